Context: an optimization exercise on an open-source flow, tuned for small area. The choices shown serve that exercise and are no tape-out recipe. RTL that was checked went through simulation tests only; none was proved equivalent to the original. Runs are listed by start time; runs that overlapped did not see each other's results, and the first one shown may already differ from the original design. The series may have gaps, and a smaller design here may also do less where the tests do not look. No functional check of the RTL was part of runs 3 to 8. Power is estimated from default activity; no workload was simulated.

==> flow/design.v <==
`timescale 1ns/10ps
module ISE(
 input               clk
,input               reset
,input       [4:0]   image_in_index
,input       [23:0]  pixel_in
,output reg          busy
,output reg          out_valid
,output reg  [1:0]   color_index
,output reg  [4:0]   image_out_index
);
reg     [21:0]  sum;
reg     [13:0]  cnt;
reg     [15:0]  avg_arr         [0:31];
reg     [ 4:0]  index_arr       [0:31];
reg     [ 1:0]  color_arr       [0:31];
reg     [ 4:0]  i;
reg             sort_end,sort_period;
wire    [7:0]   r_data          =       pixel_in[23:16];
wire    [7:0]   g_data          =       pixel_in[15: 8];
wire    [7:0]   b_data          =       pixel_in[ 7: 0];
wire            r_en            =       ( r_data >= g_data ) && ( r_data >= b_data );
wire            g_en            =       ( g_data >  r_data ) && ( g_data >= b_data );
wire            b_en            =       ( b_data >  r_data ) && ( b_data >  g_data );
reg     [13:0]  pixel_cnt;
wire    [13:0]  pixel_cnt_pre   =    busy | ( &pixel_cnt[13:0] )       ?           14'd0           :
                                                                           pixel_cnt + 14'd1       ;
reg     [13:0]  r_cnt, g_cnt, b_cnt;
wire    [13:0]  r_cnt_pre       =       busy    ?       14'd0           :
                                        r_en    ?   r_cnt + 14'd1       :
                                                    r_cnt;
wire    [13:0]  g_cnt_pre       =       busy    ?       14'd0           :
                                        g_en    ?   g_cnt + 14'd1       :
                                                    g_cnt;
wire    [13:0]  b_cnt_pre       =       busy    ?       14'd0           :
                                        b_en    ?   b_cnt + 14'd1       :
                                                    b_cnt;
reg     [21:0]  r_sum, g_sum, b_sum;
wire    [21:0]  r_sum_pre       =       busy    ?       22'd0           :
                                        r_en    ?   r_sum + r_data      :
                                                    r_sum;
wire    [21:0]  g_sum_pre       =       busy    ?       22'd0           :
                                        g_en    ?   g_sum + g_data      :
                                                    g_sum;
wire    [21:0]  b_sum_pre       =       busy    ?       22'd0           :
                                        b_en    ?   b_sum + b_data      :
                                                    b_sum;
reg     [ 1:0]  image;
wire    [ 1:0]  image_pre       =     
                                    ( &pixel_cnt[13:0] )                         ?
                                     ( ( r_cnt > g_cnt ) && ( r_cnt > b_cnt )    ?   2'h0        :
                                       ( g_cnt > r_cnt ) && ( g_cnt > b_cnt )    ?   2'h1        :
                                                                                     2'h2    )   :  image;
reg             busy_keep;
wire            busy_keep_pre   =       (&image_in_index)  && (~|pixel_cnt_pre[13:0]) ? 1'b1 : busy_keep  ;
wire            busy_pre        =  
                                    ( busy_keep )?  1'b1   :                                                
                                   ( &pixel_cnt[13:0] ) ? 1'b1:1'b0 ;
reg             image_in_index_keep;
wire            image_in_index_keep_pre   =       (&image_in_index) ? 1'b1 : image_in_index_keep  ;
wire     [5:0]  image_in_index_1          =       busy_keep_pre     ? 6'd32 :  image_in_index ;
wire            sort_end_pre    =   ( i== ( ~ ( ~image_in_index_1 + 6'd1 ) ) ) & sort_period  ;
reg             final_sort_end;
wire            final_sort_end_pre =   sort_end_pre & busy_keep ? 1'b1 : final_sort_end;
wire            sort_period_pre =   ( final_sort_end| sort_end_pre) ? 1'b0:
                                    ( busy )      ? 1'b1 :
                                       sort_period;
reg      [4:0]  out_cnt;    
wire     [4:0]  out_cnt_pre             =       out_valid ? out_cnt +1 : out_cnt;
reg             out_done;
wire            out_done_pre            =  ( out_valid & (&out_cnt) ) | out_done ;
wire            out_valid_pre           =  (&out_cnt) | out_done  ? 1'b0 :   final_sort_end  & busy_keep ;
wire     [1:0]  color_index_pre         =       out_valid_pre ? color_arr[out_cnt_pre] : color_index;
wire     [4:0]  image_out_index_pre     =       out_valid_pre ? index_arr[out_cnt_pre] : image_out_index;
wire          [4:0]  i_pre           =   ( sort_end_pre        ) ?   5'd0   :
                                           sort_period           ?   i+5'd1 :
                                                                          i ;
wire     [15:0]  avg_arr_tmp0        =  avg_arr[0]  ;
wire     [ 4:0]  index_arr_tmp0      =  index_arr[0];
wire     [ 1:0]  color_arr_tmp0      =  color_arr[0];
wire     [15:0]  avg_arr_tmp1        =  avg_arr[1]  ;
wire     [ 4:0]  index_arr_tmp1      =  index_arr[1];
wire     [ 1:0]  color_arr_tmp1      =  color_arr[1];
wire     [15:0]  avg_arr_tmp2        =  avg_arr[2]  ;
wire     [ 4:0]  index_arr_tmp2      =  index_arr[2];
wire     [ 1:0]  color_arr_tmp2      =  color_arr[2];
wire     [15:0]  avg_arr_tmp3        =  avg_arr[3]  ;
wire     [ 4:0]  index_arr_tmp3      =  index_arr[3];
wire     [ 1:0]  color_arr_tmp3      =  color_arr[3];
wire     [15:0]  avg_arr_tmp4        =  avg_arr[4]  ;
wire     [ 4:0]  index_arr_tmp4      =  index_arr[4];
wire     [ 1:0]  color_arr_tmp4      =  color_arr[4];
wire     [15:0]  avg_arr_tmp5        =  avg_arr[5]  ;
wire     [ 4:0]  index_arr_tmp5      =  index_arr[5];
wire     [ 1:0]  color_arr_tmp5      =  color_arr[5];
wire     [15:0]  avg_arr_tmp6        =  avg_arr[6]  ;
wire     [ 4:0]  index_arr_tmp6      =  index_arr[6];
wire     [ 1:0]  color_arr_tmp6      =  color_arr[6];
wire     [15:0]  avg_arr_tmp7        =  avg_arr[7]  ;
wire     [ 4:0]  index_arr_tmp7      =  index_arr[7];
wire     [ 1:0]  color_arr_tmp7      =  color_arr[7];
wire     [15:0]  avg_arr_tmp8        =  avg_arr[8]  ;
wire     [ 4:0]  index_arr_tmp8      =  index_arr[8];
wire     [ 1:0]  color_arr_tmp8      =  color_arr[8];
wire     [15:0]  avg_arr_tmp9        =  avg_arr[9]  ;
wire     [ 4:0]  index_arr_tmp9      =  index_arr[9];
wire     [ 1:0]  color_arr_tmp9      =  color_arr[9];
wire     [15:0]  avg_arr_tmp10        =  avg_arr[10]  ;
wire     [ 4:0]  index_arr_tmp10      =  index_arr[10];
wire     [ 1:0]  color_arr_tmp10      =  color_arr[10];
wire     [15:0]  avg_arr_tmp11        =  avg_arr[11]  ;
wire     [ 4:0]  index_arr_tmp11      =  index_arr[11];
wire     [ 1:0]  color_arr_tmp11      =  color_arr[11];
wire     [15:0]  avg_arr_tmp12        =  avg_arr[12]  ;
wire     [ 4:0]  index_arr_tmp12      =  index_arr[12];
wire     [ 1:0]  color_arr_tmp12      =  color_arr[12];
wire     [15:0]  avg_arr_tmp13        =  avg_arr[13]  ;
wire     [ 4:0]  index_arr_tmp13      =  index_arr[13];
wire     [ 1:0]  color_arr_tmp13      =  color_arr[13];
wire     [15:0]  avg_arr_tmp14        =  avg_arr[14]  ;
wire     [ 4:0]  index_arr_tmp14      =  index_arr[14];
wire     [ 1:0]  color_arr_tmp14      =  color_arr[14];
wire     [15:0]  avg_arr_tmp15        =  avg_arr[15]  ;
wire     [ 4:0]  index_arr_tmp15      =  index_arr[15];
wire     [ 1:0]  color_arr_tmp15      =  color_arr[15];
wire     [15:0]  avg_arr_tmp16        =  avg_arr[16]  ;
wire     [ 4:0]  index_arr_tmp16      =  index_arr[16];
wire     [ 1:0]  color_arr_tmp16      =  color_arr[16];
wire     [15:0]  avg_arr_tmp17        =  avg_arr[17]  ;
wire     [ 4:0]  index_arr_tmp17      =  index_arr[17];
wire     [ 1:0]  color_arr_tmp17      =  color_arr[17];
wire     [15:0]  avg_arr_tmp18        =  avg_arr[18]  ;
wire     [ 4:0]  index_arr_tmp18      =  index_arr[18];
wire     [ 1:0]  color_arr_tmp18      =  color_arr[18];
wire     [15:0]  avg_arr_tmp19        =  avg_arr[19]  ;
wire     [ 4:0]  index_arr_tmp19      =  index_arr[19];
wire     [ 1:0]  color_arr_tmp19      =  color_arr[19];
wire     [15:0]  avg_arr_tmp20        =  avg_arr[20]  ;
wire     [ 4:0]  index_arr_tmp20      =  index_arr[20];
wire     [ 1:0]  color_arr_tmp20      =  color_arr[20];
wire     [15:0]  avg_arr_tmp21        =  avg_arr[21]  ;
wire     [ 4:0]  index_arr_tmp21      =  index_arr[21];
wire     [ 1:0]  color_arr_tmp21      =  color_arr[21];
wire     [15:0]  avg_arr_tmp22        =  avg_arr[22]  ;
wire     [ 4:0]  index_arr_tmp22      =  index_arr[22];
wire     [ 1:0]  color_arr_tmp22      =  color_arr[22];
wire     [15:0]  avg_arr_tmp23        =  avg_arr[23]  ;
wire     [ 4:0]  index_arr_tmp23      =  index_arr[23];
wire     [ 1:0]  color_arr_tmp23      =  color_arr[23];
wire     [15:0]  avg_arr_tmp24        =  avg_arr[24]  ;
wire     [ 4:0]  index_arr_tmp24      =  index_arr[24];
wire     [ 1:0]  color_arr_tmp24      =  color_arr[24];
wire     [15:0]  avg_arr_tmp25        =  avg_arr[25]  ;
wire     [ 4:0]  index_arr_tmp25      =  index_arr[25];
wire     [ 1:0]  color_arr_tmp25      =  color_arr[25];
wire     [15:0]  avg_arr_tmp26        =  avg_arr[26]  ;
wire     [ 4:0]  index_arr_tmp26      =  index_arr[26];
wire     [ 1:0]  color_arr_tmp26      =  color_arr[26];
wire     [15:0]  avg_arr_tmp27        =  avg_arr[27]  ;
wire     [ 4:0]  index_arr_tmp27      =  index_arr[27];
wire     [ 1:0]  color_arr_tmp27      =  color_arr[27];
wire     [15:0]  avg_arr_tmp28        =  avg_arr[28]  ;
wire     [ 4:0]  index_arr_tmp28      =  index_arr[28];
wire     [ 1:0]  color_arr_tmp28      =  color_arr[28];
wire     [15:0]  avg_arr_tmp29        =  avg_arr[29]  ;
wire     [ 4:0]  index_arr_tmp29      =  index_arr[29];
wire     [ 1:0]  color_arr_tmp29      =  color_arr[29];
wire     [15:0]  avg_arr_tmp30        =  avg_arr[30]  ;
wire     [ 4:0]  index_arr_tmp30      =  index_arr[30];
wire     [ 1:0]  color_arr_tmp30      =  color_arr[30];
wire     [15:0]  avg_arr_tmp31        =  avg_arr[31]  ;
wire     [ 4:0]  index_arr_tmp31      =  index_arr[31];
wire     [ 1:0]  color_arr_tmp31      =  color_arr[31];
always @(*)
begin
    case(image_pre)
        2'h0 : cnt = r_cnt;
        2'h1 : cnt = g_cnt;
        2'h2 : cnt = b_cnt;
       default : cnt = 14'd0 ;
    endcase
end
always @(*)
begin
    case(image_pre)
        2'h0 : sum = r_sum;
        2'h1 : sum = g_sum;
        2'h2 : sum = b_sum;
       default : sum = 22'd0 ;
    endcase
end
reg     [15:0]  image_avg ;
wire    [15:0]  image_avg_pre       =       {sum,8'd0} / cnt ;
always @(posedge clk )
begin
    if( &pixel_cnt[13:0] & busy_keep_pre )
    begin
        color_arr[image_in_index_1-1]  <=      image_pre ;
        avg_arr[image_in_index_1-1]    <=      image_avg_pre ;
        index_arr[image_in_index_1-1]  <=      image_in_index_1-1;
    end
    else if( &pixel_cnt[13:0] )
    begin
        color_arr[image_in_index_1]  <=      image_pre ;
        avg_arr[image_in_index_1]    <=      image_avg_pre ;
        index_arr[image_in_index_1]  <=      image_in_index_1;
    end
    else if(sort_period)
    begin
        if( color_arr[i] < color_arr [image_in_index_1-5'd1] )
        begin
        end
        else if ( ( avg_arr[i] < avg_arr[image_in_index_1-5'd1] ) && ( color_arr[i] ==color_arr [image_in_index_1-5'd1] )  )
        begin
        end    
        else
        begin
            color_arr[i]  <=   color_arr[image_in_index_1-1];
            avg_arr[i]    <=   avg_arr[image_in_index_1-1]  ;
            index_arr[i]  <=   index_arr[image_in_index_1-1];
            color_arr[image_in_index_1-1] <=   color_arr[i];
            avg_arr[image_in_index_1-1]   <=   avg_arr[i]  ;
            index_arr[image_in_index_1-1] <=   index_arr[i];
        end      
    end
end
always @(posedge clk or posedge reset)
begin
   if (reset)
   begin
       r_cnt               <=  14'd0;
       g_cnt               <=  14'd0;
       b_cnt               <=  14'd0;
       r_sum               <=  22'd0;
       g_sum               <=  22'd0;
       b_sum               <=  22'd0;
       pixel_cnt           <=  14'd0;
       busy                <=   1'd0;
       busy_keep                <=   1'd0;
       image               <=   2'd3;
       image_avg           <=  16'd0;
       i                   <=   5'd0;
       sort_period         <=   1'd0;
       sort_end            <=   1'd0;
       final_sort_end            <=   1'b0;
       color_index             <=   2'd0;
       image_out_index         <=   5'd0;
       image_in_index_keep     <=   1'd0;
        out_valid              <=   1'd0;
        out_cnt              <=   1'd0;
        out_done             <=   1'd0;
   end
   else
   begin
       r_cnt               <=  r_cnt_pre;
       g_cnt               <=  g_cnt_pre;
       b_cnt               <=  b_cnt_pre;
       r_sum               <=  r_sum_pre;
       g_sum               <=  g_sum_pre;
       b_sum               <=  b_sum_pre;
       pixel_cnt           <=  pixel_cnt_pre;
       busy                <=  busy_pre;
       busy_keep                <=  busy_keep_pre;
       image               <=  image_pre;
       image_avg           <=  image_avg_pre;
       i                   <=  i_pre;
       sort_period         <=   sort_period_pre;
       sort_end            <=   sort_end_pre;
       final_sort_end            <=   final_sort_end_pre;
        out_valid              <=   out_valid_pre;
        out_cnt              <=   out_cnt_pre;
        out_done             <=   out_done_pre;
       color_index             <=   color_index_pre;
       image_out_index         <=   image_out_index_pre;
       image_in_index_keep     <=    image_in_index_keep_pre;
   end
end
endmodule
==> flow/run.sh <==
#!/bin/bash
# synth_recipe.tcl (not shown) runs the flow's synth.tcl, then flattens the netlist and writes it again
# the make line also repeats each setting of config.mk as NAME=value (left out here)
make -C /OpenROAD-flow-scripts/flow DESIGN_CONFIG=/design/flow/config.mk WORK_HOME=/design/flow/orfs CLKGATE_MAP_FILE= SYNTH_SCRIPT=/design/flow/synth_recipe.tcl finish
==> flow/config.mk <==
export PLATFORM = sky130hd
export DESIGN_NAME = ISE
export DESIGN_NICKNAME = ISE
export VERILOG_FILES = /design/flow/design.v
export SDC_FILE = /design/flow/constraint.sdc
export NUM_CORES = 4
export LEC_CHECK = 0
export CAP_MARGIN = 20
export CORE_MARGIN = 2
export CORE_UTILIZATION = 40
export PLACE_DENSITY = 0.6
export SLEW_MARGIN = 20
==> flow/constraint.sdc <==
create_clock -name core_clock -period 85.0 [get_ports {clk}]
set_input_delay 17.0000 -clock core_clock [delete_from_list [all_inputs] [get_ports {clk}]]
set_output_delay 17.0000 -clock core_clock [all_outputs]
set_load 0.01 [all_outputs]
==> qor.csv, run 1 <==
stage,metric,value,unit
run_status,status,no timing/DRC/antenna violations,
clocking,root_buffer,clkbuf_16,
routing,dr.pass1.iters,6,
setup_path,worst-path-max-fanout,34,
logic_synthesis,synth_seq_area_share,0.3450,
placement,dpl.hpwl,176900,um
logic_synthesis,yosysWarnings,1,
final_layout,fin_nets,7395,
logic_synthesis,synth_area,0.07474,mm2
routing,wl_per_cell,28.60,um
timing,relSlewSlack,0.1457,
floorplan,pin_count,40,
placement,portBuffers,39,
clocking,ctsHoldBuffers,0,
timing,finalCritPeriodShare,0.9376,
routing,dr_total_vias,61830,
grt,antenna_found_initial,1,
logic_synthesis,yosysUniqueCellTypes,131,
final_layout,drive_gt1_frac,0.2123,
timing,report.final.slew_viol_count,0,
logic_synthesis,synth_nets,7351,
final_layout,syn_to_final_growth,12.37,%
routing,routed_wl,271300,um
grt,grt_pass1_vias,59620,
clocking,clkTransAtPathRegs,0.06,ns
routing,vias_per_cell,6.518,
clocking,worstSkewPairLatency,0.77,ns
floorplan,die-area,0.1903,mm2
timing,setup_slack,5.307,ns
placement,place_area,0.07954,mm2
logic_synthesis,syn_avg_cell_area,10.87,um2
final_layout,design_area,0.08398,mm2
setup_path,crit_type,reg2reg,
routing,drt_iter0_markers,6948,
timing,setup_viol,0,
floorplan,core-area,0.1856,mm2
setup_path,critPathSlowestCell,or4_1,
placement,post-place-ws,-1.888,ns
logic_synthesis,async_flop_share,0.1665,
logic_synthesis,synth_edf_count,736,
floorplan,core.rowCount,158,
logic_synthesis,syn-instance-count,6876,
setup_path,cp-start-kind,register,
setup_path,required,85.45,ns
routing,ant_nets,0,
grt,grt_pass1_wl,396300,um
logic_synthesis,ys.flop_type,edfxtp_1,
logic_synthesis,ys_ff_latch,883,
timing,holdWs,0.4734,ns
floorplan,start_util,0.4026,
run,drv_cap,0,
floorplan,die_w,436.3,um
clocking,htree_levels,3,
clocking,cts_buffer_depth,3,
clocking,cts_buffers,102,
worst_hold_path,hold_path_class,reg2reg,
grt,track_usage,0.2764,
setup_path,cp_common_cell,o21a_1,
clocking,cts_tree,yes,
timing,skew,0.05051,ns
routing,drc_errors,0,
clocking,clock_sinks,883,
setup_path,critPathMaxStageDelay,0.53,ns
timing,finalHoldViolations,0,
placement,post-place-cells,9236,
final_layout,final_cells,9487,
setup_path,worstSetupEndpointType,register,
grt,grt_overflow,0,
placement,gp_congestion,0.9339,
timing,fin_crit,79.69,ns
timing,worstMarginPinSlew,1.276,ns
grt,grt_max_degree,97,
setup_path,worstPathArrival,80.14,ns
floorplan,die_h,436.3,um
timing,fmax,0.01255,GHz
[cell type report]
type | instances | area [um2]
diodes | 2 | 5.005
clock buffers | 120 | 2660
clock inverters | 69 | 679.4
fillers | 17020 | 101600
inverters | 156 | 596.8
multi-input cells | 5367 | 47830
flip-flops and latches | 883 | 25810
well taps | 2480 | 3103
repair buffers | 410 | 3302
[registers in the layout (all words and copies together), names as in the netlist, 22 cells and up]
register	cells
g_sum	22
index_arr	160
b_sum	22
avg_arr	512
color_arr	64
r_sum	22
[synthesized netlist by cell type, types with 17 or more instances]
cell type / count / share of area
nor3_1: 214 / 0.014
clkbuf_1: 365 / 0.018
a21o_1: 91 / 0.0091
a21oi_1: 342 / 0.023
xnor2_1: 161 / 0.019
o21bai_1: 33 / 0.0033
dfrtp_1: 145 / 0.049
mux4_2: 484 / 0.15
nand2b_1: 66 / 0.0055
a31oi_1: 32 / 0.0027
and3_1: 46 / 0.0039
or3_1: 47 / 0.0039
inv_1: 146 / 0.0073
o31ai_1: 63 / 0.0063
mux2i_1: 786 / 0.11
o21a_1: 216 / 0.022
o21ai_0: 279 / 0.019
xor2_1: 105 / 0.012
nor2_1: 546 / 0.027
or2_2: 46 / 0.0039
mux2_2: 86 / 0.013
nand3_1: 108 / 0.0072
a211oi_1: 28 / 0.0028
o21ai_1: 26 / 0.0017
nor2b_1: 57 / 0.0048
nor4_1: 42 / 0.0035
a21oi_2: 30 / 0.0035
a211o_1: 18 / 0.0021
ha_1: 440 / 0.074
buf_1: 63 / 0.0032
o211ai_1: 35 / 0.0035
edfxtp_1: 736 / 0.30
a22oi_1: 22 / 0.0022
o22ai_1: 80 / 0.0067
buf_2: 17 / 0.0011
nand2_1: 417 / 0.021
nand4_1: 59 / 0.0049
and2_1: 51 / 0.0043
[per-stage QoR]
stage	utilization	setup TNS, ns
2_1_floorplan	-	0
3_3_place_gp	0.4284	-4.647
3_5_place_dp	0.4285	-59.13
4_1_cts	0.4468	0
5_1_grt	0.4524	-14.87
6_report	0.4524	0
[layout by cell type (no fill, tap or decap), drive strengths merged, types with 53 or more instances in the layout]
cell type,count
clkinv,56
clkbuf,122
or2,56
nand4,60
nand2,417
mux4,484
xnor2,161
nor2,549
mux2,88
mux2i,787
nand2b,66
nand3,110
dfrtp,145
and2,53
nor3,217
o21ai,306
o22ai,80
o31ai,65
inv,158
o21a,216
buf,369
a21o,92
edfxtp,736
nor2b,57
ha,440
xor2,105
a21oi,372
[worst max-delay path, delay by kind of cell (launching register included)]
family | cells | cell delay [ns]
compound gates | 256 | 45.68
simple gates | 107 | 17.69
fa+ha+maj | 30 | 9.17
buf+inv | 20 | 3.17
mux | 11 | 3.07
flops | 1 | 0.50
[routing by layer]
metal / vias to the layer above / GRT usage / part of all wire
li1: 26820 / - / -
met1: 30710 / 0.3572 / 0.39
met2: 3494 / 0.4384 / 0.46
met3: 813 / 0.05864 / 0.10
met4: 0 / 0.1385 / 0.057
met5: - / 0 / 0
[cells by family after synthesis]
group                    count (synthesis)  share of synthesized area
flip-flops                             883                     0.3450
AND/OR/NAND/NOR                       1800                     0.1171
buffers and inverters                  630                    0.03395
adder cells (fa/ha/maj)                444                    0.07473
multiplexers                          1359                     0.2646
AO/OA/AOI/OAI                         1494                     0.1335
XOR/XNOR                               266                    0.03117
[worst paths after layout]
path                            cells past startpoint                  from                  endpoint  slack (ns)
worst min register to register                      1    out_done$_DFF_PP0_        out_done$_DFF_PP0_        0.47
max in group asynchronous                           3                 reset     b_cnt[11]$_DFFE_PP0P_       66.67
worst max-delay path                              424  g_cnt[4]$_DFFE_PP0P_  avg_arr[30][0]$_DFFE_PP_        5.31
worst max register to register                    424  g_cnt[4]$_DFFE_PP0P_  avg_arr[30][0]$_DFFE_PP_        5.31
min in group asynchronous                           2                 reset      g_sum[0]$_DFFE_PP0P_       16.77
worst min-delay path                                1    out_done$_DFF_PP0_        out_done$_DFF_PP0_        0.47
[what timing repair did]
action / CTS / global route
buffers inserted: 0 / 54
pin swaps: 0 / 38
gates resized for setup: 17 / 149
gates cloned: 0 / 6
endpoints found under the setup margin: 32 / 96
Power of run 1 is not shown: the default activity estimate is doubtful for this run.
==> run 2, diff against run 1 <==
==> flow/design.v (replaced) <==
`timescale 1ns/10ps
module ISE(
 input               clk
,input               reset
,input       [4:0]   image_in_index
,input       [23:0]  pixel_in
,output              busy
,output reg          out_valid
,output reg  [1:0]   color_index
,output reg  [4:0]   image_out_index
);
reg     [13:0]  pc;          
reg             bcyc;        
reg             fin;         
assign busy = bcyc | fin;
wire            pc_last = &pc;
wire            hi_zero = ~|pc[13:5];
wire            pc_zero = hi_zero & ~|pc[4:0];
wire            wr      = hi_zero & (&pc[4:0]);
wire            step    = hi_zero & ~pc[4] & ~bcyc;
wire            freeze  = fin & pc[10] & pc[5];
always @(posedge clk or posedge reset)
begin
    if (reset) begin
        pc   <= 14'd0;
        bcyc <= 1'b0;
        fin  <= 1'b0;
    end else begin
        bcyc <= pc_last;
        fin  <= fin | (pc_last & (&image_in_index));
        if (pc_last | bcyc)
            pc <= 14'd0;
        else if (!freeze)
            pc <= pc + 14'd1;
    end
end
wire    [7:0]   r_data = pixel_in[23:16];
wire    [7:0]   g_data = pixel_in[15: 8];
wire    [7:0]   b_data = pixel_in[ 7: 0];
wire            r_en   = (r_data >= g_data) && (r_data >= b_data);
wire            g_en   = !r_en && (g_data >= b_data);
wire            b_en   = !r_en && !g_en;
wire            cnt_en = !busy && !pc_last;
reg     [13:0]  r_cnt, g_cnt, b_cnt;
reg     [21:0]  r_sum, g_sum, b_sum;
always @(posedge clk)
begin
    r_cnt <= (pc_zero ? 14'd0 : r_cnt) + {13'd0, cnt_en & r_en};
    g_cnt <= (pc_zero ? 14'd0 : g_cnt) + {13'd0, cnt_en & g_en};
    b_cnt <= (pc_zero ? 14'd0 : b_cnt) + {13'd0, cnt_en & b_en};
    r_sum <= (pc_zero ? 22'd0 : r_sum) + {14'd0, (cnt_en & r_en) ? r_data : 8'd0};
    g_sum <= (pc_zero ? 22'd0 : g_sum) + {14'd0, (cnt_en & g_en) ? g_data : 8'd0};
    b_sum <= (pc_zero ? 22'd0 : b_sum) + {14'd0, (cnt_en & b_en) ? b_data : 8'd0};
end
wire            dom_r = (r_cnt > g_cnt) && (r_cnt > b_cnt);
wire            dom_g = !dom_r && (g_cnt > r_cnt) && (g_cnt > b_cnt);
wire    [1:0]   dom   = dom_r ? 2'd0 : dom_g ? 2'd1 : 2'd2;
wire    [13:0]  n_sel = dom_r ? r_cnt : dom_g ? g_cnt : b_cnt;
wire    [21:0]  s_sel = dom_r ? r_sum : dom_g ? g_sum : b_sum;
reg     [1:0]   d_col;
reg     [13:0]  d_n;
reg     [13:0]  d_r;
reg     [15:0]  d_q;
wire    [15:0]  d_t  = {1'b0, d_r, d_q[15]} - {2'b00, d_n};
wire            d_ge = ~d_t[15];
always @(posedge clk)
begin
    if (bcyc) begin
        d_col <= dom;
        d_n   <= n_sel;
        d_r   <= s_sel[21:8];
        d_q   <= {s_sel[7:0], 8'd0};
    end else if (step) begin
        d_r   <= d_ge ? d_t[13:0] : {d_r[12:0], d_q[15]};
        d_q   <= {d_q[14:0], d_ge};
    end
end
reg     [575:0] ring;
wire    [17:0]  tail  = ring[575:558];
wire    [4:0]   tidx  = pc[4:0];
wire            sent  = (tidx == image_out_index) && (color_index != 2'd3);
wire    [17:0]  head  = wr   ? {d_col, d_q} :
                        sent ? {2'd3, tail[15:0]} :
                               tail;
always @(posedge clk)
    ring <= {ring[557:0], head};
reg     [17:0]  best;
reg     [4:0]   best_idx;
wire            take      = (tidx == 5'd0) || (head <= best);
wire    [17:0]  best_nxt  = take ? head : best;
wire    [4:0]   bidx_nxt  = take ? tidx : best_idx;
always @(posedge clk)
begin
    best     <= best_nxt;
    best_idx <= bidx_nxt;
end
wire            pass_end = fin & (&pc[4:0]) & ~hi_zero;
always @(posedge clk or posedge reset)
begin
    if (reset) begin
        out_valid       <= 1'b0;
        color_index     <= 2'd3;
        image_out_index <= 5'd0;
    end else begin
        out_valid       <= pass_end;
        if (pass_end) begin
            color_index     <= best_nxt[17:16];
            image_out_index <= bidx_nxt;
        end
    end
end
endmodule
==> qor.csv, run 2 <==
stage,metric,value,unit,change
clocking,cts_setup_buffers,0,,unchanged
placement,place_area,0.02537,mm2,-68%
clocking,cts_tree,yes,,
logic_synthesis,synth-compound-area-share,0.08280,,-0.05071
timing,setup_viol,0,,unchanged
routing,met1_length,22110,um,-79%
logic_synthesis,yosysWarnings,1,,unchanged
clocking,cts_buffers,75,,-26%
timing,worstMarginPinSlew,1.016,ns,-0.2602 ns
timing,relSlewSlack,0.3229,,+0.1772
timing,skew,0.02739,ns,-0.02312 ns
final_layout,syn_to_final_growth,15.78,%,
placement,dpl.hpwl,29960,um,-83%
floorplan,die_w,249.7,um,-43%
clocking,worstSkewPairLatency,0.62,ns,-0.15 ns
timing,fmax,0.04649,GHz,+270%
logic_synthesis,synth_top_cell_by_area,dfxtp_1,,
run,drv_cap,0,,unchanged
timing,finalCritPeriodShare,0.2530,,-0.6845
placement,gp_congestion,0.8676,,-7.1%
setup_path,worstPathArrival,22.02,ns,-58.12 ns
final_layout,drive_gt1_frac,0.09056,,-0.1217
logic_synthesis,synth_seq_area_share,0.6716,,+0.3266
timing,report.final.slew_viol_count,0,,unchanged
floorplan,start_util,0.4023,,about the same
final_layout,insertedDiodeCount,0,,-2
logic_synthesis,yosysTopAreaCellShare,0.5795,,+0.2838
clocking,htree_levels,3,,unchanged
clocking,clkTransAtPathRegs,0.06,ns,about the same
routing,vias_per_cell,4.868,,-25%
setup_path,worst-path-max-fanout,25,,-26%
power_and_ir_drop,p_per_area,30.41,mW/mm2,
logic_synthesis,synth-xor-area-share,0.03627,,+0.005097
clocking,root_buffer,clkbuf_16,,
routing,dr_total_vias,13910,,-77%
clocking,ctsResizeCount,0,,-17
setup_path,cp_common_cell,a21o_1,,
floorplan,die-area,0.06235,mm2,-67%
logic_synthesis,synthSimpleGateAreaFrac,0.09031,,-0.02674
grt,grt_pass1_vias,14140,,-76%
setup_path,cp-start-kind,input pin,,
final_layout,top_register,ring,,
placement,portBuffers,39,,unchanged
routing,dr.pass1.iters,5,,-1
timing,finalHoldViolations,0,,unchanged
final_layout,layout_common_cells,"dfxtp_1 (699), nor2_1 (135), ha_1 (131)",,
routing,wl_per_cell,15.63,um,-45%
routing,drc_errors,0,,unchanged
logic_synthesis,syn-instance-count,1940,,-72%
logic_synthesis,synthAdderAreaFrac,0.07119,,-0.003541
logic_synthesis,synth_nets,2106,,-71%
power_and_ir_drop,ir_drop,0.02064,mV,
grt,grt_overflow,0,,unchanged
final_layout,fin_util,0.4658,,+0.01342
routing,routed.top_layer,met4,,
grt,antenna_found_initial,3,,+2
logic_synthesis,synth_area,0.02415,mm2,-68%
grt,grt_max_degree,66,,-32%
logic_synthesis,netlist_top_cells_area,"dfxtp_1 (58%), ha_1 (6.8%), edfxtp_1 (6.7%)",,
clocking,ctsHoldBuffers,0,,unchanged
setup_path,critPathMaxStageDelay,0.59,ns,+0.06 ns
final_layout,design_area,0.02796,mm2,-67%
logic_synthesis,ys.flop_type,dfxtp_1,,
logic_synthesis,synthTopCellsByCount,"dfxtp_1 (699), nor2_1 (136), ha_1 (131)",,
logic_synthesis,yosysMostFrequentCell,dfxtp_1,,
routing,drt_iter0_markers,803,,-88%
final_layout,largest_reg_flops,576,,+13%
logic_synthesis,synth_edf_count,54,,-93%
logic_synthesis,ys_ff_latch,777,,-12%
setup_path,critPathSlowestCell,a2111oi_0,,
floorplan,core.rowCount,90,,-43%
logic_synthesis,yosysUniqueCellTypes,80,,-39%
logic_synthesis,synth_top_family_by_area,simple AND/OR/NAND/NOR gates,,
worst_hold_path,hold_path_class,reg2reg,,
setup_path,worstSetupEndpointType,register,,
final_layout,final_common_cell,dfxtp_1,,
timing,holdWs,0.3117,ns,-0.1618 ns
floorplan,core-area,0.06002,mm2,-68%
final_layout,fin_nets,2183,,-70%
timing,fin_crit,21.51,ns,-58.18 ns
grt,grt_pass1_wl,73720,um,-81%
timing,rsz0062_at_grt,no,,
floorplan,pin_count,40,,unchanged
routing,wl_met3,2007,um,-93%
setup_path,crit_type,in2reg,,
grt,track_usage,0.1474,,-0.1291
floorplan,die_h,249.7,um,-43%
clocking,cts_buffer_depth,3,,unchanged
setup_path,required,85.51,ns,+0.06 ns
routing,route.met2.wl,18960,um,-85%
logic_synthesis,synth.area.mux_share,0.02135,,-0.2433
setup_path,crit_chain,clkdlybuf4s50_1 > inv_1 > ha_1 > nand2b_1 > a21o_1 > a21o_1 > a21o_1 > a211o_1 > o211a_1 > a2111oi_0 > ha_1 > inv_1 > fa_1 > nor2b_1 > o21ai_0 > a21boi_0 > o21ai_0 > a21oi_1 > nand3_1 > xor2_1,,
run_status,status,no timing/DRC/antenna violations,,
clocking,clock_sinks,777,,-12%
power_and_ir_drop,p_leak,0.01151,uW,
logic_synthesis,async_flop_share,0.03089,,-0.1356
routing,routed_wl,44680,um,-84%
timing,final.setup.tns,0,ns,unchanged
logic_synthesis,syn_avg_cell_area,12.45,um2,+15%
routing,ant_nets,0,,unchanged
-- run 2: per-layer routing --
metal / GRT usage / vias to the layer above
met1: 0.2047 / 6665
met5: 0 / -
met4: 0.06609 / 0
met3: 0.02837 / 93
met2: 0.2231 / 286
li1: - / 6870
-- run 2: worst paths after layout --
path | slack (ns) | startpoint | end | cells after the start
min in group asynchronous | 16.65 | reset | image_out_index[1]$_DFFE_PP0P_ | 2
hold reg to reg | 0.31 | ring[504]$_DFF_P_ | ring[522]$_DFF_P_ | 0
setup reg to reg | 79.80 | pc[4]$_DFFE_PP0P_ | r_sum[20]$_DFF_P_ | 16
setup / recovery | 63.49 | pixel_in[16] | g_sum[14]$_DFF_P_ | 20
hold / removal | 0.31 | ring[504]$_DFF_P_ | ring[522]$_DFF_P_ | 0
max in group asynchronous | 67.90 | reset | color_index[0]$_DFFE_PP1P_ | 3
-- run 2: cell families after synthesis --
| kind of cell | count (synthesis) |
|---|---|
| xor+xnor | 100 |
| simple gates | 441 |
| flops | 777 |
| buf+inv | 160 |
| mux | 48 |
| fa+ha+maj | 135 |
| compound gates | 279 |
-- run 2: report_power, final --
| group | switching (uW) | internal [uW] |
|---|---|---|
| Clock | 140 | 194 |
| Sequential | 12.2 | 383 |
| Combinational | 76.5 | 43.6 |
-- run 2: layout make-up --
class | instances | area (um2)
fillers | 5269 | 32060
flip-flops and latches | 777 | 16220
multi-input cells | 1003 | 7303
clock buffers | 98 | 2120
well taps | 782 | 978.4
repair buffers | 49 | 485.5
clock inverters | 38 | 436.7
inverters | 111 | 416.7
-- run 2: critical path: cells and delay by family --
family / cells / cell delay [ns]
AOI/OAI and AO/OA: 10 / 2.92
xor gates and xnor gates: 1 / 0.18
adders and majority gates: 3 / 0.93
buffers and inverters: 3 / 0.58
and+or+nand+nor: 3 / 0.41
-- run 2: through the flow --
stage	cells	setup WS, ns	power [uW]
after floorplan	1940	64.23	485.5
after global placement	2721	63.00	518.2
after detailed placement	2721	62.87	522.4
after CTS	2857	63.53	859.7
after global routing	2858	62.95	893.0
final	2858	63.49	850.3
==> run 3, diff against run 2 <==
==> flow/design.v (replaced) <==
`timescale 1ns/10ps
module ISE(
 input               clk
,input               reset
,input       [4:0]   image_in_index
,input       [23:0]  pixel_in
,output              busy
,output              out_valid
,output      [1:0]   color_index
,output reg  [4:0]   image_out_index
);
reg     [13:0]  pc;          
reg             bcyc;        
reg             fin;         
assign busy = bcyc | fin;
wire            pc_last  = &pc;
wire            pc_zero5 = ~|pc[4:0];
wire            pc_zero  = ~|pc[13:5] & pc_zero5;
wire            lo_zone  = ~|pc[13:9];                  
wire            step     = lo_zone & (&pc[4:0]);        
wire            sorting  = fin & ~lo_zone;              
wire            after1   = fin & (pc[10] | (pc[9] & (|pc[8:5])));  
wire            freeze   = fin & pc[10] & pc[9] & pc[0];
always @(posedge clk or posedge reset)
begin
    if (reset) begin
        pc   <= 14'd0;
        bcyc <= 1'b0;
        fin  <= 1'b0;
    end else begin
        bcyc <= pc_last;
        fin  <= fin | (pc_last & (&image_in_index));
        if (pc_last | bcyc)
            pc <= 14'd0;
        else if (!freeze)
            pc <= pc + 14'd1;
    end
end
wire    [7:0]   r_data = pixel_in[23:16];
wire    [7:0]   g_data = pixel_in[15: 8];
wire    [7:0]   b_data = pixel_in[ 7: 0];
wire            r_en   = (r_data >= g_data) && (r_data >= b_data);
wire            g_en   = !r_en && (g_data >= b_data);
wire            b_en   = !r_en && !g_en;
wire            cnt_en = !busy && !pc_last;
reg     [13:0]  r_cnt, g_cnt;
reg     [21:0]  r_sum, g_sum, b_sum;
always @(posedge clk)
begin
    r_cnt <= (pc_zero ? 14'd0 : r_cnt) + {13'd0, cnt_en & r_en};
    g_cnt <= (pc_zero ? 14'd0 : g_cnt) + {13'd0, cnt_en & g_en};
    r_sum <= (pc_zero ? 22'd0 : r_sum) + {14'd0, (cnt_en & r_en) ? r_data : 8'd0};
    g_sum <= (pc_zero ? 22'd0 : g_sum) + {14'd0, (cnt_en & g_en) ? g_data : 8'd0};
    b_sum <= (pc_zero ? 22'd0 : b_sum) + {14'd0, (cnt_en & b_en) ? b_data : 8'd0};
end
wire    [13:0]  b_cnt = ~(r_cnt + g_cnt);
wire            dom_r = (r_cnt > g_cnt) && (r_cnt > b_cnt);
wire            dom_g = !dom_r && (g_cnt > r_cnt) && (g_cnt > b_cnt);
wire    [1:0]   dom   = dom_r ? 2'd0 : dom_g ? 2'd1 : 2'd2;
wire    [13:0]  n_sel = dom_r ? r_cnt : dom_g ? g_cnt : b_cnt;
wire    [21:0]  s_sel = dom_r ? r_sum : dom_g ? g_sum : b_sum;
reg     [575:0] ring;
wire    [17:0]  tail = ring[575:558];
wire    [4:0]   tidx = pc[4:0];          
reg     [27:0]  xr;
wire    [13:0]  d_r = xr[13:0];
wire    [13:0]  d_n = xr[27:14];
wire    [17:0]  best     = xr[17:0];
wire    [4:0]   best_idx = xr[22:18];
wire    [15:0]  d_t  = {1'b0, d_r, tail[15]} - {2'b00, d_n};
wire            d_ge = ~d_t[15];
wire            sent = after1 && (tidx == image_out_index);
wire    [17:0]  head = bcyc ? {dom, s_sel[7:0], 8'd0} :
                       step ? {tail[17:16], tail[14:0], d_ge} :
                       sent ? {2'd3, tail[15:0]} :
                              tail;
always @(posedge clk)
    ring <= {ring[557:0], head};
wire            take     = (tidx == 5'd0) || (head <= best);
wire    [4:0]   bidx_nxt = take ? tidx : best_idx;
always @(posedge clk)
begin
    if (bcyc)
        xr <= {n_sel, s_sel[21:8]};
    else if (step)
        xr[13:0] <= d_ge ? d_t[13:0] : {d_r[12:0], tail[15]};
    else if (sorting && take)
        xr[22:0] <= {tidx, head};
end
wire            pass_end = sorting & (&pc[4:0]);
assign out_valid   = after1 & pc_zero5;
assign color_index = best[17:16];
always @(posedge clk)
    if (pass_end)
        image_out_index <= bidx_nxt;
endmodule
--- a/flow/config.mk
+++ b/flow/config.mk
@@ -9,4 +9,5 @@
 export CORE_MARGIN = 2
-export CORE_UTILIZATION = 40
-export PLACE_DENSITY = 0.6
+export CORE_UTILIZATION = 70
+export CTS_BUF_LIST = sky130_fd_sc_hd__clkbuf_4
+export PLACE_DENSITY = 0.8
 export SLEW_MARGIN = 20
==> qor.csv, run 3 <==
stage,metric,value,unit,change
logic_synthesis,yosysUniqueCellTypes,66,,-18%
timing,rsz0062_at_grt,no,,
floorplan,core-area,0.03164,mm2,-47%
power_and_ir_drop,p_leak,0.01131,uW,-1.8%
run_status,status,no timing/DRC/antenna violations,,
clocking,cts_setup_buffers,0,,unchanged
floorplan,die-area,0.03361,mm2,-46%
final_layout,final_common_cell,dfxtp_1,,
timing,relSlewSlack,0.3424,,+0.01955
power_and_ir_drop,p_per_area,28.30,mW/mm2,-6.9%
routing,drc_errors,0,,unchanged
logic_synthesis,netlist_top_cells_area,"dfxtp_1 (60%), ha_1 (7.8%), edfxtp_1 (4.4%)",,
setup_path,r2r-start,r_cnt[4]$_DFF_P_,,
grt,grt_max_degree,59,,-11%
timing,worstMarginPinSlew,0.9864,ns,-0.02932 ns
clocking,root_buffer,clkbuf_4,,
setup_path,worstSetupEndpointType,register,,
clocking,clock_sinks,719,,-7.5%
setup_path,cp-start-kind,input pin,,
logic_synthesis,ys_ff_latch,719,,-7.5%
placement,portBuffers,39,,unchanged
clocking,ctsResizeCount,0,,unchanged
timing,skew,0.06735,ns,+0.03996 ns
floorplan,die_h,183.3,um,-27%
logic_synthesis,synth_top_cell_by_area,dfxtp_1,,
floorplan,core.rowCount,65,,-28%
setup_path,crit_type,in2reg,,
routing,routed_wl,45350,um,+1.5%
setup_path,r2r.worst_path.cells,25,,+9
logic_synthesis,yosysMostFrequentCell,dfxtp_1,,
routing,vias_per_cell,5.499,,+13%
timing,finalCritPeriodShare,0.2490,,-0.004016
logic_synthesis,ys.flop_type,dfxtp_1,,
grt,antenna_found_initial,2,,-1
clocking,cts_buffer_depth,3,,unchanged
timing,fmax,0.04724,GHz,+1.6%
final_layout,reg_top3,"ring: 576 flops, xr: 28 flops",,
power_and_ir_drop,ir_drop,0.02142,mV,+3.8%
routing,ant_nets,0,,unchanged
logic_synthesis,synth_area,0.02251,mm2,-6.8%
grt,grt_overflow,0,,unchanged
clocking,worstSkewPairLatency,0.86,ns,+0.24 ns
setup_path,required,85.71,ns,+0.20 ns
timing,holdWs,0.2701,ns,-0.04153 ns
timing,fin_crit,21.17,ns,-0.3414 ns
final_layout,largest_reg_flops,576,,unchanged
timing,report.final.slew_viol_count,0,,unchanged
logic_synthesis,synth_seq_area_share,0.6576,,-0.01405
worst_hold_path,hold_start,ring[534]$_DFF_P_,,
floorplan,start_util,0.7116,,+0.3093
logic_synthesis,yosysWarnings,1,,unchanged
final_layout,syn_to_final_growth,12.38,%,
logic_synthesis,synth_nets,2055,,-2.4%
routing,drt_iter0_markers,930,,+16%
grt,grt_pass1_vias,14800,,+4.7%
clocking,htree_levels,4,,+1
placement,post-place-cells,2286,,-16%
final_layout,final_cells,2564,,-10%
logic_synthesis,synthTopCellsByCount,"dfxtp_1 (670), ha_1 (141), nor2_1 (136)",,
final_layout,drive_gt1_frac,0.1278,,+0.03722
setup_path,worst-path-max-fanout,10,,-60%
grt,track_usage,0.2817,,+0.1343
timing,setup_viol,0,,unchanged
logic_synthesis,synth_edf_count,33,,-39%
final_layout,top_register,ring,,
routing,dr_total_vias,14100,,+1.3%
floorplan,pin_count,40,,unchanged
clocking,ctsHoldBuffers,0,,unchanged
grt,grt_pass1_wl,73910,um,+0.25%
floorplan,die_w,183.3,um,-27%
logic_synthesis,yosysTopAreaCellShare,0.5958,,+0.01627
placement,dpl.hpwl,29200,um,-2.6%
clocking,clkTransAtPathRegs,0.08,ns,+0.02 ns
logic_synthesis,async_flop_share,0.02225,,-0.008635
final_layout,layout_common_cells,"dfxtp_1 (670), clkbuf_4 (230), ha_1 (141)",,
routing,dr.pass1.iters,6,,+1
worst_hold_path,hold_path_class,reg2reg,,
logic_synthesis,syn_avg_cell_area,11.99,um2,-3.7%
power_and_ir_drop,fin_total_pwr,716.1,uW,-16%
worst_hold_path,whs_path_depth,0,,unchanged
final_layout,fin_nets,2227,,+2.0%
setup_path,worstPathArrival,21.87,ns,-0.15 ns
routing,wl_per_cell,17.69,um,+13%
clocking,cts_buffers,163,,+120%
timing,finalHoldViolations,0,,unchanged
setup_path,ff2ff_setup_slack,77.61,ns,-2.19 ns
logic_synthesis,syn-instance-count,1878,,-3.2%
placement,gp_congestion,0.9374,,+8.0%
run,drv_cap,0,,unchanged
worst_hold_path,min_to,ring[552]$_DFF_P_,,
timing,final.setup.tns,0,ns,unchanged
setup_path,rr_endpoint,xr[13]$_DFFE_PP_,,
clocking,cts_tree,yes,,
-- run 3: cell types whose count changed in the layout (fill, tap and decap cells not counted), moves of 13 or more --
cell | previous run | this run
clkbuf_4 | 1 | 230
clkbuf_16 | 77 | 0
xor2_1 | 24 | 57
dfxtp_1 | 699 | 670
mux2_2 | 28 | 1
xnor2_1 | 76 | 51
clkinv_1 | 4 | 26
edfxtp_1 | 54 | 33
o221ai_1 | 21 | 3
a221oi_1 | 5 | 18
-- run 3: where the power goes --
part	internal [uW]	leakage, uW	switching (uW)
clock network	132	0.00120	129
logic	39.3	0.00419	52.9
registers	351	0.00591	11.7
total	522	0.0113	194
-- run 3: layout make-up --
type,count,area (um2)
Multi-Input combinational cell,997,7048
Timing Repair Buffer,51,478.0
Sequential cell,719,14800
Tap cell,402,503.0
Clock buffer,230,1727
Inverter,118,442.9
Fill cell,1905,6335
Clock inverter,45,294.0
Antenna cell,2,5.005
-- run 3: critical path, stage by stage --
cell	delay, ns
clkdlybuf4s50_1	0.47
ha_1	0.31
nand2b_1	0.15
a21o_1	0.18
a21o_1	0.17
a21oi_1	0.13
o21ai_0	0.09
o2111ai_1	0.24
and3_1	0.41
and2_1	0.18
ha_1	0.16
inv_1	0.05
fa_1	0.40
nor2b_1	0.12
o21ai_0	0.14
a21boi_0	0.29
o21ai_0	0.20
a21oi_1	0.70
and3_1	0.28
xnor2_1	0.13
nor2_1	0.05
-- run 3: cell families after synthesis --
kind of cell	after synthesis	synth area share
xor gates and xnor gates	108	0.04201
adders and majority gates	146	0.08281
muxes	10	0.004502
and+or+nand+nor	447	0.09714
DFF	719	0.6576
AOI/OAI and AO/OA	286	0.08631
buffers and inverters	162	0.02968
-- run 3: metrics by stage --
stage / worst slack [ns] / utilization / area, um2
after floorplan: 64.14 / - / 22510
after global placement: 63.19 / 0.7356 / 23270
after detailed placement: 63.07 / 0.7356 / 23270
after CTS: 63.97 / 0.7994 / 25290
after global routing: 63.57 / 0.7998 / 25300
final: 63.83 / 0.7998 / 25300
-- run 3: worst max-delay path by stage --
stage | startpoint | to | cells after the start
after global placement | pixel_in[8] | b_sum[18]$_DFF_P_ | 22
after detailed placement | pixel_in[8] | b_sum[20]$_DFF_P_ | 22
after global routing | pixel_in[8] | b_sum[20]$_DFF_P_ | 22
after floorplan | pixel_in[8] | b_sum[18]$_DFF_P_ | 22
after CTS | pixel_in[8] | b_sum[20]$_DFF_P_ | 22
final | pixel_in[0] | g_sum[16]$_DFF_P_ | 21
-- run 3: routing by layer --
metal / vias up / GRT usage / share of wire
met5: - / 0 / 0
met4: 0 / 0.1398 / 0.038
met3: 137 / 0.08856 / 0.079
met2: 526 / 0.4494 / 0.46
met1: 6622 / 0.3479 / 0.42
li1: 6814 / - / -
==> run 4, diff against run 3 <==
--- a/flow/config.mk
+++ b/flow/config.mk
@@ -9,5 +9,4 @@
 export CORE_MARGIN = 2
-export CORE_UTILIZATION = 70
-export CTS_BUF_LIST = sky130_fd_sc_hd__clkbuf_4
-export PLACE_DENSITY = 0.8
+export CORE_UTILIZATION = 40
+export PLACE_DENSITY = 0.6
 export SLEW_MARGIN = 20
==> qor.csv, run 4 <==
stage,metric,value,unit,change
run_status,status,no timing/DRC/antenna violations,,
timing,relSlewSlack,0.2897,,-0.05275
floorplan,die-area,0.05820,mm2,+73%
timing,finalCritPeriodShare,0.2512,,+0.002189
final_layout,layout_common_cells,"dfxtp_1 (670), ha_1 (141), nor2_1 (136)",,
clocking,worstSkewPairLatency,0.61,ns,-0.25 ns
worst_hold_path,hold_path_class,reg2reg,,
logic_synthesis,synth_top_cell_by_area,dfxtp_1,,
clocking,clock_sinks,719,,unchanged
timing,report.final.slew_viol_count,0,,unchanged
grt,grt_overflow,0,,unchanged
power_and_ir_drop,ir_drop,0.01819,mV,-15%
setup_path,crit_chain,clkdlybuf4s50_1 > inv_1 > ha_1 > nand2b_1 > a21o_1 > a21o_1 > a211o_1 > a21oi_1 > o21ai_0 > and3b_1 > and2_1 > ha_1 > inv_1 > fa_1 > nor2b_1 > o21ai_0 > a21boi_0 > o21ai_0 > a211oi_1 > nand4_1 > xor2_1 > nor2_1,,
clocking,cts_buffer_depth,3,,unchanged
grt,grt_pass1_vias,13170,,-11%
routing,wl_per_cell,15.95,um,-9.8%
logic_synthesis,synthTopCellsByCount,"dfxtp_1 (670), ha_1 (141), nor2_1 (136)",,
final_layout,insertedDiodeCount,0,,-2
setup_path,ff2ff_setup_slack,76.48,ns,-1.13 ns
timing,finalHoldViolations,0,,unchanged
floorplan,pin_count,40,,unchanged
grt,track_usage,0.1563,,-0.1254
logic_synthesis,synth_edf_count,33,,unchanged
logic_synthesis,syn-instance-count,1878,,unchanged
final_layout,final_common_cell,dfxtp_1,,
setup_path,worst-path-max-fanout,9,,-1
clocking,ctsResizeCount,0,,unchanged
logic_synthesis,ys_ff_latch,719,,unchanged
timing,holdWs,0.3177,ns,+0.04754 ns
logic_synthesis,synth_seq_area_share,0.6576,,unchanged
routing,drt_iter0_markers,880,,-5.4%
clocking,clkTransAtPathRegs,0.06,ns,-0.02 ns
setup_path,cp-start-kind,input pin,,
logic_synthesis,syn_avg_cell_area,11.99,um2,unchanged
power_and_ir_drop,p_leak,0.01137,uW,+0.52%
routing,dr_total_vias,13180,,-6.5%
timing,skew,0.02756,ns,-0.03979 ns
clocking,htree_levels,3,,-1
grt,grt_pass1_wl,71030,um,-3.9%
logic_synthesis,yosysWarnings,1,,unchanged
final_layout,syn_to_final_growth,16.59,%,
setup_path,required,85.46,ns,-0.25 ns
logic_synthesis,async_flop_share,0.02225,,unchanged
routing,drc_errors,0,,unchanged
setup_path,critPathSlowestCell,a211oi_1,,
clocking,cts_tree,yes,,
floorplan,die_w,241.2,um,+32%
floorplan,core-area,0.05542,mm2,+75%
floorplan,die_h,241.2,um,+32%
clocking,cts_setup_buffers,0,,unchanged
setup_path,worstPathArrival,21.81,ns,-0.06 ns
floorplan,start_util,0.4063,,-0.3054
power_and_ir_drop,p_per_area,29.74,mW/mm2,+5.1%
clocking,root_buffer,clkbuf_16,,
run,drv_cap,0,,unchanged
placement,gp_congestion,0.8720,,-7.0%
final_layout,largest_reg_flops,576,,unchanged
placement,portBuffers,39,,unchanged
grt,grt_max_degree,79,,+34%
logic_synthesis,yosysUniqueCellTypes,66,,unchanged
routing,routed_wl,44100,um,-2.8%
setup_path,critPathMaxStageDelay,0.73,ns,+0.03 ns
final_layout,drive_gt1_frac,0.07536,,-0.05242
logic_synthesis,ys.flop_type,dfxtp_1,,
clocking,cts_buffers,71,,-56%
timing,final.setup.tns,0,ns,unchanged
final_layout,fin_nets,2135,,-4.1%
timing,fmax,0.04683,GHz,-0.87%
setup_path,crit_type,in2reg,,
logic_synthesis,synth_nets,2055,,unchanged
routing,vias_per_cell,4.767,,-13%
logic_synthesis,yosysTopAreaCellShare,0.5958,,unchanged
final_layout,fin_util,0.4737,,-0.3261
grt,antenna_found_initial,0,,-2
timing,fin_crit,21.35,ns,+0.1861 ns
setup_path,cp_common_cell,o21ai_0,,
floorplan,core.rowCount,86,,+32%
setup_path,worstSetupEndpointType,register,,
timing,setup_viol,0,,unchanged
placement,dpl.hpwl,30040,um,+2.9%
final_layout,top_register,ring,,
logic_synthesis,netlist_top_cells_area,"dfxtp_1 (60%), ha_1 (7.8%), edfxtp_1 (4.4%)",,
routing,ant_nets,0,,unchanged
logic_synthesis,synth_area,0.02251,mm2,unchanged
routing,dr.pass1.iters,5,,-1
final_layout,reg_top3,"ring: 576 flops, xr: 28 flops",,
clocking,ctsHoldBuffers,0,,unchanged
timing,worstMarginPinSlew,1.054,ns,+0.06798 ns
logic_synthesis,yosysMostFrequentCell,dfxtp_1,,
timing,rsz0062_at_grt,no,,
[run 4: where the power goes]
part / switching, uW / internal [uW]
Sequential: 11.3 / 351
Clock: 130 / 197
Combinational: 52.1 / 38.8
Total: 194 / 587
[run 4: final timing paths]
kind / to / cells after the start / from
max: b_sum[18]$_DFF_P_ / 22 / pixel_in[8]
max reg2reg: xr[5]$_DFFE_PP_ / 26 / r_cnt[4]$_DFF_P_
min in group asynchronous: pc[12]$_DFFE_PP0P_ / 2 / reset
min reg2reg: ring[494]$_DFF_P_ / 0 / ring[476]$_DFF_P_
min: ring[494]$_DFF_P_ / 0 / ring[476]$_DFF_P_
max in group asynchronous: pc[2]$_DFFE_PP0P_ / 2 / reset
[run 4: through the flow]
| stage | instances | worst slack (ns) | instance area (um2) | power (uW) |
|---|---|---|---|---|
| 6_report | 2765 | 63.65 | 26250 | 780.7 |
| 3_3_place_gp | 2633 | 63.06 | 23720 | 455.5 |
| 2_1_floorplan | 1878 | 64.14 | 22510 | 434.2 |
| 5_1_grt | 2765 | 63.13 | 26250 | 816.1 |
| 4_1_cts | 2765 | 63.63 | 26250 | 788.3 |
| 3_5_place_dp | 2633 | 62.97 | 23720 | 458.9 |
[run 4: cell type report]
class	instances	area, um2
clock buffers	98	2136
well taps	748	935.9
multi-input cells	997	7052
fillers	4944	29170
clock inverters	34	399.1
flip-flops and latches	719	14800
inverters	118	442.9
repair buffers	51	480.5
[run 4: kinds of logic after synthesis]
kind of cell    Yosys count  synth area share
flops                   719            0.6576
xor+xnor                108           0.04201
buf+inv                 162           0.02968
compound gates          286           0.08631
mux                      10          0.004502
fa+ha+maj               146           0.08281
simple gates            447           0.09714
[run 4: layer usage]
metal  vias up  global-route usage  wire [um]
met1      6248              0.2259      22570
li1       6540                   -          -
met3        97             0.03099       1866
met5         -                   0          0
met2       297              0.2280      18330
met4         0             0.06416       1334
[run 4: critical path, delay by kind of cell]
| kind | cells | cell delay, ns |
|---|---|---|
| compound gates | 9 | 2.14 |
| simple gates | 6 | 1.09 |
| fa+ha+maj | 3 | 0.82 |
| buf+inv | 3 | 0.61 |
| xor+xnor | 1 | 0.16 |
==> run 5, diff against run 4 <==
--- a/flow/config.mk
+++ b/flow/config.mk
@@ -9,4 +9,7 @@
 export CORE_MARGIN = 2
-export CORE_UTILIZATION = 40
-export PLACE_DENSITY = 0.6
+export CORE_UTILIZATION = 70
+export CTS_BUF_LIST = sky130_fd_sc_hd__clkbuf_16
+export CTS_CLUSTER_DIAMETER = 100
+export CTS_CLUSTER_SIZE = 30
+export PLACE_DENSITY = 0.8
 export SLEW_MARGIN = 20
==> qor.csv, run 5 <==
stage,metric,value,unit,change
final_layout,seqCellArea,0.01480,mm2,unchanged
final_layout,reg_top3,"ring: 576 flops, xr: 28 flops",,
grt,track_usage,0.2575,,+0.1012
power_and_ir_drop,p_leak,0.01051,uW,-7.6%
clocking,ctsHoldBuffers,0,,unchanged
floorplan,die_h,183.3,um,-24%
timing,skew,0.02291,ns,-0.004653 ns
power_and_ir_drop,fin_total_pwr,610.6,uW,-22%
timing,rsz0062_at_grt,no,,
final_layout,nFillCells,2040,,-59%
routing,vias_per_cell,5.647,,+18%
timing,report.final.slew_viol_count,0,,unchanged
logic_synthesis,synth_top_cell_by_area,dfxtp_1,,
timing,relSlewSlack,0.4069,,+0.1172
worst_hold_path,hold_path_class,reg2reg,,
grt,grt_max_degree,59,,-25%
routing,routed_wl,42550,um,-3.5%
setup_path,cp-start-kind,input pin,,
run_status,status,no timing/DRC/antenna violations,,
logic_synthesis,synth_seq_area_share,0.6576,,unchanged
logic_synthesis,synth_nets,2055,,unchanged
final_layout,syn_to_final_growth,6.863,%,
logic_synthesis,yosysMostFrequentCell,dfxtp_1,,
grt,grt_pass1_vias,13110,,-0.42%
clocking,cts_buffer_depth,3,,unchanged
floorplan,core-area,0.03164,mm2,-43%
routing,drc_errors,0,,unchanged
routing,drt_iter0_markers,920,,+4.5%
final_layout,drive_gt1_frac,0.03068,,-0.04468
logic_synthesis,ys_ff_latch,719,,unchanged
final_layout,final_cells,2326,,-16%
floorplan,die_w,183.3,um,-24%
placement,portBuffers,39,,unchanged
final_layout,layout_common_cells,"dfxtp_1 (670), ha_1 (141), nor2_1 (136)",,
floorplan,die-area,0.03361,mm2,-42%
final_layout,top_register,ring,,
setup_path,worstPathArrival,21.83,ns,+0.02 ns
timing,setup_viol,0,,unchanged
power_and_ir_drop,p_per_area,25.38,mW/mm2,-15%
final_layout,design_area,0.02406,mm2,-8.3%
setup_path,crit_type,in2reg,,
floorplan,pin_count,40,,unchanged
placement,dpl.hpwl,29200,um,-2.8%
grt,grt_pass1_wl,68300,um,-3.8%
logic_synthesis,synth.area.mux_share,0.004502,,unchanged
setup_path,worstSetupEndpointType,register,,
logic_synthesis,synthTopCellsByCount,"dfxtp_1 (670), ha_1 (141), nor2_1 (136)",,
clocking,cts_setup_buffers,0,,unchanged
final_layout,fin_nets,2092,,-2.0%
routing,wl_per_cell,18.29,um,+15%
logic_synthesis,synth-xor-area-share,0.04201,,unchanged
logic_synthesis,synth-compound-area-share,0.08631,,unchanged
timing,fmax,0.04684,GHz,about the same
clocking,htree_levels,1,,-2
logic_synthesis,synth_top_family_by_area,simple AND/OR/NAND/NOR gates,,
placement,gp_congestion,0.9374,,+7.5%
clocking,cts_tree,yes,,
logic_synthesis,synth_area,0.02251,mm2,unchanged
setup_path,required,85.48,ns,+0.02 ns
clocking,cts_buffers,28,,-61%
timing,worstMarginPinSlew,0.8897,ns,-0.1647 ns
clocking,clock_sinks,719,,unchanged
final_layout,final_common_cell,dfxtp_1,,
logic_synthesis,syn_avg_cell_area,11.99,um2,unchanged
logic_synthesis,syn-instance-count,1878,,unchanged
power_and_ir_drop,ir_drop,0.02493,mV,+37%
final_layout,largest_reg_flops,576,,unchanged
floorplan,start_util,0.7116,,+0.3054
timing,fin_crit,21.35,ns,-0.004600 ns
clocking,ctsResizeCount,0,,unchanged
timing,finalHoldViolations,0,,unchanged
grt,grt_overflow,0,,unchanged
logic_synthesis,synthSimpleGateAreaFrac,0.09714,,unchanged
grt,antenna_found_initial,0,,unchanged
clocking,clkTransAtPathRegs,0.12,ns,+0.06 ns
placement,place_area,0.02327,mm2,-1.9%
clocking,root_buffer,clkbuf_16,,
timing,finalCritPeriodShare,0.2512,,about the same
logic_synthesis,netlist_top_cells_area,"dfxtp_1 (60%), ha_1 (7.8%), edfxtp_1 (4.4%)",,
logic_synthesis,async_flop_share,0.02225,,unchanged
routing,ant_nets,0,,unchanged
run,drv_cap,0,,unchanged
floorplan,core.rowCount,65,,-24%
logic_synthesis,yosysUniqueCellTypes,66,,unchanged
clocking,worstSkewPairLatency,0.60,ns,about the same
logic_synthesis,yosysTopAreaCellShare,0.5958,,unchanged
timing,final.setup.tns,0,ns,unchanged
final_layout,multi_input_area,0.007048,mm2,about the same
logic_synthesis,ys.flop_type,dfxtp_1,,
routing,dr.pass1.iters,7,,+2
routing,dr_total_vias,13140,,-0.35%
logic_synthesis,yosysWarnings,1,,unchanged
logic_synthesis,synthAdderAreaFrac,0.08281,,unchanged
placement,post-place-cells,2286,,-13%
logic_synthesis,synth_edf_count,33,,unchanged
setup_path,worst-path-max-fanout,9,,unchanged
[run 5: cell types whose count changed in the layout (fill, tap and decap cells not counted), sizes merged]
cell      delta
clkbuf      -70
clkinv      -13
bufinv       -6
inv          -3
clkinvlp     -2
diode        +1
[run 5: where the power goes]
part           leakage [uW]  switching (uW)  internal, uW
clock              0.000402            95.9          61.1
sequential          0.00591            11.5           351
combinational       0.00419            52.1          39.3
total                0.0105             159           451
[run 5: worst paths after layout]
| kind | startpoint | depth (start not counted) | slack, ns | to |
|---|---|---|---|---|
| setup / recovery | pixel_in[8] | 22 | 63.65 | b_sum[18]$_DFF_P_ |
| max in group asynchronous | reset | 2 | 67.82 | pc[1]$_DFFE_PP0P_ |
| min in group asynchronous | reset | 2 | 16.77 | pc[10]$_DFFE_PP0P_ |
| hold / removal | ring[38]$_DFF_P_ | 0 | 0.33 | ring[56]$_DFF_P_ |
| hold reg to reg | ring[38]$_DFF_P_ | 0 | 0.33 | ring[56]$_DFF_P_ |
| setup reg to reg | r_cnt[2]$_DFF_P_ | 25 | 77.60 | xr[10]$_DFFE_PP_ |
[run 5: logic make-up (layout without fill, tap and decap cells)]
| group | after synthesis | count (layout) |
|---|---|---|
| DFF | 719 | 719 |
| buffers and inverters | 162 | 207 |
| adders and majority gates | 146 | 146 |
| AOI/OAI and AO/OA | 286 | 286 |
| and+or+nand+nor | 447 | 447 |
| muxes | 10 | 10 |
| other | 0 | 1 |
| xor gates and xnor gates | 108 | 108 |
[run 5: area by class of cell]
type | instances | area share
multi-input combinational | 997 | 0.2929
clock inverter | 10 | 0.003328
sequential | 719 | 0.6153
tap | 402 | 0.02091
clock buffer | 28 | 0.02912
timing repair buffer | 51 | 0.01987
inverter | 118 | 0.01841
antenna | 1 | 0.0001040
[run 5: through the flow]
| step | hold WS [ns] | worst slack, ns | util |
|---|---|---|---|
| floorplan | 0.3096 | 64.14 | - |
| global placement | 0.3104 | 63.19 | 0.7356 |
| detailed placement | 0.3121 | 63.07 | 0.7356 |
| CTS | 0.3272 | 63.70 | 0.7603 |
| global route | 0.3318 | 63.30 | 0.7604 |
| finish | 0.3295 | 63.65 | 0.7605 |
[run 5: per-layer routing]
layer / global-route usage / wire, um / up-vias / part of all wire
met4: 0.07680 / 1272 / 0 / 0.030
met3: 0.03991 / 2604 / 86 / 0.061
met5: 0 / 0 / - / 0
met2: 0.4271 / 19650 / 403 / 0.46
li1: - / - / 6402 / -
met1: 0.3521 / 19020 / 6245 / 0.45
[run 5: critical path, stage by stage]
cell and delay (ns):
clkdlybuf4s50_1 0.51, inv_1 0.05, ha_1 0.26, nand2b_1 0.14, a21o_1 0.18, a21o_1 0.17, a211o_1 0.29, a21oi_1 0.13
o21ai_0 0.11, and3b_1 0.35, and2_1 0.17, ha_1 0.16, inv_1 0.05, fa_1 0.40, nor2b_1 0.13, o21ai_0 0.12
a21boi_0 0.26, o21ai_0 0.18, a211oi_1 0.73, nand4_1 0.20, xor2_1 0.17, nor2_1 0.05
==> run 6, diff against run 5 <==
--- a/flow/config.mk
+++ b/flow/config.mk
@@ -10,5 +10,5 @@
 export CORE_UTILIZATION = 70
-export CTS_BUF_LIST = sky130_fd_sc_hd__clkbuf_16
-export CTS_CLUSTER_DIAMETER = 100
-export CTS_CLUSTER_SIZE = 30
+export CTS_BUF_LIST = sky130_fd_sc_hd__clkbuf_8
+export CTS_CLUSTER_DIAMETER = 60
+export CTS_CLUSTER_SIZE = 16
 export PLACE_DENSITY = 0.8
==> qor.csv, run 6 <==
stage,metric,value,unit,change
timing,fmax,0.04684,GHz,about the same
floorplan,die_h,183.3,um,unchanged
placement,dpl.hpwl,29200,um,unchanged
routing,drt_iter0_markers,766,,-17%
timing,worstMarginPinSlew,0.9272,ns,+0.03744 ns
worst_hold_path,hold_start,ring[11]$_DFF_P_,,
setup_path,crit_type,in2reg,,
floorplan,die_w,183.3,um,unchanged
run,drv_cap,0,,unchanged
final_layout,top_register,ring,,
final_layout,final_common_cell,dfxtp_1,,
final_layout,design_area,0.02419,mm2,+0.54%
floorplan,start_util,0.7116,,unchanged
logic_synthesis,ys_ff_latch,719,,unchanged
worst_hold_path,hold_path_class,reg2reg,,
power_and_ir_drop,power.sequential.fraction,0.585,,-0.008
routing,routed_wl,42150,um,-0.93%
routing,ant_nets,0,,unchanged
final_layout,seqCellArea,0.01480,mm2,unchanged
final_layout,reg_top3,"ring: 576 flops, xr: 28 flops",,
grt,grt_pass1_wl,68400,um,+0.15%
logic_synthesis,async_flop_share,0.02225,,unchanged
power_and_ir_drop,p_switching,164.8,uW,+3.4%
grt,antenna_found_initial,0,,unchanged
routing,vias_per_cell,5.599,,-0.86%
clocking,cts_setup_buffers,0,,unchanged
final_layout,fin_nets,2118,,+1.2%
clocking,ctsHoldBuffers,0,,unchanged
logic_synthesis,yosysTopAreaCellShare,0.5958,,unchanged
logic_synthesis,synth_nets,2055,,unchanged
power_and_ir_drop,clkPwrFrac,0.267,,+0.010
final_layout,layout_common_cells,"dfxtp_1 (670), ha_1 (141), nor2_1 (136)",,
logic_synthesis,syn_avg_cell_area,11.99,um2,unchanged
setup_path,r2r-start,r_cnt[2]$_DFF_P_,,
clocking,cts_buffer_depth,3,,unchanged
logic_synthesis,synth_top_cell_by_area,dfxtp_1,,
timing,final.setup.tns,0,ns,unchanged
grt,grt_pass1_vias,13330,,+1.7%
logic_synthesis,yosysMostFrequentCell,dfxtp_1,,
timing,setup_slack,63.65,ns,-0.001400 ns
clocking,cts_tree,yes,,
setup_path,rr_endpoint,xr[3]$_DFFE_PP_,,
routing,dr_total_vias,13210,,+0.55%
floorplan,die-area,0.03361,mm2,unchanged
worst_hold_path,whs_path_depth,0,,unchanged
power_and_ir_drop,p_leak,0.01059,uW,+0.84%
floorplan,core.rowCount,65,,unchanged
final_layout,insertedDiodeCount,0,,-1
clocking,cts_buffers,54,,+93%
logic_synthesis,syn-instance-count,1878,,unchanged
timing,skew,0.05057,ns,+0.02766 ns
clocking,clock_sinks,719,,unchanged
routing,wl_per_cell,17.87,um,-2.3%
logic_synthesis,netlist_top_cells_area,"dfxtp_1 (60%), ha_1 (7.8%), edfxtp_1 (4.4%)",,
logic_synthesis,synth_area,0.02251,mm2,unchanged
final_layout,multi_input_area,0.007048,mm2,unchanged
logic_synthesis,ys.flop_type,dfxtp_1,,
timing,finalHoldViolations,0,,unchanged
routing,drc_errors,0,,unchanged
worst_hold_path,min_to,ring[29]$_DFF_P_,,
timing,report.final.slew_viol_count,0,,unchanged
power_and_ir_drop,internal_power,453.8,uW,+0.58%
setup_path,required,85.47,ns,about the same
setup_path,worstPathArrival,21.82,ns,about the same
setup_path,worst-path-max-fanout,9,,unchanged
logic_synthesis,synthTopCellsByCount,"dfxtp_1 (670), ha_1 (141), nor2_1 (136)",,
power_and_ir_drop,p_per_area,25.57,mW/mm2,+0.77%
power_and_ir_drop,ir_drop,0.02118,mV,-15%
placement,gp_congestion,0.9374,,unchanged
clocking,ctsResizeCount,0,,unchanged
timing,relSlewSlack,0.3819,,-0.02496
clocking,worstSkewPairLatency,0.65,ns,+0.05 ns
clocking,root_buffer,clkbuf_8,,
grt,track_usage,0.2582,,+0.0007286
grt,grt_overflow,0,,unchanged
final_layout,drive_gt1_frac,0.04701,,+0.01633
timing,fin_crit,21.35,ns,+0.001400 ns
logic_synthesis,yosysWarnings,1,,unchanged
final_layout,syn_to_final_growth,7.436,%,
grt,grt_max_degree,59,,unchanged
setup_path,ff2ff_setup_slack,77.69,ns,+0.09 ns
final_layout,nFillCells,2023,,-0.83%
setup_path,cp-start-kind,input pin,,
logic_synthesis,synth_seq_area_share,0.6576,,unchanged
logic_synthesis,synth_edf_count,33,,unchanged
power_and_ir_drop,swShare,0.2664,,+0.005277
clocking,htree_levels,2,,+1
clocking,clkTransAtPathRegs,0.10,ns,-0.02 ns
timing,finalCritPeriodShare,0.2512,,about the same
floorplan,core-area,0.03164,mm2,unchanged
logic_synthesis,yosysUniqueCellTypes,66,,unchanged
placement,portBuffers,39,,unchanged
floorplan,pin_count,40,,unchanged
setup_path,r2r.worst_path.cells,25,,unchanged
timing,setup_viol,0,,unchanged
setup_path,worstSetupEndpointType,register,,
timing,rsz0062_at_grt,no,,
placement,post-place-ws,63.07,ns,unchanged
placement,place_area,0.02327,mm2,unchanged
final_layout,largest_reg_flops,576,,unchanged
routing,dr.pass1.iters,5,,-2
power_and_ir_drop,p_comb_frac,0.148,,-0.002
run_status,status,no timing/DRC/antenna violations,,
==> run 6: through the flow <==
stage            util  hold slack, ns  total power, uW  instances
6_report       0.7646          0.2946            618.6       2359
4_1_cts        0.7644          0.3076            621.8       2358
5_1_grt        0.7646          0.3105            649.4       2359
3_5_place_dp   0.7356          0.3121            459.1       2286
3_3_place_gp   0.7356          0.3104            454.4       2286
2_1_floorplan       -          0.3096            434.2       1878
==> run 6: layer usage <==
layer / global-route usage / part of all wire / wire, um
met1: 0.3541 / 0.45 / 19010
met5: 0 / 0 / 0
met3: 0.04925 / 0.066 / 2798
met2: 0.4115 / 0.45 / 18950
met4: 0.09536 / 0.033 / 1399
==> run 6: power by group through the flow <==
| stage | registers [uW] | clock network (uW) | logic [uW] |
|---|---|---|---|
| floorplan | 365 | 0 | 69.2 |
| global placement | 369 | 0 | 85.2 |
| detailed placement | 370 | 0 | 89.4 |
| CTS | 362 | 170 | 90.4 |
| global route | 364 | 182 | 103 |
| finish | 362 | 165 | 91.5 |
==> run 6: critical path: stages <==
cell and delay, ns:
clkdlybuf4s50_1 0.45, inv_1 0.06, ha_1 0.26, nand2b_1 0.11, a21o_1 0.12, a21o_1 0.10, a21oi_1 0.05, o21ai_0 0.16
o2111ai_1 0.25, nor3_2 0.49, nand2_1 0.16, fa_1 0.47, nor2b_1 0.13, o21ai_0 0.22, a21boi_0 0.38, o21ai_0 0.20
a21oi_1 0.72, nand3_1 0.23, xor2_1 0.18, nor2_1 0.06
==> run 6: how the worst max path moves through the flow <==
stage,startpoint,endpoint,slack [ns],cells past startpoint
after floorplan,pixel_in[8],b_sum[18]$_DFF_P_,64.14,22
after global placement,pixel_in[8],b_sum[18]$_DFF_P_,63.19,22
after detailed placement,pixel_in[8],b_sum[20]$_DFF_P_,63.07,22
final,pixel_in[16],r_sum[18]$_DFF_P_,63.65,20
after global routing,pixel_in[8],b_sum[20]$_DFF_P_,63.32,22
after CTS,pixel_in[8],b_sum[20]$_DFF_P_,63.75,22
==> run 6: kinds of logic (layout without fill, tap and decap cells) <==
family	Yosys count	in the layout	synth area share
buffers and inverters	162	241	0.02968
and+or+nand+nor	447	447	0.09714
AOI/OAI and AO/OA	286	286	0.08631
adders and majority gates	146	146	0.08281
xor gates and xnor gates	108	108	0.04201
DFF	719	719	0.6576
muxes	10	10	0.004502
==> run 6: final cells by class <==
class                   count  share of cell area
clock buffers              55             0.03130
inverters                 118             0.01831
flip-flops and latches    719              0.6120
clock inverters            17            0.006414
repair buffers             51             0.01976
multi-input cells         997              0.2914
well taps                 402             0.02079
==> run 7, diff against run 6 <==
==> flow/flow/run.sh (new file) <==
#!/bin/bash
# Standard ORFS layout (standard.sh, unchanged synthesis), with:
#  - port buffers of the smallest buffer cell,
#  - clock tree synthesis without dummy loads.
set -euo pipefail
export BUFFER_PORTS_ARGS="-buffer_cell sky130_fd_sc_hd__buf_1"
export CTS_ARGS="-sink_clustering_enable -repair_clock_nets -buf_list sky130_fd_sc_hd__clkbuf_8 -sink_clustering_size 16 -sink_clustering_max_diameter 60 -dont_use_dummy_load"
bash standard.sh > standard_flow.log 2>&1
==> flow/standard.sh (new file) <==
#!/bin/bash
# synth_recipe.tcl (not shown) runs the flow's synth.tcl, then flattens the netlist and writes it again
# the make line also repeats each setting of config.mk as NAME=value (left out here)
make -C /OpenROAD-flow-scripts/flow DESIGN_CONFIG=/design/flow/config.mk WORK_HOME=/design/flow/orfs CLKGATE_MAP_FILE= SYNTH_SCRIPT=/design/flow/synth_recipe.tcl "${@:-finish}"
removed: flow/run.sh
==> qor.csv, run 7 <==
stage,metric,value,unit,change
run_status,status,no timing/DRC/antenna violations,,
logic_synthesis,synth_seq_area_share,0.6576,,unchanged
placement,gp_congestion,0.9046,,-3.5%
routing,wl_per_cell,18.38,um,+2.9%
logic_synthesis,synth_top_cell_by_area,dfxtp_1,,
power_and_ir_drop,p_per_area,25.37,mW/mm2,-0.78%
clocking,worstSkewPairLatency,0.63,ns,-0.02 ns
final_layout,insertedDiodeCount,0,,unchanged
timing,skew,0.04691,ns,-0.003662 ns
setup_path,cp-start-kind,input pin,,
placement,post-place-cells,2284,,-0.087%
logic_synthesis,syn_avg_cell_area,11.99,um2,unchanged
final_layout,fin_util,0.7504,,-0.01412
final_layout,final_common_cell,dfxtp_1,,
grt,antenna_found_initial,0,,unchanged
logic_synthesis,syn-instance-count,1878,,unchanged
logic_synthesis,netlist_top_cells_area,"dfxtp_1 (60%), ha_1 (7.8%), edfxtp_1 (4.4%)",,
run,drv_cap,0,,unchanged
grt,grt_pass1_vias,13340,,+0.060%
routing,drc_errors,0,,unchanged
logic_synthesis,yosysTopAreaCellShare,0.5958,,unchanged
final_layout,top_register,ring,,
clocking,cts_buffers,53,,-1.9%
timing,relSlewSlack,0.3573,,-0.02461
setup_path,worstSetupEndpointType,register,,
setup_path,required,85.50,ns,+0.03 ns
floorplan,die-area,0.03361,mm2,unchanged
clocking,htree_levels,2,,unchanged
logic_synthesis,synth_edf_count,33,,unchanged
grt,grt_pass1_wl,69380,um,+1.4%
clocking,clkTransAtPathRegs,0.09,ns,about the same
routing,vias_per_cell,5.651,,+0.93%
setup_path,cp-endpoint,b_sum[18]$_DFF_P_,,
clocking,cts_setup_buffers,0,,unchanged
setup_path,crit_path_start,pixel_in[8],,
placement,dpl.hpwl,30830,um,+5.6%
logic_synthesis,synthTopCellsByCount,"dfxtp_1 (670), ha_1 (141), nor2_1 (136)",,
logic_synthesis,ys.flop_type,dfxtp_1,,
logic_synthesis,yosysMostFrequentCell,dfxtp_1,,
final_layout,largest_reg_flops,576,,unchanged
logic_synthesis,synth_nets,2055,,unchanged
timing,rsz0062_at_grt,no,,
setup_path,worst-path-max-fanout,9,,unchanged
routing,routed_wl,42960,um,+1.9%
final_layout,drive_gt1_frac,0.03979,,-0.007217
setup_path,r2r-start,r_cnt[2]$_DFF_P_,,
logic_synthesis,async_flop_share,0.02225,,unchanged
routing,dr_total_vias,13210,,-0.0076%
clocking,cts_buffer_depth,3,,unchanged
floorplan,core.rowCount,65,,unchanged
worst_hold_path,hold_start,ring[118]$_DFF_P_,,
timing,finalHoldViolations,0,,unchanged
logic_synthesis,yosysUniqueCellTypes,66,,unchanged
clocking,root_buffer,clkbuf_8,,
timing,finalCritPeriodShare,0.2464,,-0.004739
timing,worstMarginPinSlew,0.9605,ns,+0.03337 ns
logic_synthesis,yosysWarnings,1,,unchanged
grt,grt_overflow,0,,unchanged
placement,portBuffers,39,,unchanged
timing,final.setup.tns,0,ns,unchanged
floorplan,core-area,0.03164,mm2,unchanged
setup_path,r2r.worst_path.cells,24,,-4.0%
timing,report.final.slew_viol_count,0,,unchanged
power_and_ir_drop,fin_total_pwr,602.4,uW,-2.6%
logic_synthesis,synth_area,0.02251,mm2,unchanged
final_layout,design_area,0.02374,mm2,-1.8%
setup_path,crit_type,in2reg,,
routing,ant_nets,0,,unchanged
floorplan,die_w,183.3,um,unchanged
timing,fin_crit,20.95,ns,-0.4028 ns
timing,fmax,0.04774,GHz,+1.9%
floorplan,start_util,0.7116,,unchanged
grt,track_usage,0.2634,,+0.005226
setup_path,ff2ff_setup_slack,77.23,ns,-0.46 ns
power_and_ir_drop,ir_drop,0.02590,mV,+22%
final_layout,fin_nets,2114,,-0.19%
routing,drt_iter0_markers,1102,,+44%
worst_hold_path,hold_path_class,reg2reg,,
logic_synthesis,ys_ff_latch,719,,unchanged
final_layout,reg_top3,"ring: 576 flops, xr: 28 flops",,
clocking,ctsResizeCount,0,,unchanged
final_layout,final_cells,2337,,-0.93%
placement,place_area,0.02301,mm2,-1.1%
grt,grt_max_degree,64,,+8.5%
clocking,clock_sinks,719,,unchanged
setup_path,rr_endpoint,xr[12]$_DFFE_PP_,,
final_layout,syn_to_final_growth,5.452,%,
timing,setup_viol,0,,unchanged
clocking,ctsHoldBuffers,0,,unchanged
setup_path,worstPathArrival,21.44,ns,-0.38 ns
final_layout,layout_common_cells,"dfxtp_1 (670), ha_1 (141), nor2_1 (136)",,
clocking,cts_tree,yes,,
routing,dr.pass1.iters,7,,+2
floorplan,die_h,183.3,um,unchanged
power_and_ir_drop,p_leak,0.01037,uW,-2.2%
floorplan,pin_count,40,,unchanged
==> run 7: cell counts after synthesis <==
Identical to the previous run, type by type.
==> run 7: cell families (layout without fill, tap and decap cells) <==
group	Yosys count	after routing	share of synthesized area
and+or+nand+nor	447	447	0.09714
adders and majority gates	146	146	0.08281
buffers and inverters	162	219	0.02968
DFF	719	719	0.6576
muxes	10	10	0.004502
xor gates and xnor gates	108	108	0.04201
AOI/OAI and AO/OA	286	286	0.08631
==> run 7: per-layer routing <==
layer	GRT usage	wire (um)
met3	0.04468	2761
met1	0.3591	19220
met4	0.1030	1579
met5	0	0
met2	0.4236	19400
==> run 7: report_power, final <==
group          internal (uW)  total [uW]  switching [uW]  leakage [uW]
clock                   55.8         151            94.9      0.000381
sequential               351         362            11.3       0.00591
combinational           38.2        89.7            51.5       0.00407
total                    445         602             158        0.0104
==> run 7: how the worst min path moves through the flow <==
| stage | slack (ns) | cells past startpoint | endpoint |
|---|---|---|---|
| 4_1_cts | 0.27 | 0 | ring[136]$_DFF_P_ |
| 3_5_place_dp | 0.31 | 0 | ring[203]$_DFF_P_ |
| 5_1_grt | 0.27 | 0 | ring[136]$_DFF_P_ |
| 3_3_place_gp | 0.31 | 0 | ring[107]$_DFF_P_ |
| 2_1_floorplan | 0.31 | 0 | ring[100]$_DFF_P_ |
| 6_report | 0.27 | 0 | ring[136]$_DFF_P_ |
==> run 7: critical path: stages <==
cell and delay [ns]:
buf_1 0.13, inv_1 0.07, ha_1 0.26, nand2b_1 0.14
a21o_1 0.17, a21o_1 0.17, a211o_1 0.28, a21oi_1 0.11
o21ai_0 0.11, and3b_1 0.37, and2_1 0.17, ha_1 0.17
inv_1 0.06, fa_1 0.41, nor2b_1 0.12, o21ai_0 0.10
a21boi_0 0.25, o21ai_0 0.17, a211oi_1 0.74, nand4_1 0.21
xor2_1 0.17, nor2_1 0.05
==> run 7: per-stage QoR <==
stage                     hold WS, ns  setup WS, ns
after floorplan                0.3096         64.14
after global placement         0.3098         63.55
after detailed placement       0.3121         63.47
after CTS                      0.2731         64.13
after global routing           0.2707         63.60
final                          0.2708         64.05
==> run 7: area by class of cell <==
| type | instances | area, um2 |
|---|---|---|
| Fill cell | 2060 | 7895 |
| Timing Repair Buffer | 48 | 214.0 |
| Tap cell | 402 | 503.0 |
| Multi-Input combinational cell | 997 | 7048 |
| Inverter | 118 | 442.9 |
| Clock buffer | 53 | 729.5 |
| Sequential cell | 719 | 14800 |
==> run 8, diff against run 7 <==
==> flow/flow/run.sh (replaced) <==
#!/bin/bash
# The standard layout (standard.sh), with three changes:
#  - synthesis: the standard flow's script, but ABC maps with flow/area.abc (area oriented) and no
#    adder cells are forced in (ADDER_MAP_FILE empty); registers are unchanged,
#  - port buffers of the smallest buffer cell,
#  - clock tree synthesis without dummy loads.
# Each tool's output goes to ORFS's own logs; make's output to standard_flow.log.
set -euo pipefail
W=$PWD
{ head -n 1 synth_recipe.tcl; cat flow/abc_override.tcl; tail -n +2 synth_recipe.tcl; } > area_synth.tcl
export AREA_ABC_SCRIPT=$W/flow/area.abc
export BUFFER_PORTS_ARGS="-buffer_cell sky130_fd_sc_hd__buf_1"
export CTS_ARGS="-sink_clustering_enable -repair_clock_nets -buf_list sky130_fd_sc_hd__clkbuf_8 -sink_clustering_size 16 -sink_clustering_max_diameter 60 -dont_use_dummy_load"
bash standard.sh SYNTH_SCRIPT=$W/area_synth.tcl ADDER_MAP_FILE= finish > standard_flow.log 2>&1
==> flow/flow/abc_override.tcl (new file) <==
# Map with an area-oriented ABC script instead of the one ORFS's synthesis names;
# everything else in the synthesis is the standard one.
proc abc {args} {
  set i [lsearch -exact $args -script]
  if { $i >= 0 } {
    set args [lreplace $args [expr {$i+1}] [expr {$i+1}] $::env(AREA_ABC_SCRIPT)]
  }
  yosys abc {*}$args
}
==> flow/flow/area.abc (new file) <==
strash
ifraig
scorr
dc2
strash
dch -f
amap
topo
==> qor.csv, run 8 <==
stage,metric,value,unit,change
run_status,status,no timing/DRC/antenna violations,,
logic_synthesis,syn-instance-count,1863,,-0.80%
timing,skew,0.09954,ns,+0.05263 ns
clocking,cts_setup_buffers,0,,unchanged
clocking,cts_buffer_depth,3,,unchanged
timing,final.setup.tns,0,ns,unchanged
final_layout,syn_to_final_growth,6.896,%,
final_layout,seqCellArea,0.01480,mm2,unchanged
timing,fmax,0.04378,GHz,-8.3%
logic_synthesis,netlist_top_cells_area,"dfxtp_1 (65%), nor2_1 (5.5%), edfxtp_1 (4.8%)",,
placement,dpl.hpwl,30350,um,-1.6%
final_layout,final_common_cell,dfxtp_1,,
routing,drc_errors,0,,unchanged
logic_synthesis,ys_ff_latch,719,,unchanged
logic_synthesis,yosysTopAreaCellShare,0.6519,,+0.05616
setup_path,cp-start-kind,input pin,,
final_layout,multi_input_area,0.005134,mm2,-27%
clocking,cts_tree,yes,,
logic_synthesis,async_flop_share,0.02225,,unchanged
logic_synthesis,synth_area,0.02057,mm2,-8.6%
routing,routed_wl,44430,um,+3.4%
placement,portBuffers,39,,unchanged
logic_synthesis,synth_edf_count,33,,unchanged
setup_path,required,85.56,ns,+0.06 ns
placement,gp_congestion,0.9513,,+5.2%
final_layout,top_register,ring,,
clocking,cts_buffers,52,,-1.9%
final_layout,nFillCells,1785,,-13%
routing,drt_iter0_markers,1215,,+10%
floorplan,pin_count,40,,unchanged
timing,report.final.slew_viol_count,0,,unchanged
setup_path,cp_common_cell,nor2_1,,
grt,grt_overflow,0,,unchanged
routing,wl_per_cell,18.93,um,+3.0%
clocking,clkTransAtPathRegs,0.09,ns,about the same
final_layout,reg_top3,"ring: 576 flops, xr: 28 flops",,
logic_synthesis,synthTopCellsByCount,"dfxtp_1 (670), nor2_1 (304), clkinv_1 (168)",,
timing,finalHoldViolations,0,,unchanged
logic_synthesis,synth_nets,1894,,-7.8%
setup_path,r2r.worst_path.cells,46,,+92%
grt,grt_max_degree,58,,-9.4%
routing,vias_per_cell,5.798,,+2.6%
setup_path,worstPathArrival,23.40,ns,+1.96 ns
floorplan,die-area,0.03078,mm2,-8.4%
run,drv_cap,0,,unchanged
grt,grt_pass1_vias,13240,,-0.73%
final_layout,largest_reg_flops,576,,unchanged
logic_synthesis,ys.flop_type,dfxtp_1,,
worst_hold_path,hold_path_class,reg2reg,,
worst_hold_path,whs_path_depth,0,,unchanged
logic_synthesis,syn_avg_cell_area,11.04,um2,-7.9%
logic_synthesis,yosysMostFrequentCell,dfxtp_1,,
logic_synthesis,synth_top_cell_by_area,dfxtp_1,,
clocking,ctsResizeCount,0,,unchanged
grt,grt_pass1_wl,70310,um,+1.3%
timing,relSlewSlack,0.2701,,-0.08720
setup_path,worst-path-max-fanout,7,,-2
clocking,clock_sinks,719,,unchanged
floorplan,core-area,0.02886,mm2,-8.8%
timing,setup_viol,0,,unchanged
clocking,root_buffer,clkbuf_8,,
floorplan,start_util,0.7130,,+0.001325
setup_path,worstSetupEndpointType,register,,
routing,dr.pass1.iters,5,,-2
final_layout,insertedDiodeCount,0,,unchanged
floorplan,core.rowCount,62,,-4.6%
grt,track_usage,0.2917,,+0.02831
routing,ant_nets,0,,unchanged
timing,rsz0062_at_grt,no,,
setup_path,crit_type,in2reg,,
floorplan,die_h,175.4,um,-4.3%
grt,antenna_found_initial,0,,unchanged
setup_path,critPathSlowestCell,nor2_1,,
timing,fin_crit,22.84,ns,+1.896 ns
logic_synthesis,yosysWarnings,1,,unchanged
clocking,worstSkewPairLatency,0.63,ns,about the same
final_layout,drive_gt1_frac,0.03311,,-0.006681
floorplan,die_w,175.4,um,-4.3%
routing,dr_total_vias,13610,,+3.0%
setup_path,critPathMaxStageDelay,0.34,ns,-0.40 ns
logic_synthesis,synth_seq_area_share,0.7195,,+0.06198
timing,finalCritPeriodShare,0.2687,,+0.02230
logic_synthesis,yosysUniqueCellTypes,50,,-24%
timing,worstMarginPinSlew,1.095,ns,+0.1343 ns
final_layout,layout_common_cells,"dfxtp_1 (670), nor2_1 (304), clkinv_1 (168)",,
clocking,ctsHoldBuffers,0,,unchanged
final_layout,fin_nets,1996,,-5.6%
clocking,htree_levels,2,,unchanged
[run 8: final cells by class]
| cell class | count | area share |
|---|---|---|
| sequential | 719 | 0.6731 |
| multi-input combinational | 974 | 0.2334 |
| clock buffer | 52 | 0.03254 |
| inverter | 168 | 0.02867 |
| tap | 384 | 0.02185 |
| timing repair buffer | 50 | 0.01041 |
[run 8: path summary, 6_finish.rpt]
| kind | endpoint | slack (ns) | startpoint |
|---|---|---|---|
| max reg2reg | xr[6]$_DFFE_PP_ | 75.58 | r_cnt[1]$_DFF_P_ |
| max | g_sum[20]$_DFF_P_ | 62.16 | pixel_in[1] |
| min | ring[410]$_DFF_P_ | 0.29 | ring[392]$_DFF_P_ |
| min in group asynchronous | pc[8]$_DFFE_PP0P_ | 16.37 | reset |
| min reg2reg | ring[410]$_DFF_P_ | 0.29 | ring[392]$_DFF_P_ |
| max in group asynchronous | pc[11]$_DFFE_PP0P_ | 68.32 | reset |
[run 8: logic make-up after synthesis]
group | Yosys count | synth area share
flops | 719 | 0.7195
buf+inv | 170 | 0.03138
xor+xnor | 4 | 0.001703
compound gates | 454 | 0.1439
simple gates | 516 | 0.1034
[run 8: worst max-delay path: cells and delay by family]
| family | cells | cell delay (ns) |
|---|---|---|
| compound gates | 16 | 1.88 |
| buf+inv | 5 | 0.85 |
| simple gates | 22 | 3.66 |
[run 8: layer usage]
layer / vias to the layer above / track usage / share of wire
li1: 6533 / - / -
met1: 6333 / 0.3836 / 0.42
met2: 584 / 0.4798 / 0.47
met3: 158 / 0.04545 / 0.064
met4: 0 / 0.1353 / 0.048
met5: - / 0 / 0
[run 8: through the flow]
stage	instances	hold WS [ns]	worst slack (ns)	util	cell area [um2]
2_1_floorplan	1863	0.3096	62.87	-	20570
3_3_place_gp	2295	0.3099	62.08	0.7373	21280
3_5_place_dp	2295	0.3121	61.66	0.7373	21280
4_1_cts	2347	0.2816	62.28	0.7621	21990
5_1_grt	2347	0.2767	61.39	0.7621	21990
6_report	2347	0.2892	62.16	0.7621	21990
Power of run 8 is not shown: the default activity estimate is doubtful for this run.
==> run 9, diff against run 8 <==
--- a/flow/design.v
+++ b/flow/design.v
@@ -11,2 +11,15 @@
 );
+function carry18;
+    input [17:0] a;
+    input [17:0] b;
+    input        cin;
+    integer      i;
+    reg          c;
+    begin
+        c = cin;
+        for (i = 0; i < 18; i = i + 1)
+            c = (a[i] & b[i]) | (a[i] & c) | (b[i] & c);
+        carry18 = c;
+    end
+endfunction
 reg     [13:0]  pc;          
@@ -56,4 +69,8 @@
 wire    [13:0]  b_cnt = ~(r_cnt + g_cnt);
-wire            dom_r = (r_cnt > g_cnt) && (r_cnt > b_cnt);
-wire            dom_g = !dom_r && (g_cnt > r_cnt) && (g_cnt > b_cnt);
+wire            r_gt_g = carry18({4'hf, r_cnt}, {4'h0, ~g_cnt}, 1'b0);
+wire            g_gt_r = carry18({4'hf, g_cnt}, {4'h0, ~r_cnt}, 1'b0);
+wire            r_gt_b = r_cnt[13] | carry18({4'hf, r_cnt[12:0], 1'b0}, {4'h0, g_cnt}, 1'b0);
+wire            g_gt_b = g_cnt[13] | carry18({4'hf, g_cnt[12:0], 1'b0}, {4'h0, r_cnt}, 1'b0);
+wire            dom_r = r_gt_g && r_gt_b;
+wire            dom_g = g_gt_r && g_gt_b;
 wire    [1:0]   dom   = dom_r ? 2'd0 : dom_g ? 2'd1 : 2'd2;
@@ -78,3 +95,3 @@
     ring <= {ring[557:0], head};
-wire            take     = (tidx == 5'd0) || (head <= best);
+wire            take     = (tidx == 5'd0) || carry18(best, ~head, 1'b1);    
 wire    [4:0]   bidx_nxt = take ? tidx : best_idx;
==> flow/flow/area.abc (replaced) <==
strash
ifraig
scorr
dc2
strash
dch -f
amap -F 4
strash
dc2
dch -f
amap -F 4
topo
==> qor.csv, run 9 <==
stage,metric,value,unit,change
clocking,ctsHoldBuffers,0,,unchanged
run,drv_cap,0,,unchanged
final_layout,multi_input_area,0.004703,mm2,-8.4%
final_layout,reg_top3,"ring: 576 flops, xr: 28 flops",,
clocking,htree_levels,2,,unchanged
timing,final.setup.tns,0,ns,unchanged
routing,wl_per_cell,19.12,um,+0.98%
placement,gp_congestion,0.9390,,-1.3%
clocking,cts_buffers,52,,unchanged
worst_hold_path,hold_path_class,reg2reg,,
grt,track_usage,0.2843,,-0.007394
timing,finalHoldViolations,0,,unchanged
setup_path,worstPathArrival,24.19,ns,+0.79 ns
logic_synthesis,yosysWarnings,1,,unchanged
setup_path,r2r-start,xr[0]$_DFFE_PP_,,
setup_path,cp-start-kind,input pin,,
setup_path,worstSetupEndpointType,register,,
floorplan,die_w,173.2,um,-1.3%
final_layout,seqCellArea,0.01480,mm2,unchanged
logic_synthesis,yosysTopAreaCellShare,0.6696,,+0.01771
routing,drc_errors,0,,unchanged
final_layout,insertedDiodeCount,0,,unchanged
clocking,clkTransAtPathRegs,0.10,ns,about the same
clocking,clock_sinks,719,,unchanged
logic_synthesis,synth_nets,1774,,-6.3%
logic_synthesis,syn-instance-count,1743,,-6.4%
grt,grt_overflow,0,,unchanged
placement,dpl.hpwl,28360,um,-6.6%
grt,grt_pass1_vias,12620,,-4.7%
final_layout,largest_reg_flops,576,,unchanged
routing,drt_iter0_markers,1362,,+12%
routing,vias_per_cell,5.825,,+0.47%
clocking,worstSkewPairLatency,0.62,ns,about the same
logic_synthesis,synth_top_cell_by_area,dfxtp_1,,
timing,relSlewSlack,0.4716,,+0.2016
timing,setup_viol,0,,unchanged
logic_synthesis,synthTopCellsByCount,"dfxtp_1 (670), nor2_1 (228), clkinv_1 (139)",,
setup_path,crit_type,in2reg,,
floorplan,pin_count,40,,unchanged
timing,fin_crit,23.66,ns,+0.8174 ns
timing,rsz0062_at_grt,no,,
clocking,ctsResizeCount,0,,unchanged
floorplan,start_util,0.7151,,+0.002130
setup_path,critPathSlowestCell,nor2_1,,
timing,report.final.slew_viol_count,0,,unchanged
grt,antenna_found_initial,0,,unchanged
routing,dr.pass1.iters,6,,+1
logic_synthesis,synth_seq_area_share,0.7391,,+0.01955
logic_synthesis,ys.flop_type,dfxtp_1,,
clocking,cts_buffer_depth,3,,unchanged
timing,finalCritPeriodShare,0.2784,,+0.009616
floorplan,core.rowCount,61,,-1.6%
final_layout,top_register,ring,,
routing,routed_wl,42440,um,-4.5%
timing,worstMarginPinSlew,0.7726,ns,-0.3223 ns
clocking,cts_tree,yes,,
timing,skew,0.07842,ns,-0.02113 ns
final_layout,drive_gt1_frac,0.03529,,+0.002175
final_layout,fin_nets,1875,,-6.1%
final_layout,syn_to_final_growth,7.033,%,
run_status,status,no timing/DRC/antenna violations,,
logic_synthesis,async_flop_share,0.02225,,unchanged
final_layout,nFillCells,1675,,-6.2%
logic_synthesis,synth_area,0.02003,mm2,-2.6%
placement,portBuffers,39,,unchanged
clocking,cts_setup_buffers,0,,unchanged
logic_synthesis,yosysMostFrequentCell,dfxtp_1,,
routing,ant_nets,0,,unchanged
final_layout,layout_common_cells,"dfxtp_1 (670), nor2_1 (227), clkinv_1 (139)",,
setup_path,worst-path-max-fanout,10,,+3
floorplan,die_h,173.2,um,-1.3%
logic_synthesis,yosysUniqueCellTypes,43,,-14%
floorplan,core-area,0.02801,mm2,-2.9%
clocking,root_buffer,clkbuf_8,,
setup_path,cp_common_cell,nor2_1,,
setup_path,critPathMaxStageDelay,0.52,ns,+0.18 ns
final_layout,final_common_cell,dfxtp_1,,
grt,grt_pass1_wl,67050,um,-4.6%
logic_synthesis,synth_edf_count,33,,unchanged
routing,dr_total_vias,12930,,-5.0%
setup_path,required,85.53,ns,-0.03 ns
grt,grt_max_degree,59,,+1.7%
floorplan,die-area,0.02998,mm2,-2.6%
worst_hold_path,hold_start,ring[69]$_DFF_P_,,
logic_synthesis,netlist_top_cells_area,"dfxtp_1 (67%), edfxtp_1 (4.9%), nor2_1 (4.3%)",,
logic_synthesis,syn_avg_cell_area,11.49,um2,+4.1%
setup_path,crit_path_start,pixel_in[9],,
timing,fmax,0.04227,GHz,-3.5%
logic_synthesis,ys_ff_latch,719,,unchanged
-- run 9: kinds of logic after synthesis --
| group | share of synthesized area |
|---|---|
| AND/OR/NAND/NOR | 0.08964 |
| AO/OA/AOI/OAI | 0.1445 |
| buffers and inverters | 0.02680 |
| flip-flops | 0.7391 |
-- run 9: metrics by stage --
stage	hold slack (ns)	instance area [um2]	setup slack (ns)	instances	util
2_1_floorplan	0.3096	20030	62.90	1743	-
3_3_place_gp	0.3099	20720	62.13	2168	0.7398
3_5_place_dp	0.3121	20720	61.25	2168	0.7398
4_1_cts	0.2906	21440	61.53	2220	0.7654
5_1_grt	0.2888	21440	60.60	2220	0.7654
6_report	0.2849	21440	61.34	2220	0.7654
-- run 9: critical path: cells and delay by family --
| kind | cells | cell delay (ns) |
|---|---|---|
| AOI/OAI and AO/OA | 9 | 1.41 |
| buffers and inverters | 3 | 0.51 |
| and+or+nand+nor | 28 | 5.29 |
-- run 9: cell type report --
cell class | count | area share
tap | 378 | 0.02206
inverter | 139 | 0.02434
multi-input combinational | 883 | 0.2194
timing repair buffer | 49 | 0.01033
sequential | 719 | 0.6905
clock buffer | 52 | 0.03338
-- run 9: final timing paths --
check | endpoint | slack, ns | depth (start not counted)
max | g_sum[21]$_DFF_P_ | 61.34 | 40
min | ring[87]$_DFF_P_ | 0.28 | 0
max reg2reg | xr[1]$_DFFE_PP_ | 75.17 | 55
min reg2reg | ring[87]$_DFF_P_ | 0.28 | 0
max in group asynchronous | pc[1]$_DFFE_PP0P_ | 68.34 | 2
min in group asynchronous | pc[2]$_DFFE_PP0P_ | 16.37 | 2
-- run 9: per-layer routing --
metal	GRT usage	vias to the layer above	wire length [um]
met1	0.3678	6084	17320
li1	-	6165	-
met3	0.05453	120	3319
met2	0.4768	563	20230
met5	0	-	0
met4	0.1105	0	1564
Power of run 9 is not shown: the default activity estimate is doubtful for this run.
==> run 10, diff against run 9 <==
--- a/flow/design.v
+++ b/flow/design.v
@@ -31,7 +31,10 @@
 wire            pc_zero  = ~|pc[13:5] & pc_zero5;
-wire            lo_zone  = ~|pc[13:9];                  
-wire            step     = lo_zone & (&pc[4:0]);        
-wire            sorting  = fin & ~lo_zone;              
-wire            after1   = fin & (pc[10] | (pc[9] & (|pc[8:5])));  
-wire            freeze   = fin & pc[10] & pc[9] & pc[0];
+wire            ge544    = (|pc[13:10]) | (pc[9] & (|pc[8:5]));   
+wire            ge576    = (|pc[13:10]) | (pc[9] & (|pc[8:6]));   
+wire            visit    = ~ge544 & (&pc[4:0]);                   
+wire            serial   = ~ge544 & (|pc[13:5]) & ~pc[4] & ~(&pc[3:0]);  
+wire            bit14    = pc[3:0] == 4'd14;
+wire            sorting  = fin & ge544;                           
+wire            after1   = fin & ge576;
+wire            freeze   = fin & pc[10] & pc[9] & pc[5] & pc[0];
 always @(posedge clk or posedge reset)
@@ -81,14 +84,19 @@
 wire    [4:0]   tidx = pc[4:0];          
-reg     [27:0]  xr;
-wire    [13:0]  d_r = xr[13:0];
-wire    [13:0]  d_n = xr[27:14];
+reg     [28:0]  xr;
+wire    [14:0]  d_r = xr[14:0];
+wire    [13:0]  d_n = xr[28:15];
 wire    [17:0]  best     = xr[17:0];
 wire    [4:0]   best_idx = xr[22:18];
-wire    [15:0]  d_t  = {1'b0, d_r, tail[15]} - {2'b00, d_n};
-wire            d_ge = ~d_t[15];
+reg             d_q;         
+reg             d_s;         
+reg             d_c;         
+wire            s_m  = (~bit14 & d_n[0]) ^ d_q;
+wire            s_ci = (pc[3:0] == 4'd0) ? d_q : d_c;
+wire            s_o  = d_s ^ s_m ^ s_ci;
+wire            s_co = (d_s & s_m) | (d_s & s_ci) | (s_m & s_ci);
 wire            sent = after1 && (tidx == image_out_index);
-wire    [17:0]  head = bcyc ? {dom, s_sel[7:0], 8'd0} :
-                       step ? {tail[17:16], tail[14:0], d_ge} :
-                       sent ? {2'd3, tail[15:0]} :
-                              tail;
+wire    [17:0]  head = bcyc  ? {dom, s_sel[7:0], 8'd0} :
+                       visit ? {tail[17:16], tail[14:0], d_q} :
+                       sent  ? {2'd3, tail[15:0]} :
+                               tail;
 always @(posedge clk)
@@ -99,8 +107,19 @@
 begin
-    if (bcyc)
-        xr <= {n_sel, s_sel[21:8]};
-    else if (step)
-        xr[13:0] <= d_ge ? d_t[13:0] : {d_r[12:0], tail[15]};
-    else if (sorting && take)
+    if (bcyc) begin
+        xr  <= {n_sel, 1'b0, s_sel[21:8]};
+        d_q <= 1'b1;
+    end else if (serial) begin
+        xr[14:0] <= {s_o, d_r[14:1]};
+        if (!bit14)
+            xr[28:15] <= {d_n[0], d_n[13:1]};
+        else
+            d_q <= ~s_o;
+    end else if (sorting && take)
         xr[22:0] <= {tidx, head};
+    if (visit)
+        d_s <= tail[15];
+    else if (serial)
+        d_s <= d_r[0];
+    if (serial)
+        d_c <= s_co;
 end
==> qor.csv, run 10 <==
stage,metric,value,unit,change
timing,worstMarginPinSlew,0.8932,ns,+0.1207 ns
floorplan,die_w,172.5,um,-0.36%
clocking,cts_tree,yes,,
clocking,ctsResizeCount,0,,unchanged
worst_hold_path,min_to,ring[38]$_DFF_P_,,
routing,dr_total_vias,12140,,-6.1%
setup_path,cp-start-kind,input pin,,
final_layout,nFillCells,1701,,+1.6%
setup_path,worst-path-max-fanout,8,,-2
logic_synthesis,yosysUniqueCellTypes,45,,+4.7%
routing,wl_per_cell,16.99,um,-11%
setup_path,rr_endpoint,xr[13]$_DFFE_PP_,,
timing,skew,0.07491,ns,-0.003511 ns
logic_synthesis,ys.flop_type,dfxtp_1,,
logic_synthesis,synth_top_cell_by_area,dfxtp_1,,
logic_synthesis,ys_ff_latch,723,,+0.56%
logic_synthesis,yosysTopAreaCellShare,0.6767,,+0.007029
final_layout,fin_nets,1836,,-2.1%
timing,final.setup.tns,0,ns,unchanged
logic_synthesis,synth_area,0.01988,mm2,-0.74%
setup_path,worstPathArrival,23.46,ns,-0.73 ns
logic_synthesis,syn_avg_cell_area,11.67,um2,+1.6%
logic_synthesis,synth_top_family_by_area,compound AO/OA/AOI/OAI gates,,
clocking,htree_levels,2,,unchanged
setup_path,required,85.48,ns,-0.05 ns
floorplan,core-area,0.02786,mm2,-0.54%
logic_synthesis,synth-compound-area-share,0.1347,,-0.009742
routing,drc_errors,0,,unchanged
worst_hold_path,hold_path_class,reg2reg,,
logic_synthesis,synth.area.mux_share,0,,unchanged
final_layout,final_cells,2182,,-1.7%
timing,fmax,0.04353,GHz,+3.0%
floorplan,die-area,0.02977,mm2,-0.73%
setup_path,worstSetupEndpointType,register,,
clocking,cts_setup_buffers,0,,unchanged
logic_synthesis,synthSimpleGateAreaFrac,0.08804,,-0.001594
clocking,clock_sinks,723,,+0.56%
routing,drt_iter0_markers,1168,,-14%
placement,gp_congestion,0.9120,,-2.9%
clocking,ctsHoldBuffers,0,,unchanged
floorplan,start_util,0.7137,,-0.001426
grt,track_usage,0.2522,,-0.03209
final_layout,top_register,ring,,
setup_path,r2r-start,r_cnt[2]$_DFF_P_,,
routing,routed_wl,37070,um,-13%
setup_path,r2r.worst_path.cells,46,,-16%
run,drv_cap,0,,unchanged
grt,grt_overflow,0,,unchanged
final_layout,final_common_cell,dfxtp_1,,
floorplan,pin_count,40,,unchanged
floorplan,core.rowCount,61,,unchanged
routing,dr.pass1.iters,9,,+3
grt,grt_pass1_wl,60740,um,-9.4%
timing,relSlewSlack,0.4023,,-0.06933
logic_synthesis,yosysWarnings,1,,unchanged
clocking,clkTransAtPathRegs,0.09,ns,about the same
clocking,worstSkewPairLatency,0.60,ns,-0.02 ns
timing,report.final.slew_viol_count,0,,unchanged
grt,grt_pass1_vias,11890,,-5.8%
final_layout,drive_gt1_frac,0.03605,,+0.0007633
logic_synthesis,netlist_top_cells_area,"dfxtp_1 (68%), edfxtp_1 (5.3%), nor2_1 (4.1%)",,
timing,setup_viol,0,,unchanged
final_layout,layout_common_cells,"dfxtp_1 (672), nor2_1 (217), clkinv_1 (142)",,
timing,rsz0062_at_grt,no,,
clocking,root_buffer,clkbuf_8,,
placement,dpl.hpwl,24950,um,-12%
placement,portBuffers,39,,unchanged
routing,vias_per_cell,5.563,,-4.5%
setup_path,cp_common_cell,nor2_1,,
worst_hold_path,hold_start,ring[20]$_DFF_P_,,
worst_hold_path,whs_path_depth,0,,unchanged
grt,grt_max_degree,61,,+3.4%
logic_synthesis,async_flop_share,0.02213,,-0.0001231
logic_synthesis,synth-xor-area-share,0,,unchanged
setup_path,critPathSlowestCell,nor4_1,,
clocking,cts_buffers,52,,unchanged
logic_synthesis,syn-instance-count,1703,,-2.3%
setup_path,ff2ff_setup_slack,76.98,ns,+1.81 ns
timing,fin_crit,22.97,ns,-0.6859 ns
final_layout,largest_reg_flops,576,,unchanged
setup_path,critPathMaxStageDelay,0.60,ns,+0.08 ns
grt,antenna_found_initial,0,,unchanged
final_layout,syn_to_final_growth,7.099,%,about the same
logic_synthesis,synthAdderAreaFrac,0,,unchanged
final_layout,reg_top3,"ring: 576 flops, xr: 29 flops",,
floorplan,die_h,172.5,um,-0.36%
routing,ant_nets,0,,unchanged
clocking,cts_buffer_depth,3,,unchanged
run_status,status,no timing/DRC/antenna violations,,
logic_synthesis,synth_edf_count,35,,+6.1%
logic_synthesis,yosysMostFrequentCell,dfxtp_1,,
timing,finalCritPeriodShare,0.2703,,-0.008069
logic_synthesis,synthTopCellsByCount,"dfxtp_1 (672), nor2_1 (218), clkinv_1 (142)",,
timing,finalHoldViolations,0,,unchanged
logic_synthesis,synth_seq_area_share,0.7497,,+0.01057
logic_synthesis,synth_nets,1734,,-2.3%
setup_path,crit_type,in2reg,,
placement,post-place-cells,2129,,-1.8%
[run 10: changes by cell type after synthesis, sizes merged, moves of 10 or more]
cell | previous run | this run
o221ai | 25 | 54
a22oi | 41 | 16
a21oi | 116 | 96
nand2 | 123 | 140
a221oi | 14 | 1
o22ai | 57 | 45
a222oi | 3 | 14
nor2 | 228 | 218
o21ai | 83 | 93
[run 10: kinds of logic after synthesis]
family                 Yosys count
and+or+nand+nor                425
AOI/OAI and AO/OA              411
DFF                            723
buffers and inverters          144
[run 10: layout make-up]
cell class / count / area, um2 / share of cell area
flip-flops and latches: 723 / 14900 / 0.7000
multi-input cells: 836 / 4436 / 0.2083
clock buffers: 52 / 715.7 / 0.03361
inverters: 142 / 533.0 / 0.02503
well taps: 378 / 473.0 / 0.02221
repair buffers: 50 / 229.0 / 0.01075
diodes: 1 / 2.502 / 0.0001175
[run 10: worst max-delay path by stage]
| stage | end | from | cells past startpoint |
|---|---|---|---|
| after floorplan | g_sum[21]$_DFF_P_ | pixel_in[1] | 41 |
| after global placement | g_sum[21]$_DFF_P_ | pixel_in[9] | 40 |
| after detailed placement | g_sum[21]$_DFF_P_ | pixel_in[9] | 40 |
| after CTS | g_sum[21]$_DFF_P_ | pixel_in[9] | 40 |
| after global routing | g_sum[21]$_DFF_P_ | pixel_in[1] | 43 |
| final | g_sum[21]$_DFF_P_ | pixel_in[9] | 40 |
[run 10: worst max-delay path: cells and delay by family]
kind,cells,cell delay [ns]
AND/OR/NAND/NOR,25,4.38
buffers and inverters,4,0.65
AO/OA/AOI/OAI,11,1.44
[run 10: layer usage]
metal | part of all wire | routed length (um) | GRT usage | vias up
met5 | 0 | 0 | 0 | -
met4 | 0.024 | 899 | 0.07514 | 0
met3 | 0.061 | 2244 | 0.04222 | 76
met2 | 0.47 | 17250 | 0.4111 | 380
met1 | 0.45 | 16680 | 0.3513 | 5643
li1 | - | - | - | 6039
[run 10: metrics by stage]
step           cell area (um2)  utilization  setup WS [ns]  hold slack (ns)
6_report                 21290       0.7643          62.03           0.2947
5_1_grt                  21290       0.7642          61.06           0.3003
3_5_place_dp             20570       0.7386          61.51           0.3121
2_1_floorplan            19880            -          62.79           0.3096
4_1_cts                  21290       0.7642          62.13           0.2812
3_3_place_gp             20570       0.7386          61.74           0.3099
Power of run 10 is not shown: the default activity estimate is doubtful for this run.
==> run 11, diff against run 10 <==
--- a/flow/flow/run.sh
+++ b/flow/flow/run.sh
@@ -12,3 +12,3 @@
 export BUFFER_PORTS_ARGS="-buffer_cell sky130_fd_sc_hd__buf_1"
-export CTS_ARGS="-sink_clustering_enable -repair_clock_nets -buf_list sky130_fd_sc_hd__clkbuf_8 -sink_clustering_size 16 -sink_clustering_max_diameter 60 -dont_use_dummy_load"
+export CTS_ARGS="-sink_clustering_enable -repair_clock_nets -buf_list sky130_fd_sc_hd__clkbuf_16 -sink_clustering_size 24 -sink_clustering_max_diameter 50 -dont_use_dummy_load"
 bash standard.sh SYNTH_SCRIPT=$W/area_synth.tcl ADDER_MAP_FILE= finish > standard_flow.log 2>&1
==> qor.csv, run 11 <==
stage,metric,value,unit,change
logic_synthesis,ys_ff_latch,723,,unchanged
final_layout,nFillCells,1611,,-5.3%
routing,routed_wl,42200,um,+14%
placement,dpl.hpwl,24950,um,unchanged
worst_hold_path,whs_path_depth,0,,unchanged
clocking,worstSkewPairLatency,0.57,ns,-0.03 ns
final_layout,reg_top3,"ring: 576 flops, xr: 29 flops",,
setup_path,worstPathArrival,23.61,ns,+0.15 ns
setup_path,ff2ff_setup_slack,76.80,ns,-0.18 ns
placement,portBuffers,39,,unchanged
logic_synthesis,netlist_top_cells_area,"dfxtp_1 (68%), edfxtp_1 (5.3%), nor2_1 (4.1%)",,
logic_synthesis,yosysMostFrequentCell,dfxtp_1,,
timing,skew,0.08710,ns,+0.01219 ns
clocking,ctsHoldBuffers,0,,unchanged
setup_path,critPathMaxStageDelay,0.61,ns,about the same
timing,final.setup.tns,0,ns,unchanged
logic_synthesis,synth_nets,1734,,unchanged
logic_synthesis,syn-instance-count,1703,,unchanged
worst_hold_path,hold_path_class,reg2reg,,
final_layout,final_common_cell,dfxtp_1,,
setup_path,crit_type,in2reg,,
setup_path,cp_common_cell,nor2_1,,
routing,drt_iter0_markers,1393,,+19%
floorplan,die_w,172.5,um,unchanged
grt,grt_pass1_wl,66520,um,+9.5%
clocking,clkTransAtPathRegs,0.08,ns,about the same
clocking,cts_buffers,42,,-19%
floorplan,start_util,0.7137,,unchanged
setup_path,crit_cells,40,,unchanged
final_layout,largest_reg_flops,576,,unchanged
clocking,ctsResizeCount,0,,unchanged
clocking,cts_setup_buffers,0,,unchanged
timing,setup_viol,0,,unchanged
routing,drc_errors,0,,unchanged
timing,finalCritPeriodShare,0.2728,,+0.002494
routing,dr_total_vias,12670,,+4.3%
grt,grt_max_degree,61,,unchanged
floorplan,core-area,0.02786,mm2,unchanged
setup_path,r2r.worst_path.cells,46,,unchanged
final_layout,fin_nets,1826,,-0.54%
logic_synthesis,ys.flop_type,dfxtp_1,,
routing,vias_per_cell,5.831,,+4.8%
final_layout,layout_common_cells,"dfxtp_1 (672), nor2_1 (217), clkinv_1 (142)",,
logic_synthesis,async_flop_share,0.02213,,unchanged
logic_synthesis,synth_area,0.01988,mm2,unchanged
clocking,clock_sinks,723,,unchanged
routing,wl_per_cell,19.43,um,+14%
logic_synthesis,syn_avg_cell_area,11.67,um2,unchanged
timing,finalHoldViolations,0,,unchanged
final_layout,fin_util,0.7764,,+0.01204
routing,ant_nets,0,,unchanged
timing,relSlewSlack,0.4083,,+0.006006
logic_synthesis,synth_top_cell_by_area,dfxtp_1,,
setup_path,worst-path-max-fanout,8,,unchanged
final_layout,seqCellArea,0.01490,mm2,unchanged
worst_hold_path,min_to,ring[69]$_DFF_P_,,
floorplan,pin_count,40,,unchanged
setup_path,required,85.43,ns,-0.05 ns
setup_path,critPathSlowestCell,nor4_1,,
clocking,cts_buffer_depth,3,,unchanged
final_layout,multi_input_area,0.004436,mm2,unchanged
final_layout,drive_gt1_frac,0.03067,,-0.005376
timing,worstMarginPinSlew,0.8842,ns,-0.008975 ns
placement,gp_congestion,0.9120,,unchanged
logic_synthesis,synthTopCellsByCount,"dfxtp_1 (672), nor2_1 (218), clkinv_1 (142)",,
timing,report.final.slew_viol_count,0,,unchanged
timing,rsz0062_at_grt,no,,
setup_path,cpLargestDelayFamily,simple AND/OR/NAND/NOR gates,,
timing,fmax,0.04313,GHz,-0.91%
floorplan,die-area,0.02977,mm2,unchanged
run,drv_cap,0,,unchanged
grt,antenna_found_initial,2,,+2
final_layout,syn_to_final_growth,8.785,%,
floorplan,core.rowCount,61,,unchanged
timing,fin_crit,23.19,ns,+0.2120 ns
floorplan,die_h,172.5,um,unchanged
routing,dr.pass1.iters,8,,-1
logic_synthesis,yosysTopAreaCellShare,0.6767,,unchanged
setup_path,worstSetupEndpointType,register,,
worst_hold_path,hold_start,ring[51]$_DFF_P_,,
run_status,status,no timing/DRC/antenna violations,,
clocking,cts_tree,yes,,
logic_synthesis,synth_seq_area_share,0.7497,,unchanged
setup_path,critPathBufInv,4,,unchanged
clocking,root_buffer,clkbuf_16,,
grt,track_usage,0.2826,,+0.03037
setup_path,cp-start-kind,input pin,,
logic_synthesis,yosysUniqueCellTypes,45,,unchanged
clocking,htree_levels,2,,unchanged
final_layout,top_register,ring,,
grt,grt_overflow,0,,unchanged
logic_synthesis,yosysWarnings,1,,unchanged
setup_path,rr_endpoint,xr[13]$_DFFE_PP_,,
grt,grt_pass1_vias,12390,,+4.2%
logic_synthesis,synth_edf_count,35,,unchanged
setup_path,r2r-start,r_cnt[1]$_DFF_P_,,
## run 11: cell types whose count changed in the layout (fill, tap and decap cells not counted), sizes merged
cell,previous run,this run
clkbuf,52,42
## run 11: kinds of logic (layout without fill, tap and decap cells)
group / after synthesis / in the layout / synth area share
simple gates: 425 / 425 / 0.08804
other cells: 0 / 1 / 0
compound gates: 411 / 411 / 0.1347
buf+inv: 144 / 234 / 0.02756
flops: 723 / 723 / 0.7497
## run 11: per-stage QoR
step	hold WS [ns]	setup WS, ns	instance area (um2)	cells
after detailed placement	0.3121	61.51	20570	2129
after CTS	0.2801	61.91	21630	2171
after global placement	0.3099	61.74	20570	2129
after global routing	0.2820	60.90	21630	2171
final	0.2851	61.81	21630	2172
after floorplan	0.3096	62.79	19880	1703
## run 11: metal layers
metal | share of wire | up-vias | GRT usage | wire, um
met5 | 0.00017 | - | 0 | 7
met4 | 0.043 | 2 | 0.1303 | 1810
met3 | 0.082 | 147 | 0.06508 | 3446
met2 | 0.46 | 610 | 0.4521 | 19580
met1 | 0.41 | 5889 | 0.3696 | 17360
li1 | - | 6017 | - | -
## run 11: worst max-delay path by stage
stage                startpoint                 to  slack (ns)
finish              pixel_in[9]  g_sum[21]$_DFF_P_       61.81
global route        pixel_in[1]  g_sum[21]$_DFF_P_       60.90
CTS                 pixel_in[9]  g_sum[21]$_DFF_P_       61.91
detailed placement  pixel_in[9]  g_sum[21]$_DFF_P_       61.51
global placement    pixel_in[9]  g_sum[21]$_DFF_P_       61.74
floorplan           pixel_in[1]  g_sum[21]$_DFF_P_       62.79
## run 11: cell type report
cell class / count / area share
Antenna cell: 1 / 0.0001157
Clock buffer: 42 / 0.04859
Inverter: 142 / 0.02464
Multi-Input combinational cell: 836 / 0.2051
Sequential cell: 723 / 0.6891
Tap cell: 378 / 0.02187
Timing Repair Buffer: 50 / 0.01059
Power of run 11 is not shown: the default activity estimate is doubtful for this run.
==> run 12, diff against run 11 <==
--- a/flow/flow/run.sh
+++ b/flow/flow/run.sh
@@ -12,3 +12,3 @@
 export BUFFER_PORTS_ARGS="-buffer_cell sky130_fd_sc_hd__buf_1"
-export CTS_ARGS="-sink_clustering_enable -repair_clock_nets -buf_list sky130_fd_sc_hd__clkbuf_16 -sink_clustering_size 24 -sink_clustering_max_diameter 50 -dont_use_dummy_load"
+export CTS_ARGS="-sink_clustering_enable -repair_clock_nets -buf_list {sky130_fd_sc_hd__clkbuf_8 sky130_fd_sc_hd__clkbuf_16} -sink_clustering_size 20 -sink_clustering_max_diameter 50 -dont_use_dummy_load"
 bash standard.sh SYNTH_SCRIPT=$W/area_synth.tcl ADDER_MAP_FILE= finish > standard_flow.log 2>&1
==> qor.csv, run 12 <==
stage,metric,value,unit,change
setup_path,crit_type,in2reg,,
logic_synthesis,async_flop_share,0.02213,,unchanged
final_layout,syn_to_final_growth,9.289,%,
timing,fin_crit,23.38,ns,+0.1954 ns
floorplan,pin_count,40,,unchanged
logic_synthesis,ys.flop_type,dfxtp_1,,
setup_path,cp_common_cell,nor2_1,,
routing,routed_wl,42970,um,+1.8%
logic_synthesis,synth_edf_count,35,,unchanged
setup_path,required,85.44,ns,about the same
setup_path,critPathBufInv,4,,unchanged
setup_path,cp-start-kind,input pin,,
timing,setup_viol,0,,unchanged
timing,report.final.slew_viol_count,0,,unchanged
clocking,root_buffer,clkbuf_16,,
timing,fmax,0.04277,GHz,-0.84%
setup_path,critPathSlowestCell,nor4_1,,
floorplan,die_w,172.5,um,unchanged
logic_synthesis,synth-xor-area-share,0,,unchanged
clocking,htree_levels,2,,unchanged
routing,ant_nets,0,,unchanged
clocking,worstSkewPairLatency,0.57,ns,about the same
routing,drc_errors,0,,unchanged
clocking,cts_setup_buffers,0,,unchanged
final_layout,largest_reg_flops,576,,unchanged
logic_synthesis,synth_area,0.01988,mm2,unchanged
timing,worstMarginPinSlew,0.9150,ns,+0.03072 ns
grt,grt_max_degree,61,,unchanged
clocking,ctsResizeCount,0,,unchanged
logic_synthesis,synth_top_family_by_area,compound AO/OA/AOI/OAI gates,,
timing,skew,0.07546,ns,-0.01164 ns
timing,rsz0062_at_grt,no,,
logic_synthesis,synthTopCellsByCount,"dfxtp_1 (672), nor2_1 (218), clkinv_1 (142)",,
clocking,cts_buffer_depth,3,,unchanged
logic_synthesis,synth.area.mux_share,0,,unchanged
placement,gp_congestion,0.9120,,unchanged
setup_path,worstSetupEndpointType,register,,
logic_synthesis,ys_ff_latch,723,,unchanged
final_layout,drive_gt1_frac,0.03283,,+0.002158
clocking,clock_sinks,723,,unchanged
timing,finalCritPeriodShare,0.2751,,+0.002299
grt,grt_pass1_wl,68480,um,+2.9%
floorplan,die-area,0.02977,mm2,unchanged
logic_synthesis,yosysUniqueCellTypes,45,,unchanged
clocking,cts_tree,yes,,
logic_synthesis,synth_nets,1734,,unchanged
timing,final.setup.tns,0,ns,unchanged
logic_synthesis,syn_avg_cell_area,11.67,um2,unchanged
routing,drt_iter0_markers,1378,,-1.1%
logic_synthesis,yosysWarnings,1,,unchanged
clocking,cts_buffers,46,,+9.5%
logic_synthesis,yosysMostFrequentCell,dfxtp_1,,
logic_synthesis,netlist_top_cells_area,"dfxtp_1 (68%), edfxtp_1 (5.3%), nor2_1 (4.1%)",,
grt,grt_overflow,0,,unchanged
logic_synthesis,synthAdderAreaFrac,0,,unchanged
grt,grt_pass1_vias,12710,,+2.6%
logic_synthesis,synth_top_cell_by_area,dfxtp_1,,
logic_synthesis,synthSimpleGateAreaFrac,0.08804,,unchanged
logic_synthesis,synth_seq_area_share,0.7497,,unchanged
final_layout,reg_top3,"ring: 576 flops, xr: 29 flops",,
routing,dr_total_vias,12770,,+0.85%
setup_path,worst-path-max-fanout,8,,unchanged
floorplan,core.rowCount,61,,unchanged
run,drv_cap,0,,unchanged
timing,relSlewSlack,0.3878,,-0.02056
logic_synthesis,yosysTopAreaCellShare,0.6767,,unchanged
clocking,ctsHoldBuffers,0,,unchanged
final_layout,layout_common_cells,"dfxtp_1 (672), nor2_1 (217), clkinv_1 (142)",,
worst_hold_path,hold_path_class,reg2reg,,
setup_path,cpLargestDelayFamily,simple AND/OR/NAND/NOR gates,,
grt,antenna_found_initial,0,,-2
routing,wl_per_cell,19.75,um,+1.6%
routing,dr.pass1.iters,5,,-3
setup_path,worstPathArrival,23.82,ns,+0.21 ns
timing,finalHoldViolations,0,,unchanged
final_layout,final_common_cell,dfxtp_1,,
placement,portBuffers,39,,unchanged
final_layout,fin_nets,1830,,+0.22%
clocking,clkTransAtPathRegs,0.09,ns,about the same
floorplan,die_h,172.5,um,unchanged
floorplan,core-area,0.02786,mm2,unchanged
logic_synthesis,syn-instance-count,1703,,unchanged
run_status,status,no timing/DRC/antenna violations,,
grt,track_usage,0.2891,,+0.006522
floorplan,start_util,0.7137,,unchanged
final_layout,top_register,ring,,
logic_synthesis,synth-compound-area-share,0.1347,,unchanged
placement,dpl.hpwl,24950,um,unchanged
routing,vias_per_cell,5.870,,+0.67%
setup_path,critPathMaxStageDelay,0.67,ns,+0.06 ns
[run 12: cell counts after synthesis]
Identical to the previous run, type by type.
[run 12: layout make-up]
type	instances	area, um2
sequential	723	14900
tap	378	473.0
antenna	1	2.502
timing repair buffer	50	229.0
clock buffer	46	1151
inverter	142	533.0
multi-input combinational	836	4436
fill	1571	6130
[run 12: path summary, 6_finish.rpt]
check	startpoint	endpoint	slack, ns	depth (start not counted)
min in group asynchronous	reset	pc[12]$_DFFE_PP0P_	16.39	2
max reg2reg	r_cnt[2]$_DFF_P_	xr[13]$_DFFE_PP_	76.60	46
min reg2reg	ring[51]$_DFF_P_	ring[69]$_DFF_P_	0.27	0
max in group asynchronous	reset	pc[7]$_DFFE_PP0P_	68.24	2
max	pixel_in[9]	g_sum[21]$_DFF_P_	61.62	40
min	ring[51]$_DFF_P_	ring[69]$_DFF_P_	0.27	0
[run 12: metrics by stage]
step             util  setup slack (ns)  cell area [um2]  instances  hold slack [ns]
2_1_floorplan       -             62.79            19880       1703           0.3096
3_3_place_gp   0.7386             61.74            20570       2129           0.3099
3_5_place_dp   0.7386             61.51            20570       2129           0.3121
4_1_cts        0.7799             61.80            21730       2175           0.2675
5_1_grt        0.7799             60.70            21730       2175           0.2683
6_report       0.7800             61.62            21730       2176           0.2691
[run 12: kinds of logic (layout without fill, tap and decap cells)]
| kind of cell | count (synthesis) | count (layout) |
|---|---|---|
| buffers and inverters | 144 | 238 |
| AO/OA/AOI/OAI | 411 | 411 |
| AND/OR/NAND/NOR | 425 | 425 |
| other | 0 | 1 |
| flip-flops | 723 | 723 |
[run 12: layer usage]
layer | global-route usage | up-vias | part of all wire
li1 | - | 6009 | -
met1 | 0.3803 | 5942 | 0.41
met2 | 0.4764 | 650 | 0.47
met3 | 0.05013 | 172 | 0.074
met4 | 0.1250 | 0 | 0.046
met5 | 0 | - | 0
Power of run 12 is not shown: the default activity estimate is doubtful for this run.
==> run 13, diff against run 12 <==
--- a/flow/flow/run.sh
+++ b/flow/flow/run.sh
@@ -12,3 +12,3 @@
 export BUFFER_PORTS_ARGS="-buffer_cell sky130_fd_sc_hd__buf_1"
-export CTS_ARGS="-sink_clustering_enable -repair_clock_nets -buf_list {sky130_fd_sc_hd__clkbuf_8 sky130_fd_sc_hd__clkbuf_16} -sink_clustering_size 20 -sink_clustering_max_diameter 50 -dont_use_dummy_load"
+export CTS_ARGS="-sink_clustering_enable -repair_clock_nets -buf_list sky130_fd_sc_hd__clkbuf_4 -sink_clustering_size 10 -sink_clustering_max_diameter 40 -dont_use_dummy_load"
 bash standard.sh SYNTH_SCRIPT=$W/area_synth.tcl ADDER_MAP_FILE= finish > standard_flow.log 2>&1
==> qor.csv, run 13 <==
stage,metric,value,unit,change
run_status,status,no timing/DRC/antenna violations,,
timing,finalHoldViolations,0,,unchanged
logic_synthesis,syn_avg_cell_area,11.67,um2,unchanged
final_layout,fin_nets,1868,,+2.1%
grt,antenna_found_initial,1,,+1
routing,drc_errors,0,,unchanged
timing,finalCritPeriodShare,0.2683,,-0.006796
floorplan,die_w,172.5,um,unchanged
final_layout,layout_common_cells,"dfxtp_1 (672), nor2_1 (217), clkinv_1 (142)",,
logic_synthesis,yosysWarnings,1,,unchanged
timing,rsz0062_at_grt,no,,
timing,final.setup.tns,0,ns,unchanged
final_layout,drive_gt1_frac,0.05286,,+0.02003
floorplan,die-area,0.02977,mm2,unchanged
final_layout,syn_to_final_growth,6.696,%,
routing,dr_total_vias,12380,,-3.1%
clocking,clkTransAtPathRegs,0.10,ns,about the same
timing,worstMarginPinSlew,0.8891,ns,-0.02582 ns
setup_path,cpLargestDelayFamily,simple AND/OR/NAND/NOR gates,,
clocking,cts_buffer_depth,3,,unchanged
clocking,ctsResizeCount,0,,unchanged
final_layout,final_common_cell,dfxtp_1,,
logic_synthesis,yosysUniqueCellTypes,45,,unchanged
grt,grt_overflow,0,,unchanged
clocking,worstSkewPairLatency,0.73,ns,+0.16 ns
logic_synthesis,synth_edf_count,35,,unchanged
timing,fin_crit,22.80,ns,-0.5777 ns
logic_synthesis,synthTopCellsByCount,"dfxtp_1 (672), nor2_1 (218), clkinv_1 (142)",,
routing,drt_iter0_markers,1183,,-14%
timing,setup_viol,0,,unchanged
clocking,clock_sinks,723,,unchanged
routing,wl_per_cell,16.87,um,-15%
floorplan,die_h,172.5,um,unchanged
floorplan,core.rowCount,61,,unchanged
logic_synthesis,synth_top_cell_by_area,dfxtp_1,,
clocking,cts_buffers,84,,+83%
worst_hold_path,hold_path_class,reg2reg,,
floorplan,core-area,0.02786,mm2,unchanged
final_layout,nFillCells,1744,,+11%
logic_synthesis,synth_area,0.01988,mm2,unchanged
placement,portBuffers,39,,unchanged
routing,ant_nets,0,,unchanged
logic_synthesis,netlist_top_cells_area,"dfxtp_1 (68%), edfxtp_1 (5.3%), nor2_1 (4.1%)",,
floorplan,pin_count,40,,unchanged
grt,track_usage,0.2568,,-0.03229
clocking,cts_tree,yes,,
setup_path,worst-path-max-fanout,8,,unchanged
setup_path,cp_common_cell,nor2_1,,
setup_path,worstSetupEndpointType,register,,
placement,gp_congestion,0.9120,,unchanged
routing,routed_wl,37380,um,-13%
final_layout,fin_util,0.7615,,-0.01850
logic_synthesis,ys_ff_latch,723,,unchanged
logic_synthesis,ys.flop_type,dfxtp_1,,
setup_path,crit_type,in2reg,,
run,drv_cap,0,,unchanged
clocking,ctsHoldBuffers,0,,unchanged
grt,grt_max_degree,61,,unchanged
timing,fmax,0.04385,GHz,+2.5%
logic_synthesis,synth_nets,1734,,unchanged
setup_path,critPathMaxStageDelay,0.58,ns,-0.09 ns
setup_path,critPathSlowestCell,nor4_1,,
timing,skew,0.06984,ns,-0.005618 ns
clocking,cts_setup_buffers,0,,unchanged
timing,relSlewSlack,0.4050,,+0.01728
logic_synthesis,synth_seq_area_share,0.7497,,unchanged
clocking,htree_levels,3,,+1
floorplan,start_util,0.7137,,unchanged
routing,dr.pass1.iters,8,,+3
grt,grt_pass1_vias,12090,,-4.9%
clocking,root_buffer,clkbuf_4,,
routing,vias_per_cell,5.585,,-4.9%
grt,grt_pass1_wl,61350,um,-10%
final_layout,largest_reg_flops,576,,unchanged
setup_path,required,85.59,ns,+0.15 ns
final_layout,reg_top3,"ring: 576 flops, xr: 29 flops",,
setup_path,worstPathArrival,23.39,ns,-0.43 ns
logic_synthesis,yosysTopAreaCellShare,0.6767,,unchanged
timing,report.final.slew_viol_count,0,,unchanged
setup_path,cp-start-kind,input pin,,
logic_synthesis,async_flop_share,0.02213,,unchanged
placement,dpl.hpwl,24950,um,unchanged
logic_synthesis,syn-instance-count,1703,,unchanged
setup_path,critPathBufInv,4,,unchanged
final_layout,top_register,ring,,
logic_synthesis,yosysMostFrequentCell,dfxtp_1,,
run 13: cell count changes in the layout (fill, tap and decap cells not counted), sizes merged:
| cell | previous run | this run |
|---|---|---|
| diode | 1 | 3 |
| clkbuf | 46 | 84 |
run 13: cells by family after synthesis:
| family | Yosys count | synth area share |
|---|---|---|
| flip-flops | 723 | 0.7497 |
| AND/OR/NAND/NOR | 425 | 0.08804 |
| AO/OA/AOI/OAI | 411 | 0.1347 |
| buffers and inverters | 144 | 0.02756 |
run 13: area by class of cell:
type | count | area [um2] | area share
tap | 378 | 473.0 | 0.02230
clock buffer | 84 | 630.6 | 0.02973
multi-input combinational | 836 | 4436 | 0.2091
timing repair buffer | 50 | 229.0 | 0.01079
sequential | 723 | 14900 | 0.7026
inverter | 142 | 533.0 | 0.02513
antenna | 3 | 7.507 | 0.0003539
run 13: through the flow:
| stage | hold slack (ns) | area (um2) | cells | worst slack, ns |
|---|---|---|---|---|
| after floorplan | 0.3096 | 19880 | 1703 | 62.79 |
| after global placement | 0.3099 | 20570 | 2129 | 61.74 |
| after detailed placement | 0.3121 | 20570 | 2129 | 61.51 |
| after CTS | 0.2814 | 21210 | 2213 | 62.24 |
| after global routing | 0.2946 | 21210 | 2215 | 61.18 |
| final | 0.2884 | 21210 | 2216 | 62.20 |
run 13: path summary, 6_finish.rpt:
path,to,slack [ns],from,depth (start not counted)
worst max-delay path,g_sum[21]$_DFF_P_,62.20,pixel_in[9],40
max in group asynchronous,pc[7]$_DFFE_PP0P_,68.38,reset,2
worst min register to register,ring[486]$_DFF_P_,0.29,ring[468]$_DFF_P_,0
worst min-delay path,ring[486]$_DFF_P_,0.29,ring[468]$_DFF_P_,0
min in group asynchronous,pc[13]$_DFFE_PP0P_,16.27,reset,2
worst max register to register,xr[13]$_DFFE_PP_,76.99,r_cnt[2]$_DFF_P_,46
run 13: layer usage:
layer / share of wire / vias to the layer above / track usage
met5: 0 / - / 0
li1: - / 6130 / -
met4: 0.026 / 0 / 0.09330
met2: 0.47 / 385 / 0.4170
met1: 0.44 / 5761 / 0.3436
met3: 0.063 / 100 / 0.05541
run 13: worst register-to-register path, delay by kind of cell, from the launching register on:
family          cells  cell delay, ns
compound gates     19            2.78
flops               1            0.43
buf+inv             7            1.66
simple gates       20            2.69
Power of run 13 is not shown: the default activity estimate is doubtful for this run.
==> run 14, diff against run 13 <==
--- a/flow/flow/run.sh
+++ b/flow/flow/run.sh
@@ -12,3 +12,3 @@
 export BUFFER_PORTS_ARGS="-buffer_cell sky130_fd_sc_hd__buf_1"
-export CTS_ARGS="-sink_clustering_enable -repair_clock_nets -buf_list sky130_fd_sc_hd__clkbuf_4 -sink_clustering_size 10 -sink_clustering_max_diameter 40 -dont_use_dummy_load"
+export CTS_ARGS="-sink_clustering_enable -repair_clock_nets -buf_list sky130_fd_sc_hd__clkbuf_8 -sink_clustering_size 16 -sink_clustering_max_diameter 60 -dont_use_dummy_load"
 bash standard.sh SYNTH_SCRIPT=$W/area_synth.tcl ADDER_MAP_FILE= finish > standard_flow.log 2>&1
==> flow/flow/area.abc (replaced) <==
strash
ifraig
scorr
dc2
strash
dch -f
amap -F 4
strash
dc2
dch -f
amap -F 4
strash
dc2
dch -f
amap -F 4
topo
==> qor.csv, run 14 <==
stage,metric,value,unit,change
run_status,status,no timing/DRC/antenna violations,,
timing,setup_viol,0,,unchanged
timing,finalHoldViolations,0,,unchanged
final_layout,nFillCells,1809,,+3.7%
final_layout,final_common_cell,dfxtp_1,,
logic_synthesis,async_flop_share,0.02213,,unchanged
placement,dpl.hpwl,23530,um,-5.7%
logic_synthesis,synth_seq_area_share,0.7532,,+0.003555
setup_path,worst-path-max-fanout,8,,unchanged
grt,grt_pass1_wl,56480,um,-7.9%
routing,vias_per_cell,5.615,,+0.53%
grt,track_usage,0.2411,,-0.01575
routing,dr.pass1.iters,8,,unchanged
floorplan,pin_count,40,,unchanged
floorplan,die_w,172.1,um,-0.23%
timing,finalCritPeriodShare,0.2648,,-0.003521
logic_synthesis,yosysTopAreaCellShare,0.6799,,+0.003209
floorplan,die-area,0.02963,mm2,-0.46%
final_layout,layout_common_cells,"dfxtp_1 (672), nor2_1 (218), clkinv_1 (146)",,
setup_path,cp_common_cell,nor2_1,,
clocking,root_buffer,clkbuf_8,,
timing,relSlewSlack,0.3711,,-0.03395
routing,ant_nets,0,,unchanged
clocking,htree_levels,2,,-1
final_layout,reg_top3,"ring: 576 flops, xr: 29 flops",,
setup_path,ff2ff_setup_slack,77.04,ns,+0.05 ns
logic_synthesis,ys.flop_type,dfxtp_1,,
floorplan,start_util,0.7123,,-0.001417
final_layout,drive_gt1_frac,0.03600,,-0.01687
final_layout,fin_nets,1811,,-3.1%
floorplan,core-area,0.02778,mm2,-0.27%
run,drv_cap,0,,unchanged
logic_synthesis,synthTopCellsByCount,"dfxtp_1 (672), nor2_1 (219), clkinv_1 (146)",,
clocking,ctsResizeCount,0,,unchanged
logic_synthesis,synth_nets,1709,,-1.4%
logic_synthesis,syn_avg_cell_area,11.79,um2,+1.0%
setup_path,required,85.52,ns,-0.07 ns
logic_synthesis,yosysUniqueCellTypes,44,,-2.2%
routing,dr_total_vias,12110,,-2.2%
clocking,cts_tree,yes,,
setup_path,cpLargestDelayFamily,simple AND/OR/NAND/NOR gates,,
placement,portBuffers,39,,unchanged
final_layout,largest_reg_flops,576,,unchanged
clocking,ctsHoldBuffers,0,,unchanged
timing,fin_crit,22.50,ns,-0.2993 ns
clocking,cts_setup_buffers,0,,unchanged
timing,fmax,0.04444,GHz,+1.3%
logic_synthesis,synth_area,0.01979,mm2,-0.47%
setup_path,critPathBufInv,4,,unchanged
setup_path,cp-start-kind,input pin,,
setup_path,critPathSlowestCell,nor2_1,,
grt,grt_overflow,0,,unchanged
routing,routed_wl,34920,um,-6.6%
grt,antenna_found_initial,0,,-1
final_layout,insertedDiodeCount,0,,-3
grt,grt_use_met1,0.3291,,-0.01448
routing,wl_per_cell,16.20,um,-4.0%
timing,final.setup.tns,0,ns,unchanged
setup_path,critPathMaxStageDelay,0.38,ns,-0.20 ns
setup_path,crit_type,in2reg,,
grt,grt_pass1_vias,11800,,-2.4%
logic_synthesis,yosysWarnings,1,,unchanged
clocking,cts_buffer_depth,3,,unchanged
logic_synthesis,synth_top_cell_by_area,dfxtp_1,,
routing,drt_iter0_markers,1012,,-14%
final_layout,top_register,ring,,
grt,grt_max_degree,53,,-13%
logic_synthesis,synth_edf_count,35,,unchanged
timing,report.final.slew_viol_count,0,,unchanged
logic_synthesis,syn-instance-count,1678,,-1.5%
clocking,cts_buffers,51,,-39%
logic_synthesis,ys_ff_latch,723,,unchanged
clocking,worstSkewPairLatency,0.59,ns,-0.14 ns
floorplan,die_h,172.1,um,-0.23%
logic_synthesis,netlist_top_cells_area,"dfxtp_1 (68%), edfxtp_1 (5.3%), nor2_1 (4.2%)",,
timing,skew,0.03568,ns,-0.03417 ns
routing,drc_errors,0,,unchanged
final_layout,syn_to_final_growth,7.069,%,
placement,gp_congestion,0.9408,,+3.2%
grt,top_usage_layer,met2,,
clocking,clkTransAtPathRegs,0.09,ns,about the same
grt,use_met3,0.05219,,-0.003223
worst_hold_path,hold_path_class,reg2reg,,
timing,worstMarginPinSlew,0.9335,ns,+0.04434 ns
setup_path,worstSetupEndpointType,register,,
clocking,clock_sinks,723,,unchanged
floorplan,core.rowCount,61,,unchanged
logic_synthesis,yosysMostFrequentCell,dfxtp_1,,
setup_path,worstPathArrival,23.02,ns,-0.37 ns
timing,rsz0062_at_grt,no,,
grt,met2_usage,0.3794,,-0.03757
## run 14: cell types whose count changed in the layout (fill, tap and decap cells not counted), moves of 4 or more
cell,change
a22oi_1,-9
clkbuf_4,-84
o22ai_1,+9
clkbuf_8,+51
o221ai_1,+8
clkinv_1,+4
o21ai_0,-28
nand2_1,-13
nand3_1,+4
nor2b_1,-8
a21oi_1,+6
and3_1,+4
nor3_1,+5
## run 14: cell type report
| cell class | count | area [um2] | area share |
|---|---|---|---|
| Inverter | 146 | 548.0 | 0.02587 |
| Tap cell | 378 | 473.0 | 0.02232 |
| Timing Repair Buffer | 51 | 236.5 | 0.01116 |
| Multi-Input combinational cell | 807 | 4323 | 0.2040 |
| Sequential cell | 723 | 14900 | 0.7035 |
| Clock buffer | 51 | 701.9 | 0.03313 |
## run 14: worst reg2reg max path, delay by kind of cell (launching register included)
kind | cells | cell delay, ns
AOI/OAI and AO/OA | 30 | 4.50
and+or+nand+nor | 9 | 1.49
buffers and inverters | 8 | 1.18
DFF | 1 | 0.42
## run 14: logic make-up (layout without fill, tap and decap cells)
| family | Yosys count | in the layout | synth area share |
|---|---|---|---|
| buffers and inverters | 148 | 248 | 0.02845 |
| AO/OA/AOI/OAI | 394 | 394 | 0.1328 |
| flip-flops | 723 | 723 | 0.7532 |
| AND/OR/NAND/NOR | 413 | 413 | 0.08555 |
## run 14: path summary, 6_finish.rpt
check                                  start                  to  cells past startpoint
setup / recovery                 pixel_in[9]   g_sum[21]$_DFF_P_                     39
max in group asynchronous              reset  pc[10]$_DFFE_PP0P_                      2
min in group asynchronous              reset   pc[1]$_DFFE_PP0P_                      2
hold / removal             ring[194]$_DFF_P_   ring[212]$_DFF_P_                      0
hold reg to reg            ring[194]$_DFF_P_   ring[212]$_DFF_P_                      0
setup reg to reg            g_cnt[2]$_DFF_P_    xr[13]$_DFFE_PP_                     47
## run 14: per-layer routing
metal  vias to the layer above  wire length, um
met4                         0             1195
met2                       462            15540
met3                       101             2603
met5                         -                0
li1                       5959                -
met1                      5583            15580
## run 14: per-stage QoR
step	utilization	hold WS, ns	std cells	worst slack (ns)	area, um2
6_report	0.7626	0.3116	2156	62.50	21190
5_1_grt	0.7626	0.3180	2156	61.82	21190
4_1_cts	0.7626	0.3102	2156	62.63	21190
3_5_place_dp	0.7373	0.3121	2105	62.06	20480
3_3_place_gp	0.7373	0.3097	2105	62.35	20480
2_1_floorplan	-	0.3096	1678	62.97	19790
Power of run 14 is not shown: the default activity estimate is doubtful for this run.
==> run 15, diff against run 14 <==
--- a/flow/flow/run.sh
+++ b/flow/flow/run.sh
@@ -12,3 +12,3 @@
 export BUFFER_PORTS_ARGS="-buffer_cell sky130_fd_sc_hd__buf_1"
-export CTS_ARGS="-sink_clustering_enable -repair_clock_nets -buf_list sky130_fd_sc_hd__clkbuf_8 -sink_clustering_size 16 -sink_clustering_max_diameter 60 -dont_use_dummy_load"
+export CTS_ARGS="-sink_clustering_enable -repair_clock_nets -buf_list sky130_fd_sc_hd__clkbuf_4 -sink_clustering_size 9 -sink_clustering_max_diameter 40 -dont_use_dummy_load"
 bash standard.sh SYNTH_SCRIPT=$W/area_synth.tcl ADDER_MAP_FILE= finish > standard_flow.log 2>&1
==> qor.csv, run 15 <==
stage,metric,value,unit,change
setup_path,critPathSlowestCell,nor2_1,,
setup_path,worstSetupEndpointType,register,,
worst_hold_path,whs_path_depth,0,,unchanged
final_layout,nFillCells,1857,,+2.7%
routing,dr_total_vias,12250,,+1.2%
placement,gp_congestion,0.9408,,unchanged
logic_synthesis,synth_seq_area_share,0.7532,,unchanged
grt,grt_pass1_wl,56700,um,+0.39%
final_layout,top_register,ring,,
final_layout,layout_common_cells,"dfxtp_1 (672), nor2_1 (218), clkinv_1 (146)",,
timing,fin_crit,22.39,ns,-0.1139 ns
setup_path,r2r.worst_path.cells,47,,unchanged
timing,rsz0062_at_grt,no,,
grt,grt_overflow,0,,unchanged
clocking,ctsResizeCount,0,,unchanged
setup_path,required,85.54,ns,+0.02 ns
floorplan,die_h,172.1,um,unchanged
routing,drc_errors,0,,unchanged
timing,final.setup.tns,0,ns,unchanged
final_layout,syn_to_final_growth,7.063,%,about the same
clocking,worstSkewPairLatency,0.73,ns,+0.14 ns
logic_synthesis,async_flop_share,0.02213,,unchanged
grt,grt_pass1_vias,12080,,+2.4%
logic_synthesis,ys_ff_latch,723,,unchanged
logic_synthesis,synthTopCellsByCount,"dfxtp_1 (672), nor2_1 (219), clkinv_1 (146)",,
clocking,clock_sinks,723,,unchanged
floorplan,die-area,0.02963,mm2,unchanged
placement,dpl.hpwl,23530,um,unchanged
setup_path,r2r-start,g_cnt[2]$_DFF_P_,,
grt,antenna_found_initial,1,,+1
final_layout,fin_nets,1853,,+2.3%
logic_synthesis,synth_nets,1709,,unchanged
logic_synthesis,synth_top_cell_by_area,dfxtp_1,,
final_layout,drive_gt1_frac,0.05824,,+0.02225
final_layout,largest_reg_flops,576,,unchanged
run_status,status,no timing/DRC/antenna violations,,
final_layout,reg_top3,"ring: 576 flops, xr: 29 flops",,
clocking,cts_buffer_depth,3,,unchanged
clocking,cts_setup_buffers,0,,unchanged
logic_synthesis,netlist_top_cells_area,"dfxtp_1 (68%), edfxtp_1 (5.3%), nor2_1 (4.2%)",,
routing,drt_iter0_markers,992,,-2.0%
timing,finalCritPeriodShare,0.2634,,-0.001340
setup_path,cp-start-kind,input pin,,
logic_synthesis,yosysTopAreaCellShare,0.6799,,unchanged
logic_synthesis,yosysUniqueCellTypes,44,,unchanged
run,drv_cap,0,,unchanged
timing,relSlewSlack,0.3710,,about the same
placement,portBuffers,39,,unchanged
setup_path,ff2ff_setup_slack,77.00,ns,-0.04 ns
grt,grt_max_degree,53,,unchanged
setup_path,crit_type,in2reg,,
timing,worstMarginPinSlew,0.9435,ns,+0.009988 ns
clocking,cts_tree,yes,,
final_layout,final_common_cell,dfxtp_1,,
grt,track_usage,0.2431,,+0.001979
final_layout,seqCellArea,0.01490,mm2,unchanged
clocking,htree_levels,3,,+1
clocking,ctsHoldBuffers,0,,unchanged
timing,finalHoldViolations,0,,unchanged
worst_hold_path,hold_path_class,reg2reg,,
timing,setup_viol,0,,unchanged
final_layout,multi_input_area,0.004323,mm2,unchanged
timing,fmax,0.04466,GHz,+0.51%
floorplan,core.rowCount,61,,unchanged
clocking,root_buffer,clkbuf_4,,
floorplan,die_w,172.1,um,unchanged
worst_hold_path,hold_start,ring[245]$_DFF_P_,,
logic_synthesis,yosysMostFrequentCell,dfxtp_1,,
floorplan,pin_count,40,,unchanged
logic_synthesis,yosysWarnings,1,,unchanged
routing,ant_nets,0,,unchanged
floorplan,core-area,0.02778,mm2,unchanged
setup_path,rr_endpoint,xr[8]$_DFFE_PP_,,
logic_synthesis,synth_area,0.01979,mm2,unchanged
setup_path,cp_common_cell,nor2_1,,
setup_path,worstPathArrival,22.93,ns,-0.09 ns
floorplan,start_util,0.7123,,unchanged
routing,wl_per_cell,15.88,um,-2.0%
routing,dr.pass1.iters,6,,-2
timing,report.final.slew_viol_count,0,,unchanged
timing,skew,0.1186,ns,+0.08289 ns
setup_path,worst-path-max-fanout,8,,unchanged
logic_synthesis,ys.flop_type,dfxtp_1,,
logic_synthesis,synth_edf_count,35,,unchanged
clocking,clkTransAtPathRegs,0.09,ns,about the same
logic_synthesis,syn_avg_cell_area,11.79,um2,unchanged
routing,routed_wl,34920,um,about the same
clocking,cts_buffers,93,,+82%
logic_synthesis,syn-instance-count,1678,,unchanged
worst_hold_path,min_to,ring[263]$_DFF_P_,,
routing,vias_per_cell,5.571,,-0.77%
setup_path,critPathMaxStageDelay,0.38,ns,about the same
[run 15: logic make-up after synthesis]
| family | synth area share |
|---|---|
| buffers and inverters | 0.02845 |
| AO/OA/AOI/OAI | 0.1328 |
| flip-flops | 0.7532 |
| AND/OR/NAND/NOR | 0.08555 |
[run 15: metrics by stage]
stage	instances	utilization	worst slack (ns)	cell area [um2]	hold WS (ns)
2_1_floorplan	1678	-	62.97	19790	0.3096
3_3_place_gp	2105	0.7373	62.35	20480	0.3097
3_5_place_dp	2105	0.7373	62.06	20480	0.3121
4_1_cts	2198	0.7625	62.72	21180	0.2516
5_1_grt	2199	0.7626	61.90	21190	0.2550
6_report	2199	0.7626	62.61	21190	0.2628
[run 15: worst max-delay path by stage]
| stage | cells past startpoint | endpoint | startpoint |
|---|---|---|---|
| floorplan | 38 | b_sum[21]$_DFF_P_ | pixel_in[9] |
| global placement | 39 | b_sum[21]$_DFF_P_ | pixel_in[9] |
| detailed placement | 38 | g_sum[21]$_DFF_P_ | pixel_in[9] |
| CTS | 38 | g_sum[21]$_DFF_P_ | pixel_in[9] |
| global route | 39 | g_sum[21]$_DFF_P_ | pixel_in[9] |
| finish | 38 | g_sum[21]$_DFF_P_ | pixel_in[9] |
[run 15: area by class of cell]
class,instances,share of cell area
Clock buffer,93,0.03296
Tap cell,378,0.02232
Antenna cell,1,0.0001181
Sequential cell,723,0.7035
Multi-Input combinational cell,807,0.2041
Timing Repair Buffer,51,0.01116
Inverter,146,0.02587
[run 15: critical path, delay by kind of cell]
kind | cells | cell delay (ns)
compound gates | 13 | 1.88
buf+inv | 4 | 0.59
simple gates | 21 | 3.47
[run 15: layer usage]
| layer | part of all wire | GRT usage | vias up |
|---|---|---|---|
| met5 | 0 | 0 | - |
| met4 | 0.039 | 0.1257 | 0 |
| met3 | 0.065 | 0.05310 | 99 |
| met2 | 0.44 | 0.3752 | 426 |
| met1 | 0.45 | 0.3258 | 5667 |
| li1 | - | - | 6059 |
Power of run 15 is not shown: the default activity estimate is doubtful for this run.
==> run 16, diff against run 15 <==
--- a/flow/flow/run.sh
+++ b/flow/flow/run.sh
@@ -12,3 +12,3 @@
 export BUFFER_PORTS_ARGS="-buffer_cell sky130_fd_sc_hd__buf_1"
-export CTS_ARGS="-sink_clustering_enable -repair_clock_nets -buf_list sky130_fd_sc_hd__clkbuf_4 -sink_clustering_size 9 -sink_clustering_max_diameter 40 -dont_use_dummy_load"
+export CTS_ARGS="-sink_clustering_enable -repair_clock_nets -buf_list sky130_fd_sc_hd__clkbuf_8 -sink_clustering_size 16 -sink_clustering_max_diameter 60 -dont_use_dummy_load"
 bash standard.sh SYNTH_SCRIPT=$W/area_synth.tcl ADDER_MAP_FILE= finish > standard_flow.log 2>&1
--- a/flow/config.mk
+++ b/flow/config.mk
@@ -9,7 +9,4 @@
 export CORE_MARGIN = 2
-export CORE_UTILIZATION = 70
-export CTS_BUF_LIST = sky130_fd_sc_hd__clkbuf_8
-export CTS_CLUSTER_DIAMETER = 60
-export CTS_CLUSTER_SIZE = 16
-export PLACE_DENSITY = 0.8
+export CORE_UTILIZATION = 75
+export PLACE_DENSITY = 0.85
 export SLEW_MARGIN = 20
==> qor.csv, run 16 <==
stage,metric,value,unit,change
final_layout,drive_gt1_frac,0.03545,,-0.02279
run,drv_cap,0,,unchanged
final_layout,syn_to_final_growth,6.760,%,
setup_path,cp_common_cell,nor2_1,,
placement,dpl.hpwl,24820,um,+5.5%
grt,grt_max_degree,45,,-15%
grt,track_usage,0.2654,,+0.02236
floorplan,die_h,166.4,um,-3.3%
timing,worstMarginPinSlew,0.9826,ns,+0.03912 ns
routing,drt_iter0_markers,1194,,+20%
final_layout,layout_common_cells,"dfxtp_1 (672), nor2_1 (218), clkinv_1 (146)",,
grt,grt_pass1_wl,59280,um,+4.6%
logic_synthesis,synth_nets,1709,,unchanged
clocking,clock_sinks,723,,unchanged
logic_synthesis,synth_seq_area_share,0.7532,,unchanged
logic_synthesis,ys_ff_latch,723,,unchanged
setup_path,critPathMaxStageDelay,0.43,ns,+0.05 ns
logic_synthesis,synth_area,0.01979,mm2,unchanged
logic_synthesis,yosysTopAreaCellShare,0.6799,,unchanged
timing,relSlewSlack,0.3380,,-0.03301
placement,gp_congestion,0.9350,,-0.62%
placement,portBuffers,39,,unchanged
logic_synthesis,netlist_top_cells_area,"dfxtp_1 (68%), edfxtp_1 (5.3%), nor2_1 (4.2%)",,
grt,grt_pass1_vias,11940,,-1.1%
clocking,cts_buffer_depth,3,,unchanged
clocking,ctsHoldBuffers,0,,unchanged
logic_synthesis,yosysWarnings,1,,unchanged
timing,rsz0062_at_grt,no,,
logic_synthesis,async_flop_share,0.02213,,unchanged
setup_path,worstPathArrival,23.09,ns,+0.16 ns
placement,post-place-ws,61.92,ns,-0.1364 ns
timing,report.final.slew_viol_count,0,,unchanged
final_layout,nFillCells,1456,,-22%
routing,ant_nets,0,,unchanged
final_layout,final_common_cell,dfxtp_1,,
final_layout,reg_top3,"ring: 576 flops, xr: 29 flops",,
logic_synthesis,syn_avg_cell_area,11.79,um2,unchanged
setup_path,cp-start-kind,input pin,,
final_layout,design_area,0.02113,mm2,-0.28%
final_layout,fin_nets,1810,,-2.3%
timing,setup_slack,62.38,ns,-0.2338 ns
logic_synthesis,syn-instance-count,1678,,unchanged
logic_synthesis,yosysUniqueCellTypes,44,,unchanged
logic_synthesis,ys.flop_type,dfxtp_1,,
setup_path,worst-path-max-fanout,8,,unchanged
logic_synthesis,yosysMostFrequentCell,dfxtp_1,,
clocking,ctsResizeCount,0,,unchanged
final_layout,insertedDiodeCount,0,,-1
final_layout,seqCellArea,0.01490,mm2,unchanged
grt,antenna_found_initial,0,,-1
placement,place_area,0.02042,mm2,-0.30%
setup_path,required,85.47,ns,-0.07 ns
floorplan,core.rowCount,59,,-3.3%
clocking,cts_tree,yes,,
run_status,status,no timing/DRC/antenna violations,,
routing,drc_errors,0,,unchanged
clocking,cts_setup_buffers,0,,unchanged
timing,setup_viol,0,,unchanged
clocking,htree_levels,2,,-1
setup_path,worstSetupEndpointType,register,,
routing,dr_total_vias,12320,,+0.56%
floorplan,die_w,166.4,um,-3.3%
timing,fmax,0.04420,GHz,-1.0%
routing,dr.pass1.iters,7,,+1
final_layout,top_register,ring,,
timing,fin_crit,22.62,ns,+0.2338 ns
routing,wl_per_cell,17.57,um,+11%
timing,finalHoldViolations,0,,unchanged
final_layout,multi_input_area,0.004323,mm2,unchanged
floorplan,die-area,0.02770,mm2,-6.5%
clocking,cts_buffers,51,,-45%
logic_synthesis,synth_edf_count,35,,unchanged
logic_synthesis,synth_top_cell_by_area,dfxtp_1,,
setup_path,crit_type,in2reg,,
worst_hold_path,hold_path_class,reg2reg,,
floorplan,core-area,0.02598,mm2,-6.5%
routing,routed_wl,37110,um,+6.3%
routing,vias_per_cell,5.833,,+4.7%
clocking,clkTransAtPathRegs,0.10,ns,about the same
floorplan,pin_count,40,,unchanged
grt,grt_overflow,0,,unchanged
timing,skew,0.05408,ns,-0.06448 ns
timing,finalCritPeriodShare,0.2662,,+0.002751
floorplan,start_util,0.7615,,+0.04925
clocking,worstSkewPairLatency,0.60,ns,-0.13 ns
clocking,root_buffer,clkbuf_8,,
timing,final.setup.tns,0,ns,unchanged
logic_synthesis,synthTopCellsByCount,"dfxtp_1 (672), nor2_1 (219), clkinv_1 (146)",,
final_layout,largest_reg_flops,576,,unchanged
setup_path,critPathSlowestCell,nor2_1,,
-- run 16: cell count changes in the layout (fill, tap and decap cells not counted) --
cell,delta
clkbuf_8,+51
buf_4,-1
diode_2,-1
clkbuf_4,-93
-- run 16: layer usage --
layer / vias up / part of all wire / track usage
met5: - / 0 / 0
met4: 0 / 0.032 / 0.09145
met3: 112 / 0.081 / 0.05228
met2: 540 / 0.47 / 0.4382
met1: 5721 / 0.42 / 0.3563
li1: 5946 / - / -
-- run 16: stage by stage --
| stage | hold slack, ns | instances | util |
|---|---|---|---|
| 2_1_floorplan | 0.3096 | 1678 | - |
| 3_3_place_gp | 0.3097 | 2061 | 0.7860 |
| 3_5_place_dp | 0.3121 | 2061 | 0.7860 |
| 4_1_cts | 0.2923 | 2112 | 0.8130 |
| 5_1_grt | 0.2945 | 2112 | 0.8130 |
| 6_report | 0.2885 | 2112 | 0.8130 |
-- run 16: kinds of logic (layout without fill, tap and decap cells) --
logic type / count (synthesis) / count (layout) / synth area share
simple gates: 413 / 413 / 0.08555
compound gates: 394 / 394 / 0.1328
buf+inv: 148 / 247 / 0.02845
flops: 723 / 723 / 0.7532
-- run 16: area by class of cell --
cell class | count | share of cell area
clock buffer | 51 | 0.03323
timing repair buffer | 50 | 0.01084
tap | 335 | 0.01984
inverter | 146 | 0.02594
multi-input combinational | 807 | 0.2046
sequential | 723 | 0.7055
-- run 16: path summary, 6_finish.rpt --
check                            startpoint                end  slack (ns)  cells after the start
max                             pixel_in[9]  g_sum[21]$_DFF_P_       62.38                     38
min                        ring[87]$_DFF_P_  ring[105]$_DFF_P_        0.29                      0
max reg2reg                g_cnt[2]$_DFF_P_   xr[13]$_DFFE_PP_       76.41                     47
min reg2reg                ring[87]$_DFF_P_  ring[105]$_DFF_P_        0.29                      0
max in group asynchronous             reset  pc[7]$_DFFE_PP0P_       68.27                      2
min in group asynchronous             reset  pc[2]$_DFFE_PP0P_       16.44                      2
-- run 16: critical path: cells and delay by family --
family	cells	cell delay [ns]
buffers and inverters	4	0.65
AOI/OAI and AO/OA	13	1.90
and+or+nand+nor	21	3.53
Power of run 16 is not shown: the default activity estimate is doubtful for this run.
==> run 17, diff against run 16 <==
==> flow/run.sh (new file) <==
#!/bin/bash
# synth_recipe.tcl (not shown) runs the flow's synth.tcl, then flattens the netlist and writes it again
# the make line also repeats each setting of config.mk as NAME=value (left out here)
make -C /OpenROAD-flow-scripts/flow DESIGN_CONFIG=/design/flow/config.mk WORK_HOME=/design/flow/orfs CLKGATE_MAP_FILE= SYNTH_SCRIPT=/design/flow/synth_recipe.tcl finish
--- a/flow/config.mk
+++ b/flow/config.mk
@@ -9,4 +9,7 @@
 export CORE_MARGIN = 2
-export CORE_UTILIZATION = 75
-export PLACE_DENSITY = 0.85
+export CORE_UTILIZATION = 70
+export CTS_BUF_LIST = sky130_fd_sc_hd__clkbuf_8
+export CTS_CLUSTER_DIAMETER = 60
+export CTS_CLUSTER_SIZE = 16
+export PLACE_DENSITY = 0.8
 export SLEW_MARGIN = 20
removed: flow/flow/run.sh
removed: flow/flow/abc_override.tcl
removed: flow/flow/area.abc
removed: flow/standard.sh
==> qor.csv, run 17 <==
stage,metric,value,unit,change
run_status,status,no timing/DRC/antenna violations,,
timing,worstMarginPinSlew,0.9589,ns,-0.02371 ns
clocking,worstSkewPairLatency,0.66,ns,+0.06 ns
logic_synthesis,synth_nets,2048,,+20%
clocking,ctsHoldBuffers,0,,unchanged
grt,met2_usage,0.4267,,-0.01153
clocking,cts_buffers,53,,+3.9%
setup_path,worstSetupEndpointType,register,,
placement,dpl.hpwl,29360,um,+18%
placement,gp_congestion,0.8749,,-6.4%
timing,rsz0062_at_grt,no,,
grt,grt_pass1_wl,70570,um,+19%
routing,dr.pass1.iters,7,,unchanged
clocking,root_buffer,clkbuf_8,,
floorplan,die_w,183.0,um,+10%
logic_synthesis,yosysUniqueCellTypes,78,,+77%
routing,vias_per_cell,5.593,,-4.1%
setup_path,ff2ff_setup_slack,78.71,ns,+2.30 ns
logic_synthesis,ys.flop_type,dfxtp_1,,
power_and_ir_drop,p_per_area,25.55,mW/mm2,
routing,wl_per_cell,18.55,um,+5.6%
timing,final.setup.tns,0,ns,unchanged
final_layout,final_common_cell,dfxtp_1,,
logic_synthesis,yosysMostFrequentCell,dfxtp_1,,
setup_path,worst-path-max-fanout,10,,+2
final_layout,syn_to_final_growth,7.180,%,
logic_synthesis,synthTopCellsByCount,"dfxtp_1 (672), nor2_1 (138), inv_1 (109)",,
timing,fin_crit,21.80,ns,-0.8259 ns
final_layout,fin_util,0.7617,,-0.05124
grt,track_usage,0.2676,,+0.002167
logic_synthesis,synth_top_cell_by_area,dfxtp_1,,
final_layout,largest_reg_flops,576,,unchanged
logic_synthesis,ys_ff_latch,723,,unchanged
floorplan,pin_count,40,,unchanged
worst_hold_path,hold_start,ring[94]$_DFF_P_,,
final_layout,insertedDiodeCount,0,,unchanged
logic_synthesis,syn_avg_cell_area,11.71,um2,-0.69%
timing,finalHoldViolations,0,,unchanged
grt,grt_overflow,0,,unchanged
setup_path,crit_path_start,pixel_in[16],,
timing,setup_viol,0,,unchanged
setup_path,worstPathArrival,22.38,ns,-0.71 ns
grt,top_usage_layer,met2,,
floorplan,die_h,183.0,um,+10%
logic_synthesis,async_flop_share,0.02213,,unchanged
routing,routed_wl,43990,um,+19%
final_layout,top_register,ring,,
setup_path,critPathMaxStageDelay,0.47,ns,+0.04 ns
grt,grt_pass1_vias,13190,,+10%
timing,fmax,0.04587,GHz,+3.8%
floorplan,core-area,0.03156,mm2,+21%
grt,grt_max_degree,59,,+31%
setup_path,crit_type,in2reg,,
setup_path,cp-start-kind,input pin,,
clocking,cts_tree,yes,,
final_layout,nFillCells,2004,,+38%
final_layout,layout_common_cells,"dfxtp_1 (672), nor2_1 (138), inv_1 (118)",,
floorplan,core.rowCount,65,,+10%
final_layout,seqCellArea,0.01491,mm2,about the same
routing,drt_iter0_markers,969,,-19%
routing,ant_nets,0,,unchanged
setup_path,required,85.58,ns,+0.11 ns
final_layout,drive_gt1_frac,0.05025,,+0.01480
floorplan,start_util,0.7107,,-0.05080
timing,skew,0.05929,ns,+0.005212 ns
power_and_ir_drop,p_leak,0.01004,uW,
clocking,clkTransAtPathRegs,0.10,ns,about the same
logic_synthesis,synth_seq_area_share,0.6646,,-0.08863
grt,use_met3,0.03912,,-0.01316
final_layout,multi_input_area,0.006820,mm2,+58%
logic_synthesis,synth_area,0.02243,mm2,+13%
setup_path,cp_common_cell,a21oi_1,,
logic_synthesis,netlist_top_cells_area,"dfxtp_1 (60%), ha_1 (5.4%), edfxtp_1 (4.7%)",,
timing,relSlewSlack,0.3607,,+0.02273
worst_hold_path,hold_path_class,reg2reg,,
run,drv_cap,0,,unchanged
clocking,cts_setup_buffers,0,,unchanged
grt,antenna_found_initial,0,,unchanged
final_layout,fin_nets,2085,,+15%
logic_synthesis,yosysTopAreaCellShare,0.5999,,-0.07999
final_layout,reg_top3,"ring: 576 flops, xr: 29 flops",,
routing,dr_total_vias,13270,,+7.7%
clocking,clock_sinks,723,,unchanged
timing,report.final.slew_viol_count,0,,unchanged
power_and_ir_drop,ir_drop,0.01944,mV,
clocking,ctsResizeCount,0,,unchanged
logic_synthesis,synth_edf_count,35,,unchanged
setup_path,critPathSlowestCell,clkdlybuf4s50_1,,
logic_synthesis,syn-instance-count,1915,,+14%
clocking,htree_levels,2,,unchanged
grt,grt_use_met1,0.3765,,+0.02019
placement,portBuffers,39,,unchanged
setup_path,r2r-start,g_cnt[3]$_DFF_P_,,
logic_synthesis,yosysWarnings,1,,unchanged
routing,drc_errors,0,,unchanged
floorplan,die-area,0.03349,mm2,+21%
timing,finalCritPeriodShare,0.2565,,-0.009716
clocking,cts_buffer_depth,3,,unchanged
## run 17: layout make-up
cell class              count  area share
clock inverters            17    0.005518
inverters                 111     0.01733
multi-input cells        1011      0.2837
flip-flops and latches    723      0.6201
clock buffers              56     0.03206
repair buffers             52     0.02030
well taps                 402     0.02093
## run 17: logic make-up after synthesis
logic type,after synthesis,synth area share
fa+ha+maj,108,0.06131
mux,36,0.01651
flops,723,0.6646
simple gates,444,0.09485
xor+xnor,99,0.03866
buf+inv,181,0.03202
compound gates,324,0.09206
## run 17: routing by layer
layer | routed length (um) | vias to the layer above
met4 | 1506 | 0
met5 | 0 | -
met3 | 2436 | 91
met1 | 20050 | 6247
li1 | - | 6494
met2 | 20000 | 435
## run 17: power by group
group / internal, uW / total, uW / switching, uW
Sequential: 354 / 370 / 16.0
Clock: 64.2 / 168 / 104
Combinational: 35.3 / 77.1 / 41.8
## run 17: per-stage QoR
stage                     hold WS [ns]  instance area [um2]  cells  worst slack [ns]  total power [uW]
after CTS                       0.3174                24040   2372             63.24             616.8
after global routing            0.3266                24040   2372             62.57             642.6
final                           0.2991                24040   2372             63.20             614.2
after floorplan                 0.3096                22430   1915             63.65             431.6
after detailed placement        0.3121                23130   2299             62.57             453.1
after global placement          0.3098                23130   2299             62.78             450.1
## run 17: final timing paths
path / to / depth (start not counted)
max in group asynchronous: bcyc$_DFF_PP0_ / 2
setup reg to reg: xr[8]$_DFFE_PP_ / 16
hold / removal: ring[112]$_DFF_P_ / 0
min in group asynchronous: pc[8]$_DFFE_PP0P_ / 2
setup / recovery: g_sum[20]$_DFF_P_ / 30
hold reg to reg: ring[112]$_DFF_P_ / 0
## run 17: critical path: cells and delay by family
kind	cells	cell delay [ns]
AO/OA/AOI/OAI	12	2.12
AND/OR/NAND/NOR	11	1.75
buffers and inverters	4	0.66
adder cells (fa/ha/maj)	3	0.84
==> run 18, diff against run 17 <==
==> flow/flow/run.sh (new file) <==
#!/bin/bash
# The standard layout (standard.sh), with three changes:
#  - synthesis: the standard flow's script, but ABC maps with flow/area.abc (area oriented) and no
#    adder cells are forced in (ADDER_MAP_FILE empty); registers are unchanged,
#  - port buffers of the smallest buffer cell,
#  - clock tree synthesis without dummy loads.
# Each tool's output goes to ORFS's own logs; make's output to standard_flow.log.
set -euo pipefail
W=$PWD
{ head -n 1 synth_recipe.tcl; cat flow/abc_override.tcl; tail -n +2 synth_recipe.tcl; } > area_synth.tcl
export AREA_ABC_SCRIPT=$W/flow/area.abc
export BUFFER_PORTS_ARGS="-buffer_cell sky130_fd_sc_hd__buf_1"
export CTS_ARGS="-sink_clustering_enable -repair_clock_nets -buf_list sky130_fd_sc_hd__clkbuf_4 -sink_clustering_size 9 -sink_clustering_max_diameter 40 -dont_use_dummy_load"
bash standard.sh SYNTH_SCRIPT=$W/area_synth.tcl ADDER_MAP_FILE= finish > standard_flow.log 2>&1
==> flow/flow/abc_override.tcl (new file) <==
# Map with an area-oriented ABC script instead of the one ORFS's synthesis names;
# everything else in the synthesis is the standard one.
proc abc {args} {
  set i [lsearch -exact $args -script]
  if { $i >= 0 } {
    set args [lreplace $args [expr {$i+1}] [expr {$i+1}] $::env(AREA_ABC_SCRIPT)]
  }
  yosys abc {*}$args
}
==> flow/flow/area.abc (new file) <==
strash
ifraig
scorr
dc2
strash
dch -f
amap -F 4
strash
dc2
dch -f
amap -F 4
strash
dc2
dch -f
amap -F 4
topo
==> flow/standard.sh (new file) <==
#!/bin/bash
# synth_recipe.tcl (not shown) runs the flow's synth.tcl, then flattens the netlist and writes it again
# the make line also repeats each setting of config.mk as NAME=value (left out here)
make -C /OpenROAD-flow-scripts/flow DESIGN_CONFIG=/design/flow/config.mk WORK_HOME=/design/flow/orfs CLKGATE_MAP_FILE= SYNTH_SCRIPT=/design/flow/synth_recipe.tcl "${@:-finish}"
--- a/flow/config.mk
+++ b/flow/config.mk
@@ -9,7 +9,4 @@
 export CORE_MARGIN = 2
-export CORE_UTILIZATION = 70
-export CTS_BUF_LIST = sky130_fd_sc_hd__clkbuf_8
-export CTS_CLUSTER_DIAMETER = 60
-export CTS_CLUSTER_SIZE = 16
-export PLACE_DENSITY = 0.8
+export CORE_UTILIZATION = 75
+export PLACE_DENSITY = 0.85
 export SLEW_MARGIN = 20
removed: flow/run.sh
==> qor.csv, run 18 <==
stage,metric,value,unit,change
setup_path,ff2ff_setup_slack,76.48,ns,-2.23 ns
routing,ant_nets,0,,unchanged
setup_path,required,85.62,ns,+0.04 ns
timing,setup_viol,0,,unchanged
logic_synthesis,yosysMostFrequentCell,dfxtp_1,,
timing,rsz0062_at_grt,no,,
floorplan,die-area,0.02770,mm2,-17%
grt,grt_pass1_vias,12330,,-6.5%
clocking,cts_setup_buffers,0,,unchanged
setup_path,r2r-start,g_cnt[1]$_DFF_P_,,
timing,fin_crit,22.61,ns,+0.8094 ns
setup_path,cp-start-kind,input pin,,
floorplan,pin_count,40,,unchanged
clocking,root_buffer,clkbuf_4,,
logic_synthesis,yosysUniqueCellTypes,44,,-44%
setup_path,worstPathArrival,23.23,ns,+0.85 ns
final_layout,largest_reg_flops,576,,unchanged
routing,dr.pass1.iters,10,,+3
floorplan,start_util,0.7615,,+0.05080
clocking,clkTransAtPathRegs,0.09,ns,about the same
setup_path,critPathSlowestCell,nor2_1,,
final_layout,layout_common_cells,"dfxtp_1 (672), nor2_1 (218), clkinv_1 (146)",,
logic_synthesis,synth_area,0.01979,mm2,-12%
timing,fmax,0.04423,GHz,-3.6%
clocking,cts_buffer_depth,3,,unchanged
routing,dr_total_vias,12540,,-5.5%
timing,finalCritPeriodShare,0.2660,,+0.009522
setup_path,critPathMaxStageDelay,0.42,ns,-0.05 ns
logic_synthesis,ys.flop_type,dfxtp_1,,
worst_hold_path,hold_path_class,reg2reg,,
logic_synthesis,synthTopCellsByCount,"dfxtp_1 (672), nor2_1 (219), clkinv_1 (146)",,
routing,wl_per_cell,17.10,um,-7.8%
timing,worstMarginPinSlew,0.9813,ns,+0.02245 ns
setup_path,cp_common_cell,nor2_1,,
logic_synthesis,async_flop_share,0.02213,,unchanged
logic_synthesis,synth_nets,1709,,-17%
logic_synthesis,yosysTopAreaCellShare,0.6799,,+0.07999
grt,grt_overflow,0,,unchanged
clocking,worstSkewPairLatency,0.73,ns,+0.07 ns
clocking,ctsResizeCount,0,,unchanged
routing,drt_iter0_markers,1161,,+20%
logic_synthesis,syn_avg_cell_area,11.79,um2,+0.70%
setup_path,r2r.worst_path.cells,47,,+31
final_layout,syn_to_final_growth,6.677,%,
logic_synthesis,syn-instance-count,1678,,-12%
floorplan,core.rowCount,59,,-9.2%
run_status,status,no timing/DRC/antenna violations,,
setup_path,crit_type,in2reg,,
logic_synthesis,netlist_top_cells_area,"dfxtp_1 (68%), edfxtp_1 (5.3%), nor2_1 (4.2%)",,
placement,portBuffers,39,,unchanged
grt,grt_pass1_wl,59260,um,-16%
floorplan,die_h,166.4,um,-9.0%
logic_synthesis,ys_ff_latch,723,,unchanged
clocking,htree_levels,3,,+1
setup_path,worst-path-max-fanout,8,,-2
timing,finalHoldViolations,0,,unchanged
worst_hold_path,min_to,ring[92]$_DFF_P_,,
routing,vias_per_cell,5.824,,+4.1%
timing,report.final.slew_viol_count,0,,unchanged
final_layout,reg_top3,"ring: 576 flops, xr: 29 flops",,
placement,post-place-ws,61.92,ns,-0.6497 ns
timing,skew,0.07885,ns,+0.01956 ns
grt,grt_max_degree,45,,-24%
setup_path,rr_endpoint,xr[7]$_DFFE_PP_,,
logic_synthesis,synth_seq_area_share,0.7532,,+0.08863
clocking,cts_tree,yes,,
final_layout,final_common_cell,dfxtp_1,,
final_layout,top_register,ring,,
clocking,ctsHoldBuffers,0,,unchanged
clocking,cts_buffers,91,,+72%
clocking,clock_sinks,723,,unchanged
final_layout,nFillCells,1493,,-25%
placement,gp_congestion,0.9350,,+6.9%
routing,drc_errors,0,,unchanged
floorplan,core-area,0.02598,mm2,-18%
final_layout,fin_util,0.8124,,+0.05062
run,drv_cap,0,,unchanged
placement,dpl.hpwl,24820,um,-15%
logic_synthesis,synth_top_cell_by_area,dfxtp_1,,
setup_path,worstSetupEndpointType,register,,
timing,final.setup.tns,0,ns,unchanged
logic_synthesis,yosysWarnings,1,,unchanged
timing,setup_slack,62.39,ns,-0.8094 ns
grt,track_usage,0.2665,,-0.001112
logic_synthesis,synth_edf_count,35,,unchanged
worst_hold_path,hold_start,ring[74]$_DFF_P_,,
final_layout,fin_nets,1850,,-11%
floorplan,die_w,166.4,um,-9.0%
timing,relSlewSlack,0.3389,,-0.02188
final_layout,drive_gt1_frac,0.05669,,+0.006433
routing,routed_wl,36810,um,-16%
grt,antenna_found_initial,2,,+2
worst_hold_path,whs_path_depth,0,,unchanged
==> run 18: changes by cell type after synthesis, moves of 26 or more <==
cell / change
clkbuf_1: -43
xor2_1: -30
clkinv_1: +144
nor2_1: +81
xnor2_1: -69
o21a_1: +26
mux2i_1: -31
o221ai_1: +59
inv_1: -109
ha_1: -97
nand3_1: -30
o22ai_1: +39
and2_1: -28
==> run 18: layer usage <==
metal	GRT usage	routed length, um	share of wire	vias to the layer above
met4	0.1304	1517	0.041	2
met2	0.4308	17020	0.46	586
met3	0.06131	2943	0.080	137
met5	0	13	0.00035	-
li1	-	-	-	6047
met1	0.3429	15310	0.42	5768
==> run 18: how the worst max path moves through the flow <==
| stage | slack [ns] | to | from | cells past startpoint |
|---|---|---|---|---|
| global placement | 62.27 | b_sum[21]$_DFF_P_ | pixel_in[9] | 39 |
| CTS | 62.65 | g_sum[21]$_DFF_P_ | pixel_in[9] | 38 |
| finish | 62.39 | g_sum[21]$_DFF_P_ | pixel_in[1] | 38 |
| floorplan | 62.97 | b_sum[21]$_DFF_P_ | pixel_in[9] | 38 |
| detailed placement | 61.92 | b_sum[21]$_DFF_P_ | pixel_in[9] | 39 |
| global route | 61.77 | b_sum[21]$_DFF_P_ | pixel_in[9] | 39 |
==> run 18: logic make-up (layout without fill, tap and decap cells) <==
logic type	Yosys count	after routing	share of synthesized area
flip-flops	723	723	0.7532
AND/OR/NAND/NOR	413	413	0.08555
AO/OA/AOI/OAI	394	394	0.1328
buffers and inverters	148	287	0.02845
other	0	1	0
==> run 18: layout make-up <==
type,count,area [um2],area share
antenna,1,2.502,0.0001185
clock buffer,91,683.2,0.03236
inverter,146,548.0,0.02596
multi-input combinational,807,4323,0.2048
sequential,723,14900,0.7061
tap,335,419.2,0.01986
timing repair buffer,50,229.0,0.01085
==> run 18: stage by stage <==
step,hold slack [ns],instances,area (um2)
final,0.2969,2153,21110
after global routing,0.2857,2153,21110
after CTS,0.2806,2152,21110
after detailed placement,0.3121,2061,20420
after global placement,0.3097,2061,20420
after floorplan,0.3096,1678,19790
==> run 18: critical path, delay by kind of cell <==
family	cells	cell delay (ns)
buf+inv	4	0.62
simple gates	21	3.65
compound gates	13	1.94
Power of run 18 is not shown: the default activity estimate is doubtful for this run.

## afterwards: timing with drivers on the ports
No port has a modelled driver above. Below, the same layouts with a new extraction and two added sets of constraints.
Step 1 (the two cells are an assumption about what drives the block):
set clk [get_ports {clk}]
set_driving_cell -lib_cell sky130_fd_sc_hd__clkbuf_16 $clk
set_driving_cell -lib_cell sky130_fd_sc_hd__buf_2 [delete_from_list [all_inputs] $clk]
Step 2 times the ports against the registers' clock, not the clock port: input delays grow and output delays shrink by t, the midpoint of the rising clock arrivals with the driver on.
Three values: ideal, step 1, step 2; two values: the first two.
run | t (ns) | slack for setup (ns) | worst hold slack (ns) | slew at the worst register clock pin (ns) | pins driven straight from the clock port
run 1 | 0.821 | 5.307 / 5.307 / 5.307 | 0.473 / 0.473 / 0.473 | 0.07 / 0.07 | 1
run 2 | 0.665 | 63.492 / 63.525 / 62.860 | 0.312 / 0.312 / 0.312 | 0.07 / 0.07 | 1
run 3 | 0.874 | 63.833 / 63.864 / 62.990 | 0.270 / 0.270 / 0.270 | 0.09 / 0.09 | 1
run 4 | 0.652 | 63.647 / 63.674 / 63.022 | 0.318 / 0.318 / 0.318 | 0.07 / 0.07 | 1
run 5 | 0.637 | 63.652 / 63.679 / 63.042 | 0.329 / 0.329 / 0.329 | 0.12 / 0.12 | 1
run 6 | 0.671 | 63.650 / 63.676 / 63.005 | 0.295 / 0.295 / 0.295 | 0.11 / 0.11 | 1
run 7 | 0.664 | 64.053 / 64.080 / 63.416 | 0.271 / 0.271 / 0.271 | 0.10 / 0.10 | 1
run 8 | 0.629 | 62.157 / 62.183 / 61.554 | 0.289 / 0.289 / 0.289 | 0.11 / 0.11 | 1
run 9 | 0.625 | 61.340 / 61.365 / 60.739 | 0.285 / 0.285 / 0.285 | 0.11 / 0.11 | 1
run 10 | 0.611 | 62.026 / 62.051 / 61.440 | 0.295 / 0.295 / 0.295 | 0.10 / 0.10 | 1
run 11 | 0.584 | 61.814 / 61.843 / 61.259 | 0.285 / 0.285 / 0.285 | 0.10 / 0.10 | 1
run 12 | 0.582 | 61.618 / 61.646 / 61.064 | 0.269 / 0.269 / 0.269 | 0.09 / 0.09 | 1
run 13 | 0.744 | 62.196 / 62.227 / 61.483 | 0.288 / 0.288 / 0.288 | 0.12 / 0.12 | 1
run 14 | 0.623 | 62.495 / 62.520 / 61.897 | 0.312 / 0.312 / 0.312 | 0.10 / 0.10 | 1
run 15 | 0.721 | 62.609 / 62.636 / 61.915 | 0.263 / 0.263 / 0.263 | 0.11 / 0.11 | 1
run 16 | 0.625 | 62.376 / 62.402 / 61.777 | 0.288 / 0.288 / 0.288 | 0.11 / 0.11 | 1
run 17 | 0.673 | 63.202 / 63.226 / 62.553 | 0.299 / 0.299 / 0.299 | 0.12 / 0.12 | 1
run 18 | 0.730 | 62.392 / 62.411 / 61.681 | 0.297 / 0.297 / 0.297 | 0.10 / 0.10 | 1
After both steps setup and hold are still met in every run listed. The setup slack of run 3, which loses most, moves by +0.031 ns with the drivers and by -0.843 ns with both steps.
